Context: an optimization exercise on an open-source flow, tuned for small area. The choices shown serve that exercise and are no tape-out recipe.
Where RTL was checked, it was by simulation tests only, not by an equivalence proof against the original.
Order is by start time. A run may have started before the one above it ended, and the first run may already hold edits.
Some runs may be left out. An edit can pass the tests and still lose a function that they never use.
Only the layout flow was run in runs 11 to 13; the RTL was not checked for function there.
No activity file was given, so power comes from the tool's default toggle rates.

$ cat flow/design.v
module OverZero
(
	input  [15:0] datain,
	input  [15:0] zero,
	output        flag
);
	assign flag = (datain > zero);
endmodule
module ADS8688
(
input wire rst_n,
input CLK_50M,
output clk_100,
output reg CS,
output wire SCLK,
output reg SDI,
input SDO,
output reg RST,
output reg [15:0] rddat7,rddat6,rddat5,rddat0,rddat4,rddat3,outRMS,
input [11:0] dataAddr,
input RDdata
);
reg [6:0] cnt;
reg [3:0] order;
reg [15:0] PRC;      
reg [15:0] ch_sel;		 
reg [15:0] rddat;
reg [1:0] ph;
wire spi_rise = (ph == 2'd2);
wire spi_fall = (ph == 2'd1);
always@(posedge CLK_50M or negedge rst_n)
begin
	if(!rst_n)
		ph <= 2'd0;
	else if(ph == 2'd2)
		ph <= 2'd0;
	else
		ph <= ph + 2'd1;
end
assign SCLK=~CS&(ph != 2'd2);
always@(posedge CLK_50M or negedge rst_n)
begin
	if(!rst_n)
		outRMS <= 0;
	else if(RDdata)
	begin
		case(dataAddr[7:0])				 
		8'd0:outRMS <= Power_7[47:32];
		8'd1:outRMS <= Power_7[31:16];
		8'd2:outRMS <= Power_7[15:0];
		8'd3:outRMS <= Power_6[47:32];
		8'd4:outRMS <= Power_6[31:16];
		8'd5:outRMS <= Power_6[15:0];
		8'd6:outRMS <= Power_5[47:32];
		8'd7:outRMS <= Power_5[31:16];
		8'd8:outRMS <= Power_5[15:0];
		8'd9:outRMS <= Power_0[47:32];
		8'd10:outRMS <= Power_0[31:16];
		8'd11:outRMS <= Power_0[15:0];
		8'd12:outRMS <= Power_4[47:32];
		8'd13:outRMS <= Power_4[31:16];
		8'd14:outRMS <= Power_4[15:0];
		8'd15:outRMS <= Power_3[47:32];
		8'd16:outRMS <= Power_3[31:16];
		8'd17:outRMS <= Power_3[15:0];
		8'd18:outRMS <= max_cnt[15:0];
		default: outRMS<=0;
		endcase
	end
end
always@(posedge CLK_50M or negedge rst_n)
begin
	if(!rst_n)
	begin
		cnt <= 1'd0;
		CS <= 1'd0;
		RST <= 0;
		order <= 4'd0;
		PRC <= 16'h0B00;
		ch_sel <= 16'h0000;
		rddat7 <= 16'd0;
		rddat6 <= 16'd0;
		rddat5 <= 16'd0;
		rddat0 <= 16'd0;
		rddat4 <= 16'd0;
		rddat3 <= 16'd0;
	end
	else if(spi_rise)
	begin
		RST<=1'd1;
		if(cnt<7'd50)
		begin
			CS<=1'd1;
			cnt<=cnt+1'd1;
		end
		else if(cnt>=7'd50&&cnt<=7'd82)
		begin
			CS<=0;
			cnt<=cnt+1'd1;
		end
		if(cnt>7'd82)
		begin
			if(order==4'd0)
			begin
				PRC<=16'h1901;					 
				order<=4'd1;
			end
			if(order==4'd1)
			begin
				PRC<=16'h1701;              
				order<=4'd2;
			end
			if(order==4'd2)
			begin
				PRC<=16'h1501;              
				order<=4'd3;
			end
			if(order==4'd3)
			begin
				PRC<=16'h0B01;					 
				order<=4'd4;
			end
			if(order==4'd4)
			begin
				PRC<=16'h1301;              
				order<=4'd5;
			end
			if(order==4'd5)
			begin
				PRC<=16'h1101;              
				order<=4'd6;
			end
			else if(order==4'd6)
			begin
				ch_sel<=16'hDC00;				 
				order<=4'd7;
			end
			else if(order==4'd7)
			begin
				ch_sel<=16'hD800;           
				order<=4'd8;
				rddat3<=rddat;
			end
			else if(order==4'd8)
			begin 
				ch_sel<=16'hD400;           
				order<=4'd9;
				rddat7<=rddat;
			end
			else if(order==4'd9)
			begin
				ch_sel<=16'hC000;           
				order<=4'd10;
				rddat6<=rddat;
			end
			else if(order==4'd10)
			begin 
				ch_sel<=16'hD000;           
				order<=4'd11;
				rddat5<=rddat;
			end
			else if(order==4'd11)
			begin 
				ch_sel<=16'hCC00;           
				order<=4'd12;
				rddat0<=rddat;
			end
			else if(order==4'd12)
			begin
				ch_sel<=16'hDC00;				 
				order<=4'd7;
				rddat4<=rddat;
			end
			CS<=1'd1;
			cnt<=7'd40;
		end
	end
end
always@(posedge CLK_50M or negedge rst_n) 
begin
	if(!rst_n)
	begin
		SDI<=0;
	end
	else if(spi_rise)
	begin
		if(order<=4'd6)
		begin
			case(cnt)
				7'd50:SDI <= PRC[15];
				7'd51:SDI <= PRC[14];
				7'd52:SDI <= PRC[13];
				7'd53:SDI <= PRC[12];
				7'd54:SDI <= PRC[11];
				7'd55:SDI <= PRC[10];
				7'd56:SDI <= PRC[9];
				7'd57:SDI <= PRC[8];
				7'd58:SDI <= PRC[7];
				7'd59:SDI <= PRC[6];
				7'd60:SDI <= PRC[5];
				7'd61:SDI <= PRC[4];
				7'd62:SDI <= PRC[3];
				7'd63:SDI <= PRC[2];
				7'd64:SDI <= PRC[1];
				7'd65:SDI <= PRC[0];
				default:;
			endcase
		end
		else 
		begin
			case(cnt)
				7'd50:SDI <= ch_sel[15];
				7'd51:SDI <= ch_sel[14];
				7'd52:SDI <= ch_sel[13];
				7'd53:SDI <= ch_sel[12];
				7'd54:SDI <= ch_sel[11];
				7'd55:SDI <= ch_sel[10];
				7'd56:SDI <= ch_sel[9];
				7'd57:SDI <= ch_sel[8];
				7'd58:SDI <= ch_sel[7];
				7'd59:SDI <= ch_sel[6];
				7'd60:SDI <= ch_sel[5];
				7'd61:SDI <= ch_sel[4];
				7'd62:SDI <= ch_sel[3];
				7'd63:SDI <= ch_sel[2];
				7'd64:SDI <= ch_sel[1];
				7'd65:SDI <= ch_sel[0];
				default:;
			endcase
		end
	end
end
always@(posedge CLK_50M or negedge rst_n) 
begin
	if(!rst_n)
	begin
		rddat<=0;
	end
	else if(spi_fall && order>4'd6)
	begin
		case(cnt)
			7'd67:rddat[15]<=SDO;
			7'd68:rddat[14]<=SDO;
			7'd69:rddat[13]<=SDO;
			7'd70:rddat[12]<=SDO;
			7'd71:rddat[11]<=SDO;
			7'd72:rddat[10]<=SDO;
			7'd73:rddat[9]<=SDO;
			7'd74:rddat[8]<=SDO;
			7'd75:rddat[7]<=SDO;
			7'd76:rddat[6]<=SDO;
			7'd77:rddat[5]<=SDO;
			7'd78:rddat[4]<=SDO;
			7'd79:rddat[3]<=SDO;
			7'd80:rddat[2]<=SDO;
			7'd81:rddat[1]<=SDO;
			7'd82:rddat[0]<=SDO;
			default:;
		endcase
	end	
end
reg [15:0] cnt50;
reg [47:0] power_7;
reg [47:0] power_6;
reg [47:0] power_5;
reg [47:0] power_0;
reg [47:0] power_4;
reg [47:0] power_3;
reg [47:0] Power_7;
reg [47:0] Power_6;
reg [47:0] Power_5;
reg [47:0] Power_0;
reg [47:0] Power_4;
reg [47:0] Power_3;
reg [15:0] max_cnt;
reg r1,r2;
reg cs_d;
reg [15:0] data7_abs,data6_abs,data5_abs,data0_abs,data4_abs,data3_abs;
	OverZero OverZero_inst
	(
		.datain(rddat6) ,	 
		.zero(16'd32768) ,	 
		.flag(clk_100) 	 
	);
always@(*)
begin
	data7_abs = (rddat7 > 16'd32768)?(rddat7 - 16'd32768):(16'd32768 - rddat7);
	data6_abs = (rddat6 > 16'd32768)?(rddat6 - 16'd32768):(16'd32768 - rddat6);
	data5_abs = (rddat5 > 16'd32768)?(rddat5 - 16'd32768):(16'd32768 - rddat5);
	data0_abs = (rddat0 > 16'd32768)?(rddat0 - 16'd32768):(16'd32768 - rddat0);
	data4_abs = (rddat4 > 16'd32768)?(rddat4 - 16'd32768):(16'd32768 - rddat4);
	data3_abs = (rddat3 > 16'd32768)?(rddat3 - 16'd32768):(16'd32768 - rddat3);
end
always@(posedge CLK_50M or negedge rst_n)
begin
	if(!rst_n)
		cs_d <= 1'b0;
	else
		cs_d <= CS;
end
always@(posedge CLK_50M or negedge rst_n)
begin
	if(!rst_n)
	begin
		r1 <= 1'b0;
		r2 <= 1'b0;
		cnt50 <= 16'd0;
		max_cnt <= 16'd0;
		power_7 <= 0;
		power_6 <= 0;
		power_5 <= 0;
		power_0 <= 0;
		power_4 <= 0;
		power_3 <= 0;
		Power_7 <= 0;
		Power_6 <= 0;
		Power_5 <= 0;
		Power_0 <= 0;
		Power_4 <= 0;
		Power_3 <= 0;
	end
	else if(CS & ~cs_d)
	begin
		r1 <= clk_100;
		r2 <= r1; 
		if(r1==1&&r2==0&&cnt50>7'd100)									 
		begin
			Power_7 <= power_7;
			Power_6 <= power_6;
			Power_5 <= power_5;
			Power_0 <= power_0;
			Power_4 <= power_4;
			Power_3 <= power_3;
			power_7 <= 0;
			power_6 <= 0;
			power_5 <= 0;
			power_0 <= 0;
			power_4 <= 0;
			power_3 <= 0;
			max_cnt <= cnt50;
			cnt50 <= 0;
		end
		else
		begin
			power_7 <= power_7 + data7_abs * data7_abs;
			power_6 <= power_6 + data6_abs * data6_abs;
			power_5 <= power_5 + data5_abs * data5_abs;
			power_0 <= power_0 + data0_abs * data0_abs;
			power_4 <= power_4 + data4_abs * data4_abs;
			power_3 <= power_3 + data3_abs * data3_abs;
			cnt50 <= cnt50 + 1'b1;
		end
	end
end
endmodule
$ cat flow/run.sh
#!/bin/bash
# synth_recipe.tcl (not shown) runs the flow's synth.tcl, then flattens the netlist and writes it again
# the make line also repeats each setting of config.mk as NAME=value (left out here)
make -C /OpenROAD-flow-scripts/flow DESIGN_CONFIG=/design/flow/config.mk WORK_HOME=/design/flow/orfs CLKGATE_MAP_FILE= SYNTH_SCRIPT=/design/flow/synth_recipe.tcl finish
$ cat flow/config.mk
export PLATFORM = sky130hd
export DESIGN_NAME = ADS8688
export DESIGN_NICKNAME = ADS8688
export VERILOG_FILES = /design/flow/design.v
export SDC_FILE = /design/flow/constraint.sdc
export NUM_CORES = 4
export LEC_CHECK = 0
export CAP_MARGIN = 20
export CORE_MARGIN = 2
export CORE_UTILIZATION = 40
export PLACE_DENSITY = 0.6
export SLEW_MARGIN = 20
$ cat flow/constraint.sdc
create_clock -name core_clock -period 10.0 [get_ports {CLK_50M}]
set_input_delay 2.0000 -clock core_clock [delete_from_list [all_inputs] [get_ports {CLK_50M}]]
set_output_delay 2.0000 -clock core_clock [all_outputs]
set_load 0.01 [all_outputs]
==> reports/metrics.yaml, run 1 <==
outcome:
  status: "finished clean"
placement:
  io_buffers: 128
  gp_congestion: 0.9208
  dp_hpwl_mm: 192.6
setup_path:
  endpoint_kind: "flop"
  reg2reg_from: "rddat4[5]$_DFFE_PN0P_"
  slowest_delay_ps: 610
  slowest_stage: "or4_1"
  r2r_cells: 29
  cp_max_fo: 11
  arrival_ps: 9980
  crit_required_ps: 10630
  crit_type: "flop to flop"
  r2r_end: "power_4[47]$_DFFE_PN0P_"
  cp-start-kind: "flop"
  reg2reg_slack_ps: 660
  setup.worst_path.end: "power_4[47]$_DFFE_PN0P_"
  crit_start: "rddat4[5]$_DFFE_PN0P_"
detailed_routing:
  drc: 0
  viasPerCell: 5.165
  wl_per_cell_microns: 19.58
  drt_iter0_markers: 5098
  dr.pass1.iters: 9
  postRouteAntennaNets: 0
  vias: 63676
  wl_mm: 241.4
finish:
  final_nets: 11293
  nFillCells: 20421
  syn_to_final_growth_pct: 9.344
  drive_gt1_frac: 0.05357
clocking:
  cts_setup_buffers: 0
  cts_resized: 0
  cts_tree: "done"
  clk_path_buf_depth: 3
  root_buffer: "clkbuf_16"
  cts_hold_buf: 0
  cts-htree-levels: 3
  insertion_delay_ps: 720
  numCtsBuffers: 86
  path_clk_slew_ps: 60
  clock_sinks: 764
yosys:
  seq_area_frac_synth: 0.2289
  ys_warn_count: 1
  syn_inst: 9425
  synth_compound_area_frac: 0.1021
  synth_xor_area_frac: 0.03200
  syn-cell-area_sq_um: 83530
  synth_area_per_cell_sq_um: 8.862
  synthFlopType: "dfrtp_1"
  ys_ff_latch: 764
  synthArstFlopShare: 1.000
  synth_fp_nets: 11235
  synth_adder_area_share: 0.3717
  synthDistinctLibCells: 104
  synth_edf_count: 0
  synth_top_family_by_area: "adder cells"
  synth.area.mux_share: 0.01849
  yosys.area_share.simple: 0.1338
timing:
  drv_slew: 0
  period_minus_slack_ps: 9342
  tightestPinTransition_ps: 1139
  relSlewSlack: 0.2381
  rsz0062_at_grt: "no"
  timing.fmax_ghz: 0.1070
  finalClockSkew_ps: 28.23
  fin_tns_setup_ps: 0
  hold_viol: 0
  setup_viol: 0
  finalCritPeriodShare: 0.9342
grt:
  grt_pass1_vias: 66370
  grt_pass1_wl_mm: 382.2
  grt_usage: 0.2308
  antenna_found_initial: 9
  grt_max_degree: 204
  gr-total-overflow: 0
worst_hold_path:
  hold_path_class: "flop to flop"
  hold_depth: 1
die:
  core_sq_um: 207300
  die_w_microns: 461.0
  placementRows: 167
  die_y_microns: 461.0
  fp.dieArea_sq_um: 212500
  io-pin-count: 133
  initial_core_util: 0.4030
job:
  drv_cap: 0
==> metrics by stage <==
| step | util | hold WS (ps) | instance area (sq um) | setup WS [ps] | std cells |
|---|---|---|---|---|---|
| floorplan | - | 423.8 | 83530 | 1843 | 9425 |
| global placement | 0.4267 | 439.7 | 88440 | 696.8 | 12183 |
| detailed placement | 0.4267 | 442.8 | 88440 | 545.5 | 12183 |
| CTS | 0.4405 | 452.7 | 91300 | 487.6 | 12327 |
| global route | 0.4406 | 489.3 | 91330 | 73.95 | 12328 |
| finish | 0.4406 | 455.6 | 91330 | 658.2 | 12328 |
==> cell usage after synthesis, drive strengths merged, types with 13 or more instances <==
library cell,count,area (sq um)
a21oi,275,1376
xor2,135,1190
a22o,28,245.2
nand3,141,710.7
o21a,26,195.2
a31o,13,113.9
mux2i,35,350.3
o21ai,404,2026
nor4,17,127.6
o21bai,26,195.2
or2,18,112.6
and4,14,122.6
and3,59,369.1
o22ai,77,481.7
a211oi,28,210.2
a21o,113,848.3
clkbuf,276,1040
nand4,49,306.5
inv,2140,8033
xnor2,165,1483
a221oi,39,354.1
or3,28,175.2
o31ai,56,439.2
nand2b,29,181.4
nor2,431,1628
buf,64,316.6
dfrtp,762,19070
or4,42,322.8
a31oi,33,212.7
a211o,18,157.7
nor2b,30,187.7
mux2,104,1171
a22oi,40,300.3
nand2,1606,6043
o211ai,44,330.3
and2,60,375.4
ha,648,8108
fa,1146,22940
nor3,62,326.6
==> critical path: cells and delay by family, from the launching register on <==
kind	cells	cell delay (ps)
xor gates and xnor gates	1	490
and+or+nand+nor	10	3080
adders and majority gates	7	3390
AOI/OAI and AO/OA	5	1040
DFF	1	450
buffers and inverters	6	800
==> area by class of cell <==
| type | instances | area (sq um) | area share |
|---|---|---|---|
| Sequential cell | 764 | 19120 | 0.2094 |
| Multi-Input combinational cell | 6169 | 55070 | 0.6030 |
| Tap cell | 2788 | 3488 | 0.03819 |
| Clock inverter | 29 | 456.7 | 0.005000 |
| Clock buffer | 115 | 2401 | 0.02629 |
| Timing Repair Buffer | 310 | 2705 | 0.02962 |
| Inverter | 2152 | 8082 | 0.08849 |
| Antenna cell | 1 | 2.502 | 0.00002740 |
==> cell families after synthesis <==
family                   count (synthesis)
adder cells (fa/ha/maj)               1794
multiplexers                           140
flip-flops                             764
AND/OR/NAND/NOR                       2607
AO/OA/AOI/OAI                         1328
buffers and inverters                 2492
XOR/XNOR                               300
==> how the worst min path moves through the flow <==
stage | end | from | slack (ps)
2_1_floorplan | ph[0]$_DFF_PN0_ | ph[0]$_DFF_PN0_ | 420
6_report | ph[0]$_DFF_PN0_ | ph[0]$_DFF_PN0_ | 460
3_3_place_gp | ph[0]$_DFF_PN0_ | ph[0]$_DFF_PN0_ | 440
4_1_cts | ph[0]$_DFF_PN0_ | ph[0]$_DFF_PN0_ | 450
3_5_place_dp | ph[0]$_DFF_PN0_ | ph[0]$_DFF_PN0_ | 440
5_1_grt | ch_sel[14]$_DFFE_PN0P_ | ch_sel[14]$_DFFE_PN0P_ | 490
==> sequential cells by signal, summed over array words and instances (netlist names), 5 cells and up <==
register	count
rddat6	16
power_4	48
Power_6	48
rddat	16
PRC	5
power_3	48
Power_3	48
rddat7	16
power_5	48
cnt50	16
cnt	7
power_0	48
rddat3	16
outRMS	16
rddat5	16
Power_4	48
rddat0	16
power_6	48
Power_5	48
max_cnt	16
Power_0	48
Power_7	48
rddat4	16
power_7	48
==> layout by cell type, fill, tap and decap left out, types with 60 or more instances in the layout <==
cell type        netlist  layout
a21oi_1              275     275
nor2_1               427     423
buf_4                  4     177
a21o_1               113     113
clkbuf_16              0      86
nand2_1             1602    1600
ha_1                 648     648
and2_1                60      60
clkdlybuf4s50_1        0     125
o21ai_0              397     397
mux2_2               104     104
xor2_1               134     134
fa_1                1146    1146
nand3_1              140     140
xnor2_1              160     160
o22ai_1               77      77
inv_1               2134    2134
dfrtp_1              762     762
==> layer usage <==
layer / track usage / wire, microns / up-vias
met4: 0.08787 / 10370 / 0
li1: - / - / 29516
met5: 0 / 0 / -
met2: 0.3658 / 109400 / 1783
met1: 0.3190 / 107300 / 32002
met3: 0.03442 / 14260 / 375
Power of run 1 is not shown: the default activity estimate is doubtful for this run.
==> inputs of run 2 (changes only) <==
==> flow/design.v (replaced) <==
module OverZero
(
	input  [15:0] datain,
	input  [15:0] zero,
	output        flag
);
	assign flag = (datain > zero);
endmodule
module ADS8688
(
input wire rst_n,
input CLK_50M,
output clk_100,
output reg CS,
output wire SCLK,
output reg SDI,
input SDO,
output reg RST,
output reg [15:0] rddat7,rddat6,rddat5,rddat0,rddat4,rddat3,outRMS,
input [11:0] dataAddr,
input RDdata
);
reg [1:0] ph;
wire spi_rise = (ph == 2'd2);
wire spi_fall = (ph == 2'd1);
always @(posedge CLK_50M or negedge rst_n)
	if (!rst_n)
		ph <= 2'd0;
	else if (ph == 2'd2)
		ph <= 2'd0;
	else
		ph <= ph + 2'd1;
assign SCLK = ~CS & (ph != 2'd2);
reg [6:0] cnt;
reg [3:0] order;
reg [15:0] rddat;
wire frame_end = (cnt > 7'd82);
reg [15:0] cmd;
always @(*)
	case (order)
	4'd0:  cmd = 16'h0B00;
	4'd1:  cmd = 16'h1901;
	4'd2:  cmd = 16'h1701;
	4'd3:  cmd = 16'h1501;
	4'd4:  cmd = 16'h0B01;
	4'd5:  cmd = 16'h1301;
	4'd6:  cmd = 16'h1101;
	4'd7:  cmd = 16'hDC00;
	4'd8:  cmd = 16'hD800;
	4'd9:  cmd = 16'hD400;
	4'd10: cmd = 16'hC000;
	4'd11: cmd = 16'hD000;
	4'd12: cmd = 16'hCC00;
	default: cmd = 16'hCC00;
	endcase
always @(posedge CLK_50M or negedge rst_n)
	if (!rst_n) begin
		cnt <= 7'd0;
		CS <= 1'b0;
		RST <= 1'b0;
		order <= 4'd0;
		SDI <= 1'b0;
	end else if (spi_rise) begin
		RST <= 1'b1;
		if (frame_end) begin
			CS <= 1'b1;
			cnt <= 7'd40;
			order <= (order == 4'd12) ? 4'd7 : order + 4'd1;
		end else begin
			CS <= (cnt < 7'd50);
			cnt <= cnt + 7'd1;
		end
		if (cnt >= 7'd50 && cnt <= 7'd65)
			SDI <= cmd[4'd15 - cnt[3:0] + 4'd2];
	end
always @(posedge CLK_50M)
	if (spi_fall && order > 4'd6 && cnt >= 7'd67 && cnt <= 7'd82)
		rddat <= {rddat[14:0], SDO};
always @(posedge CLK_50M or negedge rst_n)
	if (!rst_n) begin
		rddat7 <= 16'd0;
		rddat6 <= 16'd0;
		rddat5 <= 16'd0;
		rddat0 <= 16'd0;
		rddat4 <= 16'd0;
		rddat3 <= 16'd0;
	end else if (spi_rise && frame_end) begin
		if (order == 4'd7)  rddat3 <= rddat;
		if (order == 4'd8)  rddat7 <= rddat;
		if (order == 4'd9)  rddat6 <= rddat;
		if (order == 4'd10) rddat5 <= rddat;
		if (order == 4'd11) rddat0 <= rddat;
		if (order == 4'd12) rddat4 <= rddat;
	end
OverZero OverZero_inst
(
	.datain(rddat6),
	.zero(16'd32768),
	.flag(clk_100)
);
reg cs_d;
always @(posedge CLK_50M or negedge rst_n)
	if (!rst_n)
		cs_d <= 1'b0;
	else
		cs_d <= CS;
wire evt = CS & ~cs_d;
reg r1, r2;
reg [15:0] cnt50;
reg [15:0] max_cnt;
reg pvalid;       
reg accp;         
reg zf;           
wire latch = r1 & ~r2 & (cnt50 > 16'd100);
always @(posedge CLK_50M or negedge rst_n)
	if (!rst_n) begin
		r1 <= 1'b0;
		r2 <= 1'b0;
		cnt50 <= 16'd0;
		pvalid <= 1'b0;
		accp <= 1'b0;
	end else if (evt) begin
		r1 <= clk_100;
		r2 <= r1;
		cnt50 <= latch ? 16'd0 : cnt50 + 16'd1;
		accp <= ~latch;
		if (latch)
			pvalid <= 1'b1;
	end
wire t0 = (cnt[1:0] == 2'd0) && (ph == 2'd0);
wire win = (cnt >= 7'd44) && (cnt <= 7'd67);
wire [2:0] p = cnt[4:2] - 3'd3;    
wire win_end = (cnt == 7'd67) && (ph == 2'd2);
always @(posedge CLK_50M or negedge rst_n)
	if (!rst_n)
		zf <= 1'b1;
	else if (evt && latch)
		zf <= 1'b1;
	else if (win_end && accp)
		zf <= 1'b0;
reg [47:0] ring7, ring6, ring5, ring0, ring4, ring3;
reg [47:0] Power_7, Power_6, Power_5, Power_0, Power_4, Power_3;
reg [15:0] x;
reg [3:0] rsel;
always @(*)
	case (p)
	3'd0: begin x = rddat7; rsel = ring7[3:0]; end
	3'd1: begin x = rddat6; rsel = ring6[3:0]; end
	3'd2: begin x = rddat5; rsel = ring5[3:0]; end
	3'd3: begin x = rddat0; rsel = ring0[3:0]; end
	3'd4: begin x = rddat4; rsel = ring4[3:0]; end
	default: begin x = rddat3; rsel = ring3[3:0]; end
	endcase
wire c = ~x[15];
wire [14:0] v = x[14:0] ^ {15{c}};
reg [3:0] m;
always @(*)
	case ({cnt[1:0], ph})
	4'b0000: m = v[3:0];
	4'b0001: m = v[7:4];
	4'b0010: m = v[11:8];
	4'b0100: m = {1'b0, v[14:12]};
	default: m = 4'd0;
	endcase
reg [15:0] acc;
wire [15:0] acc_in = t0 ? (c ? {v, 1'b1} : 16'd0) : acc;
wire [19:0] s = acc_in + v * m;
always @(posedge CLK_50M)
	acc <= s[19:4];
reg cy;
wire [4:0] sum = (zf ? 4'd0 : rsel) + s[3:0] + (t0 ? 1'b0 : cy);
always @(posedge CLK_50M)
	cy <= sum[4];
wire act = win & accp;
always @(posedge CLK_50M) begin
	ring7 <= {(act && p == 3'd0) ? sum[3:0] : ring7[3:0], ring7[47:4]};
	ring6 <= {(act && p == 3'd1) ? sum[3:0] : ring6[3:0], ring6[47:4]};
	ring5 <= {(act && p == 3'd2) ? sum[3:0] : ring5[3:0], ring5[47:4]};
	ring0 <= {(act && p == 3'd3) ? sum[3:0] : ring0[3:0], ring0[47:4]};
	ring4 <= {(act && p == 3'd4) ? sum[3:0] : ring4[3:0], ring4[47:4]};
	ring3 <= {(act && p == 3'd5) ? sum[3:0] : ring3[3:0], ring3[47:4]};
end
always @(posedge CLK_50M)
	if (evt && latch) begin
		Power_7 <= ring7;
		Power_6 <= ring6;
		Power_5 <= ring5;
		Power_0 <= ring0;
		Power_4 <= ring4;
		Power_3 <= ring3;
		max_cnt <= cnt50;
	end
always @(posedge CLK_50M or negedge rst_n)
	if (!rst_n)
		outRMS <= 16'd0;
	else if (RDdata) begin
		if (!pvalid)
			outRMS <= 16'd0;
		else
			case (dataAddr[7:0])
			8'd0:  outRMS <= Power_7[47:32];
			8'd1:  outRMS <= Power_7[31:16];
			8'd2:  outRMS <= Power_7[15:0];
			8'd3:  outRMS <= Power_6[47:32];
			8'd4:  outRMS <= Power_6[31:16];
			8'd5:  outRMS <= Power_6[15:0];
			8'd6:  outRMS <= Power_5[47:32];
			8'd7:  outRMS <= Power_5[31:16];
			8'd8:  outRMS <= Power_5[15:0];
			8'd9:  outRMS <= Power_0[47:32];
			8'd10: outRMS <= Power_0[31:16];
			8'd11: outRMS <= Power_0[15:0];
			8'd12: outRMS <= Power_4[47:32];
			8'd13: outRMS <= Power_4[31:16];
			8'd14: outRMS <= Power_4[15:0];
			8'd15: outRMS <= Power_3[47:32];
			8'd16: outRMS <= Power_3[31:16];
			8'd17: outRMS <= Power_3[15:0];
			8'd18: outRMS <= max_cnt;
			default: outRMS <= 16'd0;
			endcase
	end
endmodule
==> reports/metrics.yaml, run 2 <==
outcome:
  status: "finished clean"
grt:
  antenna_found_initial: 1
  gr-total-overflow: 0
  grt_pass1_vias: 17570
  grt_usage: 0.1914
  grt_max_degree: 157
  grt_pass1_wl_mm: 107.9
setup_path:
  arrival_ps: 7760
  crit_required_ps: 10530
  cp_max_fo: 15
  crit_chain: "inv_1 > nor2_2 > buf_4 > nand2_1 > a21oi_1 > a21oi_1 > ha_1 > mux2_2 > o22ai_1 > nand2_1 > or2_2 > fa_1 > fa_1 > inv_1 > fa_1 > ha_1 > nor2b_1 > o2111ai_1 > a21oi_1 > o21ai_0 > nand2_1 > a311o_1 > a21o_1"
  path_buf_inv: 3
  crit_type: "flop to flop"
  crit_family: "adder cells"
  endpoint_kind: "flop"
  slowest_delay_ps: 630
  slowest_stage: "nor2_2"
  cp-start-kind: "flop"
clocking:
  cts_setup_buffers: 0
  insertion_delay_ps: 640
  clock_sinks: 775
  clk_path_buf_depth: 3
  root_buffer: "clkbuf_16"
  cts_resized: 0
  numCtsBuffers: 78
  cts-htree-levels: 3
  path_clk_slew_ps: 60
  cts_hold_buf: 0
  cts_tree: "done"
detailed_routing:
  vias: 16986
  wl_mm: 71.07
  drc: 0
  dr.pass1.iters: 5
  wl_per_cell_microns: 22.16
  viasPerCell: 5.297
  drt_iter0_markers: 1379
  postRouteAntennaNets: 0
finish:
  nFillCells: 6190
  final_cell_area_sq_um: 33690
  mostFrequentLayoutCells: "320 x edfxtp_1, 305 x dfxtp_1, 147 x dfrtp_1, 144 x mux2_2, 138 x nand2_1"
  layout_commonest_cell: "edfxtp_1"
  drive_gt1_frac: 0.1529
  fin_util: 0.4713
  final_nets: 2313
  syn_to_final_growth_pct: 16.82
  antennaDiodeCount: 0
power_and_ir_drop:
  power_mw: 6.227
  p_sw_mw: 1.306
  comb_power_share: 0.014
  seq_power_share: 0.526
  p_sw_frac: 0.2097
  power_frac_clock: 0.461
  powerDensity_nw_per_um2: 184.8
  intPower_mw: 4.921
  leakage_nw: 12.93
  ir_drop_mv: 0.1467
die:
  placementRows: 98
  die_w_microns: 272.5
  die_y_microns: 272.5
  io-pin-count: 133
  fp.dieArea_sq_um: 74260
  initial_core_util: 0.4034
  core_sq_um: 71490
timing:
  relSlewSlack: 0.2418
  hold_viol: 0
  finalClockSkew_ps: 35.06
  timing.fmax_ghz: 0.1382
  setup_viol: 0
  drv_slew: 0
  period_minus_slack_ps: 7237
  rsz0062_at_grt: "no"
  fin_tns_setup_ps: 0
  tightestPinTransition_ps: 1137
  finalCritPeriodShare: 0.7237
yosys:
  synth.area.top_cells: "edfxtp_1 33%, dfxtp_1 21%, dfrtp_1 13%, mux2_2 5.6%, fa_1 3.0%"
  synthFlopType: "edfxtp_1"
  synthArstFlopShare: 0.1935
  seq_area_frac_synth: 0.6752
  synth_common_cells: "320 x edfxtp_1, 305 x dfxtp_1, 149 x dfrtp_1"
  syn_inst: 2043
  synth_edf_count: 320
  synth_top_area_share: 0.3332
  ys_ff_latch: 775
  ys_warn_count: 1
  synthDistinctLibCells: 73
  synth_fp_nets: 2164
  synthMostInstantiatedCell: "edfxtp_1"
  yosys.area.top_type: "edfxtp_1"
  syn-cell-area_sq_um: 28840
  synth_area_per_cell_sq_um: 14.12
placement:
  io_buffers: 128
  dp_hpwl_mm: 46.58
  gp_congestion: 0.8248
  dpl_cell_area_sq_um: 31130
worst_hold_path:
  hold_path_class: "flop to flop"
job:
  drv_cap: 0
-- run 2: path summary, 6_finish.rpt --
kind                               startpoint                     to  slack, ps  depth (start not counted)
setup / recovery           cnt[3]$_DFFE_PN0P_        acc[15]$_DFF_P_       2760                         23
hold / removal              ring3[26]$_DFF_P_      ring3[22]$_DFF_P_        340                          0
setup reg to reg           cnt[3]$_DFFE_PN0P_        acc[15]$_DFF_P_       2760                         23
hold reg to reg             ring3[26]$_DFF_P_      ring3[22]$_DFF_P_        340                          0
max in group asynchronous               rst_n     cnt[3]$_DFFE_PN0P_       6960                          2
min in group asynchronous               rst_n  rddat5[9]$_DFFE_PN0P_       1430                          1
-- run 2: cells by family (layout without fill, tap and decap cells) --
group / Yosys count / count (layout) / share of synthesized area
adders and majority gates: 105 / 105 / 0.05675
muxes: 221 / 221 / 0.09164
buffers and inverters: 156 / 370 / 0.02247
AOI/OAI and AO/OA: 358 / 358 / 0.08153
and+or+nand+nor: 405 / 405 / 0.06547
DFF: 775 / 775 / 0.6752
xor gates and xnor gates: 23 / 23 / 0.006985
-- run 2: stage by stage --
| stage | std cells | hold WS, ps | worst slack [ps] |
|---|---|---|---|
| final | 3207 | 336.6 | 2763 |
| after global routing | 3207 | 348.2 | 2366 |
| after CTS | 3205 | 332.2 | 2775 |
| after detailed placement | 3060 | 332.3 | 2770 |
| after global placement | 3060 | 328.0 | 2870 |
| after floorplan | 2043 | 326.5 | 3531 |
-- run 2: final cells by class --
type	count	area, sq um	area share
clock inverters	36	361.6	0.01073
multi-input cells	1112	8727	0.2591
well taps	950	1189	0.03528
flip-flops and latches	775	19470	0.5780
repair buffers	159	1511	0.04487
inverters	66	247.7	0.007354
clock buffers	109	2180	0.06470
-- run 2: layer usage --
layer  track usage  share of wire  vias up
met5             0        0.00018        -
met4       0.04815          0.022        2
met3       0.04947          0.079      107
met2        0.3096           0.47      564
met1        0.2576           0.43     8531
li1              -              -     7782
-- run 2: power by group through the flow --
stage          sequential [mW]  clock, mW  combinational [mW]
2_1_floorplan             3.34          0              0.0411
3_3_place_gp              3.34          0              0.0842
3_5_place_dp              3.34          0              0.0848
4_1_cts                   3.27       2.93              0.0853
5_1_grt                   3.27       3.06              0.0914
6_report                  3.27       2.87              0.0848
==> inputs of run 3 (changes only) <==
--- a/flow/config.mk
+++ b/flow/config.mk
@@ -8,5 +8,6 @@
 export CAP_MARGIN = 20
 export CORE_MARGIN = 2
-export CORE_UTILIZATION = 40
-export PLACE_DENSITY = 0.6
+export CORE_UTILIZATION = 60
+export CTS_BUF_LIST = sky130_fd_sc_hd__clkbuf_2 sky130_fd_sc_hd__clkbuf_4 sky130_fd_sc_hd__clkbuf_8
+export PLACE_DENSITY = 0.7
 export SLEW_MARGIN = 20
==> reports/metrics.yaml, run 3 <==
detailed_routing:
  wl_per_cell_microns: 23.27
  drc: 0
  postRouteAntennaNets: 0
  viasPerCell: 5.883
  drt_iter0_markers: 1569
  dr.pass1.iters: 5
  vias: 17348
  wl_mm: 68.62
clocking:
  cts_resized: 0
  numCtsBuffers: 117
  clock_sinks: 775
  root_buffer: "clkbuf_8"
  cts_setup_buffers: 0
  path_clk_slew_ps: 60
  cts_tree: "done"
  cts-htree-levels: 3
  clk_path_buf_depth: 3
  insertion_delay_ps: 740
  cts_hold_buf: 0
worst_hold_path:
  hold_path_class: "flop to flop"
die:
  placementRows: 80
  die_y_microns: 223.2
  core_sq_um: 47550
  fp.dieArea_sq_um: 49830
  initial_core_util: 0.6065
  io-pin-count: 133
  die_w_microns: 223.2
yosys:
  yosys.area.top_type: "edfxtp_1"
  syn_inst: 2043
  ys_ff_latch: 775
  syn-cell-area_sq_um: 28840
  synth_top_area_share: 0.3332
  synthMostInstantiatedCell: "edfxtp_1"
  synth_area_per_cell_sq_um: 14.12
  seq_area_frac_synth: 0.6752
  synthDistinctLibCells: 73
  synth.area.top_cells: "edfxtp_1 33%, dfxtp_1 21%, dfrtp_1 13%, mux2_2 5.6%, fa_1 3.0%"
  synth_common_cells: "320 x edfxtp_1, 305 x dfxtp_1, 149 x dfrtp_1"
  synth_edf_count: 320
  ys_warn_count: 1
  synth_fp_nets: 2164
  synthArstFlopShare: 0.1935
  synthFlopType: "edfxtp_1"
setup_path:
  setup.worst_path.end: "acc[15]$_DFF_P_"
  r2r_cells: 23
  crit_type: "flop to flop"
  cp-start-kind: "flop"
  endpoint_kind: "flop"
  cp_max_fo: 18
  arrival_ps: 7790
  r2r_end: "acc[15]$_DFF_P_"
  reg2reg_from: "cnt[2]$_DFFE_PN0P_"
  crit_required_ps: 10600
  reg2reg_slack_ps: 2810
  crit_start: "cnt[2]$_DFFE_PN0P_"
timing:
  rsz0062_at_grt: "no"
  tightestPinTransition_ps: 1102
  timing.fmax_ghz: 0.1391
  finalClockSkew_ps: 54.49
  finalCritPeriodShare: 0.7191
  fin_tns_setup_ps: 0
  hold_viol: 0
  period_minus_slack_ps: 7191
  relSlewSlack: 0.2656
  setup_viol: 0
  drv_slew: 0
finish:
  mostFrequentLayoutCells: "320 x edfxtp_1, 305 x dfxtp_1, 147 x dfrtp_1, 144 x mux2_2, 142 x clkbuf_8"
  final_cell_area_sq_um: 33240
  antennaDiodeCount: 0
  nFillCells: 3243
  drive_gt1_frac: 0.1898
  syn_to_final_growth_pct: 15.27
  layout_commonest_cell: "edfxtp_1"
  multiInputGateArea_sq_um: 8732
  final_nets: 2350
  ff_latch_area_sq_um: 19470
  instances_no_fill: 2949
  fin_util: 0.6991
grt:
  grt_pass1_vias: 17706
  grt_pass1_wl_mm: 104.5
  antenna_found_initial: 0
  grt_max_degree: 87
  grt_usage: 0.2800
  gr-total-overflow: 0
placement:
  io_buffers: 128
  dpl_cell_area_sq_um: 30700
  dp_cells: 2725
  gp_congestion: 0.8375
  dp_hpwl_mm: 45.54
power_and_ir_drop:
  ir_drop_mv: 0.1025
  leakage_nw: 13.04
  powerDensity_nw_per_um2: 182.6
outcome:
  status: "finished clean"
job:
  drv_cap: 0
## run 3: kinds of logic (layout without fill, tap and decap cells)
logic type               Yosys count  in the layout  synth area share
AO/OA/AOI/OAI                    358            358           0.08153
buffers and inverters            156            447           0.02247
flip-flops                       775            775            0.6752
multiplexers                     221            221           0.09164
XOR/XNOR                          23             23          0.006985
adder cells (fa/ha/maj)          105            105           0.05675
AND/OR/NAND/NOR                  405            405           0.06547
## run 3: area by class of cell
cell class | instances | area share
clock buffers | 185 | 0.06851
clock inverters | 39 | 0.007867
inverters | 66 | 0.007453
multi-input cells | 1112 | 0.2627
flip-flops and latches | 775 | 0.5858
well taps | 615 | 0.02315
repair buffers | 157 | 0.04453
## run 3: worst min path at each step
stage / start / endpoint / slack [ps] / cells after the start
floorplan: ring0[4]$_DFF_P_ / ring0[0]$_DFF_P_ / 330 / 0
global placement: ring0[34]$_DFF_P_ / ring0[30]$_DFF_P_ / 330 / 0
detailed placement: ring4[11]$_DFF_P_ / ring4[7]$_DFF_P_ / 330 / 0
CTS: ring6[28]$_DFF_P_ / ring6[24]$_DFF_P_ / 330 / 0
global route: ring6[28]$_DFF_P_ / ring6[24]$_DFF_P_ / 340 / 0
finish: ring6[28]$_DFF_P_ / ring6[24]$_DFF_P_ / 330 / 0
## run 3: worst max-delay path, stage by stage, from the launching register on
cell,delay [ps]
dfrtp_2,370
clkinv_1,320
nor2_2,890
buf_4,260
nand2_1,50
a21oi_1,130
a21oi_1,70
ha_1,370
mux2_2,280
o22ai_1,140
nand2_1,300
or2_2,420
fa_1,510
fa_1,540
inv_1,50
fa_1,470
ha_1,350
nor2b_1,170
o2111ai_1,250
a21oi_1,160
o21ai_0,330
nand2_1,130
a311o_1,300
a21o_1,180
## run 3: through the flow
step | hold slack [ps] | total power [mW] | setup WS [ps]
3_3_place_gp | 328.1 | 3.422 | 2931
4_1_cts | 328.4 | 6.115 | 2830
2_1_floorplan | 326.5 | 3.382 | 3531
6_report | 328.7 | 6.070 | 2809
5_1_grt | 336.8 | 6.252 | 2299
3_5_place_dp | 332.9 | 3.423 | 2890
## run 3: report_power, final
group | total, mW | internal, mW | switching [mW] | leakage (nW)
Sequential | 3.28 | 3.28 | 0 | 7.68
Combinational | 0.0821 | 0.0210 | 0.0610 | 3.99
Clock | 2.71 | 1.51 | 1.21 | 1.37
## run 3: metal layers
| metal | part of all wire | track usage | vias to the layer above | wire, microns |
|---|---|---|---|---|
| met5 | 0 | 0 | - | 0 |
| met4 | 0.029 | 0.09786 | 0 | 1983 |
| met3 | 0.080 | 0.07020 | 138 | 5523 |
| met2 | 0.46 | 0.4284 | 671 | 31350 |
| met1 | 0.43 | 0.3947 | 8669 | 29760 |
| li1 | - | - | 7870 | - |
==> inputs of run 4 (changes only) <==
==> flow/config.mk (replaced) <==
export PLATFORM = sky130hd
export DESIGN_NAME = ADS8688
export DESIGN_NICKNAME = ADS8688
export VERILOG_FILES = /design/flow/design.v
export SDC_FILE = /design/flow/constraint.sdc
export NUM_CORES = 4
export LEC_CHECK = 0
export CAP_MARGIN = 20
export CORE_MARGIN = 2
export CORE_UTILIZATION = 70
export CTS_BUF_LIST = sky130_fd_sc_hd__clkbuf_4
export PLACE_DENSITY = 0.75
export SLEW_MARGIN = 20
==> reports/metrics.yaml, run 4 <==
yosys:
  syn-cell-area_sq_um: 28840
  seq_area_frac_synth: 0.6752
  synth.area.top_cells: "edfxtp_1 33%, dfxtp_1 21%, dfrtp_1 13%, mux2_2 5.6%, fa_1 3.0%"
  synth_common_cells: "320 x edfxtp_1, 305 x dfxtp_1, 149 x dfrtp_1"
  ys_warn_count: 1
  synthFlopType: "edfxtp_1"
  synth_top_area_share: 0.3332
  syn_inst: 2043
  synthMostInstantiatedCell: "edfxtp_1"
  ys_ff_latch: 775
  synth_area_per_cell_sq_um: 14.12
  synthArstFlopShare: 0.1935
  synth_fp_nets: 2164
  synth_edf_count: 320
  synthDistinctLibCells: 73
  yosys.area.top_type: "edfxtp_1"
detailed_routing:
  viasPerCell: 6.075
  drt_iter0_markers: 1786
  postRouteAntennaNets: 0
  drc: 0
  wl_mm: 69.09
  vias: 18103
  wl_per_cell_microns: 23.19
  dr.pass1.iters: 5
worst_hold_path:
  min_from: "ring6[28]$_DFF_P_"
  hold_depth: 0
  hold_path_class: "flop to flop"
  whs_endpoint: "ring6[24]$_DFF_P_"
grt:
  grt_usage: 0.3330
  grt_pass1_wl_mm: 104.6
  grt_max_degree: 85
  grt_pass1_vias: 18504
  antenna_found_initial: 1
  gr-total-overflow: 0
clocking:
  root_buffer: "clkbuf_4"
  clock_sinks: 775
  cts_resized: 0
  insertion_delay_ps: 980
  clk_path_buf_depth: 3
  cts_tree: "done"
  cts_hold_buf: 0
  path_clk_slew_ps: 80
  numCtsBuffers: 181
  cts_setup_buffers: 0
  cts-htree-levels: 4
die:
  io-pin-count: 133
  die_w_microns: 207.0
  core_sq_um: 40740
  initial_core_util: 0.7079
  fp.dieArea_sq_um: 42840
  die_y_microns: 207.0
  placementRows: 74
timing:
  relSlewSlack: 0.2604
  fin_tns_setup_ps: 0
  setup_slack_ps: 2470
  timing.fmax_ghz: 0.1328
  finalClockSkew_ps: 68.25
  hold_viol: 0
  rsz0062_at_grt: "no"
  hold_slack_ps: 289.0
  finalCritPeriodShare: 0.7530
  tightestPinTransition_ps: 1109
  drv_slew: 0
  setup_viol: 0
  period_minus_slack_ps: 7530
outcome:
  status: "finished clean"
setup_path:
  cp-start-kind: "flop"
  reg2reg_from: "cnt[3]$_DFFE_PN0P_"
  crit_required_ps: 10830
  slowest_stage: "dfrtp_1"
  reg2reg_slack_ps: 2470
  cp_max_fo: 21
  slowest_delay_ps: 880
  endpoint_kind: "flop"
  arrival_ps: 8360
  r2r_cells: 24
  crit_type: "flop to flop"
  crit_chain: "buf_4 > mux2_2 > nand2_1 > a21oi_1 > o22ai_1 > buf_4 > ha_1 > nand2b_1 > a21oi_1 > a31oi_1 > o22a_1 > or2_2 > fa_1 > fa_1 > inv_1 > fa_1 > ha_1 > nor2b_1 > o2111ai_1 > a21oi_1 > o21ai_0 > nand2_1 > a311o_1 > a21o_1"
  r2r_end: "acc[15]$_DFF_P_"
finish:
  final_nets: 2413
  mostFrequentLayoutCells: "320 x edfxtp_1, 305 x dfxtp_1, 277 x clkbuf_4, 148 x dfrtp_1, 144 x mux2_2"
  layout_commonest_cell: "edfxtp_1"
  syn_to_final_growth_pct: 14.36
  nFillCells: 2336
  drive_gt1_frac: 0.2125
  instances_no_fill: 2980
placement:
  dp_hpwl_mm: 45.16
  dpl_worst_slack_ps: 2615
  dp_cells: 2641
  gp_congestion: 0.8798
  io_buffers: 128
power_and_ir_drop:
  leakage_nw: 13.09
  powerDensity_nw_per_um2: 178.5
  ir_drop_mv: 0.1606
job:
  drv_cap: 0
run 4: where the power goes:
| part | switching [mW] | internal, mW | total (mW) |
|---|---|---|---|
| registers | 0 | 3.27 | 3.27 |
| logic | 0.0626 | 0.0211 | 0.0837 |
| clock network | 1.21 | 1.32 | 2.53 |
run 4: how the worst max path moves through the flow:
| stage | startpoint | to | slack, ps | depth (start not counted) |
|---|---|---|---|---|
| floorplan | cnt[3]$_DFFE_PN0P_ | acc[15]$_DFF_P_ | 3530 | 25 |
| global placement | cnt[3]$_DFFE_PN0P_ | acc[15]$_DFF_P_ | 2660 | 23 |
| detailed placement | cnt[3]$_DFFE_PN0P_ | acc[15]$_DFF_P_ | 2610 | 23 |
| CTS | cnt[3]$_DFFE_PN0P_ | acc[15]$_DFF_P_ | 2560 | 23 |
| global route | cnt[3]$_DFFE_PN0P_ | acc[15]$_DFF_P_ | 2010 | 23 |
| finish | cnt[3]$_DFFE_PN0P_ | acc[15]$_DFF_P_ | 2470 | 24 |
run 4: area by class of cell:
type,count,area (sq um),share of cell area
Sequential cell,775,19470,0.5904
Tap cell,532,665.6,0.02018
Antenna cell,1,2.502,0.00007588
Clock inverter,61,307.8,0.009333
Multi-Input combinational cell,1112,8732,0.2648
Inverter,66,247.7,0.007512
Clock buffer,277,2079,0.06305
Timing Repair Buffer,156,1473,0.04465
run 4: worst max-delay path: cells and delay by family (launching register included):
family,cells,cell delay [ps]
AOI/OAI and AO/OA,10,2250
and+or+nand+nor,5,940
buffers and inverters,3,800
DFF,1,880
muxes,1,380
adders and majority gates,5,2150
run 4: metal layers:
metal  share of wire  global-route usage
met1            0.41              0.4508
met2            0.47              0.5193
met3           0.094             0.09199
met4           0.025              0.1289
met5               0                   0
run 4: metrics by stage:
| stage | power [mW] | utilization | cell area [sq um] |
|---|---|---|---|
| after floorplan | 3.382 | - | 28840 |
| after global routing | 6.095 | 0.8095 | 32980 |
| final | 5.886 | 0.8095 | 32980 |
| after detailed placement | 3.423 | 0.7509 | 30590 |
| after global placement | 3.421 | 0.7509 | 30590 |
| after CTS | 5.934 | 0.8095 | 32980 |
run 4: cells by family after synthesis:
| kind of cell | count (synthesis) | share of synthesized area |
|---|---|---|
| compound gates | 358 | 0.08153 |
| xor+xnor | 23 | 0.006985 |
| fa+ha+maj | 105 | 0.05675 |
| buf+inv | 156 | 0.02247 |
| flops | 775 | 0.6752 |
| mux | 221 | 0.09164 |
| simple gates | 405 | 0.06547 |
==> inputs of run 5 (changes only) <==
--- a/flow/config.mk
+++ b/flow/config.mk
@@ -9,5 +9,7 @@
 export CORE_MARGIN = 2
 export CORE_UTILIZATION = 70
-export CTS_BUF_LIST = sky130_fd_sc_hd__clkbuf_4
+export CTS_BUF_LIST = sky130_fd_sc_hd__clkbuf_8
+export CTS_CLUSTER_DIAMETER = 50
+export CTS_CLUSTER_SIZE = 16
 export PLACE_DENSITY = 0.75
 export SLEW_MARGIN = 20
==> reports/metrics.yaml, run 5 <==
yosys:
  synthDistinctLibCells: 73
  synthMostInstantiatedCell: "edfxtp_1"
  yosys.area.top_type: "edfxtp_1"
  syn-cell-area_sq_um: 28840
  synth_edf_count: 320
  synth.area.top_cells: "edfxtp_1 33%, dfxtp_1 21%, dfrtp_1 13%, mux2_2 5.6%, fa_1 3.0%"
  ys_warn_count: 1
  ys_ff_latch: 775
  synth_common_cells: "320 x edfxtp_1, 305 x dfxtp_1, 149 x dfrtp_1"
  syn_inst: 2043
  synthFlopType: "edfxtp_1"
  synth_area_per_cell_sq_um: 14.12
  synth_top_area_share: 0.3332
  synthArstFlopShare: 0.1935
  seq_area_frac_synth: 0.6752
  synth_fp_nets: 2164
power_and_ir_drop:
  ir_drop_mv: 0.1405
  powerDensity_nw_per_um2: 156.7
  leakage_nw: 12.37
  p_sw_mw: 1.067
  p_sw_frac: 0.2146
  seq_power_share: 0.657
  power_frac_clock: 0.326
  intPower_mw: 3.906
  comb_power_share: 0.017
placement:
  dp_hpwl_mm: 45.16
  dp_cells: 2641
  io_buffers: 128
  gp_congestion: 0.8798
  dpl_worst_slack_ps: 2615
die:
  die_y_microns: 207.0
  die_w_microns: 207.0
  initial_core_util: 0.7079
  fp.dieArea_sq_um: 42840
  core_sq_um: 40740
  io-pin-count: 133
  placementRows: 74
clocking:
  numCtsBuffers: 60
  insertion_delay_ps: 700
  root_buffer: "clkbuf_8"
  cts_setup_buffers: 0
  cts_tree: "done"
  clk_path_buf_depth: 3
  path_clk_slew_ps: 100
  cts_resized: 0
  cts-htree-levels: 2
  cts_hold_buf: 0
  clock_sinks: 775
timing:
  finalCritPeriodShare: 0.7543
  finalClockSkew_ps: 39.13
  fin_tns_setup_ps: 0
  period_minus_slack_ps: 7543
  rsz0062_at_grt: "no"
  timing.fmax_ghz: 0.1326
  tightestPinTransition_ps: 1105
  setup_viol: 0
  drv_slew: 0
  relSlewSlack: 0.2631
  hold_viol: 0
  setup_slack_ps: 2457
detailed_routing:
  drt_iter0_markers: 1569
  viasPerCell: 6.276
  dr.pass1.iters: 6
  vias: 17278
  postRouteAntennaNets: 0
  wl_per_cell_microns: 24.27
  drc: 0
  wl_mm: 66.80
setup_path:
  arrival_ps: 8120
  cp_max_fo: 21
  crit_required_ps: 10570
  cp-start-kind: "flop"
  crit_type: "flop to flop"
  r2r_end: "acc[15]$_DFF_P_"
  r2r_cells: 23
  endpoint_kind: "flop"
  reg2reg_from: "cnt[3]$_DFFE_PN0P_"
  reg2reg_slack_ps: 2460
finish:
  instances_no_fill: 2753
  fin_util: 0.7789
  drive_gt1_frac: 0.1369
  final_nets: 2292
  layout_commonest_cell: "edfxtp_1"
  syn_to_final_growth_pct: 10.04
  antennaDiodeCount: 0
  mostFrequentLayoutCells: "320 x edfxtp_1, 305 x dfxtp_1, 148 x dfrtp_1, 144 x mux2_2, 138 x nand2_1"
worst_hold_path:
  whs_endpoint: "ring3[11]$_DFF_P_"
  min_from: "ring3[15]$_DFF_P_"
  hold_path_class: "flop to flop"
  hold_depth: 0
grt:
  gr-total-overflow: 0
  grt_pass1_wl_mm: 100.6
  grt_pass1_vias: 17284
  grt_usage: 0.3171
  antenna_found_initial: 0
  grt_max_degree: 85
job:
  drv_cap: 0
outcome:
  status: "finished clean"
## run 5: kinds of logic (layout without fill, tap and decap cells)
group | Yosys count | count (layout) | share of synthesized area
AOI/OAI and AO/OA | 358 | 358 | 0.08153
adders and majority gates | 105 | 105 | 0.05675
and+or+nand+nor | 405 | 405 | 0.06547
xor gates and xnor gates | 23 | 23 | 0.006985
muxes | 221 | 221 | 0.09164
buffers and inverters | 156 | 334 | 0.02247
DFF | 775 | 775 | 0.6752
## run 5: critical path, cell delays in order (launching register included)
cell,delay (ps)
dfrtp_1,900
buf_4,470
mux2_2,380
nand2_1,90
a21oi_1,70
o22ai_1,210
buf_4,280
ha_1,320
mux2_2,280
o22ai_1,140
nand2_1,330
or2_2,430
fa_1,510
fa_1,540
inv_1,50
fa_1,470
ha_1,340
nor2b_1,160
o2111ai_1,330
a21oi_1,170
o21ai_0,330
nand2_1,130
a311o_1,300
a21o_1,180
## run 5: per-layer routing
layer,vias up,track usage,wire [microns]
met2,780,0.4964,31120
met1,8676,0.4520,27640
met3,135,0.06201,6042
met5,-,0,0
met4,0,0.1084,2002
li1,7687,-,-
## run 5: through the flow
step	instance area [sq um]	total power [mW]	hold WS, ps
2_1_floorplan	28840	3.382	326.5
3_3_place_gp	30590	3.421	329.3
3_5_place_dp	30590	3.423	332.7
4_1_cts	31730	5.003	344.3
5_1_grt	31730	5.117	348.0
6_report	31730	4.973	344.1
## run 5: how the worst max path moves through the flow
stage                       startpoint              end  slack (ps)  depth (start not counted)
floorplan           cnt[3]$_DFFE_PN0P_  acc[15]$_DFF_P_        3530                         25
global placement    cnt[3]$_DFFE_PN0P_  acc[15]$_DFF_P_        2660                         23
detailed placement  cnt[3]$_DFFE_PN0P_  acc[15]$_DFF_P_        2610                         23
CTS                 cnt[3]$_DFFE_PN0P_  acc[15]$_DFF_P_        2570                         23
global route        cnt[3]$_DFFE_PN0P_  acc[15]$_DFF_P_        2020                         23
finish              cnt[3]$_DFFE_PN0P_  acc[15]$_DFF_P_        2460                         23
## run 5: power groups by stage
stage          clock network, mW  registers (mW)  logic [mW]
2_1_floorplan                  0            3.34      0.0411
5_1_grt                     1.76            3.27      0.0879
3_5_place_dp                   0            3.34      0.0818
3_3_place_gp                   0            3.34      0.0806
6_report                    1.62            3.27      0.0827
4_1_cts                     1.65            3.27      0.0821
## run 5: layout make-up
type,instances,area [sq um]
repair buffers,156,1473
inverters,66,247.7
clock inverters,48,262.8
fillers,2493,9006
multi-input cells,1112,8732
well taps,532,665.6
clock buffers,64,880.8
flip-flops and latches,775,19470
==> inputs of run 6 (changes only) <==
--- a/flow/config.mk
+++ b/flow/config.mk
@@ -9,7 +9,7 @@
 export CORE_MARGIN = 2
 export CORE_UTILIZATION = 70
-export CTS_BUF_LIST = sky130_fd_sc_hd__clkbuf_8
-export CTS_CLUSTER_DIAMETER = 50
-export CTS_CLUSTER_SIZE = 16
+export CTS_BUF_LIST = sky130_fd_sc_hd__clkbuf_16
+export CTS_CLUSTER_DIAMETER = 60
+export CTS_CLUSTER_SIZE = 28
 export PLACE_DENSITY = 0.75
 export SLEW_MARGIN = 20
==> reports/metrics.yaml, run 6 <==
placement:
  dp_hpwl_mm: 45.16
  io_buffers: 128
  dpl_worst_slack_ps: 2615
  gp_congestion: 0.8798
yosys:
  seq_area_frac_synth: 0.6752
  synthFlopType: "edfxtp_1"
  synth.area.top_cells: "edfxtp_1 33%, dfxtp_1 21%, dfrtp_1 13%, mux2_2 5.6%, fa_1 3.0%"
  syn-cell-area_sq_um: 28840
  synth_common_cells: "320 x edfxtp_1, 305 x dfxtp_1, 149 x dfrtp_1"
  synthArstFlopShare: 0.1935
  synth_edf_count: 320
  synth_area_per_cell_sq_um: 14.12
  synthMostInstantiatedCell: "edfxtp_1"
  synth_top_area_share: 0.3332
  synth_fp_nets: 2164
  synthDistinctLibCells: 73
  syn_inst: 2043
  yosys.area.top_type: "edfxtp_1"
  ys_ff_latch: 775
  ys_warn_count: 1
die:
  die_y_microns: 207.0
  die_w_microns: 207.0
  placementRows: 74
  initial_core_util: 0.7079
  core_sq_um: 40740
  fp.dieArea_sq_um: 42840
  io-pin-count: 133
timing:
  hold_slack_ps: 336.9
  relSlewSlack: 0.2842
  rsz0062_at_grt: "no"
  tightestPinTransition_ps: 1074
  finalClockSkew_ps: 34.91
  hold_viol: 0
  timing.fmax_ghz: 0.1322
  period_minus_slack_ps: 7565
  finalCritPeriodShare: 0.7565
  fin_tns_setup_ps: 0
  drv_slew: 0
  setup_slack_ps: 2435
  setup_viol: 0
finish:
  mostFrequentLayoutCells: "320 x edfxtp_1, 305 x dfxtp_1, 148 x dfrtp_1, 144 x mux2_2, 138 x nand2_1"
  syn_to_final_growth_pct: 11.62
  layout_commonest_cell: "edfxtp_1"
  final_nets: 2276
  nFillCells: 2395
  antennaDiodeCount: 0
  drive_gt1_frac: 0.1378
detailed_routing:
  dr.pass1.iters: 5
  viasPerCell: 6.312
  wl_mm: 67.52
  vias: 17188
  drt_iter0_markers: 1854
  wl_per_cell_microns: 24.80
  drc: 0
  postRouteAntennaNets: 0
grt:
  grt_pass1_wl_mm: 101.5
  gr-total-overflow: 0
  grt_pass1_vias: 17256
  antenna_found_initial: 0
  grt_max_degree: 85
  grt_usage: 0.3202
power_and_ir_drop:
  leakage_nw: 12.47
  ir_drop_mv: 0.1731
  power_mw: 5.447
  powerDensity_nw_per_um2: 169.2
worst_hold_path:
  hold_depth: 0
  whs_endpoint: "ring7[9]$_DFF_P_"
  min_from: "ring7[13]$_DFF_P_"
  hold_path_class: "flop to flop"
clocking:
  insertion_delay_ps: 610
  cts_setup_buffers: 0
  cts-htree-levels: 2
  root_buffer: "clkbuf_16"
  clk_path_buf_depth: 3
  cts_resized: 0
  cts_tree: "done"
  cts_hold_buf: 0
  path_clk_slew_ps: 100
  clock_sinks: 775
  numCtsBuffers: 44
job:
  drv_cap: 0
setup_path:
  reg2reg_from: "cnt[3]$_DFFE_PN0P_"
  endpoint_kind: "flop"
  r2r_cells: 23
  crit_chain: "buf_4 > mux2_2 > nand2_1 > a21oi_1 > o22ai_1 > buf_4 > ha_1 > mux2_2 > o22ai_1 > nand2_1 > or2_2 > fa_1 > fa_1 > inv_1 > fa_1 > ha_1 > nor2b_1 > o2111ai_1 > a21oi_1 > o21ai_0 > nand2_1 > a311o_1 > a21o_1"
  cp-start-kind: "flop"
  slowest_delay_ps: 900
  crit_type: "flop to flop"
  arrival_ps: 8040
  slowest_stage: "dfrtp_1"
  crit_required_ps: 10480
  r2r_end: "acc[15]$_DFF_P_"
  cp_max_fo: 21
  reg2reg_slack_ps: 2430
outcome:
  status: "finished clean"
==> run 6: area by class of cell <==
class,count,area [sq um],share of cell area
flip-flops and latches,775,19470,0.6049
clock buffers,47,1176,0.03654
clock inverters,35,424.2,0.01318
inverters,66,247.7,0.007696
well taps,532,665.6,0.02068
multi-input cells,1112,8732,0.2713
repair buffers,156,1473,0.04575
==> run 6: how the worst max path moves through the flow <==
| stage | start | end | slack (ps) | cells past startpoint |
|---|---|---|---|---|
| 5_1_grt | cnt[3]$_DFFE_PN0P_ | acc[15]$_DFF_P_ | 2030 | 23 |
| 4_1_cts | cnt[3]$_DFFE_PN0P_ | acc[15]$_DFF_P_ | 2550 | 23 |
| 3_3_place_gp | cnt[3]$_DFFE_PN0P_ | acc[15]$_DFF_P_ | 2660 | 23 |
| 6_report | cnt[3]$_DFFE_PN0P_ | acc[15]$_DFF_P_ | 2430 | 23 |
| 3_5_place_dp | cnt[3]$_DFFE_PN0P_ | acc[15]$_DFF_P_ | 2610 | 23 |
| 2_1_floorplan | cnt[3]$_DFFE_PN0P_ | acc[15]$_DFF_P_ | 3530 | 25 |
==> run 6: critical path, delay by kind of cell, from the launching register on <==
kind | cells | cell delay, ps
AO/OA/AOI/OAI | 8 | 1730
buffers and inverters | 3 | 770
AND/OR/NAND/NOR | 5 | 1120
flip-flops | 1 | 900
multiplexers | 2 | 670
adder cells (fa/ha/maj) | 5 | 2190
==> run 6: metrics by stage <==
stage | utilization | std cells | cell area, sq um
6_report | 0.7901 | 2723 | 32190
5_1_grt | 0.7901 | 2723 | 32190
4_1_cts | 0.7901 | 2723 | 32190
3_5_place_dp | 0.7509 | 2641 | 30590
3_3_place_gp | 0.7509 | 2641 | 30590
2_1_floorplan | - | 2043 | 28840
==> run 6: cells by family (layout without fill, tap and decap cells) <==
family	after synthesis	in the layout	share of synthesized area
DFF	775	775	0.6752
and+or+nand+nor	405	405	0.06547
AOI/OAI and AO/OA	358	358	0.08153
muxes	221	221	0.09164
buffers and inverters	156	304	0.02247
adders and majority gates	105	105	0.05675
xor gates and xnor gates	23	23	0.006985
==> run 6: power by group <==
group          switching (mW)  total [mW]  internal (mW)
Combinational          0.0622      0.0833         0.0211
Sequential                  0        3.27           3.27
Clock                    1.12        2.09          0.977
==> run 6: layer usage <==
metal | up-vias | track usage | routed length (microns)
li1 | 7670 | - | -
met1 | 8620 | 0.4505 | 27880
met4 | 0 | 0.1036 | 1859
met2 | 774 | 0.5070 | 31840
met3 | 124 | 0.06672 | 5937
met5 | - | 0 | 0
==> inputs of run 7 (changes only) <==
==> flow/flow/run.sh (new file) <==
#!/bin/bash
# The standard layout (standard.sh), changed in three ways:
#  - synthesis maps the logic with an area-oriented ABC script (flow/area.abc)
#    instead of ORFS's speed script; everything else in synthesis is the standard flow's own
#    synth_recipe.tcl, so the registers are the standard synthesis's;
#  - port buffers are sky130_fd_sc_hd__buf_1 (every port still gets one);
#  - CTS inserts no dummy loads.
# make's output goes to flow.log; ORFS writes each step's log under orfs/logs.
set -euo pipefail
W=$PWD
F=$W/flow
{
  echo "proc abc {args} { set i \[lsearch -exact \$args -script\]; if {\$i >= 0} { lset args \[expr {\$i + 1}\] $F/area.abc }; yosys abc {*}\$args }"
  cat "$W/synth_recipe.tcl"
} > "$W/area_synth.tcl"
sed -e "s#SYNTH_SCRIPT=[^ ]*#SYNTH_SCRIPT=$W/area_synth.tcl#" "$W/standard.sh" > "$W/area_standard.sh"
grep -q "SYNTH_SCRIPT=$W/area_synth.tcl" "$W/area_standard.sh"
export BUFFER_PORTS_ARGS="-buffer_cell sky130_fd_sc_hd__buf_1"
export CTS_ARGS="-sink_clustering_enable -repair_clock_nets -sink_clustering_size 16 -sink_clustering_max_diameter 50 -buf_list sky130_fd_sc_hd__clkbuf_8 -dont_use_dummy_load"
bash "$W/area_standard.sh" > "$W/flow.log" 2>&1
==> flow/flow/area.abc (new file) <==
&get -n
&st
&dch -f
&nf -p -a -R 1000
&put
topo
==> flow/standard.sh (new file) <==
#!/bin/bash
# synth_recipe.tcl (not shown) runs the flow's synth.tcl, then flattens the netlist and writes it again
# the make line also repeats each setting of config.mk as NAME=value (left out here)
make -C /OpenROAD-flow-scripts/flow DESIGN_CONFIG=/design/flow/config.mk WORK_HOME=/design/flow/orfs CLKGATE_MAP_FILE= SYNTH_SCRIPT=/design/flow/synth_recipe.tcl "${@:-finish}"
--- a/flow/config.mk
+++ b/flow/config.mk
@@ -9,7 +9,7 @@
 export CORE_MARGIN = 2
 export CORE_UTILIZATION = 70
-export CTS_BUF_LIST = sky130_fd_sc_hd__clkbuf_16
-export CTS_CLUSTER_DIAMETER = 60
-export CTS_CLUSTER_SIZE = 28
+export CTS_BUF_LIST = sky130_fd_sc_hd__clkbuf_8
+export CTS_CLUSTER_DIAMETER = 50
+export CTS_CLUSTER_SIZE = 16
 export PLACE_DENSITY = 0.75
 export SLEW_MARGIN = 20
removed: flow/run.sh
==> reports/metrics.yaml, run 7 <==
outcome:
  status: "stopped before the end"
  firstError: "ERROR: TCL interpreter returned an error: wrong # args: should be \"set varName ?newValue?\""
  stop_stage: "synthesis"
yosys:
  ys_warn_count: 1
==> inputs of run 8 (changes only) <==
==> flow/flow/area.abc (replaced) <==
strash
dch -f
amap
topo
==> reports/metrics.yaml, run 8 <==
outcome:
  status: "stopped before the end"
  stop_stage: "synthesis"
  firstError: "ERROR: TCL interpreter returned an error: wrong # args: should be \"set varName ?newValue?\""
yosys:
  ys_warn_count: 1
==> inputs of run 9 (changes only) <==
--- a/flow/flow/run.sh
+++ b/flow/flow/run.sh
@@ -11,5 +11,6 @@
 F=$W/flow
 {
-  echo "proc abc {args} { set i \[lsearch -exact \$args -script\]; if {\$i >= 0} { lset args \[expr {\$i + 1}\] $F/area.abc }; yosys abc {*}\$args }"
+  echo "set ::area_abc_script $F/area.abc"
+  echo "source $F/abc_proc.tcl"
   cat "$W/synth_recipe.tcl"
 } > "$W/area_synth.tcl"
==> flow/flow/abc_proc.tcl (new file) <==
# Point yosys's abc call at the area-oriented script; all other arguments stay.
proc abc {args} {
  set i [lsearch -exact $args -script]
  if {$i >= 0} { lset args [expr {$i + 1}] $::area_abc_script }
  yosys abc {*}$args
}
==> reports/metrics.yaml, run 9 <==
clocking:
  cts_tree: "done"
  root_buffer: "clkbuf_8"
  cts_resized: 0
  cts-htree-levels: 2
  insertion_delay_ps: 700
  cts_setup_buffers: 0
  clock_sinks: 775
  clk_path_buf_depth: 3
  path_clk_slew_ps: 100
  numCtsBuffers: 58
  cts_hold_buf: 0
yosys:
  syn-cell-area_sq_um: 26990
  synth_common_cells: "320 x edfxtp_1, 305 x dfxtp_1, 172 x nor2_1"
  syn_inst: 1902
  synthDistinctLibCells: 47
  yosys.area.top_type: "edfxtp_1"
  synthMostInstantiatedCell: "edfxtp_1"
  ys_ff_latch: 775
  synthArstFlopShare: 0.1935
  synthFlopType: "edfxtp_1"
  ys_warn_count: 1
  synth_edf_count: 320
  synth.area.top_cells: "edfxtp_1 36%, dfxtp_1 23%, dfrtp_1 14%, o22a_1 3.8%, fa_1 3.2%"
  synth_area_per_cell_sq_um: 14.19
  synth_fp_nets: 2023
  synth_top_area_share: 0.3560
  seq_area_frac_synth: 0.7213
setup_path:
  crit_required_ps: 10490
  r2r_end: "acc[14]$_DFF_P_"
  reg2reg_slack_ps: 1490
  crit_top_cell: "clkinv_1"
  cp_max_fo: 15
  endpoint_kind: "flop"
  arrival_ps: 9000
  slowest_stage: "nor2_1"
  crit_type: "flop to flop"
  cp-start-kind: "flop"
  r2r_cells: 28
  reg2reg_from: "cnt[3]$_DFFE_PN0P_"
  slowest_delay_ps: 600
placement:
  io_buffers: 128
  dp_hpwl_mm: 43.86
  dpl_worst_slack_ps: 1802
  gp_congestion: 0.9456
grt:
  grt_pass1_wl_mm: 97.98
  use_met2: 0.5234
  busiest_layer: "met2"
  grtUsageMet3: 0.05939
  grt_usage: 0.3227
  grt_pass1_vias: 17055
  antenna_found_initial: 0
  grt_max_degree: 151
  gr-total-overflow: 0
  grtUsageMet1: 0.4243
die:
  fp.dieArea_sq_um: 40150
  die_y_microns: 200.4
  io-pin-count: 133
  die_w_microns: 200.4
  initial_core_util: 0.7133
  core_sq_um: 37840
  placementRows: 71
timing:
  hold_viol: 0
  timing.fmax_ghz: 0.1175
  drv_slew: 0
  finalCritPeriodShare: 0.8508
  rsz0062_at_grt: "no"
  fin_tns_setup_ps: 0
  setup_viol: 0
  finalClockSkew_ps: 97.24
  setup_slack_ps: 1492
  tightestPinTransition_ps: 1169
  relSlewSlack: 0.2208
  period_minus_slack_ps: 8508
finish:
  syn_to_final_growth_pct: 8.450
  drive_gt1_frac: 0.05129
  final_nets: 2248
  antennaDiodeCount: 0
  fin_util: 0.7736
  mostFrequentLayoutCells: "320 x edfxtp_1, 305 x dfxtp_1, 172 x nor2_1, 149 x dfrtp_1, 143 x clkinv_1"
  layout_commonest_cell: "edfxtp_1"
detailed_routing:
  postRouteAntennaNets: 0
  viasPerCell: 6.409
  dr.pass1.iters: 6
  wl_per_cell_microns: 24.10
  drc: 0
  wl_mm: 63.54
  drt_iter0_markers: 1676
  vias: 16894
outcome:
  status: "finished clean"
worst_hold_path:
  hold_path_class: "flop to flop"
  min_from: "ring5[39]$_DFF_P_"
  hold_depth: 0
  whs_endpoint: "ring5[35]$_DFF_P_"
job:
  drv_cap: 0
==> run 9: worst max path at each step <==
stage / startpoint / to / slack, ps / cells past startpoint
after floorplan: cnt50[0]$_DFFE_PN0P_ / Power_0[0]$_DFFE_PP_ / 580 / 9
after global placement: cnt[2]$_DFFE_PN0P_ / acc[14]$_DFF_P_ / 1990 / 28
after detailed placement: cnt[2]$_DFFE_PN0P_ / acc[14]$_DFF_P_ / 1800 / 28
after CTS: cnt[3]$_DFFE_PN0P_ / acc[14]$_DFF_P_ / 1730 / 28
after global routing: cnt[3]$_DFFE_PN0P_ / acc[14]$_DFF_P_ / 990 / 29
final: cnt[3]$_DFFE_PN0P_ / acc[14]$_DFF_P_ / 1490 / 28
==> run 9: logic make-up after synthesis <==
kind of cell | Yosys count | share of synthesized area
flops | 775 | 0.7213
buf+inv | 144 | 0.02002
simple gates | 435 | 0.07189
compound gates | 443 | 0.1262
fa+ha+maj | 105 | 0.06063
==> run 9: through the flow <==
stage,cells,hold slack [ps],cell area (sq um)
3_5_place_dp,2578,333.1,28480
6_report,2636,300.9,29270
5_1_grt,2636,313.3,29270
3_3_place_gp,2578,327.9,28470
2_1_floorplan,1902,326.5,26990
4_1_cts,2636,305.9,29270
==> run 9: worst max-delay path: cells and delay by family (launching register included) <==
family	cells	cell delay, ps
adders and majority gates	5	2310
and+or+nand+nor	6	1730
AOI/OAI and AO/OA	8	2170
DFF	1	430
buffers and inverters	9	1680
==> run 9: layout make-up <==
type	count	area, sq um
well taps	511	639.4
repair buffers	165	762.0
clock buffers	58	798.3
multi-input cells	983	7057
flip-flops and latches	775	19470
fillers	2411	8569
inverters	144	548.0
==> run 9: layer usage <==
| layer | wire, microns | part of all wire |
|---|---|---|
| met4 | 3247 | 0.051 |
| met3 | 5632 | 0.089 |
| met1 | 24310 | 0.38 |
| met5 | 0 | 0 |
| met2 | 30350 | 0.48 |
Power of run 9 is not shown: the default activity estimate is doubtful for this run.
==> inputs of run 10 (changes only) <==
==> flow/flow/area.abc (replaced) <==
&get -n
&st
&dch -f
&nf -p -a -R 1000
&put
topo
==> reports/metrics.yaml, run 10 <==
finish:
  fin_util: 0.7735
  layout_commonest_cell: "edfxtp_1"
  final_nets: 2137
  drive_gt1_frac: 0.05362
  mostFrequentLayoutCells: "320 x edfxtp_1, 305 x dfxtp_1, 149 x dfrtp_1, 127 x buf_1, 113 x mux2_1"
  syn_to_final_growth_pct: 8.330
  antennaDiodeCount: 0
timing:
  timing.fmax_ghz: 0.1348
  drv_slew: 0
  fin_tns_setup_ps: 0
  finalCritPeriodShare: 0.7417
  hold_viol: 0
  setup_viol: 0
  rsz0062_at_grt: "no"
  period_minus_slack_ps: 7417
  tightestPinTransition_ps: 1095
  setup_slack_ps: 2583
  finalClockSkew_ps: 70.28
  relSlewSlack: 0.2703
  hold_slack_ps: 329.4
setup_path:
  endpoint_kind: "flop"
  crit_chain: "nor2_1 > and2_0 > buf_4 > a22oi_1 > nand2_1 > a221oi_1 > ha_1 > o22ai_1 > nor2_1 > or2_0 > fa_1 > fa_1 > clkinv_1 > fa_1 > ha_1 > nand2_1 > o21ai_0 > a211oi_1 > nor2_1 > a31oi_1 > or3_1 > o211ai_1 > a21oi_1 > xnor2_1"
  cp-start-kind: "flop"
  arrival_ps: 7920
  crit_required_ps: 10510
  r2r_cells: 24
  slowest_stage: "nor2_1"
  cp_max_fo: 15
  crit_type: "flop to flop"
  slowest_delay_ps: 810
outcome:
  status: "finished clean"
detailed_routing:
  highest_layer: "met4"
  wl_mm: 57.08
  dr.pass1.iters: 7
  wl_met3_mm: 3.958
  viasPerCell: 6.178
  wl_met1_mm: 23.29
  wl_per_cell_microns: 22.61
  postRouteAntennaNets: 0
  met2_length_mm: 27.54
  drt_iter0_markers: 1286
  vias: 15600
  drc: 0
yosys:
  syn-cell-area_sq_um: 27020
  synth_area_per_cell_sq_um: 15.06
  yosys.area.top_type: "edfxtp_1"
  synth_top_area_share: 0.3556
  synth_edf_count: 320
  synth_common_cells: "320 x edfxtp_1, 305 x dfxtp_1, 149 x dfrtp_1"
  syn_inst: 1794
  synthDistinctLibCells: 50
  synthFlopType: "edfxtp_1"
  ys_warn_count: 1
  seq_area_frac_synth: 0.7205
  synth_fp_nets: 1915
  synthMostInstantiatedCell: "edfxtp_1"
  synth.area.top_cells: "edfxtp_1 36%, dfxtp_1 23%, dfrtp_1 14%, mux2_1 4.7%, fa_1 3.2%"
  synthArstFlopShare: 0.1935
  ys_ff_latch: 775
grt:
  grt_pass1_vias: 15862
  gr-total-overflow: 0
  grt_usage: 0.2905
  antenna_found_initial: 0
  grt_max_degree: 184
  grt_pass1_wl_mm: 89.21
clocking:
  cts-htree-levels: 2
  clock_sinks: 775
  path_clk_slew_ps: 100
  clk_path_buf_depth: 3
  root_buffer: "clkbuf_8"
  cts_hold_buf: 0
  cts_resized: 0
  cts_setup_buffers: 0
  numCtsBuffers: 58
  insertion_delay_ps: 690
  cts_tree: "done"
die:
  core_sq_um: 37840
  io-pin-count: 133
  placementRows: 71
  initial_core_util: 0.7140
  die_w_microns: 200.5
  die_y_microns: 200.5
  fp.dieArea_sq_um: 40190
job:
  drv_cap: 0
placement:
  gp_congestion: 0.8768
  dpl_worst_slack_ps: 2741
  io_buffers: 128
  dp_hpwl_mm: 39.02
worst_hold_path:
  hold_depth: 0
  hold_path_class: "flop to flop"
run 10: cell types whose count changed after synthesis, moves of 15 or more:
cell,delta
a21oi_1,-17
nand3_1,+18
mux2_1,+113
xor2_1,+15
a22oi_1,+39
clkinv_1,-75
o22ai_1,-23
nor2_1,-56
nor3_1,-17
o22a_1,-116
run 10: logic make-up after synthesis:
| kind of cell | count (synthesis) | share of synthesized area |
|---|---|---|
| buffers and inverters | 69 | 0.009585 |
| AOI/OAI and AO/OA | 322 | 0.08696 |
| and+or+nand+nor | 376 | 0.06395 |
| DFF | 775 | 0.7205 |
| adders and majority gates | 105 | 0.06056 |
| muxes | 120 | 0.04968 |
| xor gates and xnor gates | 27 | 0.008751 |
run 10: final timing paths:
path | startpoint | to | slack, ps
min in group asynchronous | rst_n | rddat5[10]$_DFFE_PN0P_ | 1350
hold reg to reg | ring5[15]$_DFF_P_ | ring5[11]$_DFF_P_ | 330
setup reg to reg | cnt[3]$_DFFE_PN0P_ | acc[13]$_DFF_P_ | 2580
setup / recovery | cnt[3]$_DFFE_PN0P_ | acc[13]$_DFF_P_ | 2580
hold / removal | ring5[15]$_DFF_P_ | ring5[11]$_DFF_P_ | 330
max in group asynchronous | rst_n | rddat4[4]$_DFFE_PN0P_ | 7090
run 10: cell type report:
class | instances | area, sq um
sequential | 775 | 19470
inverter | 69 | 259.0
clock buffer | 58 | 798.3
multi-input combinational | 950 | 7351
timing repair buffer | 162 | 755.7
tap | 511 | 639.4
fill | 2400 | 8571
run 10: layer usage:
layer,vias to the layer above,GRT usage
li1,7146,-
met1,7774,0.3879
met2,553,0.4781
met3,127,0.05438
met4,0,0.1183
met5,-,0
run 10: through the flow:
step | std cells | cell area (sq um)
CTS | 2525 | 29270
finish | 2525 | 29270
floorplan | 1794 | 27020
global route | 2525 | 29270
detailed placement | 2467 | 28470
global placement | 2467 | 28470
run 10: critical path, delay by kind of cell, from the launching register on:
kind,cells,cell delay (ps)
XOR/XNOR,1,140
adder cells (fa/ha/maj),5,2280
AND/OR/NAND/NOR,8,2690
AO/OA/AOI/OAI,8,1210
buffers and inverters,2,440
flip-flops,1,510
Power of run 10 is not shown: the default activity estimate is doubtful for this run.
==> inputs of run 11 (changes only) <==
--- a/flow/design.v
+++ b/flow/design.v
@@ -165,9 +165,39 @@
 reg [15:0] acc;
 wire [15:0] acc_in = t0 ? (c ? {v, 1'b1} : 16'd0) : acc;
-wire [19:0] s = acc_in + v * m;
+wire [19:0] pp0 = {5'd0, v & {15{m[0]}}};
+wire [19:0] pp1 = {4'd0, v & {15{m[1]}}, 1'b0};
+wire [19:0] pp2 = {3'd0, v & {15{m[2]}}, 2'b0};
+wire [19:0] pp3 = {2'd0, v & {15{m[3]}}, 3'b0};
+wire [19:0] a0 = {4'd0, acc_in};
+wire [19:0] s1 = a0 ^ pp0 ^ pp1;
+wire [19:0] c1 = {(a0[18:0] & pp0[18:0]) | (a0[18:0] & pp1[18:0]) | (pp0[18:0] & pp1[18:0]), 1'b0};
+wire [19:0] s2 = s1 ^ c1 ^ pp2;
+wire [19:0] c2 = {(s1[18:0] & c1[18:0]) | (s1[18:0] & pp2[18:0]) | (c1[18:0] & pp2[18:0]), 1'b0};
+wire [19:0] s3 = s2 ^ c2 ^ pp3;
+wire [19:0] c3 = {(s2[18:0] & c2[18:0]) | (s2[18:0] & pp3[18:0]) | (c2[18:0] & pp3[18:0]), 1'b0};
+wire [20:0] rc;
+wire [19:0] s;
+assign rc[0] = 1'b0;
+genvar gi;
+generate
+	for (gi = 0; gi < 20; gi = gi + 1) begin : g_rca
+		assign s[gi] = s3[gi] ^ c3[gi] ^ rc[gi];
+		assign rc[gi+1] = (s3[gi] & c3[gi]) | (s3[gi] & rc[gi]) | (c3[gi] & rc[gi]);
+	end
+endgenerate
 always @(posedge CLK_50M)
 	acc <= s[19:4];
 reg cy;
-wire [4:0] sum = (zf ? 4'd0 : rsel) + s[3:0] + (t0 ? 1'b0 : cy);
+wire [3:0] rb = zf ? 4'd0 : rsel;
+wire [4:0] dc;
+wire [4:0] sum;
+assign dc[0] = t0 ? 1'b0 : cy;
+generate
+	for (gi = 0; gi < 4; gi = gi + 1) begin : g_dig
+		assign sum[gi] = rb[gi] ^ s[gi] ^ dc[gi];
+		assign dc[gi+1] = (rb[gi] & s[gi]) | (rb[gi] & dc[gi]) | (s[gi] & dc[gi]);
+	end
+endgenerate
+assign sum[4] = dc[4];
 always @(posedge CLK_50M)
 	cy <= sum[4];
--- a/flow/config.mk
+++ b/flow/config.mk
@@ -8,8 +8,8 @@
 export CAP_MARGIN = 20
 export CORE_MARGIN = 2
-export CORE_UTILIZATION = 70
+export CORE_UTILIZATION = 74
 export CTS_BUF_LIST = sky130_fd_sc_hd__clkbuf_8
 export CTS_CLUSTER_DIAMETER = 50
 export CTS_CLUSTER_SIZE = 16
-export PLACE_DENSITY = 0.75
+export PLACE_DENSITY = 0.8
 export SLEW_MARGIN = 20
==> reports/metrics.yaml, run 11 <==
outcome:
  status: "finished clean"
clocking:
  cts_hold_buf: 0
  cts-htree-levels: 2
  cts_tree: "done"
  clk_path_buf_depth: 3
  clock_sinks: 775
  numCtsBuffers: 58
  path_clk_slew_ps: 100
  root_buffer: "clkbuf_8"
  insertion_delay_ps: 680
finish:
  final_nets: 2107
  final_cell_area_sq_um: 29440
  layout_commonest_cell: "edfxtp_1"
  syn_to_final_growth_pct: 10.51
  instances_no_fill: 2464
  antennaDiodeCount: 0
  mostFrequentLayoutCells: "320 x edfxtp_1, 305 x dfxtp_1, 146 x dfrtp_1, 127 x buf_1, 121 x nand2_1"
  drive_gt1_frac: 0.09286
detailed_routing:
  dr.pass1.iters: 5
  drc: 0
  postRouteAntennaNets: 0
  viasPerCell: 6.282
  drt_iter0_markers: 1275
  wl_mm: 57.46
  vias: 15479
  wl_per_cell_microns: 23.32
grt:
  grt_usage: 0.3130
  grt_pass1_wl_mm: 89.64
  antenna_found_initial: 0
  gr-total-overflow: 0
  grt_max_degree: 180
  grt_pass1_vias: 15847
yosys:
  synth_area_per_cell_sq_um: 15.36
  synth.area.top_cells: "edfxtp_1 36%, dfxtp_1 23%, dfrtp_1 14%, fa_1 4.5%, mux2_1 4.5%"
  synth_common_cells: "320 x edfxtp_1, 305 x dfxtp_1, 149 x dfrtp_1"
  synthMostInstantiatedCell: "edfxtp_1"
  seq_area_frac_synth: 0.7307
  synthFlopType: "edfxtp_1"
  ys_warn_count: 1
  synthDistinctLibCells: 50
  yosys.area.top_type: "edfxtp_1"
  ys_ff_latch: 775
  syn_inst: 1735
  synth_fp_nets: 1837
  synth_edf_count: 320
  synthArstFlopShare: 0.1935
  syn-cell-area_sq_um: 26640
  synth_top_area_share: 0.3606
setup_path:
  crit_required_ps: 10550
  cp_max_fo: 8
  arrival_ps: 10260
  endpoint_kind: "flop"
  slowest_delay_ps: 540
  crit_type: "flop to flop"
  cp-start-kind: "flop"
  path_buf_inv: 6
  slowest_stage: "fa_1"
  crit_family: "adder cells"
  reg2reg_slack_ps: 290
  crit_top_cell: "fa_1"
die:
  fp.dieArea_sq_um: 37540
  io-pin-count: 133
  die_y_microns: 193.8
  die_w_microns: 193.8
  core_sq_um: 35480
  initial_core_util: 0.7509
  placementRows: 69
timing:
  relSlewSlack: 0.2568
  timing.fmax_ghz: 0.1030
  hold_viol: 0
  period_minus_slack_ps: 9711
  drv_slew: 0
  tightestPinTransition_ps: 1115
  setup_slack_ps: 288.8
  finalCritPeriodShare: 0.9711
  fin_tns_setup_ps: 0
  setup_viol: 0
  finalClockSkew_ps: 66.15
placement:
  gp_congestion: 0.9022
  dp_cells: 2394
  io_buffers: 128
  dpl_cell_area_sq_um: 28420
  dp_hpwl_mm: 39.28
  dpl_worst_slack_ps: -15.99
job:
  drv_cap: 0
worst_hold_path:
  hold_path_class: "flop to flop"
-- run 11: cell types whose count changed in the layout (fill, tap and decap cells not counted), sizes merged, moves of 12 or more --
cell / previous run / this run
a21oi: 38 / 21
a221o: 0 / 12
buf: 162 / 209
clkinv: 69 / 81
fa: 43 / 60
ha: 62 / 26
nand2b: 8 / 35
nor2: 116 / 93
o31ai: 1 / 13
or2: 16 / 2
-- run 11: cells by family after synthesis --
kind of cell	Yosys count	share of synthesized area
buffers and inverters	81	0.01141
AOI/OAI and AO/OA	293	0.08307
muxes	106	0.04480
adders and majority gates	86	0.05729
DFF	775	0.7307
xor gates and xnor gates	23	0.007561
and+or+nand+nor	371	0.06513
-- run 11: final timing paths --
path | startpoint | end | cells past startpoint
max | cnt[3]$_DFFE_PN0P_ | acc[14]$_DFF_P_ | 33
min | ring3[16]$_DFF_P_ | ring3[12]$_DFF_P_ | 0
max reg2reg | cnt[3]$_DFFE_PN0P_ | acc[14]$_DFF_P_ | 33
min reg2reg | ring3[16]$_DFF_P_ | ring3[12]$_DFF_P_ | 0
max in group asynchronous | rst_n | outRMS[10]$_DFFE_PN0P_ | 4
min in group asynchronous | rst_n | rddat6[13]$_DFFE_PN0P_ | 2
-- run 11: final cells by class --
class	instances	area [sq um]
clock buffers	58	798.3
fillers	1833	6038
inverters	81	319.1
multi-input cells	879	7128
flip-flops and latches	775	19470
well taps	461	576.8
repair buffers	210	1149
-- run 11: per-stage QoR --
stage / util / hold WS [ps]
after floorplan: - / 326.5
after global placement: 0.8011 / 328.3
after detailed placement: 0.8011 / 332.3
after CTS: 0.8241 / 314.5
after global routing: 0.8298 / 314.4
final: 0.8298 / 314.7
-- run 11: timing repair --
item                                    4_1_cts  5_1_grt
endpoints found under the setup margin        1        3
resized for setup                             1       18
setup buffers                                 2        9
pin swaps                                     0        6
-- run 11: per-layer routing --
| layer | global-route usage | wire [microns] | share of wire | vias up |
|---|---|---|---|---|
| met5 | 0 | 0 | 0 | - |
| met4 | 0.1108 | 1823 | 0.032 | 0 |
| met3 | 0.07010 | 4498 | 0.078 | 118 |
| met2 | 0.5234 | 28640 | 0.50 | 670 |
| met1 | 0.4104 | 22500 | 0.39 | 7750 |
| li1 | - | - | - | 6941 |
Power of run 11 is not shown: the default activity estimate is doubtful for this run.
==> inputs of run 12 (changes only) <==
--- a/flow/flow/run.sh
+++ b/flow/flow/run.sh
@@ -18,4 +18,4 @@
 grep -q "SYNTH_SCRIPT=$W/area_synth.tcl" "$W/area_standard.sh"
 export BUFFER_PORTS_ARGS="-buffer_cell sky130_fd_sc_hd__buf_1"
-export CTS_ARGS="-sink_clustering_enable -repair_clock_nets -sink_clustering_size 16 -sink_clustering_max_diameter 50 -buf_list sky130_fd_sc_hd__clkbuf_8 -dont_use_dummy_load"
+export CTS_ARGS="-sink_clustering_enable -repair_clock_nets -sink_clustering_size 18 -sink_clustering_max_diameter 55 -buf_list sky130_fd_sc_hd__clkbuf_8 -dont_use_dummy_load"
 bash "$W/area_standard.sh" > "$W/flow.log" 2>&1
--- a/flow/config.mk
+++ b/flow/config.mk
@@ -8,8 +8,8 @@
 export CAP_MARGIN = 20
 export CORE_MARGIN = 2
-export CORE_UTILIZATION = 74
+export CORE_UTILIZATION = 78
 export CTS_BUF_LIST = sky130_fd_sc_hd__clkbuf_8
-export CTS_CLUSTER_DIAMETER = 50
-export CTS_CLUSTER_SIZE = 16
-export PLACE_DENSITY = 0.8
+export CTS_CLUSTER_DIAMETER = 55
+export CTS_CLUSTER_SIZE = 18
+export PLACE_DENSITY = 0.85
 export SLEW_MARGIN = 20
==> reports/metrics.yaml, run 12 <==
setup_path:
  crit_required_ps: 10500
  crit_type: "flop to flop"
  endpoint_kind: "flop"
  r2r_cells: 33
  reg2reg_from: "cnt[3]$_DFFE_PN0P_"
  crit_top_cell: "fa_1"
  slowest_delay_ps: 540
  arrival_ps: 10240
  reg2reg_slack_ps: 270
  cp-start-kind: "flop"
  setup.worst_path.end: "acc[14]$_DFF_P_"
  crit_start: "cnt[3]$_DFFE_PN0P_"
  r2r_end: "acc[14]$_DFF_P_"
  slowest_stage: "fa_1"
  cp_max_fo: 7
detailed_routing:
  drt_iter0_markers: 1878
  wl_per_cell_microns: 24.31
  vias: 15771
  drc: 0
  wl_mm: 59.48
  postRouteAntennaNets: 0
  viasPerCell: 6.445
  dr.pass1.iters: 8
clocking:
  numCtsBuffers: 52
  root_buffer: "clkbuf_8"
  clock_sinks: 775
  path_clk_slew_ps: 110
  cts-htree-levels: 2
  clk_path_buf_depth: 3
  cts_tree: "done"
  insertion_delay_ps: 670
  cts_hold_buf: 0
grt:
  grt_max_degree: 164
  grt_pass1_vias: 16253
  antenna_found_initial: 0
  grt_pass1_wl_mm: 91.63
  gr-total-overflow: 0
  grt_usage: 0.3428
timing:
  finalCritPeriodShare: 0.9733
  relSlewSlack: 0.2755
  period_minus_slack_ps: 9733
  setup_viol: 0
  drv_slew: 0
  hold_slack_ps: 315.0
  timing.fmax_ghz: 0.1027
  tightestPinTransition_ps: 1087
  finalClockSkew_ps: 88.37
  hold_viol: 0
yosys:
  synthArstFlopShare: 0.1935
  ys_warn_count: 1
  synth_fp_nets: 1837
  synth_area_per_cell_sq_um: 15.36
  synth.area.top_cells: "edfxtp_1 36%, dfxtp_1 23%, dfrtp_1 14%, fa_1 4.5%, mux2_1 4.5%"
  synthDistinctLibCells: 50
  seq_area_frac_synth: 0.7307
  syn_inst: 1735
  syn-cell-area_sq_um: 26640
  synth_top_area_share: 0.3606
  yosys.area.top_type: "edfxtp_1"
  synth_common_cells: "320 x edfxtp_1, 305 x dfxtp_1, 149 x dfrtp_1"
  synthMostInstantiatedCell: "edfxtp_1"
  synth_edf_count: 320
  ys_ff_latch: 775
  synthFlopType: "edfxtp_1"
finish:
  drive_gt1_frac: 0.09055
  syn_to_final_growth_pct: 10.03
  mostFrequentLayoutCells: "320 x edfxtp_1, 305 x dfxtp_1, 146 x dfrtp_1, 127 x buf_1, 120 x nand2_1"
  final_nets: 2103
  antennaDiodeCount: 0
  layout_commonest_cell: "edfxtp_1"
job:
  drv_cap: 0
die:
  die_y_microns: 188.8
  die_w_microns: 188.8
  initial_core_util: 0.7926
  placementRows: 67
  io-pin-count: 133
  fp.dieArea_sq_um: 35650
  core_sq_um: 33620
outcome:
  status: "finished clean"
worst_hold_path:
  hold_path_class: "flop to flop"
placement:
  dp_hpwl_mm: 40.43
  gp_congestion: 0.8825
  io_buffers: 128
## run 12: cell counts after synthesis
No cell type changed its count.
## run 12: through the flow
stage	setup slack [ps]	utilization	TNS (ps)	cell area, sq um	instances
2_1_floorplan	4.490	-	0	26780	1735
3_3_place_gp	77.90	0.8441	0	28380	2377
3_5_place_dp	6.440	0.8441	0	28380	2377
4_1_cts	2.840	0.8663	0	29120	2432
5_1_grt	-8.458	0.8721	-8.458	29320	2447
6_report	267.1	0.8721	0	29320	2447
## run 12: per-layer routing
metal,share of wire,routed length (microns),track usage,vias to the layer above
li1,-,-,-,6948
met2,0.49,28950,0.5669,844
met5,0,0,0,-
met3,0.092,5492,0.07264,158
met4,0.047,2790,0.1478,0
met1,0.37,22250,0.4477,7821
## run 12: critical path, delay by kind of cell (launching register included)
family | cells | cell delay (ps)
compound gates | 3 | 440
buf+inv | 6 | 570
simple gates | 4 | 650
fa+ha+maj | 20 | 7500
flops | 1 | 450
## run 12: area by class of cell
type                       count  area, sq um
multi-input combinational    880         7112
fill                        1482         4299
tap                          448        560.5
clock buffer                  52        715.7
sequential                   775        19470
inverter                      81        319.1
timing repair buffer         211         1136
## run 12: worst min-delay path by stage
stage	start	slack, ps	end	cells past startpoint
6_report	ring3[43]$_DFF_P_	310	ring3[39]$_DFF_P_	0
5_1_grt	ring3[16]$_DFF_P_	320	ring3[12]$_DFF_P_	0
3_5_place_dp	ring3[37]$_DFF_P_	330	ring3[33]$_DFF_P_	0
2_1_floorplan	ring0[4]$_DFF_P_	330	ring0[0]$_DFF_P_	0
3_3_place_gp	ring3[33]$_DFF_P_	330	ring3[29]$_DFF_P_	0
4_1_cts	ring3[43]$_DFF_P_	320	ring3[39]$_DFF_P_	0
## run 12: logic make-up (layout without fill, tap and decap cells)
group                    Yosys count  after routing  synth area share
flip-flops                       775            775            0.7307
AND/OR/NAND/NOR                  371            371           0.06513
AO/OA/AOI/OAI                    293            294           0.08307
multiplexers                     106            106           0.04480
adder cells (fa/ha/maj)           86             86           0.05729
buffers and inverters             81            344           0.01141
XOR/XNOR                          23             23          0.007561
## run 12: repair_timing
action	4_1_cts	5_1_grt
endpoints found under the setup margin	1	3
buffers inserted	3	14
pin swaps	0	7
gates cloned	0	1
resized for setup	1	17
endpoints found under the hold margin	0	0
Power of run 12 is not shown: the default activity estimate is doubtful for this run.
==> inputs of run 13 (changes only) <==
--- a/flow/design.v
+++ b/flow/design.v
@@ -176,14 +176,6 @@
 wire [19:0] s3 = s2 ^ c2 ^ pp3;
 wire [19:0] c3 = {(s2[18:0] & c2[18:0]) | (s2[18:0] & pp3[18:0]) | (c2[18:0] & pp3[18:0]), 1'b0};
-wire [20:0] rc;
-wire [19:0] s;
-assign rc[0] = 1'b0;
+wire [19:0] s = s3 + c3;
 genvar gi;
-generate
-	for (gi = 0; gi < 20; gi = gi + 1) begin : g_rca
-		assign s[gi] = s3[gi] ^ c3[gi] ^ rc[gi];
-		assign rc[gi+1] = (s3[gi] & c3[gi]) | (s3[gi] & rc[gi]) | (c3[gi] & rc[gi]);
-	end
-endgenerate
 always @(posedge CLK_50M)
 	acc <= s[19:4];
==> reports/metrics.yaml, run 13 <==
timing:
  period_minus_slack_ps: 8311
  fin_tns_setup_ps: 0
  relSlewSlack: 0.2326
  hold_viol: 0
  rsz0062_at_grt: "no"
  finalClockSkew_ps: 100.8
  finalCritPeriodShare: 0.8311
  timing.fmax_ghz: 0.1203
  setup_viol: 0
  drv_slew: 0
  setup_slack_ps: 1689
  tightestPinTransition_ps: 1150
placement:
  dpl_worst_slack_ps: 1821
  gp_congestion: 0.9080
  dp_hpwl_mm: 42.45
  dp_cells: 2386
  io_buffers: 128
yosys:
  synth_fp_nets: 1885
  synth_top_family_by_area: "compound AO/OA/AOI/OAI gates"
  yosys.area.top_type: "edfxtp_1"
  synth_compound_area_frac: 0.08624
  synth.area.top_cells: "edfxtp_1 36%, dfxtp_1 23%, dfrtp_1 14%, mux2_1 4.4%, fa_1 3.5%"
  synth_edf_count: 320
  seq_area_frac_synth: 0.7242
  syn-cell-area_sq_um: 26880
  yosys.area_share.simple: 0.06525
  ys_warn_count: 1
  synth_common_cells: "320 x edfxtp_1, 305 x dfxtp_1, 149 x dfrtp_1"
  ys_ff_latch: 775
  synth_area_per_cell_sq_um: 15.12
  synthFlopType: "edfxtp_1"
  syn_inst: 1778
  synth.area.mux_share: 0.04812
  synthDistinctLibCells: 55
  synth_adder_area_share: 0.05548
  synthMostInstantiatedCell: "edfxtp_1"
  synth_xor_area_frac: 0.01010
  synthArstFlopShare: 0.1935
  synth_top_area_share: 0.3574
finish:
  nFillCells: 1574
  layout_commonest_cell: "edfxtp_1"
  mostFrequentLayoutCells: "320 x edfxtp_1, 305 x dfxtp_1, 149 x dfrtp_1, 127 x buf_1, 116 x nand2_1"
  instances_no_fill: 2438
  final_nets: 2099
  antennaDiodeCount: 0
  syn_to_final_growth_pct: 7.805
  drive_gt1_frac: 0.05477
grt:
  grtUsageMet1: 0.4687
  busiest_layer: "met2"
  gr-total-overflow: 0
  grt_max_degree: 170
  use_met2: 0.6327
  grt_usage: 0.3728
  antenna_found_initial: 1
  grtUsageMet3: 0.07785
  grt_pass1_vias: 17033
  grt_pass1_wl_mm: 98.93
detailed_routing:
  wl_per_cell_microns: 26.64
  dr.pass1.iters: 6
  drc: 0
  wl_mm: 64.95
  drt_iter0_markers: 1760
  postRouteAntennaNets: 0
  viasPerCell: 6.757
  vias: 16473
setup_path:
  arrival_ps: 8820
  crit_required_ps: 10510
  crit_start: "cnt[2]$_DFFE_PN0P_"
  crit_type: "flop to flop"
  cp-start-kind: "flop"
  reg2reg_from: "cnt[2]$_DFFE_PN0P_"
  endpoint_kind: "flop"
  cp_max_fo: 16
die:
  core_sq_um: 33700
  die_y_microns: 189.7
  initial_core_util: 0.7978
  fp.dieArea_sq_um: 35970
  placementRows: 67
  die_w_microns: 189.7
  io-pin-count: 133
clocking:
  root_buffer: "clkbuf_8"
  cts_setup_buffers: 0
  clk_path_buf_depth: 3
  clock_sinks: 775
  cts_tree: "done"
  cts_resized: 0
  numCtsBuffers: 52
  insertion_delay_ps: 680
  cts_hold_buf: 0
  cts-htree-levels: 2
  path_clk_slew_ps: 110
worst_hold_path:
  hold_path_class: "flop to flop"
  min_from: "ring0[10]$_DFF_P_"
outcome:
  status: "finished clean"
job:
  drv_cap: 0
==> run 13: logic make-up after synthesis <==
logic type,count (synthesis)
adder cells (fa/ha/maj),91
AO/OA/AOI/OAI,318
AND/OR/NAND/NOR,371
flip-flops,775
XOR/XNOR,31
buffers and inverters,76
multiplexers,116
==> run 13: area by class of cell <==
class,count,area (sq um),share of cell area
timing repair buffer,160,737.0,0.02543
clock buffer,52,715.7,0.02469
multi-input combinational,927,7214,0.2489
tap,448,560.5,0.01934
inverter,76,285.3,0.009843
sequential,775,19470,0.6718
==> run 13: path summary, 6_finish.rpt <==
check | to | slack, ps | cells after the start
max reg2reg | acc[15]$_DFF_P_ | 1690 | 25
max in group asynchronous | ph[0]$_DFF_PN0_ | 6580 | 3
min in group asynchronous | outRMS[6]$_DFFE_PN0P_ | 1270 | 1
min | ring0[6]$_DFF_P_ | 260 | 0
min reg2reg | ring0[6]$_DFF_P_ | 260 | 0
max | acc[15]$_DFF_P_ | 1690 | 25
==> run 13: per-layer routing <==
metal,vias up,share of wire
li1,7018,-
met1,8171,0.35
met5,-,0.00023
met2,1074,0.50
met3,208,0.099
met4,2,0.048
==> run 13: stage by stage <==
stage,area [sq um],hold WS [ps],util
finish,28980,264.2,0.8600
global route,28980,275.0,0.8600
CTS,28980,266.4,0.8600
detailed placement,28270,333.3,0.8388
global placement,28270,327.6,0.8388
floorplan,26880,326.5,-
==> run 13: worst max-delay path: stages (launching register included) <==
cell      delay [ps]
dfrtp_1          600
clkinv_1         330
nor4_2           480
a221o_1          210
a221o_1          570
clkinv_1         450
ha_1             490
nor2_1            90
a311oi_1         800
or2_0            210
fa_1             440
fa_1             510
fa_1             550
clkinv_1          70
ha_1             240
fa_1             410
nand3_1          110
nand2_1           80
a211o_1          300
o21ai_0          140
o21a_1           210
o21ai_0          200
a31oi_1          300
o21ai_0          170
a21oi_1          170
nor2b_1           50
Power of run 13 is not shown: the default activity estimate is doubtful for this run.
==> inputs of run 14 (changes only) <==
--- a/flow/design.v
+++ b/flow/design.v
@@ -164,5 +164,7 @@
 	endcase
 reg [15:0] acc;
+reg [4:1] dq;
 wire [15:0] acc_in = t0 ? (c ? {v, 1'b1} : 16'd0) : acc;
+wire [4:0] dq_in = t0 ? 5'd0 : {1'b0, dq};
 wire [19:0] pp0 = {5'd0, v & {15{m[0]}}};
 wire [19:0] pp1 = {4'd0, v & {15{m[1]}}, 1'b0};
@@ -176,8 +178,19 @@
 wire [19:0] s3 = s2 ^ c2 ^ pp3;
 wire [19:0] c3 = {(s2[18:0] & c2[18:0]) | (s2[18:0] & pp3[18:0]) | (c2[18:0] & pp3[18:0]), 1'b0};
-wire [19:0] s = s3 + c3;
+wire [19:0] s;
+wire [20:0] rc;
 genvar gi;
-always @(posedge CLK_50M)
+generate
+	for (gi = 0; gi < 20; gi = gi + 1) begin : g_cpa
+		wire cin = (gi % 4 == 0) ? dq_in[gi / 4] : rc[gi];
+		assign s[gi] = s3[gi] ^ c3[gi] ^ cin;
+		assign rc[gi+1] = (s3[gi] & c3[gi]) | (s3[gi] & cin) | (c3[gi] & cin);
+	end
+endgenerate
+assign rc[0] = 1'b0;
+always @(posedge CLK_50M) begin
 	acc <= s[19:4];
+	dq <= {rc[16], rc[12], rc[8], rc[4]};
+end
 reg cy;
 wire [3:0] rb = zf ? 4'd0 : rsel;
==> reports/metrics.yaml, run 14 <==
outcome:
  status: "finished clean"
timing:
  hold_viol: 0
  timing.fmax_ghz: 0.1306
  drv_slew: 0
  tightestPinTransition_ps: 1090
  relSlewSlack: 0.2700
  fin_tns_setup_ps: 0
  finalClockSkew_ps: 57.79
  hold_slack_ps: 331.0
  setup_viol: 0
  period_minus_slack_ps: 7655
  finalCritPeriodShare: 0.7655
  rsz0062_at_grt: "no"
setup_path:
  slowest_stage: "a311oi_2"
  crit_required_ps: 10480
  crit_type: "flop to flop"
  crit_top_cell: "fa_1"
  cp_max_fo: 23
  cp-start-kind: "flop"
  crit_chain: "nand2_1 > nor2_2 > buf_4 > nor2_1 > a221o_1 > buf_4 > xor2_1 > nor2_1 > a311oi_2 > nor2b_1 > fa_1 > clkinv_1 > fa_1 > fa_1 > fa_1 > fa_1 > fa_1 > clkinv_1 > fa_1"
  endpoint_kind: "flop"
  arrival_ps: 8140
  slowest_delay_ps: 890
detailed_routing:
  drc: 0
  wl_mm: 59.61
  postRouteAntennaNets: 0
  wl_per_cell_microns: 24.65
  dr.pass1.iters: 8
  drt_iter0_markers: 1850
  viasPerCell: 6.516
  vias: 15755
yosys:
  syn-cell-area_sq_um: 26800
  synth_edf_count: 320
  ys_warn_count: 1
  synthDistinctLibCells: 51
  synth_common_cells: "320 x edfxtp_1, 309 x dfxtp_1, 149 x dfrtp_1"
  synthMostInstantiatedCell: "edfxtp_1"
  synthFlopType: "edfxtp_1"
  ys_ff_latch: 779
  seq_area_frac_synth: 0.7295
  syn_inst: 1754
  synth_fp_nets: 1857
  synth.area.top_cells: "edfxtp_1 36%, dfxtp_1 23%, dfrtp_1 14%, fa_1 4.5%, mux2_1 4.4%"
  synthArstFlopShare: 0.1926
  yosys.area.top_type: "edfxtp_1"
  synth_top_area_share: 0.3585
  synth_area_per_cell_sq_um: 15.28
clocking:
  clock_sinks: 779
  cts_setup_buffers: 0
  root_buffer: "clkbuf_8"
  cts_tree: "done"
  numCtsBuffers: 51
  cts_resized: 0
  insertion_delay_ps: 650
  clk_path_buf_depth: 3
  path_clk_slew_ps: 110
  cts_hold_buf: 0
  cts-htree-levels: 2
finish:
  final_nets: 2075
  drive_gt1_frac: 0.05076
  antennaDiodeCount: 0
  syn_to_final_growth_pct: 7.960
  layout_commonest_cell: "edfxtp_1"
  mostFrequentLayoutCells: "320 x edfxtp_1, 309 x dfxtp_1, 149 x dfrtp_1, 138 x nand2_1, 127 x buf_1"
  nFillCells: 1593
die:
  fp.dieArea_sq_um: 35860
  placementRows: 67
  die_y_microns: 189.4
  initial_core_util: 0.7953
  die_w_microns: 189.4
  core_sq_um: 33700
  io-pin-count: 133
grt:
  grt_max_degree: 230
  grt_usage: 0.3399
  grt_pass1_vias: 16232
  gr-total-overflow: 0
  antenna_found_initial: 0
  grt_pass1_wl_mm: 91.25
placement:
  gp_congestion: 0.8771
  dp_hpwl_mm: 39.81
  io_buffers: 128
worst_hold_path:
  hold_path_class: "flop to flop"
job:
  drv_cap: 0
==> run 14: cell types whose count changed after synthesis, sizes merged, moves of 7 or more <==
cell    previous run  this run
nand3             54        45
fa                47        60
a221oi            22        14
mux2i             10         0
or2               30         4
ha                44        27
a221o              2        15
nand2            116       138
a22o              28        20
o31ai              5        12
a21oi             41        20
nand2b             8        29
a22oi             75        87
==> run 14: worst paths after layout <==
| path | from | end | slack, ps | cells past startpoint |
|---|---|---|---|---|
| setup / recovery | cnt[3]$_DFFE_PN0P_ | acc[7]$_DFF_P_ | 2350 | 19 |
| hold / removal | ring0[11]$_DFF_P_ | ring0[7]$_DFF_P_ | 330 | 0 |
| setup reg to reg | cnt[3]$_DFFE_PN0P_ | acc[7]$_DFF_P_ | 2350 | 19 |
| hold reg to reg | ring0[11]$_DFF_P_ | ring0[7]$_DFF_P_ | 330 | 0 |
| max in group asynchronous | rst_n | rddat3[10]$_DFFE_PN0P_ | 6630 | 3 |
| min in group asynchronous | rst_n | SDI$_DFFE_PN0P_ | 1370 | 1 |
==> run 14: routing by layer <==
layer,routed length [microns],vias to the layer above,global-route usage
met5,0,-,0
met4,2425,0,0.1425
met3,5238,165,0.07525
met2,29720,831,0.5731
met1,22230,7865,0.4330
li1,-,6894,-
==> run 14: cell type report <==
cell class | instances | area (sq um) | share of cell area
clock buffers | 51 | 701.9 | 0.02426
inverters | 80 | 300.3 | 0.01038
multi-input cells | 895 | 7023 | 0.2427
flip-flops and latches | 779 | 19550 | 0.6757
well taps | 448 | 560.5 | 0.01937
repair buffers | 165 | 798.3 | 0.02759
==> run 14: logic make-up (layout without fill, tap and decap cells) <==
| logic type | after synthesis | count (layout) | share of synthesized area |
|---|---|---|---|
| simple gates | 378 | 378 | 0.06522 |
| xor+xnor | 26 | 26 | 0.008497 |
| flops | 779 | 779 | 0.7295 |
| fa+ha+maj | 87 | 87 | 0.05742 |
| mux | 104 | 104 | 0.04370 |
| compound gates | 300 | 300 | 0.08450 |
| buf+inv | 80 | 296 | 0.01120 |
==> run 14: through the flow <==
stage                       util  cells  worst slack (ps)  cell area, sq um
after floorplan                -   1754              1013             26810
after global placement    0.8368   2366              2485             28200
after detailed placement  0.8368   2366              2434             28200
after CTS                 0.8576   2417              2381             28900
after global routing      0.8586   2418              1986             28930
final                     0.8586   2418              2345             28930
==> run 14: critical path: cells and delay by family (launching register included) <==
kind	cells	cell delay [ps]
fa+ha+maj	7	3200
buf+inv	4	810
flops	1	520
xor+xnor	1	370
compound gates	2	1470
simple gates	5	1110
Power of run 14 is not shown: the default activity estimate is doubtful for this run.
==> inputs of run 15 (changes only) <==
--- a/flow/config.mk
+++ b/flow/config.mk
@@ -8,8 +8,9 @@
 export CAP_MARGIN = 20
 export CORE_MARGIN = 2
-export CORE_UTILIZATION = 78
+export CORE_UTILIZATION = 80
 export CTS_BUF_LIST = sky130_fd_sc_hd__clkbuf_8
 export CTS_CLUSTER_DIAMETER = 55
 export CTS_CLUSTER_SIZE = 18
-export PLACE_DENSITY = 0.85
+export GPL_TIMING_DRIVEN = 0
+export PLACE_DENSITY = 0.88
 export SLEW_MARGIN = 20
==> reports/metrics.yaml, run 15 <==
placement:
  io_buffers: 128
  gp_congestion: 0.8893
  dp_cells: 2380
  dp_hpwl_mm: 45.03
job:
  drv_cap: 0
clocking:
  clk_path_buf_depth: 3
  numCtsBuffers: 51
  clock_sinks: 779
  cts_tree: "done"
  cts_setup_buffers: 0
  insertion_delay_ps: 650
  cts_hold_buf: 0
  cts-htree-levels: 2
  root_buffer: "clkbuf_8"
  cts_resized: 0
  path_clk_slew_ps: 100
setup_path:
  r2r_cells: 18
  r2r_end: "acc[11]$_DFF_P_"
  reg2reg_from: "cnt[3]$_DFFE_PN0P_"
  crit_family: "adder cells"
  crit_top_cell: "fa_1"
  crit_chain: "nand2_1 > nor2_4 > nor2_4 > a221o_2 > buf_12 > xor2_1 > o22ai_1 > nor2_1 > nor2b_1 > fa_1 > clkinv_1 > fa_1 > fa_1 > fa_1 > fa_1 > fa_1 > clkinv_1 > fa_1"
  arrival_ps: 7940
  cp_num_cells: 18
  slowest_delay_ps: 820
  path_buf_inv: 3
  crit_type: "flop to flop"
  crit_start: "cnt[3]$_DFFE_PN0P_"
  endpoint_kind: "flop"
  reg2reg_slack_ps: 2530
  slowest_stage: "nor2_1"
  cp-start-kind: "flop"
  crit_required_ps: 10470
  cp_max_fo: 31
  setup.worst_path.end: "acc[11]$_DFF_P_"
detailed_routing:
  drt_iter0_markers: 2198
  vias: 16707
  postRouteAntennaNets: 0
  dr.pass1.iters: 6
  drc: 0
  wl_per_cell_microns: 27.86
  viasPerCell: 6.872
  wl_mm: 67.73
grt:
  grt_max_degree: 41
  grt_pass1_vias: 17242
  antenna_found_initial: 0
  grt_usage: 0.3966
  grt_pass1_wl_mm: 103.5
  grtUsageMet3: 0.07355
  grtUsageMet1: 0.4967
  gr-total-overflow: 0
  use_met2: 0.6794
  busiest_layer: "met2"
timing:
  hold_viol: 0
  drv_slew: 0
  finalClockSkew_ps: 55.72
  rsz0062_at_grt: "no"
  period_minus_slack_ps: 7471
  relSlewSlack: 0.2208
  timing.fmax_ghz: 0.1339
  finalCritPeriodShare: 0.7471
  tightestPinTransition_ps: 1167
  setup_viol: 0
yosys:
  synthMostInstantiatedCell: "edfxtp_1"
  synth_area_per_cell_sq_um: 15.28
  synth_top_area_share: 0.3585
  synthArstFlopShare: 0.1926
  synth_fp_nets: 1857
  seq_area_frac_synth: 0.7295
  ys_warn_count: 1
  syn_inst: 1754
  ys_ff_latch: 779
  synth_common_cells: "320 x edfxtp_1, 309 x dfxtp_1, 149 x dfrtp_1"
  synth.area.top_cells: "edfxtp_1 36%, dfxtp_1 23%, dfrtp_1 14%, fa_1 4.5%, mux2_1 4.4%"
  syn-cell-area_sq_um: 26800
  synth_edf_count: 320
  yosys.area.top_type: "edfxtp_1"
  synthDistinctLibCells: 51
  synthFlopType: "edfxtp_1"
die:
  die_y_microns: 187.0
  placementRows: 67
  die_w_microns: 187.0
  fp.dieArea_sq_um: 34980
  io-pin-count: 133
  core_sq_um: 33280
  initial_core_util: 0.8053
finish:
  antennaDiodeCount: 0
  drive_gt1_frac: 0.06959
  syn_to_final_growth_pct: 9.571
  mostFrequentLayoutCells: "320 x edfxtp_1, 309 x dfxtp_1, 149 x dfrtp_1, 137 x nand2_1, 126 x buf_1"
  instances_no_fill: 2431
  layout_commonest_cell: "edfxtp_1"
  final_nets: 2088
worst_hold_path:
  hold_path_class: "flop to flop"
outcome:
  status: "finished clean"
==> run 15: cell count changes in the layout (fill, tap and decap cells not counted), moves of 4 or more <==
| cell | previous run | this run |
|---|---|---|
| buf_8 | 0 | 17 |
| buf_12 | 1 | 5 |
| buf_4 | 34 | 5 |
| buf_2 | 0 | 8 |
| nor2_1 | 81 | 61 |
| buf_6 | 1 | 13 |
| nor2_2 | 3 | 18 |
| nor2_4 | 0 | 5 |
==> run 15: cells by family (layout without fill, tap and decap cells) <==
logic type / count (synthesis) / after routing / share of synthesized area
AND/OR/NAND/NOR: 378 / 378 / 0.06522
flip-flops: 779 / 779 / 0.7295
adder cells (fa/ha/maj): 87 / 87 / 0.05742
buffers and inverters: 80 / 309 / 0.01120
AO/OA/AOI/OAI: 300 / 300 / 0.08450
XOR/XNOR: 26 / 26 / 0.008497
multiplexers: 104 / 104 / 0.04370
==> run 15: layer usage <==
metal / wire [microns] / vias up
met1: 23370 / 8347
met3: 6718 / 224
met2: 34320 / 1201
met4: 3324 / 0
li1: - / 6935
met5: 0 / -
==> run 15: worst register-to-register path, stage by stage (launching register included) <==
cell and delay [ps]:
dfrtp_1 580, nand2_1 180, nor2_4 680, nor2_4 300
a221o_2 440, buf_12 170, xor2_1 420, o22ai_1 210
nor2_1 820, nor2b_1 140, fa_1 530, clkinv_1 100
fa_1 510, fa_1 530, fa_1 450, fa_1 400
fa_1 370, clkinv_1 60, fa_1 400
==> run 15: metrics by stage <==
stage	utilization	cell area, sq um	hold WS [ps]	setup TNS, ps	worst slack (ps)
2_1_floorplan	-	26810	326.5	0	1013
3_3_place_gp	0.8369	27850	327.2	-553770	-1748
3_5_place_dp	0.8613	28660	332.7	0	2702
4_1_cts	0.8824	29370	332.9	0	2641
5_1_grt	0.8824	29370	332.2	0	2267
6_report	0.8824	29370	327.4	0	2529
==> run 15: worst min path at each step <==
stage / depth (start not counted) / slack (ps) / startpoint / end
after floorplan: 0 / 330 / ring0[4]$_DFF_P_ / ring0[0]$_DFF_P_
after global placement: 0 / 330 / ring6[25]$_DFF_P_ / ring6[21]$_DFF_P_
after detailed placement: 0 / 330 / ring4[9]$_DFF_P_ / ring4[5]$_DFF_P_
after CTS: 0 / 330 / ring4[35]$_DFF_P_ / ring4[31]$_DFF_P_
after global routing: 0 / 330 / ring4[35]$_DFF_P_ / ring4[31]$_DFF_P_
final: 0 / 330 / ring4[35]$_DFF_P_ / ring4[31]$_DFF_P_
==> run 15: final cells by class <==
cell class	instances	area, sq um
clock buffers	51	701.9
fillers	1367	3915
inverters	80	300.3
multi-input cells	895	7091
flip-flops and latches	779	19550
well taps	448	560.5
repair buffers	178	1162
Power of run 15 is not shown: the default activity estimate is doubtful for this run.
==> inputs of run 16 (changes only) <==
--- a/flow/design.v
+++ b/flow/design.v
@@ -34,5 +34,4 @@
 reg [6:0] cnt;
 reg [3:0] order;
-reg [15:0] rddat;
 wire frame_end = (cnt > 7'd82);
 reg [15:0] cmd;
@@ -74,7 +73,5 @@
 			SDI <= cmd[4'd15 - cnt[3:0] + 4'd2];
 	end
-always @(posedge CLK_50M)
-	if (spi_fall && order > 4'd6 && cnt >= 7'd67 && cnt <= 7'd82)
-		rddat <= {rddat[14:0], SDO};
+wire capture = spi_fall && order > 4'd6 && cnt >= 7'd67 && cnt <= 7'd82;
 always @(posedge CLK_50M or negedge rst_n)
 	if (!rst_n) begin
@@ -130,4 +127,5 @@
 wire t0 = (cnt[1:0] == 2'd0) && (ph == 2'd0);
 wire win = (cnt >= 7'd44) && (cnt <= 7'd67);
+wire mac = (cnt >= 7'd44) && (cnt <= 7'd66);
 wire [2:0] p = cnt[4:2] - 3'd3;    
 wire win_end = (cnt == 7'd67) && (ph == 2'd2);
@@ -189,17 +187,22 @@
 endgenerate
 assign rc[0] = 1'b0;
-always @(posedge CLK_50M) begin
-	acc <= s[19:4];
+always @(posedge CLK_50M)
+	if (mac)
+		acc <= s[19:4];
+	else if (capture)
+		acc <= {acc[14:0], SDO};
+wire [15:0] rddat = acc;
+always @(posedge CLK_50M)
 	dq <= {rc[16], rc[12], rc[8], rc[4]};
-end
 reg cy;
 wire [3:0] rb = zf ? 4'd0 : rsel;
 wire [4:0] dc;
 wire [4:0] sum;
+wire [3:0] pd = mac ? s[3:0] : 4'd0;
 assign dc[0] = t0 ? 1'b0 : cy;
 generate
 	for (gi = 0; gi < 4; gi = gi + 1) begin : g_dig
-		assign sum[gi] = rb[gi] ^ s[gi] ^ dc[gi];
-		assign dc[gi+1] = (rb[gi] & s[gi]) | (rb[gi] & dc[gi]) | (s[gi] & dc[gi]);
+		assign sum[gi] = rb[gi] ^ pd[gi] ^ dc[gi];
+		assign dc[gi+1] = (rb[gi] & pd[gi]) | (rb[gi] & dc[gi]) | (pd[gi] & dc[gi]);
 	end
 endgenerate
--- a/flow/config.mk
+++ b/flow/config.mk
@@ -8,9 +8,8 @@
 export CAP_MARGIN = 20
 export CORE_MARGIN = 2
-export CORE_UTILIZATION = 80
+export CORE_UTILIZATION = 82
 export CTS_BUF_LIST = sky130_fd_sc_hd__clkbuf_8
 export CTS_CLUSTER_DIAMETER = 55
 export CTS_CLUSTER_SIZE = 18
-export GPL_TIMING_DRIVEN = 0
-export PLACE_DENSITY = 0.88
+export PLACE_DENSITY = 0.9
 export SLEW_MARGIN = 20
==> reports/metrics.yaml, run 16 <==
clocking:
  cts-htree-levels: 2
  cts_resized: 0
  numCtsBuffers: 50
  cts_setup_buffers: 0
  clock_sinks: 763
  insertion_delay_ps: 650
  clk_path_buf_depth: 3
  cts_hold_buf: 0
  root_buffer: "clkbuf_8"
  path_clk_slew_ps: 100
  cts_tree: "done"
placement:
  dpl_worst_slack_ps: 1833
  dpl_cell_area_sq_um: 28020
  io_buffers: 128
  gp_congestion: 0.8980
  dp_hpwl_mm: 42.29
yosys:
  synth_fp_nets: 1873
  synthMostInstantiatedCell: "edfxtp_1"
  syn_inst: 1766
  syn-cell-area_sq_um: 26670
  yosys.area.top_type: "edfxtp_1"
  synth_top_area_share: 0.3603
  synth.area.top_cells: "edfxtp_1 36%, dfxtp_1 22%, dfrtp_1 14%, mux2_1 4.7%, fa_1 4.5%"
  synthDistinctLibCells: 52
  synth_edf_count: 320
  synthArstFlopShare: 0.1966
  synth_common_cells: "320 x edfxtp_1, 293 x dfxtp_1, 149 x dfrtp_1"
  synthFlopType: "edfxtp_1"
  ys_ff_latch: 763
  ys_warn_count: 1
  synth_area_per_cell_sq_um: 15.10
  seq_area_frac_synth: 0.7210
grt:
  grt_usage: 0.4100
  gr-total-overflow: 0
  antenna_found_initial: 0
  grt_pass1_wl_mm: 101.9
  grt_max_degree: 204
  grt_pass1_vias: 17265
detailed_routing:
  wl_met3_mm: 6.638
  highest_layer: "met4"
  met2_length_mm: 33.47
  wl_met1_mm: 23.23
  viasPerCell: 6.916
  drt_iter0_markers: 2397
  drc: 0
  wl_mm: 67.11
  vias: 16730
  wl_per_cell_microns: 27.74
  postRouteAntennaNets: 0
  dr.pass1.iters: 7
finish:
  mostFrequentLayoutCells: "320 x edfxtp_1, 293 x dfxtp_1, 149 x dfrtp_1, 131 x nand2_1, 127 x buf_1"
  layout_commonest_cell: "edfxtp_1"
  syn_to_final_growth_pct: 7.740
  fin_util: 0.8900
  drive_gt1_frac: 0.05165
  final_cell_area_sq_um: 28740
  final_nets: 2084
setup_path:
  crit_type: "flop to flop"
  crit_required_ps: 10350
  endpoint_kind: "flop"
  cp_max_fo: 22
  arrival_ps: 8640
  cp-start-kind: "flop"
timing:
  finalCritPeriodShare: 0.8296
  setup_viol: 0
  tightestPinTransition_ps: 1228
  fin_tns_setup_ps: 0
  rsz0062_at_grt: "no"
  hold_viol: 0
  timing.fmax_ghz: 0.1205
  setup_slack_ps: 1704
  finalClockSkew_ps: 74.95
  relSlewSlack: 0.1811
  period_minus_slack_ps: 8296
  drv_slew: 0
die:
  die_y_microns: 184.4
  io-pin-count: 133
  initial_core_util: 0.8260
  die_w_microns: 184.4
  placementRows: 66
  fp.dieArea_sq_um: 33980
  core_sq_um: 32290
worst_hold_path:
  hold_path_class: "flop to flop"
outcome:
  status: "finished clean"
job:
  drv_cap: 0
## run 16: cell count changes in the layout (fill, tap and decap cells not counted), moves of 9 or more
cell and change:
nor3_1 -9, nor2_1 +33, a221oi_1 +13, a221o_1 -12, clkinv_1 -10, buf_4 +24, buf_6 -13, a22o_1 +14
a21oi_1 +12, dfxtp_1 -16, buf_8 -16, mux2i_1 +9, a222oi_1 -10, nand3_1 +13
## run 16: through the flow
step / hold slack [ps] / std cells
finish: 312.1 / 2419
global route: 328.1 / 2417
CTS: 326.8 / 2416
detailed placement: 333.5 / 2366
global placement: 327.1 / 2366
floorplan: 326.5 / 1766
## run 16: critical path: stages, from the launching register on
cell	delay, ps
dfrtp_1	620
a21oi_2	100
buf_4	280
nor4_2	250
buf_4	410
a221o_1	220
a221o_1	550
clkinv_1	330
ha_1	440
o21ai_0	130
nor2_1	850
nor2_1	120
fa_1	530
clkinv_1	100
fa_1	520
fa_1	540
fa_1	460
fa_1	400
fa_1	390
clkinv_1	70
fa_1	420
mux2_1	320
## run 16: worst paths after layout
check / start / slack (ps) / depth (start not counted) / to
max in group asynchronous: rst_n / 6620 / 3 / rddat0[1]$_DFFE_PN0P_
max reg2reg: cnt[3]$_DFFE_PN0P_ / 1700 / 21 / acc[7]$_DFFE_PP_
max: cnt[3]$_DFFE_PN0P_ / 1700 / 21 / acc[7]$_DFFE_PP_
min in group asynchronous: rst_n / 1440 / 1 / outRMS[12]$_DFFE_PN0P_
min: ring5[39]$_DFF_P_ / 310 / 0 / ring5[35]$_DFF_P_
min reg2reg: ring5[39]$_DFF_P_ / 310 / 0 / ring5[35]$_DFF_P_
## run 16: area by class of cell
type	count	area, sq um
clock buffers	50	688.2
diodes	2	5.005
multi-input cells	933	7261
inverters	70	262.8
flip-flops and latches	763	19230
repair buffers	159	737.0
fillers	1266	3552
well taps	442	553.0
## run 16: cell families (layout without fill, tap and decap cells)
family | Yosys count | in the layout | share of synthesized area
buffers and inverters | 70 | 279 | 0.009851
DFF | 763 | 763 | 0.7210
other | 0 | 2 | 0
adders and majority gates | 91 | 91 | 0.05958
muxes | 121 | 121 | 0.05066
and+or+nand+nor | 401 | 401 | 0.06948
AOI/OAI and AO/OA | 296 | 296 | 0.08158
xor gates and xnor gates | 24 | 24 | 0.007881
## run 16: routing by layer
metal | global-route usage | up-vias
li1 | - | 6926
met1 | 0.5121 | 8321
met2 | 0.6756 | 1216
met3 | 0.08733 | 267
met4 | 0.2326 | 0
met5 | 0 | -
Power of run 16 is not shown: the default activity estimate is doubtful for this run.
==> inputs of run 17 (changes only) <==
--- a/flow/config.mk
+++ b/flow/config.mk
@@ -6,10 +6,10 @@
 export NUM_CORES = 4
 export LEC_CHECK = 0
-export CAP_MARGIN = 20
+export CAP_MARGIN = 0
 export CORE_MARGIN = 2
-export CORE_UTILIZATION = 82
+export CORE_UTILIZATION = 78
 export CTS_BUF_LIST = sky130_fd_sc_hd__clkbuf_8
 export CTS_CLUSTER_DIAMETER = 55
 export CTS_CLUSTER_SIZE = 18
-export PLACE_DENSITY = 0.9
-export SLEW_MARGIN = 20
+export PLACE_DENSITY = 0.85
+export SLEW_MARGIN = 0
==> reports/metrics.yaml, run 17 <==
placement:
  gp_congestion: 0.8956
  io_buffers: 128
  dp_hpwl_mm: 40.80
detailed_routing:
  viasPerCell: 6.527
  drt_iter0_markers: 1980
  wl_per_cell_microns: 24.56
  dr.pass1.iters: 6
  vias: 15802
  wl_mm: 59.46
  drc: 0
  postRouteAntennaNets: 0
die:
  die_w_microns: 188.9
  initial_core_util: 0.7934
  die_y_microns: 188.9
  placementRows: 67
  io-pin-count: 133
  core_sq_um: 33620
  fp.dieArea_sq_um: 35690
timing:
  fin_tns_setup_ps: 0
  drv_slew: 0
  period_minus_slack_ps: 8279
  hold_viol: 0
  finalCritPeriodShare: 0.8279
  finalClockSkew_ps: 74.98
  setup_viol: 0
  timing.fmax_ghz: 0.1208
  rsz0062_at_grt: "no"
  tightestPinTransition_ps: 1229
  relSlewSlack: 0.1797
setup_path:
  r2r_cells: 22
  slowest_delay_ps: 850
  cp_max_fo: 23
  path_buf_inv: 6
  crit_family: "adder cells"
  cp_num_cells: 22
  crit_chain: "clkinv_1 > nor2_2 > buf_4 > nor4_2 > buf_4 > a221o_1 > a221o_1 > buf_4 > xor2_1 > o22ai_1 > nor2_1 > nor2_1 > fa_1 > clkinv_1 > fa_1 > fa_1 > fa_1 > fa_1 > fa_1 > clkinv_1 > fa_1 > mux2_1"
  crit_top_cell: "fa_1"
  arrival_ps: 8640
  crit_required_ps: 10360
  endpoint_kind: "flop"
  reg2reg_slack_ps: 1720
  cp-start-kind: "flop"
  crit_type: "flop to flop"
  slowest_stage: "nor2_1"
yosys:
  synth_top_area_share: 0.3603
  synthArstFlopShare: 0.1966
  syn-cell-area_sq_um: 26670
  synth_edf_count: 320
  seq_area_frac_synth: 0.7210
  synth_area_per_cell_sq_um: 15.10
  syn_inst: 1766
  synth_common_cells: "320 x edfxtp_1, 293 x dfxtp_1, 149 x dfrtp_1"
  ys_warn_count: 1
  synthFlopType: "edfxtp_1"
  synth_fp_nets: 1873
  synthMostInstantiatedCell: "edfxtp_1"
  yosys.area.top_type: "edfxtp_1"
  ys_ff_latch: 763
  synthDistinctLibCells: 52
  synth.area.top_cells: "edfxtp_1 36%, dfxtp_1 22%, dfrtp_1 14%, mux2_1 4.7%, fa_1 4.5%"
finish:
  syn_to_final_growth_pct: 7.684
  fin_util: 0.8544
  nFillCells: 1631
  multiInputGateArea_sq_um: 7266
  final_nets: 2082
  drive_gt1_frac: 0.05271
  antennaDiodeCount: 0
  mostFrequentLayoutCells: "320 x edfxtp_1, 293 x dfxtp_1, 149 x dfrtp_1, 131 x nand2_1, 127 x buf_1"
  ff_latch_area_sq_um: 19230
  layout_commonest_cell: "edfxtp_1"
clocking:
  clk_path_buf_depth: 3
  cts_hold_buf: 0
  clock_sinks: 763
  cts_setup_buffers: 0
  cts-htree-levels: 2
  cts_tree: "done"
  cts_resized: 0
  root_buffer: "clkbuf_8"
  insertion_delay_ps: 640
  path_clk_slew_ps: 90
  numCtsBuffers: 50
worst_hold_path:
  hold_path_class: "flop to flop"
  hold_depth: 0
grt:
  grt_usage: 0.3421
  gr-total-overflow: 0
  antenna_found_initial: 0
  grt_max_degree: 201
  grt_pass1_wl_mm: 91.32
  grt_pass1_vias: 15910
job:
  drv_cap: 0
outcome:
  status: "finished clean"
[run 17: worst paths after layout]
path                                     from                     to
min                         ring5[38]$_DFF_P_      ring5[34]$_DFF_P_
max in group asynchronous               rst_n  rddat0[0]$_DFFE_PN0P_
min reg2reg                 ring5[38]$_DFF_P_      ring5[34]$_DFF_P_
max                        cnt[2]$_DFFE_PN0P_      acc[11]$_DFFE_PP_
max reg2reg                cnt[2]$_DFFE_PN0P_      acc[11]$_DFFE_PP_
min in group asynchronous               rst_n  outRMS[1]$_DFFE_PN0P_
[run 17: final cells by class]
cell class | count | share of cell area
sequential | 763 | 0.6695
timing repair buffer | 157 | 0.02487
multi-input combinational | 933 | 0.2530
inverter | 70 | 0.009148
tap | 448 | 0.01952
clock buffer | 50 | 0.02396
[run 17: worst reg2reg max path: stages, from the launching register on]
cell and delay, ps:
dfrtp_1 560, clkinv_1 310, nor2_2 160, buf_4 380
nor4_2 60, buf_4 280, a221o_1 400, a221o_1 440
buf_4 280, xor2_1 350, o22ai_1 150, nor2_1 850
nor2_1 150, fa_1 580, clkinv_1 70, fa_1 500
fa_1 440, fa_1 470, fa_1 470, fa_1 430
clkinv_1 70, fa_1 390, mux2_1 290
[run 17: metrics by stage]
step | std cells | hold WS [ps] | area, sq um | setup WS, ps
after floorplan | 1766 | 326.5 | 26680 | 899.6
after global placement | 2371 | 327.9 | 28030 | 1861
after detailed placement | 2371 | 332.8 | 28030 | 1777
after CTS | 2421 | 306.3 | 28720 | 1792
after global routing | 2421 | 303.3 | 28720 | 1362
final | 2421 | 308.9 | 28720 | 1721
[run 17: kinds of logic (layout without fill, tap and decap cells)]
group                    after synthesis  after routing  synth area share
flip-flops                           763            763            0.7210
buffers and inverters                 70            277          0.009851
AO/OA/AOI/OAI                        296            296           0.08158
multiplexers                         121            121           0.05066
AND/OR/NAND/NOR                      401            401           0.06948
adder cells (fa/ha/maj)               91             91           0.05958
XOR/XNOR                              24             24          0.007881
[run 17: routing by layer]
metal  share of wire  GRT usage  up-vias
met3           0.076    0.04819      177
met5               0          0        -
met4           0.046     0.1433        0
met1            0.38     0.4604     7916
met2            0.50     0.5721      795
li1                -          -     6914
Power of run 17 is not shown: the default activity estimate is doubtful for this run.
==> inputs of run 18 (changes only) <==
--- a/flow/config.mk
+++ b/flow/config.mk
@@ -6,5 +6,5 @@
 export NUM_CORES = 4
 export LEC_CHECK = 0
-export CAP_MARGIN = 0
+export CAP_MARGIN = 5
 export CORE_MARGIN = 2
 export CORE_UTILIZATION = 78
@@ -13,3 +13,3 @@
 export CTS_CLUSTER_SIZE = 18
 export PLACE_DENSITY = 0.85
-export SLEW_MARGIN = 0
+export SLEW_MARGIN = 5
==> reports/metrics.yaml, run 18 <==
timing:
  drv_slew: 0
  setup_slack_ps: 1721
  finalClockSkew_ps: 74.98
  timing.fmax_ghz: 0.1208
  finalCritPeriodShare: 0.8279
  rsz0062_at_grt: "no"
  fin_tns_setup_ps: 0
  hold_viol: 0
  tightestPinTransition_ps: 1229
  relSlewSlack: 0.1797
  period_minus_slack_ps: 8279
  setup_viol: 0
yosys:
  syn_inst: 1766
  synth_area_per_cell_sq_um: 15.10
  ys_ff_latch: 763
  seq_area_frac_synth: 0.7210
  synthFlopType: "edfxtp_1"
  synth_edf_count: 320
  ys_warn_count: 1
  synthDistinctLibCells: 52
  synth_top_area_share: 0.3603
  synthArstFlopShare: 0.1966
  synth_fp_nets: 1873
  yosys.area.top_type: "edfxtp_1"
  syn-cell-area_sq_um: 26670
  synthMostInstantiatedCell: "edfxtp_1"
  synth.area.top_cells: "edfxtp_1 36%, dfxtp_1 22%, dfrtp_1 14%, mux2_1 4.7%, fa_1 4.5%"
  synth_common_cells: "320 x edfxtp_1, 293 x dfxtp_1, 149 x dfrtp_1"
setup_path:
  r2r_end: "acc[11]$_DFFE_PP_"
  endpoint_kind: "flop"
  crit_type: "flop to flop"
  setup.worst_path.end: "acc[11]$_DFFE_PP_"
  crit_start: "cnt[2]$_DFFE_PN0P_"
  r2r_cells: 22
  cp-start-kind: "flop"
  reg2reg_slack_ps: 1720
  reg2reg_from: "cnt[2]$_DFFE_PN0P_"
  cp_max_fo: 23
  arrival_ps: 8640
  crit_required_ps: 10360
clocking:
  clk_path_buf_depth: 3
  numCtsBuffers: 50
  cts_hold_buf: 0
  cts_setup_buffers: 0
  insertion_delay_ps: 640
  path_clk_slew_ps: 90
  cts-htree-levels: 2
  clock_sinks: 763
  root_buffer: "clkbuf_8"
  cts_tree: "done"
  cts_resized: 0
detailed_routing:
  viasPerCell: 6.527
  drt_iter0_markers: 1980
  dr.pass1.iters: 6
  wl_per_cell_microns: 24.56
  wl_mm: 59.46
  vias: 15802
  postRouteAntennaNets: 0
  drc: 0
grt:
  grt_pass1_wl_mm: 91.32
  grt_pass1_vias: 15910
  grt_usage: 0.3421
  gr-total-overflow: 0
  antenna_found_initial: 0
  grt_max_degree: 201
die:
  fp.dieArea_sq_um: 35690
  die_y_microns: 188.9
  placementRows: 67
  core_sq_um: 33620
  io-pin-count: 133
  die_w_microns: 188.9
  initial_core_util: 0.7934
finish:
  mostFrequentLayoutCells: "320 x edfxtp_1, 293 x dfxtp_1, 149 x dfrtp_1, 131 x nand2_1, 127 x buf_1"
  nFillCells: 1631
  layout_commonest_cell: "edfxtp_1"
  syn_to_final_growth_pct: 7.684
  final_cell_area_sq_um: 28720
  ff_latch_area_sq_um: 19230
  multiInputGateArea_sq_um: 7266
  drive_gt1_frac: 0.05271
  final_nets: 2082
  antennaDiodeCount: 0
  instances_no_fill: 2421
placement:
  io_buffers: 128
  gp_congestion: 0.8956
  dp_cells: 2371
  dpl_cell_area_sq_um: 28030
  dp_hpwl_mm: 40.80
  dpl_worst_slack_ps: 1777
outcome:
  status: "finished clean"
worst_hold_path:
  hold_path_class: "flop to flop"
job:
  drv_cap: 0
==> run 18: worst min path at each step <==
stage | startpoint | to | slack [ps] | cells past startpoint
6_report | ring5[38]$_DFF_P_ | ring5[34]$_DFF_P_ | 310 | 0
5_1_grt | ring5[38]$_DFF_P_ | ring5[34]$_DFF_P_ | 300 | 0
4_1_cts | ring5[38]$_DFF_P_ | ring5[34]$_DFF_P_ | 310 | 0
3_5_place_dp | ring4[6]$_DFF_P_ | ring4[2]$_DFF_P_ | 330 | 0
3_3_place_gp | ring4[17]$_DFF_P_ | ring4[13]$_DFF_P_ | 330 | 0
2_1_floorplan | ring0[4]$_DFF_P_ | ring0[0]$_DFF_P_ | 330 | 0
==> run 18: final cells by class <==
class	instances	share of cell area
Timing Repair Buffer	157	0.02487
Sequential cell	763	0.6695
Multi-Input combinational cell	933	0.2530
Inverter	70	0.009148
Tap cell	448	0.01952
Clock buffer	50	0.02396
==> run 18: cells by family after synthesis <==
group | count (synthesis) | share of synthesized area
AO/OA/AOI/OAI | 296 | 0.08158
AND/OR/NAND/NOR | 401 | 0.06948
adder cells (fa/ha/maj) | 91 | 0.05958
flip-flops | 763 | 0.7210
XOR/XNOR | 24 | 0.007881
buffers and inverters | 70 | 0.009851
multiplexers | 121 | 0.05066
==> run 18: through the flow <==
| stage | utilization | hold slack (ps) |
|---|---|---|
| 2_1_floorplan | - | 326.5 |
| 3_3_place_gp | 0.8339 | 327.9 |
| 3_5_place_dp | 0.8339 | 332.8 |
| 4_1_cts | 0.8544 | 306.3 |
| 5_1_grt | 0.8544 | 303.3 |
| 6_report | 0.8544 | 308.9 |
==> run 18: critical path: stages (launching register included) <==
cell and delay (ps):
dfrtp_1 560, clkinv_1 300, nor2_2 160, buf_4 380, nor4_2 60, buf_4 280, a221o_1 390, a221o_1 440
buf_4 270, xor2_1 350, o22ai_1 150, nor2_1 850, nor2_1 150, fa_1 580, clkinv_1 70, fa_1 500
fa_1 440, fa_1 470, fa_1 470, fa_1 430, clkinv_1 70, fa_1 390, mux2_1 290
==> run 18: layer usage <==
layer,wire [microns],GRT usage
met4,2709,0.1433
met5,0,0
met3,4508,0.04819
met2,29520,0.5721
met1,22730,0.4604
Power of run 18 is not shown: the default activity estimate is doubtful for this run.
==> inputs of run 19 (changes only) <==
--- a/flow/config.mk
+++ b/flow/config.mk
@@ -6,5 +6,5 @@
 export NUM_CORES = 4
 export LEC_CHECK = 0
-export CAP_MARGIN = 5
+export CAP_MARGIN = 20
 export CORE_MARGIN = 2
 export CORE_UTILIZATION = 78
@@ -13,3 +13,3 @@
 export CTS_CLUSTER_SIZE = 18
 export PLACE_DENSITY = 0.85
-export SLEW_MARGIN = 5
+export SLEW_MARGIN = 20
==> reports/metrics.yaml, run 19 <==
detailed_routing:
  vias: 15789
  drt_iter0_markers: 1960
  dr.pass1.iters: 6
  postRouteAntennaNets: 0
  wl_per_cell_microns: 24.52
  drc: 0
  viasPerCell: 6.522
  wl_mm: 59.35
die:
  placementRows: 67
  die_y_microns: 188.9
  die_w_microns: 188.9
  fp.dieArea_sq_um: 35690
  io-pin-count: 133
  core_sq_um: 33620
  initial_core_util: 0.7934
clocking:
  cts-htree-levels: 2
  cts_hold_buf: 0
  cts_setup_buffers: 0
  numCtsBuffers: 50
  insertion_delay_ps: 640
  path_clk_slew_ps: 90
  clock_sinks: 763
  cts_resized: 0
  root_buffer: "clkbuf_8"
  cts_tree: "done"
  clk_path_buf_depth: 3
yosys:
  synth_top_area_share: 0.3603
  synth_fp_nets: 1873
  yosys.area.top_type: "edfxtp_1"
  synth_area_per_cell_sq_um: 15.10
  syn_inst: 1766
  synth.area.top_cells: "edfxtp_1 36%, dfxtp_1 22%, dfrtp_1 14%, mux2_1 4.7%, fa_1 4.5%"
  synthDistinctLibCells: 52
  syn-cell-area_sq_um: 26670
  synthMostInstantiatedCell: "edfxtp_1"
  synth_edf_count: 320
  synth_common_cells: "320 x edfxtp_1, 293 x dfxtp_1, 149 x dfrtp_1"
  ys_warn_count: 1
  seq_area_frac_synth: 0.7210
  ys_ff_latch: 763
  synthArstFlopShare: 0.1966
  synthFlopType: "edfxtp_1"
timing:
  setup_viol: 0
  relSlewSlack: 0.2150
  fin_tns_setup_ps: 0
  period_minus_slack_ps: 8279
  rsz0062_at_grt: "no"
  hold_viol: 0
  finalClockSkew_ps: 74.95
  drv_slew: 0
  timing.fmax_ghz: 0.1208
  finalCritPeriodShare: 0.8279
  tightestPinTransition_ps: 1176
grt:
  grt_max_degree: 201
  antenna_found_initial: 0
  grt_pass1_vias: 15910
  grt_usage: 0.3421
  gr-total-overflow: 0
  grt_pass1_wl_mm: 91.32
setup_path:
  crit_type: "flop to flop"
  endpoint_kind: "flop"
  r2r_end: "acc[11]$_DFFE_PP_"
  cp_max_fo: 23
  arrival_ps: 8640
  setup.worst_path.end: "acc[11]$_DFFE_PP_"
  crit_required_ps: 10360
  reg2reg_from: "cnt[2]$_DFFE_PN0P_"
  r2r_cells: 22
  crit_start: "cnt[2]$_DFFE_PN0P_"
  cp-start-kind: "flop"
  reg2reg_slack_ps: 1720
finish:
  layout_commonest_cell: "edfxtp_1"
  mostFrequentLayoutCells: "320 x edfxtp_1, 293 x dfxtp_1, 149 x dfrtp_1, 131 x nand2_1, 127 x buf_1"
  nFillCells: 1630
  drive_gt1_frac: 0.05271
  syn_to_final_growth_pct: 7.703
  antennaDiodeCount: 0
  final_nets: 2082
job:
  drv_cap: 0
placement:
  gp_congestion: 0.8956
  dp_hpwl_mm: 40.80
  io_buffers: 128
outcome:
  status: "finished clean"
worst_hold_path:
  hold_path_class: "flop to flop"
==> run 19: cell counts after synthesis <==
No cell type changed its count.
==> run 19: critical path: stages (launching register included) <==
cell and delay [ps]:
dfrtp_1 560, clkinv_1 300, nor2_2 160, buf_4 380
nor4_2 60, buf_4 280, a221o_1 390, a221o_1 440
buf_4 270, xor2_1 350, o22ai_1 150, nor2_1 850
nor2_1 150, fa_1 580, clkinv_1 70, fa_1 500
fa_1 440, fa_1 470, fa_1 470, fa_1 430
clkinv_1 70, fa_1 390, mux2_1 290
==> run 19: area by class of cell <==
cell class              count  area [sq um]  share of cell area
flip-flops and latches    763         19230              0.6694
multi-input cells         933          7271              0.2531
repair buffers            157         714.4             0.02487
clock buffers              50         688.2             0.02396
well taps                 448         560.5             0.01951
inverters                  70         262.8            0.009147
==> run 19: logic make-up (layout without fill, tap and decap cells) <==
family | Yosys count | count (layout) | share of synthesized area
adders and majority gates | 91 | 91 | 0.05958
and+or+nand+nor | 401 | 401 | 0.06948
xor gates and xnor gates | 24 | 24 | 0.007881
AOI/OAI and AO/OA | 296 | 296 | 0.08158
buffers and inverters | 70 | 277 | 0.009851
muxes | 121 | 121 | 0.05066
DFF | 763 | 763 | 0.7210
==> run 19: metrics by stage <==
step                      worst slack (ps)  area (sq um)  hold slack (ps)    util  cells
after CTS                             1792         28720            306.3  0.8544   2421
after detailed placement              1777         28030            332.8  0.8339   2371
after global routing                  1362         28730            303.3  0.8545   2421
after global placement                1861         28030            327.9  0.8339   2371
after floorplan                      899.6         26680            326.5       -   1766
final                                 1721         28730            308.9  0.8545   2421
==> run 19: worst min-delay path by stage <==
stage | startpoint | to | slack, ps | cells after the start
after global placement | ring4[17]$_DFF_P_ | ring4[13]$_DFF_P_ | 330 | 0
final | ring5[38]$_DFF_P_ | ring5[34]$_DFF_P_ | 310 | 0
after detailed placement | ring4[6]$_DFF_P_ | ring4[2]$_DFF_P_ | 330 | 0
after CTS | ring5[38]$_DFF_P_ | ring5[34]$_DFF_P_ | 310 | 0
after floorplan | ring0[4]$_DFF_P_ | ring0[0]$_DFF_P_ | 330 | 0
after global routing | ring5[38]$_DFF_P_ | ring5[34]$_DFF_P_ | 300 | 0
==> run 19: metal layers <==
layer	share of wire	track usage	up-vias	routed length, microns
li1	-	-	6910	-
met2	0.50	0.5721	793	29470
met1	0.38	0.4604	7910	22640
met5	0	0	-	0
met4	0.046	0.1433	0	2714
met3	0.076	0.04819	176	4525
Power of run 19 is not shown: the default activity estimate is doubtful for this run.
==> inputs of run 20 (changes only) <==
--- a/flow/flow/run.sh
+++ b/flow/flow/run.sh
@@ -18,4 +18,4 @@
 grep -q "SYNTH_SCRIPT=$W/area_synth.tcl" "$W/area_standard.sh"
 export BUFFER_PORTS_ARGS="-buffer_cell sky130_fd_sc_hd__buf_1"
-export CTS_ARGS="-sink_clustering_enable -repair_clock_nets -sink_clustering_size 18 -sink_clustering_max_diameter 55 -buf_list sky130_fd_sc_hd__clkbuf_8 -dont_use_dummy_load"
+export CTS_ARGS="-sink_clustering_enable -repair_clock_nets -sink_clustering_size 30 -sink_clustering_max_diameter 60 -buf_list sky130_fd_sc_hd__clkbuf_16 -dont_use_dummy_load"
 bash "$W/area_standard.sh" > "$W/flow.log" 2>&1
--- a/flow/config.mk
+++ b/flow/config.mk
@@ -9,7 +9,7 @@
 export CORE_MARGIN = 2
 export CORE_UTILIZATION = 78
-export CTS_BUF_LIST = sky130_fd_sc_hd__clkbuf_8
-export CTS_CLUSTER_DIAMETER = 55
-export CTS_CLUSTER_SIZE = 18
+export CTS_BUF_LIST = sky130_fd_sc_hd__clkbuf_16
+export CTS_CLUSTER_DIAMETER = 60
+export CTS_CLUSTER_SIZE = 30
 export PLACE_DENSITY = 0.85
 export SLEW_MARGIN = 20
==> reports/metrics.yaml, run 20 <==
outcome:
  status: "finished clean"
clocking:
  cts_tree: "done"
  cts-htree-levels: 2
  cts_setup_buffers: 0
  path_clk_slew_ps: 90
  root_buffer: "clkbuf_16"
  cts_resized: 0
  clock_sinks: 763
  numCtsBuffers: 38
  clk_path_buf_depth: 3
  cts_hold_buf: 0
  insertion_delay_ps: 580
setup_path:
  crit_start: "cnt[2]$_DFFE_PN0P_"
  endpoint_kind: "flop"
  crit_top_cell: "fa_1"
  crit_family: "adder cells"
  arrival_ps: 8590
  slowest_delay_ps: 840
  slowest_stage: "nor2_1"
  setup.worst_path.end: "acc[11]$_DFFE_PP_"
  path_buf_inv: 6
  reg2reg_from: "cnt[2]$_DFFE_PN0P_"
  cp_max_fo: 23
  crit_required_ps: 10270
  r2r_cells: 22
  crit_chain: "clkinv_1 > nor2_2 > buf_4 > nor4_2 > buf_4 > a221o_1 > a221o_1 > buf_4 > xor2_1 > o22ai_1 > nor2_1 > nor2_1 > fa_1 > clkinv_1 > fa_1 > fa_1 > fa_1 > fa_1 > fa_1 > clkinv_1 > fa_1 > mux2_1"
  cp_num_cells: 22
  r2r_end: "acc[11]$_DFFE_PP_"
  reg2reg_slack_ps: 1690
  crit_type: "flop to flop"
  cp-start-kind: "flop"
finish:
  multiInputGateArea_sq_um: 7276
  layout_commonest_cell: "edfxtp_1"
  ff_latch_area_sq_um: 19230
  drive_gt1_frac: 0.04789
  final_nets: 2072
  mostFrequentLayoutCells: "320 x edfxtp_1, 293 x dfxtp_1, 149 x dfrtp_1, 131 x nand2_1, 127 x buf_1"
  nFillCells: 1495
  syn_to_final_growth_pct: 8.824
  antennaDiodeCount: 0
yosys:
  synth.area.top_cells: "edfxtp_1 36%, dfxtp_1 22%, dfrtp_1 14%, mux2_1 4.7%, fa_1 4.5%"
  ys_warn_count: 1
  synth_top_area_share: 0.3603
  synthDistinctLibCells: 52
  synth_area_per_cell_sq_um: 15.10
  synthArstFlopShare: 0.1966
  synth_fp_nets: 1873
  synthMostInstantiatedCell: "edfxtp_1"
  syn_inst: 1766
  synth_edf_count: 320
  seq_area_frac_synth: 0.7210
  yosys.area.top_type: "edfxtp_1"
  synthFlopType: "edfxtp_1"
  syn-cell-area_sq_um: 26670
  ys_ff_latch: 763
  synth_common_cells: "320 x edfxtp_1, 293 x dfxtp_1, 149 x dfrtp_1"
timing:
  drv_slew: 0
  rsz0062_at_grt: "no"
  timing.fmax_ghz: 0.1203
  hold_viol: 0
  setup_viol: 0
  finalCritPeriodShare: 0.8315
  finalClockSkew_ps: 66.19
  fin_tns_setup_ps: 0
  period_minus_slack_ps: 8315
  relSlewSlack: 0.07860
  tightestPinTransition_ps: 1381
detailed_routing:
  drc: 0
  dr.pass1.iters: 8
  viasPerCell: 6.873
  drt_iter0_markers: 2364
  vias: 16570
  postRouteAntennaNets: 0
  wl_mm: 66.76
  wl_per_cell_microns: 27.69
placement:
  gp_congestion: 0.8956
  dp_hpwl_mm: 40.80
  io_buffers: 128
grt:
  antenna_found_initial: 0
  grt_usage: 0.3744
  grt_pass1_vias: 16576
  grt_pass1_wl_mm: 99.12
  gr-total-overflow: 0
  grt_max_degree: 201
die:
  placementRows: 67
  die_y_microns: 188.9
  core_sq_um: 33620
  io-pin-count: 133
  die_w_microns: 188.9
  initial_core_util: 0.7934
  fp.dieArea_sq_um: 35690
job:
  drv_cap: 0
worst_hold_path:
  hold_path_class: "flop to flop"
==> run 20: cell counts after synthesis <==
No cell type changed its count.
==> run 20: cells by family after synthesis <==
kind of cell / Yosys count / share of synthesized area
xor+xnor: 24 / 0.007881
mux: 121 / 0.05066
flops: 763 / 0.7210
fa+ha+maj: 91 / 0.05958
simple gates: 401 / 0.06948
buf+inv: 70 / 0.009851
compound gates: 296 / 0.08158
==> run 20: layout make-up <==
cell class | instances | area share
inverters | 70 | 0.009053
well taps | 448 | 0.01931
repair buffers | 159 | 0.02569
clock buffers | 38 | 0.03276
multi-input cells | 933 | 0.2507
flip-flops and latches | 763 | 0.6625
==> run 20: worst min-delay path by stage <==
| stage | start | slack [ps] | end | cells past startpoint |
|---|---|---|---|---|
| after detailed placement | ring4[6]$_DFF_P_ | 330 | ring4[2]$_DFF_P_ | 0 |
| after floorplan | ring0[4]$_DFF_P_ | 330 | ring0[0]$_DFF_P_ | 0 |
| final | ring3[20]$_DFF_P_ | 330 | ring3[16]$_DFF_P_ | 0 |
| after global placement | ring4[17]$_DFF_P_ | 330 | ring4[13]$_DFF_P_ | 0 |
| after global routing | ring6[26]$_DFF_P_ | 330 | ring6[22]$_DFF_P_ | 0 |
| after CTS | ring3[20]$_DFF_P_ | 320 | ring3[16]$_DFF_P_ | 0 |
==> run 20: routing by layer <==
layer | track usage | part of all wire | vias up | wire length, microns
met5 | 0 | 0 | - | 0
met4 | 0.1614 | 0.052 | 0 | 3488
met3 | 0.05468 | 0.096 | 253 | 6414
met2 | 0.6324 | 0.50 | 1228 | 33320
met1 | 0.4944 | 0.35 | 8171 | 23540
li1 | - | - | 6918 | -
==> run 20: per-stage QoR <==
stage,std cells,setup WS [ps],hold slack [ps],area (sq um),utilization
6_report,2411,1685,327.1,29030,0.8634
5_1_grt,2411,1334,333.7,29030,0.8634
4_1_cts,2409,1751,323.5,28980,0.8622
3_5_place_dp,2371,1777,332.8,28030,0.8339
3_3_place_gp,2371,1861,327.9,28030,0.8339
2_1_floorplan,1766,899.6,326.5,26680,-
==> run 20: worst reg2reg max path: cells and delay by family (launching register included) <==
family	cells	cell delay, ps
AOI/OAI and AO/OA	3	990
xor gates and xnor gates	1	340
adders and majority gates	7	3280
buffers and inverters	6	1380
DFF	1	570
muxes	1	290
and+or+nand+nor	4	1210
Power of run 20 is not shown: the default activity estimate is doubtful for this run.
==> inputs of run 21 (changes only) <==
--- a/flow/flow/run.sh
+++ b/flow/flow/run.sh
@@ -18,4 +18,4 @@
 grep -q "SYNTH_SCRIPT=$W/area_synth.tcl" "$W/area_standard.sh"
 export BUFFER_PORTS_ARGS="-buffer_cell sky130_fd_sc_hd__buf_1"
-export CTS_ARGS="-sink_clustering_enable -repair_clock_nets -sink_clustering_size 30 -sink_clustering_max_diameter 60 -buf_list sky130_fd_sc_hd__clkbuf_16 -dont_use_dummy_load"
+export CTS_ARGS="-sink_clustering_enable -repair_clock_nets -sink_clustering_size 18 -sink_clustering_max_diameter 55 -buf_list sky130_fd_sc_hd__clkbuf_8 -dont_use_dummy_load"
 bash "$W/area_standard.sh" > "$W/flow.log" 2>&1
==> flow/flow/area.abc (replaced) <==
strash
dc2
&get -n
&st
&dch -f
&nf -p -a -R 1000
&put
mfs3 -ae
strash
dc2
&get -n
&st
&dch -f
&nf -p -a -R 1000
&put
mfs3 -ae
strash
dc2
&get -n
&st
&dch -f
&nf -p -a -R 1000
&put
mfs3 -ae
topo
--- a/flow/config.mk
+++ b/flow/config.mk
@@ -9,7 +9,7 @@
 export CORE_MARGIN = 2
 export CORE_UTILIZATION = 78
-export CTS_BUF_LIST = sky130_fd_sc_hd__clkbuf_16
-export CTS_CLUSTER_DIAMETER = 60
-export CTS_CLUSTER_SIZE = 30
+export CTS_BUF_LIST = sky130_fd_sc_hd__clkbuf_8
+export CTS_CLUSTER_DIAMETER = 55
+export CTS_CLUSTER_SIZE = 18
 export PLACE_DENSITY = 0.85
 export SLEW_MARGIN = 20
==> reports/metrics.yaml, run 21 <==
outcome:
  status: "finished clean"
die:
  fp.dieArea_sq_um: 35270
  core_sq_um: 33360
  die_w_microns: 187.8
  placementRows: 67
  io-pin-count: 133
  initial_core_util: 0.7898
  die_y_microns: 187.8
clocking:
  cts_setup_buffers: 0
  clk_path_buf_depth: 3
  insertion_delay_ps: 660
  cts_tree: "done"
  cts_resized: 0
  numCtsBuffers: 51
  root_buffer: "clkbuf_8"
  clock_sinks: 763
  cts_hold_buf: 0
  cts-htree-levels: 2
  path_clk_slew_ps: 110
timing:
  period_minus_slack_ps: 7824
  drv_slew: 0
  tightestPinTransition_ps: 1213
  setup_viol: 0
  timing.fmax_ghz: 0.1278
  finalClockSkew_ps: 80.03
  relSlewSlack: 0.1908
  rsz0062_at_grt: "no"
  finalCritPeriodShare: 0.7824
  hold_viol: 0
  fin_tns_setup_ps: 0
job:
  drv_cap: 0
finish:
  syn_to_final_growth_pct: 8.195
  final_nets: 2029
  mostFrequentLayoutCells: "320 x edfxtp_1, 293 x dfxtp_1, 149 x dfrtp_1, 127 x buf_1, 121 x nand2_1"
  drive_gt1_frac: 0.06042
  instances_no_fill: 2368
  final_cell_area_sq_um: 28510
  layout_commonest_cell: "edfxtp_1"
  nFillCells: 1640
  antennaDiodeCount: 0
placement:
  gp_congestion: 0.8993
  io_buffers: 128
  dp_cells: 2316
  dpl_cell_area_sq_um: 27780
  dp_hpwl_mm: 42.36
setup_path:
  endpoint_kind: "flop"
  crit_type: "flop to flop"
  cp-start-kind: "flop"
  arrival_ps: 8210
  crit_required_ps: 10380
  cp_max_fo: 21
detailed_routing:
  postRouteAntennaNets: 0
  vias: 16045
  dr.pass1.iters: 9
  wl_mm: 63.92
  drt_iter0_markers: 2497
  wl_per_cell_microns: 26.99
  drc: 0
  viasPerCell: 6.776
yosys:
  synth_area_per_cell_sq_um: 15.49
  synthDistinctLibCells: 47
  synthArstFlopShare: 0.1966
  synth_fp_nets: 1808
  syn_inst: 1701
  syn-cell-area_sq_um: 26350
  ys_warn_count: 1
  synthMostInstantiatedCell: "edfxtp_1"
  synth_top_area_share: 0.3646
  seq_area_frac_synth: 0.7297
  synthFlopType: "edfxtp_1"
  yosys.area.top_type: "edfxtp_1"
  synth.area.top_cells: "edfxtp_1 36%, dfxtp_1 22%, dfrtp_1 14%, mux2_1 4.7%, fa_1 4.6%"
  synth_common_cells: "320 x edfxtp_1, 293 x dfxtp_1, 149 x dfrtp_1"
  synth_edf_count: 320
  ys_ff_latch: 763
grt:
  grt_max_degree: 174
  antenna_found_initial: 0
  grt_pass1_wl_mm: 97.10
  gr-total-overflow: 0
  grt_pass1_vias: 16533
  grt_usage: 0.3710
worst_hold_path:
  hold_path_class: "flop to flop"
run 21: metrics by stage:
stage	hold slack [ps]	worst slack, ps	utilization
2_1_floorplan	326.5	619.2	-
3_3_place_gp	328.1	2360	0.8327
3_5_place_dp	332.8	2307	0.8327
4_1_cts	320.8	2261	0.8538
5_1_grt	320.2	1771	0.8546
6_report	318.0	2176	0.8546
run 21: worst paths after layout:
path,from,endpoint,slack (ps),cells after the start
max reg2reg,cnt[4]$_DFFE_PN0P_,acc[11]$_DFFE_PP_,2180,20
min,ring0[30]$_DFF_P_,ring0[26]$_DFF_P_,320,0
max,cnt[4]$_DFFE_PN0P_,acc[11]$_DFFE_PP_,2180,20
min reg2reg,ring0[30]$_DFF_P_,ring0[26]$_DFF_P_,320,0
max in group asynchronous,rst_n,outRMS[3]$_DFFE_PN0P_,7510,2
min in group asynchronous,rst_n,rddat4[11]$_DFFE_PN0P_,1220,1
run 21: cell families after synthesis:
logic type,synth area share
AO/OA/AOI/OAI,0.08086
AND/OR/NAND/NOR,0.06538
XOR/XNOR,0.005317
flip-flops,0.7297
multiplexers,0.04776
buffers and inverters,0.01068
adder cells (fa/ha/maj),0.06030
run 21: worst max-delay path, cell delays in order (launching register included):
cell	delay [ps]
dfrtp_1	570
nand2_1	200
nor2_2	40
buf_4	270
a222oi_1	320
a21oi_1	160
a21oi_2	730
xor2_1	400
o22ai_1	140
nor2_1	840
nor2_1	150
fa_1	590
clkinv_1	80
fa_1	500
fa_1	450
fa_1	460
fa_1	470
fa_1	430
clkinv_1	70
fa_1	370
mux2_1	290
run 21: layer usage:
metal  vias to the layer above  track usage  part of all wire
met5                         -            0                 0
met4                         0       0.1647             0.049
met3                       215      0.06738             0.096
met2                      1040       0.6208              0.50
met1                      7967       0.4846              0.36
li1                       6823            -                 -
run 21: cell type report:
| cell class | count | area (sq um) | share of cell area |
|---|---|---|---|
| Sequential cell | 763 | 19230 | 0.6744 |
| Multi-Input combinational cell | 863 | 6942 | 0.2435 |
| Timing Repair Buffer | 168 | 784.5 | 0.02751 |
| Clock buffer | 51 | 701.9 | 0.02462 |
| Tap cell | 448 | 560.5 | 0.01966 |
| Inverter | 75 | 294.0 | 0.01031 |
Power of run 21 is not shown: the default activity estimate is doubtful for this run.
==> inputs of run 22 (changes only) <==
--- a/flow/design.v
+++ b/flow/design.v
@@ -16,5 +16,5 @@
 output reg SDI,
 input SDO,
-output reg RST,
+output RST,
 output reg [15:0] rddat7,rddat6,rddat5,rddat0,rddat4,rddat3,outRMS,
 input [11:0] dataAddr,
@@ -35,4 +35,5 @@
 reg [3:0] order;
 wire frame_end = (cnt > 7'd82);
+assign RST = |cnt;
 reg [15:0] cmd;
 always @(*)
@@ -57,9 +58,7 @@
 		cnt <= 7'd0;
 		CS <= 1'b0;
-		RST <= 1'b0;
 		order <= 4'd0;
 		SDI <= 1'b0;
 	end else if (spi_rise) begin
-		RST <= 1'b1;
 		if (frame_end) begin
 			CS <= 1'b1;
@@ -96,11 +95,5 @@
 	.flag(clk_100)
 );
-reg cs_d;
-always @(posedge CLK_50M or negedge rst_n)
-	if (!rst_n)
-		cs_d <= 1'b0;
-	else
-		cs_d <= CS;
-wire evt = CS & ~cs_d;
+wire evt = (ph == 2'd0) && ((cnt == 7'd1) || (cnt == 7'd40 && order != 4'd0));
 reg r1, r2;
 reg [15:0] cnt50;
==> reports/metrics.yaml, run 22 <==
detailed_routing:
  wl_per_cell_microns: 27.13
  wl_mm: 63.72
  drt_iter0_markers: 2622
  dr.pass1.iters: 9
  viasPerCell: 6.838
  drc: 0
  postRouteAntennaNets: 0
  vias: 16062
die:
  fp.dieArea_sq_um: 35210
  die_w_microns: 187.7
  die_y_microns: 187.7
  core_sq_um: 33360
  initial_core_util: 0.7885
  placementRows: 67
  io-pin-count: 133
setup_path:
  reg2reg_slack_ps: 2030
  cp_max_fo: 15
  crit_start: "cnt[2]$_DFFE_PN0P_"
  crit_required_ps: 10370
  endpoint_kind: "flop"
  cp-start-kind: "flop"
  arrival_ps: 8340
  r2r_cells: 19
  r2r_end: "acc[11]$_DFFE_PP_"
  reg2reg_from: "cnt[2]$_DFFE_PN0P_"
  crit_type: "flop to flop"
yosys:
  synth_top_area_share: 0.3653
  synth_area_per_cell_sq_um: 15.55
  synth.area.top_cells: "edfxtp_1 37%, dfxtp_1 22%, dfrtp_1 14%, mux2_1 4.8%, fa_1 4.6%"
  synthArstFlopShare: 0.1945
  ys_ff_latch: 761
  synthDistinctLibCells: 48
  yosys.area.top_type: "edfxtp_1"
  synth_common_cells: "320 x edfxtp_1, 293 x dfxtp_1, 147 x dfrtp_1"
  syn_inst: 1692
  seq_area_frac_synth: 0.7290
  synthFlopType: "edfxtp_1"
  synth_edf_count: 320
  synthMostInstantiatedCell: "edfxtp_1"
  synth_fp_nets: 1799
  ys_warn_count: 1
  syn-cell-area_sq_um: 26310
grt:
  grtUsageMet3: 0.07636
  grt_pass1_vias: 16351
  grt_usage: 0.3672
  grt_pass1_wl_mm: 96.08
  busiest_layer: "met2"
  use_met2: 0.6009
  gr-total-overflow: 0
  antenna_found_initial: 0
  grt_max_degree: 207
  grtUsageMet1: 0.4850
worst_hold_path:
  whs_endpoint: "ring3[42]$_DFF_P_"
  min_from: "ring3[46]$_DFF_P_"
  hold_path_class: "flop to flop"
  hold_depth: 0
timing:
  timing.fmax_ghz: 0.1254
  relSlewSlack: 0.1883
  fin_tns_setup_ps: 0
  finalClockSkew_ps: 77.86
  setup_viol: 0
  period_minus_slack_ps: 7974
  finalCritPeriodShare: 0.7974
  drv_slew: 0
  tightestPinTransition_ps: 1216
  rsz0062_at_grt: "no"
  hold_viol: 0
clocking:
  cts_resized: 0
  clock_sinks: 761
  cts-htree-levels: 2
  numCtsBuffers: 50
  insertion_delay_ps: 650
  root_buffer: "clkbuf_8"
  clk_path_buf_depth: 3
  cts_hold_buf: 0
  path_clk_slew_ps: 100
  cts_setup_buffers: 0
  cts_tree: "done"
placement:
  dp_hpwl_mm: 43.08
  io_buffers: 128
  gp_congestion: 0.9050
outcome:
  status: "finished clean"
finish:
  mostFrequentLayoutCells: "320 x edfxtp_1, 293 x dfxtp_1, 147 x dfrtp_1, 127 x buf_1, 113 x mux2_1"
  drive_gt1_frac: 0.05629
  layout_commonest_cell: "edfxtp_1"
  final_nets: 2010
  nFillCells: 1638
  syn_to_final_growth_pct: 8.085
  antennaDiodeCount: 0
  ff_latch_area_sq_um: 19180
  multiInputGateArea_sq_um: 6990
job:
  drv_cap: 0
-- run 22: cell types whose count changed in the layout (fill, tap and decap cells not counted), moves of 11 or more --
cell      previous run  this run
or2_0                5        31
nand2b_1            35         7
a222oi_1           111        99
nand2_1            121        79
nor2_1              81       101
nor3_1              17        28
o21ai_0             51        31
a21oi_1             36        54
-- run 22: area by class of cell --
| cell class | instances | area share |
|---|---|---|
| clock buffers | 50 | 0.02420 |
| inverters | 69 | 0.009108 |
| repair buffers | 160 | 0.02662 |
| flip-flops and latches | 761 | 0.6745 |
| well taps | 448 | 0.01971 |
| multi-input cells | 861 | 0.2458 |
-- run 22: worst max path at each step --
stage,to,slack [ps],cells past startpoint
after floorplan,acc[3]$_DFFE_PP_,2240,18
after global placement,acc[11]$_DFFE_PP_,2280,19
after detailed placement,acc[11]$_DFFE_PP_,2090,19
after CTS,acc[11]$_DFFE_PP_,2090,19
after global routing,acc[11]$_DFFE_PP_,1580,19
final,acc[11]$_DFFE_PP_,2030,19
-- run 22: metrics by stage --
step	area (sq um)	worst slack [ps]	utilization	hold slack, ps	instances
2_1_floorplan	26320	2242	-	326.5	1692
3_3_place_gp	27700	2284	0.8302	328.4	2298
3_5_place_dp	27700	2085	0.8303	333.1	2298
4_1_cts	28390	2087	0.8509	308.2	2348
5_1_grt	28430	1576	0.8522	307.5	2349
6_report	28430	2026	0.8522	309.7	2349
-- run 22: cell families after synthesis --
family                     synth area share
DFF                                  0.7291
and+or+nand+nor                     0.06554
AOI/OAI and AO/OA                   0.08057
muxes                               0.04913
adders and majority gates           0.06040
buffers and inverters              0.009988
xor gates and xnor gates           0.005327
-- run 22: critical path: stages, from the launching register on --
cell	delay, ps
dfrtp_1	650
clkinv_1	330
nor2_2	730
a222oi_1	190
and2_0	390
buf_4	300
ha_1	380
o22ai_1	110
nor2_1	830
nor2_1	150
fa_1	580
clkinv_1	80
fa_1	510
fa_1	430
fa_1	410
fa_1	470
fa_1	430
clkinv_1	70
fa_1	390
mux2_1	310
-- run 22: metal layers --
metal | up-vias | routed length (microns)
met5 | - | 0
met4 | 0 | 2876
met3 | 190 | 6637
met2 | 1083 | 31040
met1 | 8019 | 23170
li1 | 6770 | -
Power of run 22 is not shown: the default activity estimate is doubtful for this run.
==> inputs of run 23 (changes only) <==
--- a/flow/config.mk
+++ b/flow/config.mk
@@ -12,4 +12,4 @@
 export CTS_CLUSTER_DIAMETER = 55
 export CTS_CLUSTER_SIZE = 18
-export PLACE_DENSITY = 0.85
+export PLACE_DENSITY = 0.7
 export SLEW_MARGIN = 20
==> reports/metrics.yaml, run 23 <==
outcome:
  status: "finished clean"
finish:
  mostFrequentLayoutCells: "320 x edfxtp_1, 293 x dfxtp_1, 147 x dfrtp_1, 127 x buf_1, 113 x mux2_1"
  drive_gt1_frac: 0.05564
  antennaDiodeCount: 0
  layout_commonest_cell: "edfxtp_1"
  final_nets: 2014
  syn_to_final_growth_pct: 8.137
grt:
  grt_pass1_vias: 16589
  grt_usage: 0.3831
  gr-total-overflow: 0
  grt_pass1_wl_mm: 99.11
  antenna_found_initial: 0
  grt_max_degree: 163
setup_path:
  arrival_ps: 8200
  path_buf_inv: 4
  cp_max_fo: 17
  reg2reg_from: "cnt[2]$_DFFE_PN0P_"
  crit_chain: "clkinv_1 > nor2_2 > a222oi_1 > and2_0 > buf_4 > ha_1 > o22ai_1 > nor2_1 > nor2_1 > fa_1 > clkinv_1 > fa_1 > fa_1 > fa_1 > fa_1 > fa_1 > clkinv_1 > fa_1 > mux2_1"
  crit_required_ps: 10330
  slowest_stage: "nor2_1"
  slowest_delay_ps: 830
  setup.worst_path.end: "acc[11]$_DFFE_PP_"
  cp_num_cells: 19
  endpoint_kind: "flop"
  crit_start: "cnt[2]$_DFFE_PN0P_"
  reg2reg_slack_ps: 2130
  cp-start-kind: "flop"
  crit_type: "flop to flop"
  crit_top_cell: "fa_1"
  r2r_end: "acc[11]$_DFFE_PP_"
  crit_family: "adder cells"
  r2r_cells: 19
detailed_routing:
  postRouteAntennaNets: 0
  wl_per_cell_microns: 27.93
  vias: 16234
  viasPerCell: 6.899
  drt_iter0_markers: 2723
  wl_mm: 65.71
  dr.pass1.iters: 8
  drc: 0
timing:
  hold_viol: 0
  period_minus_slack_ps: 7872
  fin_tns_setup_ps: 0
  rsz0062_at_grt: "no"
  relSlewSlack: 0.1870
  timing.fmax_ghz: 0.1270
  finalCritPeriodShare: 0.7872
  tightestPinTransition_ps: 1215
  drv_slew: 0
  finalClockSkew_ps: 91.31
  setup_viol: 0
die:
  placementRows: 67
  die_y_microns: 187.7
  initial_core_util: 0.7885
  io-pin-count: 133
  core_sq_um: 33360
  fp.dieArea_sq_um: 35210
  die_w_microns: 187.7
yosys:
  synthDistinctLibCells: 48
  yosys.area.top_type: "edfxtp_1"
  synthArstFlopShare: 0.1945
  synth_area_per_cell_sq_um: 15.55
  synth_edf_count: 320
  synthFlopType: "edfxtp_1"
  ys_warn_count: 1
  syn-cell-area_sq_um: 26310
  ys_ff_latch: 761
  synth_fp_nets: 1799
  synth_common_cells: "320 x edfxtp_1, 293 x dfxtp_1, 147 x dfrtp_1"
  synth.area.top_cells: "edfxtp_1 37%, dfxtp_1 22%, dfrtp_1 14%, mux2_1 4.8%, fa_1 4.6%"
  seq_area_frac_synth: 0.7290
  synth_top_area_share: 0.3653
  syn_inst: 1692
  synthMostInstantiatedCell: "edfxtp_1"
placement:
  io_buffers: 128
  dp_hpwl_mm: 42.94
  gp_congestion: 0.9021
clocking:
  path_clk_slew_ps: 100
  cts_setup_buffers: 0
  cts_hold_buf: 0
  root_buffer: "clkbuf_8"
  cts-htree-levels: 2
  cts_tree: "done"
  cts_resized: 0
  clock_sinks: 761
  numCtsBuffers: 51
  clk_path_buf_depth: 3
  insertion_delay_ps: 670
worst_hold_path:
  hold_path_class: "flop to flop"
job:
  drv_cap: 0
## run 23: cell counts after synthesis
Identical to the previous run, type by type.
## run 23: per-layer routing
layer / GRT usage / wire [microns]
met2: 0.6373 / 32360
met5: 0 / 0
met4: 0.1853 / 3382
met3: 0.07617 / 7152
met1: 0.4922 / 22820
## run 23: cell type report
| type | count | area, sq um |
|---|---|---|
| clock buffer | 51 | 701.9 |
| fill | 1682 | 4916 |
| inverter | 69 | 259.0 |
| multi-input combinational | 861 | 6984 |
| sequential | 761 | 19180 |
| tap | 448 | 560.5 |
| timing repair buffer | 163 | 763.2 |
## run 23: cells by family (layout without fill, tap and decap cells)
logic type | count (synthesis) | count (layout) | share of synthesized area
compound gates | 279 | 279 | 0.08057
buf+inv | 70 | 283 | 0.009988
simple gates | 360 | 360 | 0.06554
xor+xnor | 16 | 16 | 0.005327
flops | 761 | 761 | 0.7291
mux | 115 | 115 | 0.04913
fa+ha+maj | 91 | 91 | 0.06040
## run 23: worst min path at each step
| stage | start | slack (ps) | cells after the start | endpoint |
|---|---|---|---|---|
| finish | ring5[21]$_DFF_P_ | 300 | 0 | ring5[17]$_DFF_P_ |
| global route | ring5[21]$_DFF_P_ | 310 | 0 | ring5[17]$_DFF_P_ |
| CTS | ring5[21]$_DFF_P_ | 300 | 0 | ring5[17]$_DFF_P_ |
| detailed placement | ring4[38]$_DFF_P_ | 330 | 0 | ring4[34]$_DFF_P_ |
| global placement | ring4[44]$_DFF_P_ | 330 | 0 | ring4[40]$_DFF_P_ |
| floorplan | ring0[4]$_DFF_P_ | 330 | 0 | ring0[0]$_DFF_P_ |
## run 23: worst register-to-register path: stages, from the launching register on
cell and delay, ps:
dfrtp_1 610, clkinv_1 320, nor2_2 820, a222oi_1 190, and2_0 190, buf_4 220, ha_1 430, o22ai_1 120
nor2_1 830, nor2_1 160, fa_1 600, clkinv_1 80, fa_1 450, fa_1 410, fa_1 460, fa_1 460
fa_1 440, clkinv_1 70, fa_1 390, mux2_1 310
## run 23: metrics by stage
step	hold WS (ps)	area, sq um	std cells	utilization	setup WS (ps)
2_1_floorplan	326.5	26320	1692	-	2242
3_3_place_gp	327.9	27720	2301	0.8308	2420
3_5_place_dp	332.3	27730	2302	0.8312	2371
4_1_cts	302.3	28430	2353	0.8522	2290
5_1_grt	305.2	28450	2353	0.8527	1748
6_report	295.2	28450	2353	0.8527	2128
Power of run 23 is not shown: the default activity estimate is doubtful for this run.
==> inputs of run 24 (changes only) <==
--- a/flow/flow/run.sh
+++ b/flow/flow/run.sh
@@ -18,4 +18,4 @@
 grep -q "SYNTH_SCRIPT=$W/area_synth.tcl" "$W/area_standard.sh"
 export BUFFER_PORTS_ARGS="-buffer_cell sky130_fd_sc_hd__buf_1"
-export CTS_ARGS="-sink_clustering_enable -repair_clock_nets -sink_clustering_size 18 -sink_clustering_max_diameter 55 -buf_list sky130_fd_sc_hd__clkbuf_8 -dont_use_dummy_load"
+export CTS_ARGS="-sink_clustering_enable -repair_clock_nets -sink_clustering_size 10 -sink_clustering_max_diameter 40 -buf_list sky130_fd_sc_hd__clkbuf_4 -dont_use_dummy_load"
 bash "$W/area_standard.sh" > "$W/flow.log" 2>&1
--- a/flow/config.mk
+++ b/flow/config.mk
@@ -9,7 +9,7 @@
 export CORE_MARGIN = 2
 export CORE_UTILIZATION = 78
-export CTS_BUF_LIST = sky130_fd_sc_hd__clkbuf_8
-export CTS_CLUSTER_DIAMETER = 55
-export CTS_CLUSTER_SIZE = 18
-export PLACE_DENSITY = 0.7
+export CTS_BUF_LIST = sky130_fd_sc_hd__clkbuf_4
+export CTS_CLUSTER_DIAMETER = 40
+export CTS_CLUSTER_SIZE = 10
+export PLACE_DENSITY = 0.85
 export SLEW_MARGIN = 20
==> reports/metrics.yaml, run 24 <==
outcome:
  status: "finished clean"
finish:
  final_nets: 2051
  instances_no_fill: 2391
  drive_gt1_frac: 0.07570
  syn_to_final_growth_pct: 8.099
  mostFrequentLayoutCells: "320 x edfxtp_1, 293 x dfxtp_1, 147 x dfrtp_1, 127 x buf_1, 113 x mux2_1"
  nFillCells: 1640
  layout_commonest_cell: "edfxtp_1"
setup_path:
  crit_required_ps: 10500
  slowest_delay_ps: 840
  crit_chain: "clkinv_1 > nor2_2 > a222oi_1 > and2_0 > buf_4 > xnor2_1 > o22ai_1 > nor2_1 > nor2_1 > fa_1 > clkinv_1 > fa_1 > fa_1 > fa_1 > fa_1 > fa_1 > clkinv_1 > fa_1 > mux2_1"
  path_buf_inv: 4
  crit_type: "flop to flop"
  cp_max_fo: 15
  crit_top_cell: "fa_1"
  arrival_ps: 8540
  endpoint_kind: "flop"
  slowest_stage: "nor2_1"
  crit_family: "adder cells"
  cp-start-kind: "flop"
grt:
  gr-total-overflow: 0
  grt_pass1_wl_mm: 98.21
  grt_max_degree: 207
  grt_usage: 0.3765
  grt_pass1_vias: 16761
  antenna_found_initial: 1
clocking:
  cts_tree: "done"
  clock_sinks: 761
  clk_path_buf_depth: 3
  numCtsBuffers: 89
  cts_hold_buf: 0
  path_clk_slew_ps: 100
  root_buffer: "clkbuf_4"
  cts_setup_buffers: 0
  cts-htree-levels: 3
  cts_resized: 0
  insertion_delay_ps: 830
timing:
  tightestPinTransition_ps: 1258
  setup_slack_ps: 1960
  period_minus_slack_ps: 8040
  finalCritPeriodShare: 0.8040
  fin_tns_setup_ps: 0
  timing.fmax_ghz: 0.1244
  setup_viol: 0
  relSlewSlack: 0.1583
  rsz0062_at_grt: "no"
  finalClockSkew_ps: 96.30
  drv_slew: 0
  hold_viol: 0
yosys:
  synthDistinctLibCells: 48
  syn_inst: 1692
  synth.area.top_cells: "edfxtp_1 37%, dfxtp_1 22%, dfrtp_1 14%, mux2_1 4.8%, fa_1 4.6%"
  synth_xor_area_frac: 0.005327
  synth_fp_nets: 1799
  synth_area_per_cell_sq_um: 15.55
  synth_top_family_by_area: "compound AO/OA/AOI/OAI gates"
  synth_edf_count: 320
  synth_common_cells: "320 x edfxtp_1, 293 x dfxtp_1, 147 x dfrtp_1"
  yosys.area_share.simple: 0.06554
  syn-cell-area_sq_um: 26310
  ys_warn_count: 1
  yosys.area.top_type: "edfxtp_1"
  synthFlopType: "edfxtp_1"
  synthMostInstantiatedCell: "edfxtp_1"
  synthArstFlopShare: 0.1945
  ys_ff_latch: 761
  synth.area.mux_share: 0.04913
  synth_adder_area_share: 0.06040
  synth_top_area_share: 0.3653
  synth_compound_area_frac: 0.08057
  seq_area_frac_synth: 0.7290
die:
  core_sq_um: 33360
  io-pin-count: 133
  die_y_microns: 187.7
  initial_core_util: 0.7885
  die_w_microns: 187.7
  fp.dieArea_sq_um: 35210
  placementRows: 67
placement:
  dp_cells: 2298
  gp_congestion: 0.9050
  dp_hpwl_mm: 43.08
  io_buffers: 128
  dpl_worst_slack_ps: 2085
job:
  drv_cap: 0
detailed_routing:
  wl_mm: 64.75
  viasPerCell: 6.852
  vias: 16384
  drc: 0
  drt_iter0_markers: 2771
  wl_per_cell_microns: 27.08
  postRouteAntennaNets: 0
  dr.pass1.iters: 11
worst_hold_path:
  hold_path_class: "flop to flop"
run 24: cell counts after synthesis:
Identical to the previous run, type by type.
run 24: metrics by stage:
step	util	instance area [sq um]	hold WS, ps
6_report	0.8524	28440	303.6
3_3_place_gp	0.8302	27700	328.4
5_1_grt	0.8524	28440	280.3
4_1_cts	0.8503	28370	297.1
3_5_place_dp	0.8303	27700	333.1
2_1_floorplan	-	26320	326.5
run 24: cell families after synthesis:
group,Yosys count
compound gates,279
xor+xnor,16
buf+inv,70
fa+ha+maj,91
simple gates,360
flops,761
mux,115
run 24: routing by layer:
layer / global-route usage / vias up / part of all wire
met4: 0.1805 / 0 / 0.044
met3: 0.07486 / 193 / 0.11
met5: 0 / - / 0
met1: 0.4958 / 8157 / 0.36
met2: 0.6148 / 1147 / 0.49
li1: - / 6887 / -
run 24: final timing paths:
kind / from / slack (ps) / endpoint / cells after the start
min in group asynchronous: rst_n / 1200 / outRMS[14]$_DFFE_PN0P_ / 2
max in group asynchronous: rst_n / 7210 / rddat3[5]$_DFFE_PN0P_ / 4
hold / removal: ring3[18]$_DFF_P_ / 300 / ring3[14]$_DFF_P_ / 0
setup reg to reg: cnt[2]$_DFFE_PN0P_ / 1960 / acc[11]$_DFFE_PP_ / 19
setup / recovery: cnt[2]$_DFFE_PN0P_ / 1960 / acc[11]$_DFFE_PP_ / 19
hold reg to reg: ring3[18]$_DFF_P_ / 300 / ring3[14]$_DFF_P_ / 0
run 24: final cells by class:
cell class | instances | area (sq um) | area share
sequential | 761 | 19180 | 0.6744
tap | 448 | 560.5 | 0.01971
inverter | 69 | 259.0 | 0.009107
multi-input combinational | 861 | 6978 | 0.2454
timing repair buffer | 162 | 790.8 | 0.02781
clock buffer | 89 | 668.1 | 0.02349
antenna | 1 | 2.502 | 0.00008799
Power of run 24 is not shown: the default activity estimate is doubtful for this run.
==> inputs of run 25 (changes only) <==
--- a/flow/flow/run.sh
+++ b/flow/flow/run.sh
@@ -18,4 +18,4 @@
 grep -q "SYNTH_SCRIPT=$W/area_synth.tcl" "$W/area_standard.sh"
 export BUFFER_PORTS_ARGS="-buffer_cell sky130_fd_sc_hd__buf_1"
-export CTS_ARGS="-sink_clustering_enable -repair_clock_nets -sink_clustering_size 10 -sink_clustering_max_diameter 40 -buf_list sky130_fd_sc_hd__clkbuf_4 -dont_use_dummy_load"
+export CTS_ARGS="-sink_clustering_enable -repair_clock_nets -sink_clustering_size 12 -sink_clustering_max_diameter 45 -buf_list {sky130_fd_sc_hd__clkbuf_4 sky130_fd_sc_hd__clkbuf_8} -dont_use_dummy_load"
 bash "$W/area_standard.sh" > "$W/flow.log" 2>&1
--- a/flow/config.mk
+++ b/flow/config.mk
@@ -9,7 +9,7 @@
 export CORE_MARGIN = 2
 export CORE_UTILIZATION = 78
-export CTS_BUF_LIST = sky130_fd_sc_hd__clkbuf_4
-export CTS_CLUSTER_DIAMETER = 40
-export CTS_CLUSTER_SIZE = 10
+export CTS_BUF_LIST = sky130_fd_sc_hd__clkbuf_4 sky130_fd_sc_hd__clkbuf_8
+export CTS_CLUSTER_DIAMETER = 45
+export CTS_CLUSTER_SIZE = 12
 export PLACE_DENSITY = 0.85
 export SLEW_MARGIN = 20
==> reports/metrics.yaml, run 25 <==
outcome:
  status: "finished clean"
die:
  placementRows: 67
  core_sq_um: 33360
  io-pin-count: 133
  die_y_microns: 187.7
  initial_core_util: 0.7885
  die_w_microns: 187.7
  fp.dieArea_sq_um: 35210
yosys:
  ys_ff_latch: 761
  syn_inst: 1692
  synth_edf_count: 320
  synth.area.top_cells: "edfxtp_1 37%, dfxtp_1 22%, dfrtp_1 14%, mux2_1 4.8%, fa_1 4.6%"
  synthDistinctLibCells: 48
  synthFlopType: "edfxtp_1"
  synth_common_cells: "320 x edfxtp_1, 293 x dfxtp_1, 147 x dfrtp_1"
  synth_fp_nets: 1799
  seq_area_frac_synth: 0.7290
  yosys.area.top_type: "edfxtp_1"
  synth_top_area_share: 0.3653
  synthArstFlopShare: 0.1945
  synthMostInstantiatedCell: "edfxtp_1"
  syn-cell-area_sq_um: 26310
  synth_area_per_cell_sq_um: 15.55
  ys_warn_count: 1
finish:
  layout_commonest_cell: "edfxtp_1"
  antennaDiodeCount: 0
  mostFrequentLayoutCells: "320 x edfxtp_1, 293 x dfxtp_1, 147 x dfrtp_1, 127 x buf_1, 113 x mux2_1"
  final_cell_area_sq_um: 28790
  final_nets: 2036
  syn_to_final_growth_pct: 9.422
  drive_gt1_frac: 0.06850
clocking:
  numCtsBuffers: 76
  path_clk_slew_ps: 80
  cts_setup_buffers: 0
  root_buffer: "clkbuf_8"
  cts_resized: 0
  clock_sinks: 761
  cts_hold_buf: 0
  clk_path_buf_depth: 3
  insertion_delay_ps: 670
  cts-htree-levels: 3
  cts_tree: "done"
detailed_routing:
  wl_per_cell_microns: 28.48
  vias: 16495
  viasPerCell: 6.945
  dr.pass1.iters: 9
  wl_mm: 67.65
  drt_iter0_markers: 2861
  drc: 0
  postRouteAntennaNets: 0
grt:
  antenna_found_initial: 0
  grt_pass1_wl_mm: 101.6
  grt_max_degree: 207
  gr-total-overflow: 0
  grt_usage: 0.3922
  grt_pass1_vias: 17105
timing:
  finalClockSkew_ps: 93.86
  timing.fmax_ghz: 0.1253
  relSlewSlack: 0.1006
  drv_slew: 0
  hold_viol: 0
  period_minus_slack_ps: 7984
  rsz0062_at_grt: "no"
  finalCritPeriodShare: 0.7984
  tightestPinTransition_ps: 1346
  setup_viol: 0
  fin_tns_setup_ps: 0
setup_path:
  arrival_ps: 8370
  cp-start-kind: "flop"
  endpoint_kind: "flop"
  cp_max_fo: 15
  crit_required_ps: 10380
  r2r_cells: 19
  crit_type: "flop to flop"
worst_hold_path:
  hold_depth: 0
  hold_path_class: "flop to flop"
placement:
  io_buffers: 128
  dpl_cell_area_sq_um: 27700
  gp_congestion: 0.9050
  dp_hpwl_mm: 43.08
job:
  drv_cap: 0
-- run 25: cell counts after synthesis --
No cell type changed its count.
-- run 25: through the flow --
step / worst slack, ps / hold WS, ps / instances / util
floorplan: 2242 / 326.5 / 1692 / -
global placement: 2284 / 328.4 / 2298 / 0.8302
detailed placement: 2085 / 333.1 / 2298 / 0.8303
CTS: 2102 / 322.4 / 2374 / 0.8616
global route: 1584 / 318.7 / 2375 / 0.8628
finish: 2016 / 325.0 / 2375 / 0.8628
-- run 25: worst paths after layout --
| kind | startpoint | end | slack [ps] |
|---|---|---|---|
| max in group asynchronous | rst_n | rddat3[5]$_DFFE_PN0P_ | 7030 |
| min | ring7[22]$_DFF_P_ | ring7[18]$_DFF_P_ | 330 |
| min in group asynchronous | rst_n | outRMS[2]$_DFFE_PN0P_ | 1520 |
| max | cnt[2]$_DFFE_PN0P_ | acc[11]$_DFFE_PP_ | 2020 |
| min reg2reg | ring7[22]$_DFF_P_ | ring7[18]$_DFF_P_ | 330 |
| max reg2reg | cnt[2]$_DFFE_PN0P_ | acc[11]$_DFFE_PP_ | 2020 |
-- run 25: cells by family after synthesis --
family | synth area share
muxes | 0.04913
xor gates and xnor gates | 0.005327
adders and majority gates | 0.06040
DFF | 0.7291
and+or+nand+nor | 0.06554
AOI/OAI and AO/OA | 0.08057
buffers and inverters | 0.009988
-- run 25: area by class of cell --
type                            count  area, sq um
Clock buffer                       76         1046
Inverter                           69        259.0
Timing Repair Buffer              160        753.2
Tap cell                          448        560.5
Multi-Input combinational cell    861         6988
Sequential cell                   761        19180
Fill cell                        1522         4578
-- run 25: layer usage --
metal  global-route usage  up-vias  part of all wire
li1                     -     6819                 -
met1               0.5036     8174              0.35
met2               0.6375     1289              0.49
met3              0.09414      213              0.11
met4               0.1959        0             0.049
met5                    0        -                 0
-- run 25: critical path: stages, from the launching register on --
cell and delay, ps:
dfrtp_1 640, clkinv_1 330, nor2_2 730, a222oi_1 180
and2_0 390, buf_4 310, xnor2_1 390, o22ai_1 120
nor2_1 820, nor2_1 150, fa_1 580, clkinv_1 80
fa_1 510, fa_1 430, fa_1 410, fa_1 470
fa_1 430, clkinv_1 70, fa_1 400, mux2_1 310
Power of run 25 is not shown: the default activity estimate is doubtful for this run.
==> inputs of run 26 (changes only) <==
--- a/flow/flow/run.sh
+++ b/flow/flow/run.sh
@@ -18,4 +18,4 @@
 grep -q "SYNTH_SCRIPT=$W/area_synth.tcl" "$W/area_standard.sh"
 export BUFFER_PORTS_ARGS="-buffer_cell sky130_fd_sc_hd__buf_1"
-export CTS_ARGS="-sink_clustering_enable -repair_clock_nets -sink_clustering_size 12 -sink_clustering_max_diameter 45 -buf_list {sky130_fd_sc_hd__clkbuf_4 sky130_fd_sc_hd__clkbuf_8} -dont_use_dummy_load"
+export CTS_ARGS="-sink_clustering_enable -repair_clock_nets -sink_clustering_size 18 -sink_clustering_max_diameter 55 -buf_list sky130_fd_sc_hd__clkbuf_8 -dont_use_dummy_load"
 bash "$W/area_standard.sh" > "$W/flow.log" 2>&1
--- a/flow/flow/area.abc
+++ b/flow/flow/area.abc
@@ -1,2 +1,10 @@
+strash
+dc2
+&get -n
+&st
+&dch -f
+&nf -p -a -R 1000
+&put
+mfs3 -ae
 strash
 dc2
--- a/flow/config.mk
+++ b/flow/config.mk
@@ -9,7 +9,7 @@
 export CORE_MARGIN = 2
 export CORE_UTILIZATION = 78
-export CTS_BUF_LIST = sky130_fd_sc_hd__clkbuf_4 sky130_fd_sc_hd__clkbuf_8
-export CTS_CLUSTER_DIAMETER = 45
-export CTS_CLUSTER_SIZE = 12
+export CTS_BUF_LIST = sky130_fd_sc_hd__clkbuf_8
+export CTS_CLUSTER_DIAMETER = 55
+export CTS_CLUSTER_SIZE = 18
 export PLACE_DENSITY = 0.85
 export SLEW_MARGIN = 20
==> reports/metrics.yaml, run 26 <==
timing:
  fin_tns_setup_ps: 0
  timing.fmax_ghz: 0.1275
  rsz0062_at_grt: "no"
  finalCritPeriodShare: 0.7840
  relSlewSlack: 0.1844
  hold_viol: 0
  tightestPinTransition_ps: 1219
  period_minus_slack_ps: 7840
  finalClockSkew_ps: 91.79
  setup_viol: 0
  drv_slew: 0
grt:
  grt_max_degree: 226
  grtUsageMet3: 0.06307
  grt_pass1_wl_mm: 96.26
  grt_pass1_vias: 16356
  grt_usage: 0.3692
  grtUsageMet1: 0.4853
  antenna_found_initial: 0
  busiest_layer: "met2"
  gr-total-overflow: 0
  use_met2: 0.6151
yosys:
  synth_area_per_cell_sq_um: 15.55
  synthFlopType: "edfxtp_1"
  synthArstFlopShare: 0.1945
  ys_warn_count: 1
  synth.area.top_cells: "edfxtp_1 37%, dfxtp_1 22%, dfrtp_1 14%, mux2_1 4.8%, fa_1 4.6%"
  syn_inst: 1692
  seq_area_frac_synth: 0.7291
  syn-cell-area_sq_um: 26310
  synth_edf_count: 320
  synthDistinctLibCells: 46
  yosys.area.top_type: "edfxtp_1"
  synth_top_area_share: 0.3653
  synth_common_cells: "320 x edfxtp_1, 293 x dfxtp_1, 147 x dfrtp_1"
  ys_ff_latch: 761
  synthMostInstantiatedCell: "edfxtp_1"
  synth_fp_nets: 1799
setup_path:
  crit_chain: "nand2_1 > nor2_1 > buf_4 > a222oi_1 > and2_0 > buf_4 > xnor2_1 > o22ai_1 > nor2_1 > nor2_1 > fa_1 > clkinv_1 > fa_1 > fa_1 > fa_1 > fa_1 > fa_1 > clkinv_1 > fa_1 > mux2_1"
  reg2reg_from: "cnt[3]$_DFFE_PN0P_"
  arrival_ps: 8230
  crit_required_ps: 10390
  crit_family: "adder cells"
  path_buf_inv: 4
  cp_max_fo: 16
  crit_type: "flop to flop"
  r2r_cells: 20
  endpoint_kind: "flop"
  cp-start-kind: "flop"
  slowest_delay_ps: 780
  slowest_stage: "nor2_1"
  reg2reg_slack_ps: 2160
  r2r_end: "acc[11]$_DFFE_PP_"
  crit_top_cell: "fa_1"
detailed_routing:
  drt_iter0_markers: 2688
  viasPerCell: 6.865
  dr.pass1.iters: 9
  drc: 0
  wl_per_cell_microns: 27.26
  postRouteAntennaNets: 0
  wl_mm: 63.97
  vias: 16112
clocking:
  cts-htree-levels: 2
  cts_resized: 0
  cts_tree: "done"
  numCtsBuffers: 51
  cts_hold_buf: 0
  insertion_delay_ps: 680
  clk_path_buf_depth: 3
  path_clk_slew_ps: 100
  root_buffer: "clkbuf_8"
  clock_sinks: 761
  cts_setup_buffers: 0
placement:
  io_buffers: 128
  dp_hpwl_mm: 41.57
  gp_congestion: 0.8925
  dp_cells: 2294
die:
  io-pin-count: 133
  die_y_microns: 187.6
  placementRows: 67
  fp.dieArea_sq_um: 35210
  core_sq_um: 33360
  die_w_microns: 187.6
  initial_core_util: 0.7884
job:
  drv_cap: 0
worst_hold_path:
  min_from: "ring7[42]$_DFF_P_"
  whs_endpoint: "ring7[38]$_DFF_P_"
  hold_depth: 0
  hold_path_class: "flop to flop"
finish:
  instances_no_fill: 2347
  drive_gt1_frac: 0.05740
  antennaDiodeCount: 0
  mostFrequentLayoutCells: "320 x edfxtp_1, 293 x dfxtp_1, 147 x dfrtp_1, 127 x buf_1, 113 x mux2_1"
  fin_util: 0.8528
  layout_commonest_cell: "edfxtp_1"
  syn_to_final_growth_pct: 8.172
  final_nets: 2008
outcome:
  status: "finished clean"
run 26: cell count changes in the layout (fill, tap and decap cells not counted), sizes merged, moves of 2 or more:
cell,before,now
nand4,21,24
nor3,36,31
buf,159,156
and2,9,11
xnor2,12,14
nand2,79,82
a21oi,55,53
xor2,4,2
a22o,5,1
and3,12,10
clkbuf,77,52
a22oi,39,42
a311oi,1,3
run 26: worst max-delay path by stage:
stage                     cells after the start               start                end  slack, ps
after global placement                       20  cnt[3]$_DFFE_PN0P_  acc[11]$_DFFE_PP_       2550
after floorplan                              18  cnt[4]$_DFFE_PN0P_   acc[3]$_DFFE_PP_       2270
final                                        20  cnt[3]$_DFFE_PN0P_  acc[11]$_DFFE_PP_       2160
after CTS                                    20  cnt[3]$_DFFE_PN0P_  acc[11]$_DFFE_PP_       2220
after detailed placement                     20  cnt[2]$_DFFE_PN0P_  acc[11]$_DFFE_PP_       2270
after global routing                         20  cnt[2]$_DFFE_PN0P_  acc[11]$_DFFE_PP_       1790
run 26: kinds of logic after synthesis:
logic type | after synthesis | share of synthesized area
flops | 761 | 0.7291
simple gates | 358 | 0.06507
compound gates | 280 | 0.08081
mux | 115 | 0.04913
fa+ha+maj | 91 | 0.06041
buf+inv | 71 | 0.01013
xor+xnor | 16 | 0.005327
run 26: area by class of cell:
cell class	instances	area (sq um)
inverters	70	262.8
clock buffers	51	701.9
fillers	1658	4910
repair buffers	157	760.7
flip-flops and latches	761	19180
well taps	448	560.5
multi-input cells	860	6989
run 26: stage by stage:
| step | setup WS, ps | cell area, sq um | hold slack, ps |
|---|---|---|---|
| floorplan | 2268 | 26310 | 326.5 |
| global placement | 2549 | 27660 | 327.3 |
| detailed placement | 2266 | 27700 | 334.3 |
| CTS | 2224 | 28400 | 280.0 |
| global route | 1792 | 28450 | 273.8 |
| finish | 2160 | 28450 | 289.2 |
run 26: layer usage:
metal | routed length [microns] | up-vias | part of all wire
met3 | 6259 | 214 | 0.098
met1 | 22530 | 8020 | 0.35
met4 | 3053 | 0 | 0.048
met5 | 0 | - | 0
met2 | 32130 | 1106 | 0.50
li1 | - | 6772 | -
run 26: worst register-to-register path, stage by stage (launching register included):
cell and delay, ps:
dfrtp_1 630, nand2_1 260, nor2_1 440, buf_4 370
a222oi_1 190, and2_0 200, buf_4 230, xnor2_1 510
o22ai_1 190, nor2_1 780, nor2_1 170, fa_1 590
clkinv_1 80, fa_1 400, fa_1 460, fa_1 460
fa_1 460, fa_1 440, clkinv_1 70, fa_1 370
mux2_1 300
Power of run 26 is not shown: the default activity estimate is doubtful for this run.
==> inputs of run 27 (changes only) <==
--- a/flow/flow/area.abc
+++ b/flow/flow/area.abc
@@ -1,10 +1,2 @@
-strash
-dc2
-&get -n
-&st
-&dch -f
-&nf -p -a -R 1000
-&put
-mfs3 -ae
 strash
 dc2
--- a/flow/config.mk
+++ b/flow/config.mk
@@ -8,8 +8,8 @@
 export CAP_MARGIN = 20
 export CORE_MARGIN = 2
-export CORE_UTILIZATION = 78
+export CORE_UTILIZATION = 75
 export CTS_BUF_LIST = sky130_fd_sc_hd__clkbuf_8
 export CTS_CLUSTER_DIAMETER = 55
 export CTS_CLUSTER_SIZE = 18
-export PLACE_DENSITY = 0.85
+export PLACE_DENSITY = 0.8
 export SLEW_MARGIN = 20
==> reports/metrics.yaml, run 27 <==
outcome:
  status: "finished clean"
setup_path:
  crit_family: "adder cells"
  arrival_ps: 8270
  path_buf_inv: 3
  crit_type: "flop to flop"
  crit_top_cell: "fa_1"
  endpoint_kind: "flop"
  cp_max_fo: 15
  crit_required_ps: 10380
  crit_start: "cnt[2]$_DFFE_PN0P_"
  crit_chain: "nand2_1 > nor2_1 > buf_4 > a222oi_1 > and2_0 > ha_1 > o22ai_1 > nor2_1 > nor2_1 > fa_1 > clkinv_1 > fa_1 > fa_1 > fa_1 > fa_1 > fa_1 > clkinv_1 > fa_1 > mux2_1"
  cp-start-kind: "flop"
  slowest_delay_ps: 830
  reg2reg_from: "cnt[2]$_DFFE_PN0P_"
  slowest_stage: "nor2_1"
job:
  drv_cap: 0
yosys:
  synth_top_area_share: 0.3653
  ys_warn_count: 1
  ys_ff_latch: 761
  synth.area.top_cells: "edfxtp_1 37%, dfxtp_1 22%, dfrtp_1 14%, mux2_1 4.8%, fa_1 4.6%"
  synth_common_cells: "320 x edfxtp_1, 293 x dfxtp_1, 147 x dfrtp_1"
  synthFlopType: "edfxtp_1"
  synthMostInstantiatedCell: "edfxtp_1"
  synth_fp_nets: 1799
  yosys.area.top_type: "edfxtp_1"
  synthDistinctLibCells: 48
  synth_area_per_cell_sq_um: 15.55
  syn-cell-area_sq_um: 26310
  syn_inst: 1692
  seq_area_frac_synth: 0.7290
  synthArstFlopShare: 0.1945
  synth_edf_count: 320
detailed_routing:
  wl_met3_mm: 6.272
  vias: 15764
  wl_met1_mm: 23.23
  dr.pass1.iters: 9
  wl_mm: 62.81
  met2_length_mm: 30.33
  highest_layer: "met4"
  drc: 0
  wl_per_cell_microns: 26.59
  viasPerCell: 6.674
  postRouteAntennaNets: 0
  drt_iter0_markers: 2287
placement:
  dpl_worst_slack_ps: 2311
  dp_hpwl_mm: 42.63
  gp_congestion: 0.9222
  io_buffers: 128
clocking:
  cts_hold_buf: 0
  cts_resized: 0
  path_clk_slew_ps: 100
  numCtsBuffers: 52
  clock_sinks: 761
  clk_path_buf_depth: 3
  cts-htree-levels: 2
  cts_setup_buffers: 0
  cts_tree: "done"
  insertion_delay_ps: 680
  root_buffer: "clkbuf_8"
timing:
  period_minus_slack_ps: 7889
  timing.fmax_ghz: 0.1268
  fin_tns_setup_ps: 0
  finalCritPeriodShare: 0.7889
  drv_slew: 0
  finalClockSkew_ps: 73.91
  setup_slack_ps: 2111
  hold_slack_ps: 313.3
  hold_viol: 0
  relSlewSlack: 0.1501
  rsz0062_at_grt: "no"
  setup_viol: 0
  tightestPinTransition_ps: 1275
finish:
  final_nets: 2016
  nFillCells: 1846
  layout_commonest_cell: "edfxtp_1"
  mostFrequentLayoutCells: "320 x edfxtp_1, 293 x dfxtp_1, 147 x dfrtp_1, 127 x buf_1, 113 x mux2_1"
  syn_to_final_growth_pct: 8.247
  antennaDiodeCount: 0
  drive_gt1_frac: 0.05611
die:
  die_w_microns: 191.3
  core_sq_um: 34540
  io-pin-count: 133
  die_y_microns: 191.3
  placementRows: 68
  initial_core_util: 0.7616
  fp.dieArea_sq_um: 36590
worst_hold_path:
  min_from: "ring3[42]$_DFF_P_"
  hold_path_class: "flop to flop"
grt:
  gr-total-overflow: 0
  grt_pass1_vias: 15937
  grt_usage: 0.3536
  grt_pass1_wl_mm: 94.19
  antenna_found_initial: 0
  grt_max_degree: 207
-- run 27: cell count changes in the layout (fill, tap and decap cells not counted), sizes merged, moves of 3 or more --
cell	previous run	this run
a22o	1	5
a22oi	42	39
buf	156	163
nand2	82	79
nand4	24	21
nor3	31	36
-- run 27: logic make-up (layout without fill, tap and decap cells) --
group,after synthesis,after routing,share of synthesized area
buffers and inverters,70,285,0.009988
AO/OA/AOI/OAI,279,279,0.08057
adder cells (fa/ha/maj),91,91,0.06040
flip-flops,761,761,0.7291
AND/OR/NAND/NOR,360,360,0.06554
multiplexers,115,115,0.04913
XOR/XNOR,16,16,0.005327
-- run 27: worst paths after layout --
kind,end,slack (ps),cells past startpoint
min in group asynchronous,outRMS[7]$_DFFE_PN0P_,1310,1
max in group asynchronous,rddat5[1]$_DFFE_PN0P_,6670,3
setup reg to reg,acc[11]$_DFFE_PP_,2110,19
hold / removal,ring3[38]$_DFF_P_,310,0
setup / recovery,acc[11]$_DFFE_PP_,2110,19
hold reg to reg,ring3[38]$_DFF_P_,310,0
-- run 27: stage by stage --
stage	cells	cell area [sq um]	utilization
after floorplan	1692	26320	-
after global placement	2308	27730	0.8027
after detailed placement	2308	27730	0.8027
after CTS	2360	28440	0.8234
after global routing	2362	28480	0.8244
final	2362	28480	0.8244
-- run 27: metal layers --
metal,track usage,up-vias
met5,0,-
met4,0.1734,0
met3,0.07013,186
met2,0.5687,946
met1,0.4688,7847
li1,-,6785
-- run 27: layout make-up --
type	count	area, sq um	share of cell area
multi-input cells	861	6967	0.2446
clock buffers	52	715.7	0.02513
well taps	455	569.3	0.01999
inverters	69	259.0	0.009095
flip-flops and latches	761	19180	0.6735
repair buffers	164	787.0	0.02764
-- run 27: worst reg2reg max path, stage by stage (launching register included) --
cell	delay, ps
dfrtp_1	650
nand2_1	280
nor2_1	830
buf_4	380
a222oi_1	140
and2_0	220
ha_1	400
o22ai_1	120
nor2_1	770
nor2_1	160
fa_1	580
clkinv_1	70
fa_1	520
fa_1	450
fa_1	410
fa_1	470
fa_1	430
clkinv_1	70
fa_1	380
mux2_1	290
Power of run 27 is not shown: the default activity estimate is doubtful for this run.
==> inputs of run 28 (changes only) <==
--- a/flow/config.mk
+++ b/flow/config.mk
@@ -7,9 +7,10 @@
 export LEC_CHECK = 0
 export CAP_MARGIN = 20
+export CORE_ASPECT_RATIO = 0.5
 export CORE_MARGIN = 2
-export CORE_UTILIZATION = 75
+export CORE_UTILIZATION = 78
 export CTS_BUF_LIST = sky130_fd_sc_hd__clkbuf_8
 export CTS_CLUSTER_DIAMETER = 55
 export CTS_CLUSTER_SIZE = 18
-export PLACE_DENSITY = 0.8
+export PLACE_DENSITY = 0.85
 export SLEW_MARGIN = 20
==> reports/metrics.yaml, run 28 <==
finish:
  nFillCells: 1499
  drive_gt1_frac: 0.05722
  multiInputGateArea_sq_um: 6972
  mostFrequentLayoutCells: "320 x edfxtp_1, 293 x dfxtp_1, 147 x dfrtp_1, 127 x buf_1, 113 x mux2_1"
  syn_to_final_growth_pct: 8.038
  fin_util: 0.8585
  ff_latch_area_sq_um: 19180
  final_cell_area_sq_um: 28420
  layout_commonest_cell: "edfxtp_1"
  final_nets: 2014
die:
  io-pin-count: 133
  die_w_microns: 263.7
  die_y_microns: 133.9
  placementRows: 47
  fp.dieArea_sq_um: 35300
  core_sq_um: 33110
  initial_core_util: 0.7946
setup_path:
  crit_chain: "nand2_1 > nor2_2 > a222oi_1 > and2_0 > buf_4 > ha_1 > o22ai_1 > nor2_1 > nor2_1 > fa_1 > clkinv_1 > fa_1 > fa_1 > fa_1 > fa_1 > fa_1 > clkinv_1 > fa_1 > mux2_1"
  arrival_ps: 7760
  crit_family: "adder cells"
  slowest_stage: "nor2_1"
  path_buf_inv: 3
  slowest_delay_ps: 810
  crit_required_ps: 10390
  crit_type: "flop to flop"
  cp-start-kind: "flop"
  cp_max_fo: 17
  crit_top_cell: "fa_1"
  endpoint_kind: "flop"
timing:
  finalClockSkew_ps: 115.9
  drv_slew: 0
  tightestPinTransition_ps: 1262
  period_minus_slack_ps: 7370
  setup_viol: 0
  rsz0062_at_grt: "no"
  timing.fmax_ghz: 0.1357
  fin_tns_setup_ps: 0
  hold_viol: 0
  finalCritPeriodShare: 0.7370
  relSlewSlack: 0.1579
clocking:
  insertion_delay_ps: 670
  path_clk_slew_ps: 110
  numCtsBuffers: 48
  clk_path_buf_depth: 3
  cts-htree-levels: 2
  clock_sinks: 761
  cts_resized: 0
  cts_setup_buffers: 0
  root_buffer: "clkbuf_8"
  cts_hold_buf: 0
  cts_tree: "done"
yosys:
  synth_common_cells: "320 x edfxtp_1, 293 x dfxtp_1, 147 x dfrtp_1"
  ys_ff_latch: 761
  synthFlopType: "edfxtp_1"
  synth_top_area_share: 0.3653
  ys_warn_count: 1
  synth_fp_nets: 1799
  seq_area_frac_synth: 0.7290
  synthDistinctLibCells: 48
  synth.area.top_cells: "edfxtp_1 37%, dfxtp_1 22%, dfrtp_1 14%, mux2_1 4.8%, fa_1 4.6%"
  syn_inst: 1692
  synth_edf_count: 320
  syn-cell-area_sq_um: 26310
  synth_area_per_cell_sq_um: 15.55
  yosys.area.top_type: "edfxtp_1"
  synthArstFlopShare: 0.1945
  synthMostInstantiatedCell: "edfxtp_1"
detailed_routing:
  viasPerCell: 7.062
  wl_mm: 68.18
  vias: 16575
  dr.pass1.iters: 12
  drc: 0
  drt_iter0_markers: 3001
  wl_per_cell_microns: 29.05
  postRouteAntennaNets: 0
placement:
  io_buffers: 128
  dpl_cell_area_sq_um: 27720
  gp_congestion: 0.9294
  dp_hpwl_mm: 43.96
grt:
  grt_pass1_vias: 16605
  grt_usage: 0.3929
  antenna_found_initial: 1
  gr-total-overflow: 0
  grt_pass1_wl_mm: 101.6
  grt_max_degree: 159
outcome:
  status: "finished clean"
job:
  drv_cap: 0
worst_hold_path:
  hold_path_class: "flop to flop"
run 28: cell counts after synthesis:
No cell type changed its count.
run 28: layout make-up:
class,instances,area share
clock buffers,48,0.02324
inverters,69,0.009112
repair buffers,166,0.02804
diodes,1,0.00008804
well taps,441,0.01941
multi-input cells,861,0.2453
flip-flops and latches,761,0.6748
run 28: path summary, 6_finish.rpt:
check	cells past startpoint	to	start	slack [ps]
max	19	acc[3]$_DFFE_PP_	cnt[2]$_DFFE_PN0P_	2630
min	0	ring6[2]$_DFF_P_	ring6[6]$_DFF_P_	300
max reg2reg	19	acc[3]$_DFFE_PP_	cnt[2]$_DFFE_PN0P_	2630
min reg2reg	0	ring6[2]$_DFF_P_	ring6[6]$_DFF_P_	300
max in group asynchronous	2	rddat6[10]$_DFFE_PN0P_	rst_n	7290
min in group asynchronous	1	outRMS[8]$_DFFE_PN0P_	rst_n	1400
run 28: through the flow:
step | instances | setup slack (ps) | hold WS (ps)
global route | 2346 | 2341 | 308.5
CTS | 2344 | 2687 | 294.2
detailed placement | 2296 | 2704 | 332.8
global placement | 2295 | 2830 | 327.8
finish | 2347 | 2630 | 295.6
floorplan | 1692 | 2242 | 326.5
run 28: logic make-up after synthesis:
family                     share of synthesized area
DFF                                           0.7291
and+or+nand+nor                              0.06554
AOI/OAI and AO/OA                            0.08057
muxes                                        0.04913
adders and majority gates                    0.06040
buffers and inverters                       0.009988
xor gates and xnor gates                    0.005327
run 28: layer usage:
| metal | global-route usage | vias to the layer above | routed length, microns |
|---|---|---|---|
| met4 | 0.1537 | 0 | 2686 |
| met2 | 0.6319 | 1345 | 31990 |
| met3 | 0.09400 | 231 | 9023 |
| met1 | 0.5337 | 8219 | 24480 |
| li1 | - | 6780 | - |
| met5 | 0 | - | 0 |
Power of run 28 is not shown: the default activity estimate is doubtful for this run.
==> inputs of run 29 (changes only) <==
--- a/flow/flow/area.abc
+++ b/flow/flow/area.abc
@@ -24,2 +24,6 @@
 mfs3 -ae
 topo
+stime -c
+buffer -c
+upsize -c
+dnsize -c
--- a/flow/config.mk
+++ b/flow/config.mk
@@ -7,5 +7,4 @@
 export LEC_CHECK = 0
 export CAP_MARGIN = 20
-export CORE_ASPECT_RATIO = 0.5
 export CORE_MARGIN = 2
 export CORE_UTILIZATION = 78
==> reports/metrics.yaml, run 29 <==
die:
  die_y_microns: 188.8
  io-pin-count: 133
  die_w_microns: 188.8
  initial_core_util: 0.7921
  placementRows: 67
  fp.dieArea_sq_um: 35630
  core_sq_um: 33620
detailed_routing:
  postRouteAntennaNets: 0
  wl_per_cell_microns: 27.23
  wl_mm: 63.84
  drc: 0
  dr.pass1.iters: 6
  drt_iter0_markers: 2537
  vias: 16066
  viasPerCell: 6.854
timing:
  rsz0062_at_grt: "no"
  drv_slew: 0
  period_minus_slack_ps: 7613
  tightestPinTransition_ps: 1166
  timing.fmax_ghz: 0.1313
  fin_tns_setup_ps: 0
  finalClockSkew_ps: 74.83
  hold_viol: 0
  relSlewSlack: 0.2216
  finalCritPeriodShare: 0.7613
  setup_viol: 0
grt:
  grt_usage: 0.3674
  grt_pass1_wl_mm: 96.90
  antenna_found_initial: 0
  grt_pass1_vias: 16271
  grt_max_degree: 93
  gr-total-overflow: 0
setup_path:
  slowest_stage: "nor2_1"
  endpoint_kind: "flop"
  crit_required_ps: 10370
  path_buf_inv: 3
  crit_top_cell: "fa_1"
  slowest_delay_ps: 860
  crit_chain: "nand2_1 > nor2_2 > buf_4 > a222oi_1 > and2_1 > xnor2_1 > o22ai_1 > nor2_1 > nor2_1 > fa_1 > inv_1 > fa_1 > fa_1 > fa_1 > fa_1 > fa_1 > inv_1 > fa_1 > mux2_2"
  cp-start-kind: "flop"
  crit_family: "adder cells"
  arrival_ps: 7990
  cp_max_fo: 20
  crit_type: "flop to flop"
yosys:
  synth.area.top_cells: "edfxtp_1 36%, dfxtp_1 22%, dfrtp_1 14%, mux2_2 4.8%, fa_1 4.5%"
  synth_top_area_share: 0.3609
  synthFlopType: "edfxtp_1"
  synth_common_cells: "320 x edfxtp_1, 293 x dfxtp_1, 147 x dfrtp_1"
  synthMostInstantiatedCell: "edfxtp_1"
  yosys.area.top_type: "edfxtp_1"
  synth_area_per_cell_sq_um: 15.15
  seq_area_frac_synth: 0.7203
  ys_warn_count: 1
  syn_inst: 1758
  synth_edf_count: 320
  synth_fp_nets: 1865
  ys_ff_latch: 761
  syn-cell-area_sq_um: 26630
  synthArstFlopShare: 0.1945
  synthDistinctLibCells: 61
clocking:
  cts_resized: 0
  path_clk_slew_ps: 110
  cts_tree: "done"
  numCtsBuffers: 51
  insertion_delay_ps: 660
  clk_path_buf_depth: 3
  clock_sinks: 761
  cts_setup_buffers: 0
  root_buffer: "clkbuf_8"
  cts_hold_buf: 0
  cts-htree-levels: 2
outcome:
  status: "finished clean"
finish:
  mostFrequentLayoutCells: "320 x edfxtp_1, 293 x dfxtp_1, 147 x dfrtp_1, 127 x buf_1, 113 x mux2_2"
  layout_commonest_cell: "edfxtp_1"
  antennaDiodeCount: 0
  final_nets: 2005
  drive_gt1_frac: 0.1382
  syn_to_final_growth_pct: 6.804
job:
  drv_cap: 0
placement:
  io_buffers: 128
  gp_congestion: 0.9016
  dp_hpwl_mm: 42.57
worst_hold_path:
  hold_path_class: "flop to flop"
## run 29: cell count changes in the layout (fill, tap and decap cells not counted), sizes merged
cell	change
diode	-1
clkbuf	+3
clkinv	-69
inv	+69
buf	-12
## run 29: worst register-to-register path, cell delays in order (launching register included)
cell and delay, ps:
dfrtp_1 670, nand2_1 250, nor2_2 130, buf_4 380
a222oi_1 160, and2_1 500, xnor2_1 570, o22ai_1 120
nor2_1 860, nor2_1 150, fa_1 580, inv_1 50
fa_1 450, fa_1 410, fa_1 460, fa_1 470
fa_1 420, inv_1 90, fa_1 390, mux2_2 260
## run 29: cells by family after synthesis
family | after synthesis | synth area share
XOR/XNOR | 16 | 0.005262
multiplexers | 115 | 0.04854
flip-flops | 761 | 0.7203
buffers and inverters | 136 | 0.01964
AO/OA/AOI/OAI | 279 | 0.08026
adder cells (fa/ha/maj) | 91 | 0.05967
AND/OR/NAND/NOR | 360 | 0.06635
## run 29: layer usage
layer	vias up	GRT usage	wire, microns
met1	8035	0.4966	22860
met5	-	0	0
met3	178	0.06891	7084
met4	0	0.1553	2780
li1	6768	-	-
met2	1085	0.5983	31110
## run 29: final timing paths
path | depth (start not counted) | slack (ps) | start | to
worst min register to register | 0 | 290 | ring3[45]$_DFF_P_ | ring3[41]$_DFF_P_
worst max-delay path | 19 | 2390 | cnt[4]$_DFFE_PN0P_ | acc[11]$_DFFE_PP_
worst min-delay path | 0 | 290 | ring3[45]$_DFF_P_ | ring3[41]$_DFF_P_
max in group asynchronous | 3 | 6670 | rst_n | rddat7[8]$_DFFE_PN0P_
worst max register to register | 19 | 2390 | cnt[4]$_DFFE_PN0P_ | acc[11]$_DFFE_PP_
min in group asynchronous | 1 | 1330 | rst_n | outRMS[13]$_DFFE_PN0P_
## run 29: metrics by stage
step                utilization  hold WS, ps  std cells  area (sq um)  setup WS [ps]
floorplan                     -        326.5       1758         26630          99.98
CTS                      0.8453        296.3       2344         28420           2514
detailed placement       0.8244        333.3       2293         27710           2541
finish                   0.8460        293.4       2344         28440           2387
global route             0.8460        298.1       2344         28440           2046
global placement         0.8244        327.7       2293         27710           2646
## run 29: area by class of cell
class / instances / area [sq um]
clock buffer: 51 / 701.9
fill: 1635 / 5176
inverter: 69 / 259.0
multi-input combinational: 861 / 7056
sequential: 761 / 19180
tap: 448 / 560.5
timing repair buffer: 154 / 683.2
Power of run 29 is not shown: the default activity estimate is doubtful for this run.

==> static timing again, ports no longer ideal <==
The results above use ideal ports. As a check the final layouts listed here were re-extracted and re-timed, cells and wires unchanged. Step 1 sets driving cells, clkbuf_16 on the clock port and buf_2 on the other inputs (assumed; they add their load-dependent delay and slew). Step 2, shift: input delay + t, output delay - t, t = (earliest + latest rising clock arrival at the registers) / 2. This alone moves slack from input paths to output paths. Three values: ideal ports, drivers, drivers and shift; two values: the first two.
run	t, ns	setup slack, ns	hold slack, ns	worst register clock-pin slew, ns	pins driven straight from the clock port
run 1	0.798	0.658 / 0.658 / 0.658	0.456 / 0.456 / 0.456	0.07 / 0.07	1
run 2	0.683	2.763 / 2.763 / 2.763	0.337 / 0.337 / 0.337	0.07 / 0.07	1
run 3	0.770	2.809 / 2.809 / 2.809	0.329 / 0.329 / 0.329	0.08 / 0.08	1
run 4	1.007	2.470 / 2.470 / 2.470	0.289 / 0.289 / 0.289	0.08 / 0.08	1
run 5	0.736	2.457 / 2.457 / 2.457	0.344 / 0.344 / 0.344	0.11 / 0.11	1
run 6	0.649	2.435 / 2.435 / 2.435	0.337 / 0.337 / 0.337	0.10 / 0.10	1
run 9	0.708	1.492 / 1.492 / 1.492	0.301 / 0.301 / 0.301	0.10 / 0.10	1
run 10	0.709	2.583 / 2.583 / 2.583	0.329 / 0.329 / 0.329	0.10 / 0.10	1
run 11	0.687	0.289 / 0.289 / 0.289	0.315 / 0.315 / 0.315	0.10 / 0.10	1
run 12	0.675	0.267 / 0.267 / 0.267	0.315 / 0.315 / 0.315	0.11 / 0.11	1
run 13	0.682	1.689 / 1.689 / 1.689	0.264 / 0.264 / 0.264	0.11 / 0.11	1
run 14	0.676	2.345 / 2.345 / 2.345	0.331 / 0.331 / 0.331	0.11 / 0.11	1
run 15	0.671	2.529 / 2.529 / 2.529	0.327 / 0.327 / 0.327	0.12 / 0.12	1
run 16	0.670	1.704 / 1.704 / 1.704	0.312 / 0.312 / 0.312	0.12 / 0.12	1
run 17	0.657	1.721 / 1.721 / 1.721	0.309 / 0.309 / 0.309	0.11 / 0.11	1
run 18	0.657	1.721 / 1.721 / 1.721	0.309 / 0.309 / 0.309	0.11 / 0.11	1
run 19	0.657	1.721 / 1.721 / 1.721	0.309 / 0.309 / 0.309	0.11 / 0.11	1
run 20	0.599	1.685 / 1.685 / 1.685	0.327 / 0.327 / 0.327	0.11 / 0.11	1
run 21	0.683	2.176 / 2.176 / 2.176	0.318 / 0.318 / 0.318	0.12 / 0.12	1
run 22	0.660	2.026 / 2.026 / 2.026	0.310 / 0.310 / 0.310	0.11 / 0.11	1
run 23	0.688	2.128 / 2.128 / 2.128	0.295 / 0.295 / 0.295	0.12 / 0.12	1
run 24	0.832	1.960 / 1.960 / 1.960	0.304 / 0.304 / 0.304	0.11 / 0.11	1
run 25	0.674	2.016 / 2.016 / 2.016	0.325 / 0.325 / 0.325	0.10 / 0.10	1
run 26	0.688	2.160 / 2.160 / 2.160	0.289 / 0.289 / 0.289	0.12 / 0.12	1
run 27	0.696	2.111 / 2.111 / 2.111	0.313 / 0.313 / 0.313	0.11 / 0.11	1
run 28	0.663	2.630 / 2.630 / 2.630	0.296 / 0.296 / 0.296	0.12 / 0.12	1
run 29	0.673	2.387 / 2.387 / 2.387	0.293 / 0.293 / 0.293	0.12 / 0.12	1
After both steps setup and hold are still met in every run listed.
